What follows belongs to an exercise in optimizing a design on an open flow for small area and a short achievable clock period; a production flow would make more cautious choices.
Where RTL was checked, it was by simulation tests only, not by an equivalence proof against the original.
Runs are listed by start time; runs that overlapped did not see each other's results, and the first one shown may already differ from the original design.
The series may have gaps, and a smaller design here may also do less where the tests do not look.
Function not checked in runs 2 to 4: the RTL went through the layout flow alone.
Power is estimated from default activity; no workload was simulated.

==> flow/run.sh <==
#!/bin/bash
# synth_recipe.tcl (not shown) runs the flow's synth.tcl, then flattens the netlist and writes it again
# the make line also repeats each setting of config.mk as NAME=value (left out here)
make -C /OpenROAD-flow-scripts/flow DESIGN_CONFIG=/design/flow/config.mk WORK_HOME=/design/flow/orfs CLKGATE_MAP_FILE= SYNTH_SCRIPT=/design/flow/synth_recipe.tcl finish
==> flow/config.mk <==
export PLATFORM = sky130hd
export DESIGN_NAME = sorting_network_top
export DESIGN_NICKNAME = sorting_network_top
export VERILOG_FILES = /design/flow/design.v
export SDC_FILE = /design/flow/constraint.sdc
export NUM_CORES = 4
export LEC_CHECK = 0
export CAP_MARGIN = 20
export CORE_MARGIN = 2
export CORE_UTILIZATION = 40
export SLEW_MARGIN = 20
==> flow/constraint.sdc <==
create_clock -name core_clock -period 5.0 [get_ports {clk_i}]
set_input_delay 1.0000 -clock core_clock [delete_from_list [all_inputs] [get_ports {clk_i}]]
set_output_delay 1.0000 -clock core_clock [all_outputs]
set_load 0.01 [all_outputs]
==> flow/design.v <==
module sorting_network_top (
  input          clk_i,
  input          rst_i,
  input  [99:0]  data_i,
  input          data_valid_i,
  output [99:0]  data_o,
  output         data_valid_o
);
  sorting_network #(
    .NUMBER_WIDTH   ( 10 ),
    .NUMBERS_AMOUNT ( 10 )
  ) u_sorting_network (
    .clk_i        ( clk_i        ),
    .rst_i        ( rst_i        ),
    .data_i       ( data_i       ),
    .data_valid_i ( data_valid_i ),
    .data_o       ( data_o       ),
    .data_valid_o ( data_valid_o )
  );
endmodule

module sorting_network #(
  parameter int NUMBER_WIDTH   = 10,
  parameter int NUMBERS_AMOUNT = 10
)(
  input                                                 clk_i,
  input                                                 rst_i,
  input  [NUMBERS_AMOUNT - 1 : 0][NUMBER_WIDTH - 1 : 0] data_i,
  input                                                 data_valid_i,
  output [NUMBERS_AMOUNT - 1 : 0][NUMBER_WIDTH - 1 : 0] data_o,
  output                                                data_valid_o
);
localparam int LAYERS_AMOUNT = NUMBERS_AMOUNT + 1;
function logic [2 * NUMBER_WIDTH - 1 : 0] comp_and_swap
(
  input logic [2 * NUMBER_WIDTH - 1 : 0] unsorted_data
);
  logic [2 * NUMBER_WIDTH - 1 : 0] sorted_data;
  if( unsorted_data[NUMBER_WIDTH - 1 : 0] > unsorted_data[2 * NUMBER_WIDTH - 1 : NUMBER_WIDTH] )
    begin
      sorted_data[NUMBER_WIDTH - 1 : 0]                = unsorted_data[2 * NUMBER_WIDTH - 1 : NUMBER_WIDTH];
      sorted_data[2 * NUMBER_WIDTH - 1 : NUMBER_WIDTH] = unsorted_data[NUMBER_WIDTH - 1 : 0];
    end
  else
    begin
      sorted_data[NUMBER_WIDTH - 1 : 0]                = unsorted_data[NUMBER_WIDTH - 1 : 0];
      sorted_data[2 * NUMBER_WIDTH - 1 : NUMBER_WIDTH] = unsorted_data[2 * NUMBER_WIDTH - 1 : NUMBER_WIDTH];
    end
  comp_and_swap = sorted_data;
endfunction
logic [LAYERS_AMOUNT - 1 : 0][NUMBERS_AMOUNT - 1 : 0][NUMBER_WIDTH - 1 : 0] network;
logic [LAYERS_AMOUNT - 1 : 0][NUMBERS_AMOUNT - 1 : 0][NUMBER_WIDTH - 1 : 0] network_comb;
logic [LAYERS_AMOUNT - 1 : 0]                                               data_valid_d;
always_comb
  begin
    network_comb[0] = data_i;
    network_comb[LAYERS_AMOUNT - 1 : 1] = network[LAYERS_AMOUNT - 1 : 1];
    for( int layer = 1; layer < LAYERS_AMOUNT; layer++ )
      if( layer % 2 )
        if( NUMBERS_AMOUNT % 2 )
          begin
            for( int pair = 0; pair < NUMBERS_AMOUNT - 1; pair += 2 )
              network_comb[layer][pair + 1 -: 2] = comp_and_swap( network[layer - 1][pair + 1 -: 2] );
            network_comb[layer][NUMBERS_AMOUNT - 1] = network[layer - 1][NUMBERS_AMOUNT - 1];
          end
        else
          for( int pair = 0; pair < NUMBERS_AMOUNT; pair += 2 )
            network_comb[layer][pair + 1 -: 2] = comp_and_swap( network[layer - 1][pair + 1 -: 2] );
      else
        if( NUMBERS_AMOUNT % 2 )
          begin
            network_comb[layer][0] = network[layer - 1][0];
            for( int pair = 1; pair < NUMBERS_AMOUNT; pair += 2 ) 
              network_comb[layer][pair + 1 -: 2] = comp_and_swap( network[layer - 1][pair + 1 -: 2] );
          end
        else
          begin
            network_comb[layer][0]                  = network[layer - 1][0];
            for( int pair = 1; pair < NUMBERS_AMOUNT - 1; pair += 2 ) 
              network_comb[layer][pair + 1 -: 2] = comp_and_swap( network[layer - 1][pair + 1 -: 2] );
            network_comb[layer][NUMBERS_AMOUNT - 1] = network[layer - 1][NUMBERS_AMOUNT - 1];
          end
  end
always_ff @( posedge clk_i, posedge rst_i )
  if( rst_i )
    network <= '0;
  else
    network <= network_comb;
always_ff @( posedge clk_i, posedge rst_i )
  if( rst_i )
    data_valid_d <= '0;
  else
    begin
      data_valid_d[0] <= data_valid_i;
      for( int i = 1; i < LAYERS_AMOUNT; i++ )
        data_valid_d[i] <= data_valid_d[i - 1];
    end
assign data_o       = network[LAYERS_AMOUNT - 1];
assign data_valid_o = data_valid_d[LAYERS_AMOUNT - 1];
endmodule
==> impl_metrics.tcl, run 1 <==
set metrics [dict create \
    ioPinCount 204 \
    timing.hold.ws_ps 330 \
    dpl.hpwl_um 118000 \
    period_needed_ps 2670 \
    gp_congestion 0.874 \
    fmax_mhz 374 \
    htreeDepth 3 \
    num_rows 155 \
    status "no timing/DRC/antenna violations" \
    worstSkewPairLatency_ps 760 \
    antenna_left 0 \
    cp_slowest_cell "clkdlybuf4s50_1" \
    hold_end "u_sorting_network.network[896]" \
    grt_max_degree 156 \
    multi_input_area_mm2 0.0374 \
    die_w_um 427 \
    ys_top_cells_by_count "dfrtp_1, nand4_1, o211ai_2" \
    register_area_mm2 0.0278 \
    cts-root-buf "clkbuf_16" \
    async_reset_ff_share_pct 100 \
    synth.most_common_cell "dfrtp_1" \
    netlist_area_mm2 0.0717 \
    portBuffers 203 \
    synth_edf_count 0 \
    cts_made_buffers 119 \
    antenna_found_initial 0 \
    maxCapViolCount 0 \
    path_cells "clkdlybuf4s50_1" \
    clkSinkCount 1111 \
    cp_max_fo 1 \
    postSynthAreaPerCell_um2 9.89 \
    synth_top_cell_area_share_pct 38.8 \
    cpLargestDelayFamily "buffers and inverters" \
    ys_warn_count 1 \
    placed_area_mm2 0.0730 \
    nFillCells 16800 \
    coreArea_mm2 0.178 \
    skew_ps 30.7 \
    cts_hold_buf 0 \
    die_area_mm2 0.183 \
    reg2reg_from "u_sorting_network.network[749]" \
    drc 0 \
    post_cts_resized 0 \
    wl_per_cell_um 18.5 \
    path_clk_slew_ps 60 \
    ys_seq_area_share_pct 38.8 \
    syn_to_final_growth_pct 7.77 \
    tns_ps 0 \
    path_buf_inv 1 \
    relSlewSlack_pct 38.3 \
    wirelength_um 172000 \
    r2r_cells 6 \
    fin_area_mm2 0.0772 \
    chipHeight_um 427 \
    start_util_pct 40.2 \
    clockBufferDepth 3 \
    hold_class "reg -> reg" \
    period_share_pct 53.4 \
    yosysTopAreaCell "dfrtp_1" \
    start_kind "flop" \
    synthCells 7242 \
    crit_path_max_incr_delay_ps 540 \
    fin_util_pct 43.3 \
    grt_overflow_total 0 \
    rrSetupSlack_ps 2420 \
    slew_viol_final 0 \
    yosys-top-cells-area "dfrtp_1, o211ai_2, nand4_1, ha_1, nand3_1" \
    via_per_inst 6.09 \
    vias 56700 \
    antenna_cells 0 \
    yosysUniqueCellTypes 23 \
    timing.rr.end "u_sorting_network.network[833]" \
    track_usage_pct 18.5 \
    postCtsSetupBuffers 0 \
    critPathRequiredTime_ps 4000 \
    rsz0062_at_grt "false" \
    setup_viol 0 \
    grt_pass1_vias 54400 \
    drt_iter0_markers 5383 \
    tightest_slew_ps 923 \
    tritoncts "done" \
    end_kind "output pin" \
    nets 7411 \
    hold_viol_final 0 \
    min_path_cells 0 \
    drive_gt1_share_pct 19.5 \
    startpoint "u_sorting_network.network[1017]" \
    grt_pass1_wl_um 286000 \
    cp.arrival_ps 1670 \
    synth_nets 7795 \
    critPathKind "reg -> out" \
    min_from "u_sorting_network.network[796]" \
    synth_seq_cells 1111 \
    first_pass_iters 6 \
    ys.flop_type "dfrtp_1" \
]
cells in the final DEF (no fill, tap or decap), drive strengths merged:
master,n
clkinvlp,7
o211a,90
and4,135
nand2,90
nand4,990
nand3,900
ha,450
nor2b,45
o211ai,990
a21oi,135
o21ai,900
clkinv,30
bufinv,10
inv,505
and3,45
clkbuf,170
a2bb2oi,45
dfrtp,1111
buf,112
clkdlybuf4s50,203
worst max-delay path by stage:
stage	end	slack, ps	depth (start not counted)
after floorplan	u_sorting_network.data_valid_d[0]	-11330	1
after global placement	u_sorting_network.network[51]	2360	4
after detailed placement	u_sorting_network.network[54]	2340	4
after CTS	data_o[17]	2230	1
after global routing	data_o[95]	2230	1
final	data_o[17]	2330	1
flip-flops by register name, summed over array words and instances (netlist names):
name,cells
u_sorting_network.network,1100
u_sorting_network.data_valid_d,11
stage by stage:
step	std cells	setup WS, ps
final	9318	2330
after global routing	9318	2230
after CTS	9318	2230
after detailed placement	9092	2340
after global placement	9090	2360
after floorplan	7242	-11330
area by class of cell:
class	instances	area share, %
Multi-Input combinational cell	4815	48.4
Clock inverter	56	0.833
Tap cell	2355	3.82
Clock buffer	170	4.61
Inverter	496	2.42
Timing Repair Buffer	315	3.90
Sequential cell	1111	36.0
cells by family (layout without fill, tap and decap cells):
kind of cell    after synthesis  in the layout  synth area share, %
simple gates               2205           2205                 18.3
compound gates             2160           2160                 26.0
buf+inv                    1316           1037                 9.02
flops                      1111           1111                 38.8
fa+ha+maj                   450            450                 7.86
metal layers:
metal | share of wire, % | vias up | track usage [%]
li1 | - | 26900 | -
met1 | 45 | 28000 | 26.1
met3 | 4.5 | 276 | 2.26
met5 | 0 | - | 0
met2 | 48 | 1595 | 30.0
met4 | 2.1 | 0 | 4.62
Power of run 1 is not shown: the default activity estimate is doubtful for this run.
==> run 2: changes to the inputs <==
==> flow/design.v (replaced) <==
module sorting_network_top (
  input          clk_i,
  input          rst_i,
  input  [99:0]  data_i,
  input          data_valid_i,
  output [99:0]  data_o,
  output         data_valid_o
);
  sorting_network #(
    .NUMBER_WIDTH   ( 10 ),
    .NUMBERS_AMOUNT ( 10 )
  ) u_sorting_network (
    .clk_i        ( clk_i        ),
    .rst_i        ( rst_i        ),
    .data_i       ( data_i       ),
    .data_valid_i ( data_valid_i ),
    .data_o       ( data_o       ),
    .data_valid_o ( data_valid_o )
  );
endmodule

module sorting_network #(
  parameter int NUMBER_WIDTH   = 10,
  parameter int NUMBERS_AMOUNT = 10
)(
  input                                                 clk_i,
  input                                                 rst_i,
  input  [NUMBERS_AMOUNT - 1 : 0][NUMBER_WIDTH - 1 : 0] data_i,
  input                                                 data_valid_i,
  output [NUMBERS_AMOUNT - 1 : 0][NUMBER_WIDTH - 1 : 0] data_o,
  output                                                data_valid_o
);
localparam int N  = NUMBERS_AMOUNT;
localparam int W  = NUMBER_WIDTH;
localparam int RW = $clog2( N + 1 );
logic [N - 1 : 0][N - 1 : 0]         gt_comb;
logic [N - 1 : 0][N - 1 : 0]         gt_q;
logic [N - 1 : 0][W - 1 : 0]         data_q;
logic [N - 1 : 0][RW - 1 : 0]        rank;
logic [N - 1 : 0][W - 1 : 0]         sorted_comb;
logic [N - 1 : 0][W - 1 : 0]         sorted_q;
logic [1 : 0]                        valid_d;
always_comb
  begin
    gt_comb = '0;
    for( int i = 0; i < N; i++ )
      for( int j = i + 1; j < N; j++ )
        gt_comb[i][j] = data_i[i] > data_i[j];
  end
always_ff @( posedge clk_i )
  begin
    data_q <= data_i;
    for( int i = 0; i < N; i++ )
      for( int j = i + 1; j < N; j++ )
        gt_q[i][j] <= gt_comb[i][j];
  end
always_comb
  begin
    for( int i = 0; i < N; i++ )
      begin
        rank[i] = '0;
        for( int j = 0; j < N; j++ )
          if( j < i )
            rank[i] = rank[i] + RW'( !gt_q[j][i] );
          else if( j > i )
            rank[i] = rank[i] + RW'( gt_q[i][j] );
      end
    for( int k = 0; k < N; k++ )
      begin
        sorted_comb[k] = '0;
        for( int i = 0; i < N; i++ )
          sorted_comb[k] = sorted_comb[k] | ( data_q[i] & {W{rank[i] == RW'( k )}} );
      end
  end
always_ff @( posedge clk_i )
  sorted_q <= sorted_comb;
always_ff @( posedge clk_i, posedge rst_i )
  if( rst_i )
    valid_d <= '0;
  else
    valid_d <= { valid_d[0], data_valid_i };
assign data_o       = sorted_q;
assign data_valid_o = valid_d[1];
endmodule
==> impl_metrics.tcl, run 2 <==
set metrics [dict create \
    synthCells 2879 \
    synthMuxAreaShare_pct 0 \
    post_cts_resized 0 \
    ioPinCount 204 \
    antenna_left 0 \
    die_area_mm2 0.0618 \
    placed_area_mm2 0.0274 \
    nFillCells 5646 \
    fin_area_mm2 0.0284 \
    critPathKind "reg -> reg" \
    cts_made_buffers 30 \
    grt_util_met2_pct 64.7 \
    synth_top_family_by_area "adder cells" \
    wl_per_cell_um 34.4 \
    clockBufferDepth 3 \
    clkSinkCount 247 \
    tritoncts "done" \
    period_needed_ps 4710 \
    rsz0062_at_grt "false" \
    syn_to_final_growth_pct 18.9 \
    synth.most_common_cell "ha_1" \
    synth_seq_cells 247 \
    grt_overflow_total 0 \
    gp_congestion 1.05 \
    maxCapViolCount 0 \
    skew_ps 18.3 \
    nets 3772 \
    cp.arrival_ps 5200 \
    synth_edf_count 0 \
    chipHeight_um 249 \
    cp_slowest_cell "a31o_1" \
    cts_hold_buf 0 \
    ys_warn_count 1 \
    synthAdderAreaFrac_pct 30.9 \
    hold_class "reg -> reg" \
    netlist_area_mm2 0.0239 \
    grt_pass1_wl_um 190000 \
    status "no timing/DRC/antenna violations" \
    mostFrequentLayoutCell "ha_1" \
    vias 27500 \
    grt_pass1_vias 27000 \
    tightest_slew_ps 1110 \
    yosysUniqueCellTypes 60 \
    start_util_pct 40.5 \
    start_kind "flop" \
    yosys-top-cells-area "ha_1, dfxtp_1, o22ai_1, nand2_1, fa_1" \
    postCtsSetupBuffers 0 \
    relSlewSlack_pct 26.0 \
    cp_max_fo 10 \
    ys_top_cells_by_count "ha_1, nand2_1, o22ai_1" \
    synth_top_cell_area_share_pct 26.7 \
    wirelength_um 135000 \
    grt.busiest_layer "met2" \
    synth_nets 3542 \
    portBuffers 203 \
    cpMostUsedCell "fa_1" \
    period_share_pct 94.2 \
    dpl.hpwl_um 97500 \
    postSynthAreaPerCell_um2 8.31 \
    largest_registers "u_sorting_network.data_q: 100 flops, u_sorting_network.sorted_q: 100 flops, u_sorting_network.gt_q: 45 flops" \
    cts-root-buf "clkbuf_16" \
    die_w_um 249 \
    async_reset_ff_share_pct 0.810 \
    ys.flop_type "dfxtp_1" \
    crit_path_max_incr_delay_ps 530 \
    coreArea_mm2 0.0590 \
    critPathRequiredTime_ps 5480 \
    layout_common_cells "ha_1, nand2_1, o22ai_1" \
    hold_viol_final 0 \
    synth-xor-area-share_pct 0 \
    path_cells "inv_1 -> ha_1 -> inv_1 -> fa_1 -> fa_1 -> fa_1 -> inv_1 -> ha_1 -> fa_1 -> nor2b_1 -> a31o_1 -> nand3_1 -> o21ai_0 -> or3_1 -> or3_1" \
    setup_viol 0 \
    grtUsageMet1_pct 49.9 \
    synth_simple_gate_area_share_pct 19.0 \
    synth_compound_area_share_pct 24.3 \
    htreeDepth 1 \
    track_usage_pct 41.7 \
    num_rows 89 \
    drt_iter0_markers 3958 \
    timing.hold.ws_ps 357 \
    worstSkewPairLatency_ps 620 \
    fmax_mhz 212 \
    first_pass_iters 12 \
    slew_viol_final 0 \
    yosysTopAreaCell "ha_1" \
    via_per_inst 7.04 \
    path_clk_slew_ps 70 \
    tns_ps 0 \
    grtUsageMet3_pct 11.4 \
    ys_seq_area_share_pct 20.7 \
    drive_gt1_share_pct 6.22 \
    grt_max_degree 26 \
    end_kind "flop" \
    antenna_found_initial 3 \
    drc 0 \
]
## run 2: changes by cell type after synthesis, sizes merged, moves of 282 or more
cell    change
o21ai     -837
clkbuf    -291
buf       -411
dfrtp    -1109
nand3     -780
o211ai    -967
inv       -282
nand4     -909
## run 2: layer usage
layer,routed length (um),up-vias
li1,-,11500
met1,49100,13000
met2,57300,2337
met3,16500,675
met4,11500,2
met5,18,-
## run 2: cells by family (layout without fill, tap and decap cells)
group                    after synthesis  in the layout
AO/OA/AOI/OAI                        839            839
adder cells (fa/ha/maj)              560            560
buffers and inverters                314            568
flip-flops                           247            247
other                                  0              4
AND/OR/NAND/NOR                      919            919
## run 2: stage by stage
stage | setup slack (ps) | utilization, % | cells
global placement | 304 | 46.4 | 3850
CTS | 245 | 48.2 | 3906
finish | 288 | 48.2 | 3910
detailed placement | 228 | 46.4 | 3850
floorplan | 793 | - | 2879
global route | 47.3 | 48.2 | 3906
## run 2: final cells by class
type                    count  area [um^2]  area share (%)
clock buffers              36          803            2.82
multi-input cells        2318        17800            62.6
flip-flops and latches    247         4950            17.4
diodes                      4         10.0          0.0352
inverters                 214          803            2.82
repair buffers            298         2830            9.96
clock inverters            20          273           0.959
well taps                 773          967            3.40
## run 2: worst paths after layout
check / start / slack [ps] / depth (start not counted) / to
setup reg to reg: u_sorting_network.gt_q[1] / 290 / 15 / u_sorting_network.sorted_q[2]
max in group asynchronous: rst_i / 4350 / 2 / u_sorting_network.valid_d[0]
setup / recovery: u_sorting_network.gt_q[1] / 290 / 15 / u_sorting_network.sorted_q[2]
hold / removal: u_sorting_network.valid_d[0] / 360 / 0 / u_sorting_network.valid_d[1]
hold reg to reg: u_sorting_network.valid_d[0] / 360 / 0 / u_sorting_network.valid_d[1]
min in group asynchronous: rst_i / 540 / 2 / u_sorting_network.valid_d[1]
## run 2: critical path, delay by kind of cell, from the launching register on
family                     cells  cell delay [ps]
AOI/OAI and AO/OA              2              620
adders and majority gates      6             2390
buffers and inverters          3              150
DFF                            1              330
and+or+nand+nor                4             1090
Power of run 2 is not shown: the default activity estimate is doubtful for this run.
==> run 3: changes to the inputs <==
==> flow/design.v (replaced) <==
module sorting_network_top (
  input          clk_i,
  input          rst_i,
  input  [99:0]  data_i,
  input          data_valid_i,
  output [99:0]  data_o,
  output         data_valid_o
);
  sorting_network #(
    .NUMBER_WIDTH   ( 10 ),
    .NUMBERS_AMOUNT ( 10 )
  ) u_sorting_network (
    .clk_i        ( clk_i        ),
    .rst_i        ( rst_i        ),
    .data_i       ( data_i       ),
    .data_valid_i ( data_valid_i ),
    .data_o       ( data_o       ),
    .data_valid_o ( data_valid_o )
  );
endmodule

module sorting_network #(
  parameter int NUMBER_WIDTH   = 10,
  parameter int NUMBERS_AMOUNT = 10
)(
  input                                                 clk_i,
  input                                                 rst_i,
  input  [NUMBERS_AMOUNT - 1 : 0][NUMBER_WIDTH - 1 : 0] data_i,
  input                                                 data_valid_i,
  output [NUMBERS_AMOUNT - 1 : 0][NUMBER_WIDTH - 1 : 0] data_o,
  output                                                data_valid_o
);
localparam int N = NUMBERS_AMOUNT;
localparam int W = NUMBER_WIDTH;
function automatic logic gt_f( input logic [W - 1 : 0] a, input logic [W - 1 : 0] b );
  logic c;
  c = 1'b0;
  for( int i = 0; i < W; i++ )
    c = ( a[i] & ~b[i] ) | ( a[i] & c ) | ( ~b[i] & c );
  gt_f = c;
endfunction
function automatic logic [3 : 0] csa9_f( input logic [8 : 0] b );
  logic [2 : 0] s, c;
  logic         w1, w2a, w2b, w4;
  for( int g = 0; g < 3; g++ )
    begin
      s[g] = b[3 * g] ^ b[3 * g + 1] ^ b[3 * g + 2];
      c[g] = ( b[3 * g] & b[3 * g + 1] ) | ( b[3 * g] & b[3 * g + 2] ) | ( b[3 * g + 1] & b[3 * g + 2] );
    end
  w1  = s[0] ^ s[1] ^ s[2];
  w2a = ( s[0] & s[1] ) | ( s[0] & s[2] ) | ( s[1] & s[2] );
  w2b = c[0] ^ c[1] ^ c[2];
  w4  = ( c[0] & c[1] ) | ( c[0] & c[2] ) | ( c[1] & c[2] );
  csa9_f = { w4, w2b, w2a, w1 };
endfunction
function automatic logic [9 : 0] dec_f( input logic [3 : 0] r );
  logic [4 : 0] m;
  m[0] = ~r[3] & ~r[2] & ~r[1];
  m[1] = ~r[3] & ( r[2] ^ r[1] );
  m[2] = ( ~r[3] & r[2] & r[1] ) | ( r[3] & ~r[2] & ~r[1] );
  m[3] = r[3] & ( r[2] ^ r[1] );
  m[4] = r[3] & r[2] & r[1];
  for( int k = 0; k < 10; k++ )
    dec_f[k] = m[k / 2] & ( r[0] == k[0] );
endfunction
logic [N - 1 : 0][N - 1 : 0]  gt;
logic [N - 1 : 0][8 : 0]      votes;
logic [N - 1 : 0][3 : 0]      rank;
logic [N - 1 : 0][9 : 0]      sel;
logic [N - 1 : 0][W - 1 : 0]  sorted;
logic [N - 1 : 0][W - 1 : 0]  data_q1;
logic [N - 1 : 0][W - 1 : 0]  sorted_q;
logic [N - 1 : 0][3 : 0]      rank_q;
logic [1 : 0]                 valid_d;
always_comb
  begin
    gt = '0;
    for( int i = 0; i < N; i++ )
      for( int j = i + 1; j < N; j++ )
        gt[i][j] = gt_f( data_i[i], data_i[j] );
  end
always_comb
  for( int i = 0; i < N; i++ )
    begin
      for( int j = 0; j < N - 1; j++ )
        votes[i][j] = ( j < i ) ? !gt[j][i] : gt[i][j + 1];
      rank[i] = csa9_f( votes[i] );
    end
always_comb
  for( int k = 0; k < N; k++ )
    begin
      sorted[k] = '0;
      for( int i = 0; i < N; i++ )
        begin
          sel[i]    = dec_f( rank_q[i] );
          sorted[k] = sorted[k] | ( data_q1[i] & {W{sel[i][k]}} );
        end
    end
always_ff @( posedge clk_i )
  begin
    data_q1  <= data_i;
    rank_q   <= rank;
    sorted_q <= sorted;
  end
always_ff @( posedge clk_i, posedge rst_i )
  if( rst_i )
    valid_d <= '0;
  else
    valid_d <= { valid_d[0], data_valid_i };
assign data_o       = sorted_q;
assign data_valid_o = valid_d[1];
endmodule
==> impl_metrics.tcl, run 3 <==
set metrics [dict create \
    status "no timing/DRC/antenna violations" \
    die_w_um 217 \
    ys_warn_count 1 \
    netlist_area_mm2 0.0182 \
    rrSetupSlack_ps 2550 \
    totalPowerFinal_w 0.0122 \
    die_area_mm2 0.0472 \
    maxCapViolCount 0 \
    hold_viol_final 0 \
    yosysTopAreaCell "dfxtp_1" \
    synth.most_common_cell "a22oi_1" \
    critPathRequiredTime_ps 5440 \
    drive_gt1_share_pct 13.4 \
    vias 23000 \
    timing.rr.end "u_sorting_network.sorted_q[55]" \
    cts_hold_buf 0 \
    end_kind "flop" \
    cp_max_fo 8 \
    power_density_mw_per_mm2 549 \
    async_reset_ff_share_pct 0.826 \
    gp_congestion 1.09 \
    slew_viol_final 0 \
    synthCells 2242 \
    yosysUniqueCellTypes 64 \
    setup_ws_ps 375 \
    ys_seq_area_share_pct 26.7 \
    antenna_left 0 \
    cp.arrival_ps 5060 \
    postSynthAreaPerCell_um2 8.11 \
    ys_top_cells_by_count "a22oi_1, dfxtp_1, nor2_1" \
    nets 2550 \
    cts-root-buf "clkbuf_16" \
    synth_edf_count 0 \
    tightest_slew_ps 1350 \
    cts_made_buffers 27 \
    first_pass_iters 7 \
    min_from "u_sorting_network.valid_d[0]" \
    tritoncts "done" \
    min_path_cells 0 \
    grt_pass1_vias 21700 \
    relSlewSlack_pct 9.65 \
    coreArea_mm2 0.0451 \
    clockBufferDepth 3 \
    crit_path_max_incr_delay_ps 750 \
    start_util_pct 40.3 \
    pre_cts_ws_ps -70.9 \
    ioPinCount 204 \
    dpl.hpwl_um 81200 \
    synth_seq_cells 242 \
    grt_overflow_total 0 \
    drc 0 \
    track_usage_pct 45.7 \
    skew_ps 20.6 \
    via_per_inst 7.62 \
    rsz0062_at_grt "false" \
    path_clk_slew_ps 60 \
    hold_end "u_sorting_network.valid_d[1]" \
    portBuffers 203 \
    period_share_pct 92.5 \
    worstSkewPairLatency_ps 570 \
    wirelength_um 111000 \
    critPathKind "in -> reg" \
    path_cells "clkdlybuf4s50_1 -> buf_4 -> a222oi_1 -> o221ai_1 -> o21ai_0 -> buf_4 -> o21ai_0 -> a222oi_1 -> a21oi_1 -> fa_1 -> inv_1 -> fa_1" \
    drt_iter0_markers 4266 \
    largest_registers "u_sorting_network.data_q1: 100 flops, u_sorting_network.sorted_q: 100 flops, u_sorting_network.rank_q: 40 flops" \
    num_rows 78 \
    antenna_cells 0 \
    yosys-top-cells-area "dfxtp_1, a22oi_1, a221oi_1, a22o_1, fa_1" \
    mostFrequentLayoutCell "a22oi_1" \
    grt_max_degree 19 \
    synth_nets 2394 \
    chipHeight_um 217 \
    grt_pass1_wl_um 158000 \
    syn_to_final_growth_pct 22.1 \
    ir_worst_vdd_mv 0.454 \
    nFillCells 4386 \
    cp_slowest_cell "clkdlybuf4s50_1" \
    htreeDepth 1 \
    period_needed_ps 4620 \
    reg2reg_from "u_sorting_network.rank_q[14]" \
    startpoint "data_i[24]" \
    leakage_nw 8.22 \
    postCtsSetupBuffers 0 \
    wl_per_cell_um 36.9 \
    post_cts_resized 0 \
    clkSinkCount 242 \
    synth_top_cell_area_share_pct 26.4 \
    start_kind "input port" \
    hold_class "reg -> reg" \
    tns_ps 0 \
    layout_common_cells "a22oi_1, dfxtp_1, clkdlybuf4s50_1" \
    fin_util_pct 49.2 \
    antenna_found_initial 1 \
    ys.flop_type "dfxtp_1" \
    fmax_mhz 216 \
    setup_viol 0 \
    r2r_cells 7 \
]
run 3: cell count changes after synthesis, moves of 60 or more:
cell,before,now
nor3_1,95,24
nand2_1,277,57
buf_1,11,76
a22o_1,29,100
inv_1,214,98
o22ai_1,254,82
nand3_1,120,5
nor2b_1,84,23
clkbuf_1,67,127
ha_1,510,6
a221oi_1,25,118
a22oi_1,60,370
run 3: worst max-delay path by stage:
| stage | endpoint | slack [ps] | cells past startpoint |
|---|---|---|---|
| global route | u_sorting_network.rank_q[28] | 290 | 12 |
| floorplan | u_sorting_network.rank_q[12] | 1310 | 11 |
| detailed placement | u_sorting_network.rank_q[28] | -70 | 12 |
| finish | u_sorting_network.rank_q[28] | 380 | 12 |
| global placement | u_sorting_network.rank_q[28] | -50 | 12 |
| CTS | u_sorting_network.rank_q[28] | 510 | 12 |
run 3: final cells by class:
cell class | count | area [um^2] | share of cell area [%]
clock inverters | 10 | 143 | 0.642
clock buffers | 34 | 722 | 3.25
flip-flops and latches | 242 | 4850 | 21.9
multi-input cells | 1608 | 11800 | 53.1
well taps | 600 | 751 | 3.38
repair buffers | 393 | 3470 | 15.6
inverters | 126 | 475 | 2.14
run 3: per-stage QoR:
stage               hold slack [ps]  cell area, um^2  instances
floorplan                       331            18200       2242
global placement                339            21300       2966
detailed placement              341            21300       2967
CTS                             365            22200       3011
global route                    379            22200       3013
finish                          367            22200       3013
run 3: power by group:
group	internal [W]	switching, W	leakage [nW]	total [W]
combinational	0.00268	0.00418	5.77	0.00687
clock	0.00117	0.000831	0.409	0.00200
sequential	0.00259	0.000737	2.04	0.00333
total	0.00644	0.00575	8.22	0.0122
run 3: cells by family after synthesis:
logic type,synth area share [%]
flip-flops,26.7
AND/OR/NAND/NOR,12.7
buffers and inverters,9.16
AO/OA/AOI/OAI,43.5
adder cells (fa/ha/maj),7.01
XOR/XNOR,0.867
run 3: per-layer routing:
metal | share of wire (%) | GRT usage (%)
met1 | 37 | 58.2
met2 | 43 | 69.1
met3 | 13 | 11.0
met4 | 8.2 | 29.2
met5 | 0 | 0
run 3: critical path: cells and delay by family:
| family | cells | cell delay [ps] |
|---|---|---|
| buffers and inverters | 4 | 1350 |
| AO/OA/AOI/OAI | 6 | 1700 |
| adder cells (fa/ha/maj) | 2 | 1000 |
==> run 4: changes to the inputs <==
--- a/flow/config.mk
+++ b/flow/config.mk
@@ -10,2 +10,3 @@
 export CORE_UTILIZATION = 40
+export SETUP_SLACK_MARGIN = 2.5
 export SLEW_MARGIN = 20
==> impl_metrics.tcl, run 4 <==
set metrics [dict create \
    dpl.hpwl_um 82000 \
    yosys-top-cells-area "dfxtp_1, a22oi_1, a221oi_1, a22o_1, fa_1" \
    drive_gt1_share_pct 32.9 \
    relSlewSlack_pct 14.9 \
    period_needed_ps 3610 \
    synth_seq_cells 242 \
    coreArea_mm2 0.0451 \
    rsz0062_at_grt "true" \
    grt_pass1_vias 22900 \
    num_rows 78 \
    cts-root-buf "clkbuf_16" \
    slew_viol_final 0 \
    placed_area_mm2 0.0215 \
    cp_max_fo 6 \
    first_pass_iters 13 \
    ys_seq_area_share_pct 26.7 \
    grt_overflow_total 0 \
    vias 24300 \
    power_density_mw_per_mm2 499 \
    reg2reg_from "u_sorting_network.rank_q[17]" \
    async_reset_ff_share_pct 0.826 \
    path_clk_slew_ps 70 \
    track_usage_pct 48.7 \
    critPathRequiredTime_ps 5510 \
    leakage_nw 9.60 \
    cts_made_buffers 26 \
    ioPinCount 204 \
    maxCapViolCount 0 \
    ys_warn_count 1 \
    status "no timing/DRC/antenna violations" \
    rrSetupSlack_ps 2540 \
    synthCells 2242 \
    cts_hold_buf 0 \
    nets 2731 \
    largest_registers "u_sorting_network.data_q1: 100 flops, u_sorting_network.sorted_q: 100 flops, u_sorting_network.rank_q: 40 flops" \
    start_kind "input port" \
    tightest_slew_ps 1270 \
    layout_common_cells "a22oi_1, buf_4, dfxtp_1" \
    antenna_left 0 \
    ys_top_cells_by_count "a22oi_1, dfxtp_1, nor2_1" \
    r2r_cells 7 \
    syn_to_final_growth_pct 39.6 \
    antenna_found_initial 4 \
    gp_congestion 1.09 \
    fin_area_mm2 0.0254 \
    grt_max_degree 19 \
    tns_ps 0 \
    synth.most_common_cell "a22oi_1" \
    totalPowerFinal_w 0.0127 \
    worstSkewPairLatency_ps 580 \
    yosysTopAreaCell "dfxtp_1" \
    yosysUniqueCellTypes 64 \
    clkSinkCount 242 \
    cp.arrival_ps 4120 \
    synth_nets 2394 \
    tritoncts "done" \
    setup_viol 0 \
    postSynthAreaPerCell_um2 8.11 \
    die_w_um 217 \
    start_util_pct 40.3 \
    fmax_mhz 277 \
    wirelength_um 119000 \
    die_area_mm2 0.0472 \
    portBuffers 203 \
    crit_path_end "u_sorting_network.rank_q[32]" \
    wl_per_cell_um 37.1 \
    chipHeight_um 217 \
    grt_pass1_wl_um 168000 \
    startpoint "data_i[86]" \
    ir_worst_vdd_mv 0.288 \
    drc 0 \
    synth_edf_count 0 \
    clockBufferDepth 3 \
    period_share_pct 72.2 \
    netlist_area_mm2 0.0182 \
    nFillCells 4136 \
    timing.rr.end "u_sorting_network.sorted_q[43]" \
    htreeDepth 1 \
    synth_top_cell_area_share_pct 26.4 \
    critPathKind "in -> reg" \
    mostFrequentLayoutCell "a22oi_1" \
    hold_viol_final 0 \
    via_per_inst 7.59 \
    end_kind "flop" \
    hold_class "reg -> reg" \
    drt_iter0_markers 4315 \
    ys.flop_type "dfxtp_1" \
    skew_ps 29.2 \
]
-- run 4: cell counts after synthesis --
No cell type changed its count.
-- run 4: how the worst min path moves through the flow --
stage,start,end,depth (start not counted)
2_1_floorplan,u_sorting_network.valid_d[0],u_sorting_network.valid_d[1],0
3_3_place_gp,u_sorting_network.valid_d[0],u_sorting_network.valid_d[1],0
3_5_place_dp,u_sorting_network.valid_d[0],u_sorting_network.valid_d[1],0
4_1_cts,u_sorting_network.valid_d[0],u_sorting_network.valid_d[1],0
5_1_grt,u_sorting_network.valid_d[0],u_sorting_network.valid_d[1],0
6_report,u_sorting_network.valid_d[0],u_sorting_network.valid_d[1],0
-- run 4: repair_timing --
| action | CTS | global route |
|---|---|---|
| resized for setup | 635 | 118 |
| buffers inserted | 128 | 43 |
| pin swaps | 141 | 85 |
| endpoints found under the setup margin | 40 | 44 |
| gates cloned | 12 | 1 |
-- run 4: metal layers --
layer,GRT usage [%],vias to the layer above,routed length [um]
met3,14.5,739,16700
met2,70.9,2553,48300
li1,-,9548,-
met4,34.1,2,11100
met1,61.5,11500,42600
met5,0,-,14
-- run 4: area by class of cell --
type	instances	area [um^2]	share of cell area, %
repair buffers	570	5160	20.3
clock buffers	33	708	2.79
clock inverters	13	136	0.537
diodes	4	10.0	0.0394
flip-flops and latches	242	4850	19.1
well taps	600	751	2.96
inverters	126	624	2.46
multi-input cells	1608	13100	51.6
repair inverters	5	36.3	0.143
-- run 4: stage by stage --
step / util [%] / hold WS (ps) / instances / setup WS, ps
3_3_place_gp: 47.6 / 336 / 2960 / 328
2_1_floorplan: - / 331 / 2242 / 1400
4_1_cts: 54.6 / 356 / 3150 / 1530
5_1_grt: 56.3 / 376 / 3197 / 1300
3_5_place_dp: 47.8 / 343 / 2964 / 174
6_report: 56.3 / 354 / 3201 / 1390
-- run 4: worst max-delay path, cell delays in order --
cell	delay, ps
buf_4	130
inv_4	80
a222oi_1	510
o221ai_1	250
o21ai_2	310
o21ai_1	120
a222oi_1	460
a21oi_1	130
fa_2	560
inv_2	40
fa_2	510
-- run 4: power by group --
part | switching, W | internal, W
logic | 0.00445 | 0.00295
clock network | 0.000852 | 0.00111
registers | 0.000708 | 0.00259
total | 0.00601 | 0.00665
-- run 4: cells by family (layout without fill, tap and decap cells) --
logic type	after synthesis	after routing	synth area share (%)
buffers and inverters	392	747	9.16
XOR/XNOR	18	18	0.867
AND/OR/NAND/NOR	453	453	12.7
other	0	4	0
flip-flops	242	242	26.7
AO/OA/AOI/OAI	1057	1057	43.5
adder cells (fa/ha/maj)	80	80	7.01
==> run 5: changes to the inputs <==
--- a/flow/design.v
+++ b/flow/design.v
@@ -71,5 +71,7 @@
 logic [N - 1 : 0][W - 1 : 0]  data_q1;
+logic [N - 1 : 0][W - 1 : 0]  data_q2;
 logic [N - 1 : 0][W - 1 : 0]  sorted_q;
+logic [N - 1 : 0][N - 1 : 0]  gt_q;
 logic [N - 1 : 0][3 : 0]      rank_q;
-logic [1 : 0]                 valid_d;
+logic [2 : 0]                 valid_d;
 always_comb
@@ -85,3 +87,3 @@
       for( int j = 0; j < N - 1; j++ )
-        votes[i][j] = ( j < i ) ? !gt[j][i] : gt[i][j + 1];
+        votes[i][j] = ( j < i ) ? !gt_q[j][i] : gt_q[i][j + 1];
       rank[i] = csa9_f( votes[i] );
@@ -95,3 +97,3 @@
           sel[i]    = dec_f( rank_q[i] );
-          sorted[k] = sorted[k] | ( data_q1[i] & {W{sel[i][k]}} );
+          sorted[k] = sorted[k] | ( data_q2[i] & {W{sel[i][k]}} );
         end
@@ -101,2 +103,6 @@
     data_q1  <= data_i;
+    for( int i = 0; i < N; i++ )
+      for( int j = i + 1; j < N; j++ )
+        gt_q[i][j] <= gt[i][j];
+    data_q2  <= data_q1;
     rank_q   <= rank;
@@ -108,5 +114,5 @@
   else
-    valid_d <= { valid_d[0], data_valid_i };
+    valid_d <= { valid_d[1 : 0], data_valid_i };
 assign data_o       = sorted_q;
-assign data_valid_o = valid_d[1];
+assign data_valid_o = valid_d[2];
 endmodule
--- a/flow/config.mk
+++ b/flow/config.mk
@@ -10,3 +10,3 @@
 export CORE_UTILIZATION = 40
-export SETUP_SLACK_MARGIN = 2.5
+export SETUP_SLACK_MARGIN = 2.7
 export SLEW_MARGIN = 20
==> impl_metrics.tcl, run 5 <==
set metrics [dict create \
    mostFrequentLayoutCell "dfxtp_1" \
    vias 24300 \
    drt_iter0_markers 4412 \
    setup_viol 0 \
    cp_max_fo 10 \
    p_clk_share_pct 21.4 \
    cp_slowest_cell "nor3_2" \
    start_util_pct 40.3 \
    tns_ps 0 \
    ys_top_cells_by_count "dfxtp_1, a22oi_1, nor2b_1" \
    ys_warn_count 1 \
    p_seq_share_pct 32.5 \
    ioPinCount 204 \
    yosys-top-cells-area "dfxtp_1, a22oi_1, nor2b_1, fa_1, nand2b_1" \
    cts_hold_buf 0 \
    grt_pass1_wl_um 174000 \
    die_w_um 239 \
    ir_worst_vdd_mv 0.288 \
    path_clk_slew_ps 70 \
    path_cells "nand2b_1 -> nor3_2 -> a221oi_1 -> nand4_1" \
    antenna_cells 0 \
    fin_util_pct 50.2 \
    combPwrFrac_pct 46.2 \
    period_needed_ps 2430 \
    yosysUniqueCellTypes 63 \
    start_kind "flop" \
    grt_pass1_vias 23500 \
    cp.arrival_ps 2900 \
    maxCapViolCount 0 \
    synthCells 2434 \
    cpLargestDelayFamily "simple AND/OR/NAND/NOR gates" \
    ys_seq_area_share_pct 35.2 \
    dpl.hpwl_um 87700 \
    tritoncts "done" \
    r2r_cells 4 \
    fin_area_mm2 0.0275 \
    cts-root-buf "clkbuf_16" \
    critPathKind "reg -> reg" \
    gp_congestion 0.997 \
    grt_overflow_total 0 \
    layout_common_cells "dfxtp_1, a22oi_1, nor2b_1" \
    chipHeight_um 239 \
    hold_viol_final 0 \
    clkSinkCount 388 \
    relSlewSlack_pct 12.1 \
    die_area_mm2 0.0572 \
    antenna_left 0 \
    yosysTopAreaCell "dfxtp_1" \
    antenna_found_initial 2 \
    fmax_mhz 411 \
    netlist_area_mm2 0.0221 \
    crit_path_max_incr_delay_ps 990 \
    drc 0 \
    p_sw_w 0.00647 \
    async_reset_ff_share_pct 0.773 \
    dp.cells 3150 \
    leakage_nw 10.1 \
    placed_area_mm2 0.0245 \
    worst-path-stages 4 \
    first_pass_iters 10 \
    htreeDepth 2 \
    rsz0062_at_grt "true" \
    worstSkewPairLatency_ps 590 \
    grtUsageMet3_pct 9.46 \
    wl_per_cell_um 37.6 \
    grt_max_degree 21 \
    grt.busiest_layer "met2" \
    skew_ps 35.2 \
    tightest_slew_ps 1310 \
    end_kind "flop" \
    path_buf_inv 0 \
    nFillCells 5125 \
    drive_gt1_share_pct 18.2 \
    synth_nets 2587 \
    synth_top_cell_area_share_pct 34.8 \
    ys.flop_type "dfxtp_1" \
    syn_to_final_growth_pct 24.3 \
    via_per_inst 7.37 \
    portBuffers 203 \
    status "no timing/DRC/antenna violations" \
    synth_edf_count 0 \
    grt_util_met2_pct 66.0 \
    hold_class "reg -> reg" \
    period_share_pct 48.6 \
    swShare_pct 44.2 \
    synth.most_common_cell "dfxtp_1" \
    min_path_cells 0 \
    postSynthAreaPerCell_um2 9.09 \
    nets 2716 \
    coreArea_mm2 0.0549 \
    power_density_mw_per_mm2 532 \
    largest_registers "u_sorting_network.data_q1: 100 flops, u_sorting_network.data_q2: 100 flops, u_sorting_network.sorted_q: 100 flops" \
    synth_seq_cells 388 \
    fin_cells 3299 \
    p_int_w 0.00816 \
    clockBufferDepth 3 \
    critPathRequiredTime_ps 5470 \
    cts_made_buffers 41 \
    track_usage_pct 42.2 \
    grtUsageMet1_pct 50.6 \
    num_rows 86 \
    wirelength_um 124000 \
    slew_viol_final 0 \
    totalPowerFinal_w 0.0146 \
]
## run 5: cell types whose count changed in the layout (fill, tap and decap cells not counted), moves of 29 or more
cell	previous run	this run
nor2b_1	20	223
a22oi_1	366	282
dlygate4sd2_1	7	113
fa_2	38	0
a211oi_1	1	30
fa_1	5	50
inv_2	39	2
nor2_1	115	34
buf_6	51	16
nand2b_1	66	160
clkdlybuf4s50_1	114	21
dfxtp_1	240	384
a211o_1	3	43
buf_4	311	91
## run 5: metal layers
layer  up-vias  routed length (um)  share of wire [%]
met5         -                   0                  0
met4         0               11700                9.4
met3       639               13100                 11
met2      2178               54200                 44
met1     11700               45000                 36
li1       9770                   -                  -
## run 5: logic make-up (layout without fill, tap and decap cells)
kind of cell	count (synthesis)	count (layout)	synth area share, %
AO/OA/AOI/OAI	938	938	33.8
XOR/XNOR	10	10	0.701
adder cells (fa/ha/maj)	51	51	4.57
buffers and inverters	342	503	6.19
flip-flops	388	388	35.2
AND/OR/NAND/NOR	705	705	19.6
## run 5: worst paths after layout
path                                               startpoint                        endpoint  slack (ps)
worst max-delay path             u_sorting_network.rank_q[16]  u_sorting_network.sorted_q[15]        2570
worst min-delay path            u_sorting_network.data_q1[81]   u_sorting_network.data_q2[81]         320
worst max register to register   u_sorting_network.rank_q[16]  u_sorting_network.sorted_q[15]        2570
worst min register to register  u_sorting_network.data_q1[81]   u_sorting_network.data_q2[81]         320
max in group asynchronous                               rst_i    u_sorting_network.valid_d[2]        4270
min in group asynchronous                               rst_i    u_sorting_network.valid_d[0]         610
## run 5: worst reg2reg max path, stage by stage, from the launching register on
cell and delay (ps):
dfxtp_1 620, nand2b_1 180, nor3_2 990, a221oi_1 270, nand4_1 250
## run 5: what timing repair did
action,CTS,global route
pin swaps,86,37
setup buffers,40,27
gates resized for setup,455,158
endpoints found under the setup margin,156,79
hold endpoints to repair,0,0
gates cloned,1,4
## run 5: power groups by stage
stage	combinational, W	sequential [W]	clock (W)
after floorplan	0.00383	0.00431	0
after global routing	0.00703	0.00479	0.00328
final	0.00675	0.00475	0.00313
after global placement	0.00643	0.00473	0
after CTS	0.00633	0.00468	0.00315
after detailed placement	0.00646	0.00476	0
## run 5: layout make-up
cell class | instances | area (um^2) | area share (%)
tap | 704 | 881 | 3.20
clock inverter | 23 | 260 | 0.946
clock buffer | 52 | 1150 | 4.17
sequential | 388 | 7780 | 28.3
timing repair buffer | 327 | 3000 | 10.9
timing repair inverter | 2 | 12.5 | 0.0455
multi-input combinational | 1704 | 14000 | 50.8
inverter | 99 | 465 | 1.69
## run 5: stage by stage
step,setup slack (ps),hold WS (ps)
2_1_floorplan,2720,310
3_3_place_gp,976,310
3_5_place_dp,1040,312
4_1_cts,2650,322
5_1_grt,2550,321
6_report,2570,318
==> run 6: changes to the inputs <==
==> flow/flow/run.sh (new file) <==
#!/bin/bash
# The standard layout (standard.sh: ORFS synthesis through finish), with two
# changes to how ORFS builds it:
#  - the port buffers that buffer_ports inserts are buf_4 cells instead of the delay-cell
#    footprint it picks by default, and
#  - timing repair may resize cells across footprints (MATCH_CELL_FOOTPRINT=0).
# Every tool's output goes to ORFS's own logs; make's output goes to flow_make.log here.
set -euo pipefail
bash standard.sh MATCH_CELL_FOOTPRINT=0 "BUFFER_PORTS_ARGS=-buffer_cell sky130_fd_sc_hd__buf_4" finish > flow_make.log 2>&1
==> flow/standard.sh (new file) <==
#!/bin/bash
# synth_recipe.tcl (not shown) runs the flow's synth.tcl, then flattens the netlist and writes it again
# the make line also repeats each setting of config.mk as NAME=value (left out here)
make -C /OpenROAD-flow-scripts/flow DESIGN_CONFIG=/design/flow/config.mk WORK_HOME=/design/flow/orfs CLKGATE_MAP_FILE= SYNTH_SCRIPT=/design/flow/synth_recipe.tcl "${@:-finish}"
--- a/flow/config.mk
+++ b/flow/config.mk
@@ -10,3 +10,3 @@
 export CORE_UTILIZATION = 40
-export SETUP_SLACK_MARGIN = 2.7
+export SETUP_SLACK_MARGIN = 2.9
 export SLEW_MARGIN = 20
removed: flow/run.sh
==> impl_metrics.tcl, run 6 <==
set metrics [dict create \
    combPwrFrac_pct 47.0 \
    reg2reg_from "u_sorting_network.rank_q[10]" \
    fin_cells 3263 \
    synth_top_cell_area_share_pct 34.8 \
    nets 2679 \
    cpLargestDelayFamily "compound AO/OA/AOI/OAI gates" \
    mostFrequentLayoutCell "dfxtp_1" \
    leakage_nw 9.63 \
    yosys-top-cells-area "dfxtp_1, a22oi_1, nor2b_1, fa_1, nand2b_1" \
    worst-path-stages 6 \
    synthCells 2434 \
    timing.rr.end "u_sorting_network.sorted_q[41]" \
    swShare_pct 43.9 \
    period_needed_ps 2410 \
    worstSkewPairLatency_ps 590 \
    rrSetupSlack_ps 2850 \
    coreArea_mm2 0.0549 \
    via_per_inst 7.38 \
    setup_viol 0 \
    antenna_left 0 \
    netlist_area_mm2 0.0221 \
    synth_nets 2587 \
    path_clk_slew_ps 60 \
    clockBufferDepth 3 \
    num_rows 86 \
    track_usage_pct 41.9 \
    cp.arrival_ps 2830 \
    die_w_um 239 \
    end_kind "flop" \
    relSlewSlack_pct 35.7 \
    syn_to_final_growth_pct 21.4 \
    startpoint "data_i[94]" \
    rsz0062_at_grt "true" \
    wl_per_cell_um 37.8 \
    yosysUniqueCellTypes 63 \
    htreeDepth 2 \
    layout_common_cells "dfxtp_1, a22oi_1, buf_4" \
    maxCapViolCount 0 \
    largest_registers "u_sorting_network.data_q1: 100 flops, u_sorting_network.data_q2: 100 flops, u_sorting_network.sorted_q: 100 flops" \
    skew_ps 41.5 \
    critPathRequiredTime_ps 5420 \
    dp.cells 3126 \
    cts_hold_buf 0 \
    grt_pass1_vias 22600 \
    grt_max_degree 21 \
    wirelength_um 123000 \
    hold_viol_final 0 \
    chipHeight_um 239 \
    power_density_mw_per_mm2 557 \
    ys_warn_count 1 \
    cp_max_fo 19 \
    synth_edf_count 0 \
    tightest_slew_ps 960 \
    drive_gt1_share_pct 22.3 \
    gp_congestion 1.04 \
    first_pass_iters 11 \
    ir_worst_vdd_mv 0.280 \
    tritoncts "done" \
    status "no timing/DRC/antenna violations" \
    crit_path_end "u_sorting_network.gt_q[59]" \
    drt_iter0_markers 4490 \
    dpl.hpwl_um 88100 \
    clkSinkCount 388 \
    ys_seq_area_share_pct 35.2 \
    portBuffers 203 \
    ioPinCount 204 \
    slew_viol_final 0 \
    start_util_pct 40.3 \
    postSynthAreaPerCell_um2 9.09 \
    die_area_mm2 0.0572 \
    async_reset_ff_share_pct 0.773 \
    p_seq_share_pct 32.0 \
    synth.most_common_cell "dfxtp_1" \
    critPathKind "in -> reg" \
    path_buf_inv 1 \
    fmax_mhz 414 \
    period_share_pct 48.3 \
    cp_slowest_cell "a211oi_1" \
    totalPowerFinal_w 0.0150 \
    antenna_found_initial 7 \
    cts-root-buf "clkbuf_16" \
    start_kind "input port" \
    p_sw_w 0.00657 \
    hold_class "in -> async" \
    ys.flop_type "dfxtp_1" \
    yosysTopAreaCell "dfxtp_1" \
    grt_overflow_total 0 \
    grt_pass1_wl_um 172000 \
    synth_seq_cells 388 \
    crit_path_max_incr_delay_ps 690 \
    tns_ps 0 \
    drc 0 \
    path_cells "buf_4 -> nor2b_1 -> a211oi_1 -> o21ai_0 -> o2111ai_1 -> o311ai_0" \
    ys_top_cells_by_count "dfxtp_1, a22oi_1, nor2b_1" \
    r2r_cells 5 \
    p_int_w 0.00838 \
    p_clk_share_pct 21.0 \
    vias 24100 \
    cts_made_buffers 41 \
]
## run 6: cell count changes in the layout (fill, tap and decap cells not counted), sizes merged, moves of 2 or more
cell	change
buf	+155
dlymetal6s2s	-17
clkinvlp	+2
inv	+3
clkdlybuf4s15	-18
clkinv	-8
dlygate4sd2	-113
clkdlybuf4s50	-21
clkbuf	-20
## run 6: routing by layer
| layer | track usage [%] | wire length (um) | vias up |
|---|---|---|---|
| met2 | 64.8 | 53100 | 2089 |
| li1 | - | - | 9687 |
| met5 | 0 | 0 | - |
| met4 | 32.1 | 12300 | 0 |
| met3 | 9.75 | 13000 | 628 |
| met1 | 50.5 | 45000 | 11700 |
## run 6: repair_timing
action	4_1_cts	5_1_grt
endpoints found under the hold margin	0	0
pin swaps	16	48
resized for setup	99	134
setup endpoints to repair	93	105
buffers inserted	25	36
## run 6: power groups by stage
stage | registers (W) | logic (W) | clock network (W)
2_1_floorplan | 0.00431 | 0.00384 | 0
3_3_place_gp | 0.00472 | 0.00627 | 0
3_5_place_dp | 0.00476 | 0.00631 | 0
4_1_cts | 0.00470 | 0.00645 | 0.00317
5_1_grt | 0.00482 | 0.00728 | 0.00328
6_report | 0.00479 | 0.00703 | 0.00314
## run 6: logic make-up after synthesis
family	after synthesis	synth area share (%)
compound gates	938	33.8
simple gates	705	19.6
flops	388	35.2
buf+inv	342	6.19
fa+ha+maj	51	4.57
xor+xnor	10	0.701
## run 6: per-stage QoR
step                area [um^2]  hold slack, ps  setup slack [ps]  utilization (%)
global placement          23800             310              1380             43.3
CTS                       25900             299              2790             47.2
detailed placement        23800             312              1650             43.5
finish                    26900             316              2590             48.9
floorplan                 22200             310              2880                -
global route              26900             309              2780             48.9
## run 6: how the worst min path moves through the flow
stage | startpoint | end | slack, ps | cells past startpoint
2_1_floorplan | u_sorting_network.data_q1[0] | u_sorting_network.data_q2[0] | 310 | 0
3_3_place_gp | u_sorting_network.data_q1[67] | u_sorting_network.data_q2[67] | 310 | 0
3_5_place_dp | u_sorting_network.data_q1[2] | u_sorting_network.data_q2[2] | 310 | 0
4_1_cts | rst_i | u_sorting_network.valid_d[0] | 300 | 2
5_1_grt | rst_i | u_sorting_network.valid_d[0] | 310 | 2
6_report | rst_i | u_sorting_network.valid_d[2] | 320 | 2
## run 6: area by class of cell
| cell class | count | area [um^2] |
|---|---|---|
| Clock buffer | 52 | 1130 |
| Clock inverter | 23 | 277 |
| Timing Repair Buffer | 292 | 2410 |
| Tap cell | 704 | 881 |
| Inverter | 99 | 427 |
| Sequential cell | 388 | 7790 |
| Multi-Input combinational cell | 1704 | 13900 |
| Antenna cell | 1 | 2.50 |
| Fill cell | 5095 | 28000 |
## run 6: worst reg2reg max path, cell delays in order, from the launching register on
cell and delay, ps:
dfxtp_1 720, nand3b_1 330, a21oi_4 490, a22oi_1 180, nand2_1 90, nand4b_1 210
==> run 7: changes to the inputs <==
--- a/flow/config.mk
+++ b/flow/config.mk
@@ -10,2 +10,4 @@
 export CORE_UTILIZATION = 40
+export CTS_CLUSTER_DIAMETER = 150
+export CTS_CLUSTER_SIZE = 30
 export SETUP_SLACK_MARGIN = 2.9
==> impl_metrics.tcl, run 7 <==
set metrics [dict create \
    status "no timing/DRC/antenna violations" \
    syn_to_final_growth_pct 17.0 \
    register_area_mm2 0.00779 \
    wl_per_cell_um 38.4 \
    die_w_um 239 \
    timing.hold.ws_ps 304 \
    gp_congestion 1.04 \
    cp_slowest_cell "nand4_1" \
    netlist_area_mm2 0.0221 \
    ys_top_cells_by_count "dfxtp_1, a22oi_1, nor2b_1" \
    ioPinCount 204 \
    grt_overflow_total 0 \
    vias 23900 \
    die_area_mm2 0.0572 \
    hold_class "in -> async" \
    chipHeight_um 239 \
    grt_pass1_wl_um 172000 \
    start_util_pct 40.3 \
    cts-root-buf "clkbuf_16" \
    synth_nets 2587 \
    end_kind "flop" \
    crit_path_max_incr_delay_ps 560 \
    ys_seq_area_share_pct 35.2 \
    nFillCells 5149 \
    start_kind "input port" \
    critPathRequiredTime_ps 5440 \
    mostFrequentLayoutCell "dfxtp_1" \
    fin_area_mm2 0.0259 \
    path_cells "buf_4 -> inv_1 -> a22oi_2 -> nand4_1 -> o2111ai_2 -> o311ai_1" \
    totalPowerFinal_w 0.0135 \
    coreArea_mm2 0.0549 \
    synth_seq_cells 388 \
    tritoncts "done" \
    multi_input_area_mm2 0.0139 \
    synthCells 2434 \
    period_share_pct 47.4 \
    antenna_found_initial 5 \
    postSynthAreaPerCell_um2 9.09 \
    setup_viol 0 \
    layout_common_cells "dfxtp_1, a22oi_1, buf_4" \
    cts_made_buffers 17 \
    rrSetupSlack_ps 2870 \
    yosysUniqueCellTypes 63 \
    path_clk_slew_ps 110 \
    dpl.hpwl_um 88100 \
    ys.flop_type "dfxtp_1" \
    leakage_nw 9.17 \
    maxCapViolCount 0 \
    ir_worst_vdd_mv 0.317 \
    slew_viol_final 0 \
    synth_edf_count 0 \
    worstSkewPairLatency_ps 570 \
    drive_gt1_share_pct 20.6 \
    clkSinkCount 388 \
    first_pass_iters 10 \
    hold_viol_final 0 \
    power_density_mw_per_mm2 522 \
    portBuffers 203 \
    drc 0 \
    skew_ps 35.0 \
    wirelength_um 123000 \
    via_per_inst 7.43 \
    antenna_left 0 \
    cts_hold_buf 0 \
    clockBufferDepth 3 \
    fmax_mhz 422 \
    grt_pass1_vias 22200 \
    tns_ps 0 \
    async_reset_ff_share_pct 0.773 \
    relSlewSlack_pct 33.5 \
    yosys-top-cells-area "dfxtp_1, a22oi_1, nor2b_1, fa_1, nand2b_1" \
    reg2reg_from "u_sorting_network.rank_q[10]" \
    rsz0062_at_grt "true" \
    htreeDepth 1 \
    placed_area_mm2 0.0238 \
    largest_registers "u_sorting_network.data_q1: 100 flops, u_sorting_network.data_q2: 100 flops, u_sorting_network.sorted_q: 100 flops" \
    r2r_cells 5 \
    startpoint "data_i[66]" \
    nets 2651 \
    yosysTopAreaCell "dfxtp_1" \
    critPathKind "in -> reg" \
    synth_top_cell_area_share_pct 34.8 \
    synth.most_common_cell "dfxtp_1" \
    fin_util_pct 47.2 \
    num_rows 86 \
    cp_max_fo 12 \
    period_needed_ps 2370 \
    cp.arrival_ps 2810 \
    timing.rr.end "u_sorting_network.sorted_q[40]" \
    drt_iter0_markers 4550 \
    tightest_slew_ps 996 \
    track_usage_pct 41.7 \
    grt_max_degree 32 \
    crit_path_end "u_sorting_network.gt_q[26]" \
    ys_warn_count 1 \
]
==> run 7: cell counts after synthesis <==
Identical to the previous run, type by type.
==> run 7: how the worst min path moves through the flow <==
stage / end / slack, ps
final: u_sorting_network.valid_d[0] / 300
after global routing: u_sorting_network.valid_d[2] / 300
after CTS: u_sorting_network.valid_d[0] / 300
after floorplan: u_sorting_network.data_q2[0] / 310
after global placement: u_sorting_network.data_q2[67] / 310
after detailed placement: u_sorting_network.data_q2[2] / 310
==> run 7: cell type report <==
type,count,area share (%)
multi-input cells,1704,53.7
flip-flops and latches,388,30.1
repair buffers,287,9.17
well taps,704,3.40
clock buffers,19,1.71
inverters,99,1.65
clock inverters,5,0.193
repair inverters,1,0.0290
diodes,2,0.0193
==> run 7: stage by stage <==
step                      worst slack, ps  cells
final                                2630   3209
after floorplan                      2880   2434
after detailed placement             1650   3126
after global routing                 2620   3207
after global placement               1380   3121
after CTS                            2770   3169
==> run 7: repair_timing <==
| action | 4_1_cts | 5_1_grt |
|---|---|---|
| pin swaps | 20 | 47 |
| buffers inserted | 18 | 38 |
| setup endpoints to repair | 92 | 102 |
| resized for setup | 110 | 122 |
| cloned | 1 | 0 |
==> run 7: critical path: cells and delay by family <==
kind            cells  cell delay (ps)
buf+inv             2              390
compound gates      3              850
simple gates        1              560
==> run 7: cell families (layout without fill, tap and decap cells) <==
group                    Yosys count  in the layout  share of synthesized area (%)
XOR/XNOR                          10             10                          0.701
flip-flops                       388            388                           35.2
other                              0              2                              0
AO/OA/AOI/OAI                    938            938                           33.8
AND/OR/NAND/NOR                  705            705                           19.6
adder cells (fa/ha/maj)           51             51                           4.57
buffers and inverters            342            411                           6.19
==> run 7: where the power goes <==
| group | internal, W | switching, W | total [W] |
|---|---|---|---|
| Sequential | 0.00385 | 0.000932 | 0.00478 |
| Clock | 0.000659 | 0.00103 | 0.00169 |
| Combinational | 0.00274 | 0.00430 | 0.00704 |
==> run 7: per-layer routing <==
layer / routed length, um / part of all wire (%) / up-vias / GRT usage (%)
met2: 53300 / 43 / 2050 / 65.3
met4: 11800 / 9.6 / 0 / 29.7
met5: 0 / 0 / - / 0
li1: - / - / 9598 / -
met1: 45300 / 37 / 11600 / 50.8
met3: 12800 / 10 / 627 / 9.31
==> run 8: changes to the inputs <==
==> flow/flow/run.sh (replaced) <==
#!/bin/bash
# The standard layout (standard.sh: ORFS synthesis through finish), with three
# changes to how ORFS builds it:
#  - the port buffers that buffer_ports inserts are buf_4 cells instead of the delay-cell
#    footprint it picks by default,
#  - timing repair may resize cells across footprints (MATCH_CELL_FOOTPRINT=0), and
#  - the pins are placed with inputs on the left edge and outputs on the right (flow/io.tcl).
# Every tool's output goes to ORFS's own logs; make's output goes to flow_make.log here.
set -euo pipefail
bash standard.sh MATCH_CELL_FOOTPRINT=0 "BUFFER_PORTS_ARGS=-buffer_cell sky130_fd_sc_hd__buf_4" \
  "IO_CONSTRAINTS=$PWD/flow/io.tcl" finish > flow_make.log 2>&1
==> flow/flow/io.tcl (new file) <==
# Pin placement: every input on the left edge, every output on the right edge, so the
# pipeline runs from left to right and the all-pairs comparators sit near their inputs.
set_io_pin_constraint -direction INPUT -region left:*
set_io_pin_constraint -direction OUTPUT -region right:*
==> impl_metrics.tcl, run 8 <==
set metrics [dict create \
    ys_top_cells_by_count "dfxtp_1, a22oi_1, nor2b_1" \
    dpl.hpwl_um 90700 \
    coreArea_mm2 0.0549 \
    ioPinCount 204 \
    grt_max_degree 31 \
    drc 0 \
    critPathRequiredTime_ps 4000 \
    cp_slowest_cell "dfrtp_2" \
    start_kind "flop" \
    worstSkewPairLatency_ps 580 \
    synth_top_cell_area_share_pct 34.8 \
    skew_ps 47.9 \
    power_density_mw_per_mm2 535 \
    num_rows 86 \
    via_per_inst 7.45 \
    critPathKind "reg -> out" \
    synth_seq_cells 388 \
    grt_overflow_total 0 \
    path_cells "buf_6" \
    grt_pass1_vias 22600 \
    vias 23900 \
    synthCells 2434 \
    die_area_mm2 0.0572 \
    synth.most_common_cell "dfxtp_1" \
    async_reset_ff_share_pct 0.773 \
    hold_class "reg -> reg" \
    maxCapViolCount 0 \
    totalPowerFinal_w 0.0139 \
    start_util_pct 40.3 \
    yosysUniqueCellTypes 63 \
    yosysTopAreaCell "dfxtp_1" \
    grt_pass1_wl_um 174000 \
    synth_nets 2587 \
    r2r_cells 5 \
    tns_ps 0 \
    reg2reg_from "u_sorting_network.rank_q[36]" \
    timing.hold.ws_ps 294 \
    tritoncts "done" \
    rsz0062_at_grt "true" \
    cp.arrival_ps 1220 \
    wl_per_cell_um 39.0 \
    first_pass_iters 10 \
    status "no timing/DRC/antenna violations" \
    mostFrequentLayoutCell "dfxtp_1" \
    min_from "u_sorting_network.data_q1[5]" \
    setup_viol 0 \
    end_kind "output pin" \
    ys_warn_count 1 \
    slew_viol_final 0 \
    portBuffers 203 \
    largest_registers "u_sorting_network.data_q1: 100 flops, u_sorting_network.data_q2: 100 flops, u_sorting_network.sorted_q: 100 flops" \
    cts-root-buf "clkbuf_16" \
    path_clk_slew_ps 120 \
    yosys-top-cells-area "dfxtp_1, a22oi_1, nor2b_1, fa_1, nand2b_1" \
    gp_congestion 1.08 \
    cp_max_fo 1 \
    period_needed_ps 2220 \
    nFillCells 5211 \
    timing.rr.end "u_sorting_network.sorted_q[34]" \
    layout_common_cells "dfxtp_1, a22oi_1, buf_4" \
    hold_end "u_sorting_network.data_q2[5]" \
    syn_to_final_growth_pct 17.2 \
    clockBufferDepth 3 \
    ys_seq_area_share_pct 35.2 \
    ir_worst_vdd_mv 0.405 \
    synth_edf_count 0 \
    fmax_mhz 451 \
    die_w_um 239 \
    hold_viol_final 0 \
    clkSinkCount 388 \
    cts_made_buffers 17 \
    crit_path_max_incr_delay_ps 510 \
    netlist_area_mm2 0.0221 \
    tightest_slew_ps 1030 \
    antenna_cells 0 \
    min_path_cells 0 \
    postSynthAreaPerCell_um2 9.09 \
    track_usage_pct 42.7 \
    leakage_nw 9.24 \
    antenna_left 0 \
    chipHeight_um 239 \
    antenna_found_initial 7 \
    ys.flop_type "dfxtp_1" \
    relSlewSlack_pct 30.8 \
    nets 2659 \
    cpLargestDelayFamily "flip-flops" \
    wirelength_um 125000 \
    path_buf_inv 1 \
    drt_iter0_markers 4033 \
    htreeDepth 1 \
    period_share_pct 44.3 \
    drive_gt1_share_pct 20.8 \
    rrSetupSlack_ps 2820 \
]
## run 8: cell counts after synthesis
Identical to the previous run, type by type.
## run 8: metal layers
metal	track usage [%]	wire, um	up-vias
li1	-	-	9604
met1	52.9	46800	11600
met2	65.0	53300	2146
met3	9.92	13700	547
met4	31.0	11500	4
met5	0.519	55	-
## run 8: through the flow
stage               cells  setup WS (ps)  util, %  instance area (um^2)
floorplan            2434           2880        -                 22200
global placement     3145           1280     43.7                 24000
detailed placement   3148           1770     43.8                 24000
CTS                  3185           2780     45.9                 25200
global route         3212           2750     47.3                 25900
finish               3212           2780     47.3                 25900
## run 8: how the worst max path moves through the flow
stage                                 endpoint  cells after the start                    startpoint
floorplan           u_sorting_network.gt_q[89]                      7                    data_i[92]
global placement    u_sorting_network.gt_q[58]                      6                    data_i[82]
detailed placement  u_sorting_network.gt_q[56]                      6                    data_i[62]
CTS                               data_valid_o                      1  u_sorting_network.valid_d[2]
global route                      data_valid_o                      1  u_sorting_network.valid_d[2]
finish                            data_valid_o                      1  u_sorting_network.valid_d[2]
## run 8: area by class of cell
| type | count | area (um^2) | share of cell area, % |
|---|---|---|---|
| Clock buffer | 18 | 429 | 1.65 |
| Timing Repair inverter | 1 | 7.51 | 0.0289 |
| Multi-Input combinational cell | 1704 | 13900 | 53.5 |
| Tap cell | 704 | 881 | 3.39 |
| Timing Repair Buffer | 295 | 2460 | 9.49 |
| Clock inverter | 3 | 45.0 | 0.174 |
| Sequential cell | 388 | 7810 | 30.1 |
| Inverter | 99 | 422 | 1.63 |
## run 8: kinds of logic after synthesis
family	count (synthesis)	share of synthesized area (%)
buf+inv	342	6.19
xor+xnor	10	0.701
compound gates	938	33.8
flops	388	35.2
fa+ha+maj	51	4.57
simple gates	705	19.6
## run 8: timing repair
action                                  4_1_cts  5_1_grt
resized for setup                           110      107
gates cloned                                  1        0
hold buffers                                  0        0
endpoints found under the setup margin       83       89
pin swaps                                    28       44
buffers inserted                             15       27
## run 8: where the power goes
group / switching [W] / total [W] / internal (W)
Sequential: 0.000963 / 0.00482 / 0.00386
Clock: 0.00102 / 0.00166 / 0.000643
Combinational: 0.00459 / 0.00740 / 0.00281
==> run 9: changes to the inputs <==
--- a/flow/design.v
+++ b/flow/design.v
@@ -55,3 +55,3 @@
 endfunction
-function automatic logic [9 : 0] dec_f( input logic [3 : 0] r );
+function automatic logic [5 : 0] half_f( input logic [3 : 0] r );
   logic [4 : 0] m;
@@ -62,4 +62,3 @@
   m[4] = r[3] & r[2] & r[1];
-  for( int k = 0; k < 10; k++ )
-    dec_f[k] = m[k / 2] & ( r[0] == k[0] );
+  half_f = { m, r[0] };
 endfunction
@@ -67,3 +66,3 @@
 logic [N - 1 : 0][8 : 0]      votes;
-logic [N - 1 : 0][3 : 0]      rank;
+logic [N - 1 : 0][5 : 0]      rank;
 logic [N - 1 : 0][9 : 0]      sel;
@@ -74,3 +73,3 @@
 logic [N - 1 : 0][N - 1 : 0]  gt_q;
-logic [N - 1 : 0][3 : 0]      rank_q;
+logic [N - 1 : 0][5 : 0]      rank_q;
 logic [2 : 0]                 valid_d;
@@ -88,3 +87,3 @@
         votes[i][j] = ( j < i ) ? !gt_q[j][i] : gt_q[i][j + 1];
-      rank[i] = csa9_f( votes[i] );
+      rank[i] = half_f( csa9_f( votes[i] ) );
     end
@@ -96,3 +95,4 @@
         begin
-          sel[i]    = dec_f( rank_q[i] );
+          for( int m = 0; m < N; m++ )
+            sel[i][m] = rank_q[i][1 + m / 2] & ( rank_q[i][0] == m[0] );
           sorted[k] = sorted[k] | ( data_q2[i] & {W{sel[i][k]}} );
--- a/flow/config.mk
+++ b/flow/config.mk
@@ -10,4 +10,4 @@
 export CORE_UTILIZATION = 40
-export CTS_CLUSTER_DIAMETER = 150
-export CTS_CLUSTER_SIZE = 30
+export CTS_CLUSTER_DIAMETER = 100
+export CTS_CLUSTER_SIZE = 20
 export SETUP_SLACK_MARGIN = 2.9
==> impl_metrics.tcl, run 9 <==
set metrics [dict create \
    grt_overflow_total 0 \
    totalPowerFinal_w 0.0139 \
    setup_ws_ps 2740 \
    synth_top_family_by_area "compound AO/OA/AOI/OAI gates" \
    antenna_found_initial 8 \
    gp_congestion 1.05 \
    period_share_pct 45.1 \
    synthAdderAreaFrac_pct 4.41 \
    grt_pass1_wl_um 183000 \
    yosys-top-cells-area "dfxtp_1, nor2b_1, a22oi_1, fa_1, nand2b_1" \
    grt_pass1_vias 23800 \
    cp_max_fo 1 \
    portBuffers 203 \
    wl_per_cell_um 39.9 \
    yosysTopAreaCell "dfxtp_1" \
    cp_slowest_cell "dfrtp_2" \
    start_kind "flop" \
    status "no timing/DRC/antenna violations" \
    relSlewSlack_pct 12.8 \
    timing.hold.ws_ps 272 \
    num_rows 87 \
    fin_util_pct 45.2 \
    start_util_pct 40.5 \
    vias 24700 \
    end_kind "output pin" \
    cpLargestDelayFamily "flip-flops" \
    nFillCells 5464 \
    fmax_mhz 443 \
    maxCapViolCount 0 \
    synth_compound_area_share_pct 33.1 \
    clockBufferDepth 3 \
    synth_simple_gate_area_share_pct 19.7 \
    cts_made_buffers 27 \
    slew_viol_final 0 \
    layout_common_cells "dfxtp_1, nor2b_1, a22oi_1" \
    drive_gt1_share_pct 13.8 \
    netlist_area_mm2 0.0229 \
    synth_edf_count 0 \
    synthCells 2540 \
    die_w_um 243 \
    synth_nets 2693 \
    ys_top_cells_by_count "dfxtp_1, nor2b_1, a22oi_1" \
    synthMuxAreaShare_pct 0 \
    die_area_mm2 0.0592 \
    ys.flop_type "dfxtp_1" \
    synth_seq_cells 408 \
    synth.most_common_cell "dfxtp_1" \
    register_area_mm2 0.00821 \
    track_usage_pct 42.6 \
    tns_ps 0 \
    skew_ps 51.2 \
    path_clk_slew_ps 90 \
    setup_viol 0 \
    chipHeight_um 243 \
    tritoncts "done" \
    hold_viol_final 0 \
    multi_input_area_mm2 0.0134 \
    ys_seq_area_share_pct 35.7 \
    path_cells "buf_6" \
    first_pass_iters 9 \
    ioPinCount 204 \
    synth_top_cell_area_share_pct 35.4 \
    tightest_slew_ps 1310 \
    ir_worst_vdd_mv 0.317 \
    pre_cts_ws_ps 2070 \
    syn_to_final_growth_pct 11.6 \
    power_density_mw_per_mm2 544 \
    synth-xor-area-share_pct 0.382 \
    critPathKind "reg -> out" \
    antenna_left 0 \
    cts-root-buf "clkbuf_16" \
    yosysUniqueCellTypes 45 \
    path_buf_inv 1 \
    mostFrequentLayoutCell "dfxtp_1" \
    wirelength_um 131000 \
    async_reset_ff_share_pct 0.735 \
    hold_class "in -> async" \
    htreeDepth 1 \
    drt_iter0_markers 4271 \
    rsz0062_at_grt "true" \
    nets 2679 \
    postSynthAreaPerCell_um2 9.02 \
    worstSkewPairLatency_ps 620 \
    leakage_nw 9.01 \
    critPathRequiredTime_ps 4000 \
    grt_max_degree 55 \
    coreArea_mm2 0.0565 \
    via_per_inst 7.49 \
    largest_registers "u_sorting_network.data_q1: 100 flops, u_sorting_network.data_q2: 100 flops, u_sorting_network.sorted_q: 100 flops" \
    drc 0 \
    dpl.hpwl_um 92300 \
    crit_path_max_incr_delay_ps 500 \
    cp.arrival_ps 1260 \
    clkSinkCount 408 \
    period_needed_ps 2260 \
    ys_warn_count 1 \
]
-- run 9: changes by cell type in the layout (fill, tap and decap cells not counted), moves of 26 or more --
| cell | previous run | this run |
|---|---|---|
| a32oi_1 | 0 | 94 |
| nor2b_1 | 222 | 304 |
| and2_1 | 1 | 48 |
| a22oi_1 | 294 | 249 |
| a32o_1 | 0 | 44 |
| buf_4 | 270 | 230 |
| a222oi_1 | 38 | 0 |
| nand4_1 | 106 | 141 |
| a22o_1 | 83 | 55 |
| nand2_1 | 49 | 23 |
-- run 9: repair_timing --
action | in CTS | in global routing
hold buffers | 0 | 0
resized for setup | 28 | 57
pin swaps | 0 | 2
buffers inserted | 5 | 1
endpoints found under the setup margin | 44 | 63
-- run 9: per-layer routing --
metal	routed length, um	track usage, %	vias to the layer above	part of all wire [%]
li1	-	-	9796	-
met1	49300	53.2	11800	38
met2	53200	62.6	2328	40
met3	16500	11.7	727	13
met4	12500	31.8	2	9.5
met5	13	0	-	0.0099
-- run 9: cell type report --
cell class	count	area share (%)
multi-input combinational	1748	52.3
sequential	408	32.1
timing repair buffer	236	7.03
tap	756	3.70
clock buffer	27	2.64
inverter	105	1.72
clock inverter	9	0.480
antenna	3	0.0294
-- run 9: power by group --
| part | switching, W | total (W) | internal, W |
|---|---|---|---|
| clock network | 0.00121 | 0.00226 | 0.00105 |
| logic | 0.00443 | 0.00677 | 0.00234 |
| registers | 0.000838 | 0.00488 | 0.00404 |
-- run 9: cell families (layout without fill, tap and decap cells) --
family / Yosys count / count (layout)
xor+xnor: 10 / 10
other cells: 0 / 3
fa+ha+maj: 51 / 51
simple gates: 736 / 736
flops: 408 / 408
buf+inv: 384 / 377
compound gates: 951 / 951
-- run 9: final timing paths --
| kind | start | slack (ps) | endpoint | depth (start not counted) |
|---|---|---|---|---|
| max | u_sorting_network.valid_d[2] | 2740 | data_valid_o | 1 |
| min | rst_i | 270 | u_sorting_network.valid_d[1] | 2 |
| max reg2reg | u_sorting_network.rank_q[30] | 2850 | u_sorting_network.sorted_q[3] | 4 |
| min reg2reg | u_sorting_network.data_q1[65] | 320 | u_sorting_network.data_q2[65] | 0 |
| max in group asynchronous | rst_i | 4580 | u_sorting_network.valid_d[2] | 2 |
| min in group core_clock | u_sorting_network.data_q1[65] | 320 | u_sorting_network.data_q2[65] | 0 |
-- run 9: per-stage QoR --
stage	cells	area [um^2]
2_1_floorplan	2540	22900
3_3_place_gp	3247	24500
3_5_place_dp	3247	24500
4_1_cts	3288	25400
5_1_grt	3289	25600
6_report	3292	25600
==> run 10: changes to the inputs <==
==> flow/flow/run.sh (replaced) <==
#!/bin/bash
# The standard layout (standard.sh: ORFS synthesis through finish), with these
# changes to how ORFS builds it:
#  - port buffers: buf_4 on every input, buf_2 on every output (flow/pre_gpl.tcl), instead
#    of the delay-cell footprint that buffer_ports picks by default,
#  - timing repair may resize cells across footprints (MATCH_CELL_FOOTPRINT=0), and
#  - the pins are placed with inputs on the left edge and outputs on the right (flow/io.tcl).
# Every tool's output goes to ORFS's own logs; make's output goes to flow_make.log here.
set -euo pipefail
bash standard.sh MATCH_CELL_FOOTPRINT=0 \
  "PRE_GLOBAL_PLACE_TCL=$PWD/flow/pre_gpl.tcl" \
  "BUFFER_PORTS_ARGS=-inputs -buffer_cell sky130_fd_sc_hd__buf_4" \
  "IO_CONSTRAINTS=$PWD/flow/io.tcl" finish > flow_make.log 2>&1
==> flow/flow/pre_gpl.tcl (new file) <==
# Output ports get buf_2 buffers (the standard buffer_ports call that follows then buffers
# the inputs only, with the cell BUFFER_PORTS_ARGS names).
buffer_ports -outputs -buffer_cell sky130_fd_sc_hd__buf_2
--- a/flow/config.mk
+++ b/flow/config.mk
@@ -10,4 +10,2 @@
 export CORE_UTILIZATION = 40
-export CTS_CLUSTER_DIAMETER = 100
-export CTS_CLUSTER_SIZE = 20
 export SETUP_SLACK_MARGIN = 2.9
==> impl_metrics.tcl, run 10 <==
set metrics [dict create \
    ys_seq_area_share_pct 35.7 \
    cts-root-buf "clkbuf_16" \
    layout_common_cells "dfxtp_1, nor2b_1, a22oi_1" \
    nFillCells 5419 \
    r2r_cells 3 \
    setup_viol 0 \
    relSlewSlack_pct 18.5 \
    largest_registers "u_sorting_network.data_q1: 100 flops, u_sorting_network.data_q2: 100 flops, u_sorting_network.sorted_q: 100 flops" \
    mostFrequentLayoutCell "dfxtp_1" \
    synth_edf_count 0 \
    combPwrFrac_pct 42.6 \
    synth_nets 2693 \
    slew_viol_final 0 \
    tns_ps 0 \
    leakage_nw 8.92 \
    drt_iter0_markers 4672 \
    dpl.hpwl_um 90800 \
    grt_pass1_vias 23800 \
    ioPinCount 204 \
    power_density_mw_per_mm2 566 \
    rsz0062_at_grt "true" \
    vias 25000 \
    gp_congestion 1.06 \
    ys_warn_count 1 \
    track_usage_pct 42.8 \
    synth_top_cell_area_share_pct 35.4 \
    die_area_mm2 0.0592 \
    ys_top_cells_by_count "dfxtp_1, nor2b_1, a22oi_1" \
    cts_made_buffers 43 \
    p_sw_w 0.00669 \
    cp_slowest_cell "nand4_1" \
    tritoncts "done" \
    period_needed_ps 2220 \
    antenna_found_initial 10 \
    critPathRequiredTime_ps 5450 \
    portBuffers 203 \
    async_reset_ff_share_pct 0.735 \
    clkSinkCount 408 \
    path_clk_slew_ps 60 \
    postSynthAreaPerCell_um2 9.02 \
    cp_max_fo 13 \
    totalPowerFinal_w 0.0145 \
    p_seq_share_pct 35.0 \
    synth_seq_cells 408 \
    grt_pass1_wl_um 183000 \
    fmax_mhz 450 \
    pre_cts_ws_ps 1690 \
    end_kind "flop" \
    num_rows 87 \
    rrSetupSlack_ps 2860 \
    ys.flop_type "dfxtp_1" \
    netlist_area_mm2 0.0229 \
    wl_per_cell_um 40.5 \
    via_per_inst 7.70 \
    antenna_left 0 \
    hold_viol_final 0 \
    clockBufferDepth 3 \
    coreArea_mm2 0.0565 \
    timing.rr.end "u_sorting_network.sorted_q[2]" \
    hold_class "in -> async" \
    cpLargestDelayFamily "compound AO/OA/AOI/OAI gates" \
    nets 2607 \
    cts_hold_buf 0 \
    grt_overflow_total 0 \
    start_util_pct 40.5 \
    crit_path_max_incr_delay_ps 420 \
    synth.most_common_cell "dfxtp_1" \
    drive_gt1_share_pct 12.2 \
    setup_ws_ps 2780 \
    cp.arrival_ps 2670 \
    yosys-top-cells-area "dfxtp_1, nor2b_1, a22oi_1, fa_1, nand2b_1" \
    ir_worst_vdd_mv 0.338 \
    worstSkewPairLatency_ps 610 \
    path_buf_inv 3 \
    skew_ps 37.3 \
    synthCells 2540 \
    critPathKind "in -> reg" \
    drc 0 \
    syn_to_final_growth_pct 12.1 \
    htreeDepth 2 \
    reg2reg_from "u_sorting_network.rank_q[43]" \
    wirelength_um 131000 \
    die_w_um 243 \
    first_pass_iters 9 \
    yosysTopAreaCell "dfxtp_1" \
    period_share_pct 44.4 \
    start_kind "input port" \
    p_clk_share_pct 22.5 \
    chipHeight_um 243 \
    yosysUniqueCellTypes 45 \
    tightest_slew_ps 1220 \
    grt_max_degree 40 \
    swShare_pct 46.1 \
    maxCapViolCount 0 \
    path_cells "buf_8 -> clkinvlp_4 -> buf_12 -> a2111oi_4 -> nand4_1 -> o2111ai_2 -> o311ai_2" \
    p_int_w 0.00784 \
    status "no timing/DRC/antenna violations" \
]
==> run 10: cell counts after synthesis <==
Identical to the previous run, type by type.
==> run 10: kinds of logic after synthesis <==
| logic type | count (synthesis) | share of synthesized area [%] |
|---|---|---|
| xor+xnor | 10 | 0.382 |
| fa+ha+maj | 51 | 4.41 |
| simple gates | 736 | 19.7 |
| buf+inv | 384 | 6.71 |
| compound gates | 951 | 33.1 |
| flops | 408 | 35.7 |
==> run 10: metrics by stage <==
step                      hold WS (ps)  std cells  area [um^2]  util (%)
after detailed placement           312       3151        23700      42.0
after global routing               293       3245        25700      45.4
after global placement             311       3151        23700      42.0
after CTS                          262       3239        25300      44.8
final                              290       3249        25700      45.4
after floorplan                    310       2540        22900         -
==> run 10: area by class of cell <==
type	instances	area [um^2]	share of cell area, %
clock buffers	61	1230	4.81
clock inverters	19	224	0.872
flip-flops and latches	408	8200	31.9
multi-input cells	1748	13500	52.4
diodes	4	10.0	0.0390
inverters	105	437	1.70
repair buffers	147	1160	4.53
repair inverters	1	7.51	0.0292
well taps	756	946	3.68
==> run 10: how the worst max path moves through the flow <==
stage	startpoint	to	slack [ps]	cells after the start
global placement	data_i[62]	u_sorting_network.gt_q[6]	1690	6
floorplan	data_i[12]	u_sorting_network.gt_q[1]	2880	6
detailed placement	data_i[62]	u_sorting_network.gt_q[6]	1690	6
CTS	data_i[62]	u_sorting_network.gt_q[6]	2800	6
global route	data_i[17]	u_sorting_network.gt_q[1]	2810	6
finish	data_i[82]	u_sorting_network.gt_q[48]	2780	7
==> run 10: what timing repair did <==
item                                    in CTS  in global routing
gates cloned                                 1                  0
endpoints found under the setup margin      49                 74
pin swaps                                    0                 15
buffers inserted                             7                  6
gates resized for setup                     23                 75
==> run 10: metal layers <==
metal	share of wire (%)	track usage, %	vias up
met5	0.0084	0.408	-
met4	8.9	29.8	2
met3	14	15.4	761
met2	40	60.9	2571
met1	37	53.6	12000
li1	-	-	9701
==> run 10: worst register-to-register path, stage by stage (launching register included) <==
cell and delay (ps):
dfxtp_1 740, nor2b_1 830, a22oi_1 180, nand4_1 270
==> run 10: power groups by stage <==
stage | Clock, W | Combinational, W | Sequential, W
2_1_floorplan | 0 | 0.00351 | 0.00458
3_3_place_gp | 0 | 0.00567 | 0.00507
3_5_place_dp | 0 | 0.00567 | 0.00509
4_1_cts | 0.00331 | 0.00570 | 0.00503
5_1_grt | 0.00343 | 0.00630 | 0.00510
6_report | 0.00326 | 0.00618 | 0.00508
==> run 11: changes to the inputs <==
--- a/flow/config.mk
+++ b/flow/config.mk
@@ -10,2 +10,4 @@
 export CORE_UTILIZATION = 40
+export CTS_CLUSTER_DIAMETER = 100
+export CTS_CLUSTER_SIZE = 20
 export SETUP_SLACK_MARGIN = 2.9
==> impl_metrics.tcl, run 11 <==
set metrics [dict create \
    grt_overflow_total 0 \
    synth_nets 2693 \
    cp_max_fo 11 \
    setup_viol 0 \
    rsz0062_at_grt "true" \
    nFillCells 5452 \
    tns_ps 0 \
    largest_registers "u_sorting_network.data_q1: 100 flops, u_sorting_network.data_q2: 100 flops, u_sorting_network.sorted_q: 100 flops" \
    cts-root-buf "clkbuf_16" \
    yosysUniqueCellTypes 45 \
    die_w_um 243 \
    first_pass_iters 9 \
    cp_slowest_cell "a21oi_2" \
    crit_path_max_incr_delay_ps 490 \
    hold_viol_final 0 \
    leakage_nw 8.55 \
    wl_per_cell_um 41.0 \
    highest_layer "met4" \
    cts_made_buffers 27 \
    wl_met1_um 49700 \
    critPathRequiredTime_ps 5520 \
    yosys-top-cells-area "dfxtp_1, nor2b_1, a22oi_1, fa_1, nand2b_1" \
    totalPowerFinal_w 0.0135 \
    synth_top_cell_area_share_pct 35.4 \
    met3_length_um 17700 \
    antenna_left 0 \
    ioPinCount 204 \
    yosysTopAreaCell "dfxtp_1" \
    start_util_pct 40.5 \
    syn_to_final_growth_pct 8.76 \
    start_kind "input port" \
    nets 2585 \
    tightest_slew_ps 1250 \
    netlist_area_mm2 0.0229 \
    via_per_inst 7.76 \
    dpl.hpwl_um 90800 \
    synth_seq_cells 408 \
    status "no timing/DRC/antenna violations" \
    maxCapViolCount 0 \
    portBuffers 203 \
    grt_pass1_wl_um 183000 \
    clkSinkCount 408 \
    synthCells 2540 \
    ys_top_cells_by_count "dfxtp_1, nor2b_1, a22oi_1" \
    clockBufferDepth 3 \
    wl_met2_um 52800 \
    placed_area_mm2 0.0237 \
    htreeDepth 1 \
    slew_viol_final 0 \
    grt_pass1_vias 23600 \
    relSlewSlack_pct 16.4 \
    fmax_mhz 445 \
    worstSkewPairLatency_ps 620 \
    num_rows 87 \
    wirelength_um 131000 \
    mostFrequentLayoutCell "dfxtp_1" \
    drc 0 \
    antenna_found_initial 10 \
    gp_congestion 1.06 \
    period_needed_ps 2250 \
    hold_class "in -> async" \
    drt_iter0_markers 4608 \
    path_clk_slew_ps 80 \
    ir_worst_vdd_mv 0.302 \
    fin_area_mm2 0.0249 \
    synth.most_common_cell "dfxtp_1" \
    coreArea_mm2 0.0565 \
    path_cells "buf_4 -> clkinv_1 -> a21oi_2 -> o2111ai_1 -> o311ai_1" \
    cp.arrival_ps 2770 \
    postSynthAreaPerCell_um2 9.02 \
    layout_common_cells "dfxtp_1, nor2b_1, a22oi_1" \
    end_kind "flop" \
    drive_gt1_share_pct 10.5 \
    chipHeight_um 243 \
    track_usage_pct 42.7 \
    skew_ps 24.8 \
    register_area_mm2 0.00820 \
    ys.flop_type "dfxtp_1" \
    ys_seq_area_share_pct 35.7 \
    synth_edf_count 0 \
    grt_max_degree 40 \
    ys_warn_count 1 \
    multi_input_area_mm2 0.0134 \
    period_share_pct 44.9 \
    tritoncts "done" \
    power_density_mw_per_mm2 541 \
    vias 24800 \
    critPathKind "in -> reg" \
    die_area_mm2 0.0592 \
    async_reset_ff_share_pct 0.735 \
]
run 11: cell counts after synthesis:
No cell type changed its count.
run 11: what timing repair did:
| action | CTS | global route |
|---|---|---|
| hold buffers | 0 | 0 |
| setup endpoints to repair | 47 | 71 |
| endpoints found under the hold margin | 0 | 0 |
| resized for setup | 23 | 65 |
| cloned | 1 | 0 |
| buffers inserted | 7 | 0 |
| pin swaps | 0 | 9 |
run 11: logic make-up (layout without fill, tap and decap cells):
family	after synthesis	count (layout)	share of synthesized area [%]
compound gates	951	951	33.1
xor+xnor	10	10	0.382
fa+ha+maj	51	51	4.41
buf+inv	384	282	6.71
flops	408	408	35.7
other cells	0	3	0
simple gates	736	736	19.7
run 11: layout make-up:
cell class	instances	area share, %
antenna	3	0.0301
clock buffer	28	2.81
clock inverter	7	0.427
inverter	105	1.75
multi-input combinational	1748	53.8
sequential	408	32.9
tap	756	3.80
timing repair buffer	141	4.41
timing repair inverter	1	0.0301
run 11: path summary, 6_finish.rpt:
path | startpoint | endpoint | slack, ps | cells after the start
worst max-delay path | data_i[27] | u_sorting_network.gt_q[25] | 2750 | 5
worst min-delay path | rst_i | u_sorting_network.valid_d[0] | 250 | 2
worst max register to register | u_sorting_network.rank_q[34] | u_sorting_network.sorted_q[66] | 2800 | 4
worst min register to register | u_sorting_network.data_q1[74] | u_sorting_network.data_q2[74] | 320 | 0
max in group asynchronous | rst_i | u_sorting_network.valid_d[2] | 4610 | 2
min in group core_clock | u_sorting_network.data_q1[74] | u_sorting_network.data_q2[74] | 320 | 0
run 11: worst max-delay path: cells and delay by family:
family | cells | cell delay [ps]
buf+inv | 2 | 750
compound gates | 3 | 1010
run 11: power by group:
part / total [W] / internal [W] / switching [W]
clock network: 0.00223 / 0.00104 / 0.00119
logic: 0.00617 / 0.00191 / 0.00427
registers: 0.00507 / 0.00405 / 0.00102
total: 0.0135 / 0.00700 / 0.00647
run 11: metal layers:
layer	global-route usage (%)	up-vias
met4	28.7	0
met5	0.408	-
met3	13.3	678
met2	61.5	2620
met1	54.5	11900
li1	-	9621
run 11: metrics by stage:
| step | hold slack, ps | util, % | setup WS, ps | std cells |
|---|---|---|---|---|
| final | 252 | 44.1 | 2750 | 3197 |
| after global routing | 257 | 44.1 | 2820 | 3195 |
| after CTS | 238 | 43.7 | 2820 | 3194 |
| after detailed placement | 312 | 42.0 | 1690 | 3151 |
| after global placement | 311 | 42.0 | 1690 | 3151 |
| after floorplan | 310 | - | 2880 | 2540 |
==> run 12: changes to the inputs <==
--- a/flow/config.mk
+++ b/flow/config.mk
@@ -9,3 +9,3 @@
 export CORE_MARGIN = 2
-export CORE_UTILIZATION = 40
+export CORE_UTILIZATION = 50
 export CTS_CLUSTER_DIAMETER = 100
==> impl_metrics.tcl, run 12 <==
set metrics [dict create \
    setup_viol 0 \
    mostFrequentLayoutCell "dfxtp_1" \
    die_w_um 218 \
    drive_gt1_share_pct 11.8 \
    clkSinkCount 408 \
    die_area_mm2 0.0475 \
    skew_ps 35.2 \
    fmax_mhz 417 \
    power_density_mw_per_mm2 533 \
    grt_max_degree 50 \
    ir_worst_vdd_mv 0.479 \
    track_usage_pct 50.4 \
    rsz0062_at_grt "true" \
    dp.cells 2991 \
    cpLargestDelayFamily "compound AO/OA/AOI/OAI gates" \
    drc 0 \
    ioPinCount 204 \
    synth_edf_count 0 \
    worstSkewPairLatency_ps 610 \
    period_needed_ps 2400 \
    slew_viol_final 0 \
    maxCapViolCount 0 \
    synthCells 2540 \
    syn_to_final_growth_pct 8.84 \
    period_share_pct 48.0 \
    synth_nets 2693 \
    nFillCells 4100 \
    status "no timing/DRC/antenna violations" \
    coreArea_mm2 0.0453 \
    grt_pass1_vias 23700 \
    path_buf_inv 2 \
    critPathKind "in -> reg" \
    ys_seq_area_share_pct 35.7 \
    start_kind "input port" \
    clockBufferDepth 3 \
    htreeDepth 1 \
    chipHeight_um 218 \
    layout_common_cells "dfxtp_1, nor2b_1, a22oi_1" \
    antenna_found_initial 7 \
    yosys-top-cells-area "dfxtp_1, nor2b_1, a22oi_1, fa_1, nand2b_1" \
    nets 2592 \
    first_pass_iters 9 \
    tightest_slew_ps 1370 \
    ys_top_cells_by_count "dfxtp_1, nor2b_1, a22oi_1" \
    netlist_area_mm2 0.0229 \
    portBuffers 203 \
    end_kind "flop" \
    path_clk_slew_ps 80 \
    multi_input_area_mm2 0.0136 \
    wirelength_um 123000 \
    vias 25200 \
    yosysTopAreaCell "dfxtp_1" \
    cts_made_buffers 26 \
    ys.flop_type "dfxtp_1" \
    synth.most_common_cell "dfxtp_1" \
    async_reset_ff_share_pct 0.735 \
    hold_viol_final 0 \
    critPathRequiredTime_ps 5470 \
    via_per_inst 8.26 \
    postSynthAreaPerCell_um2 9.02 \
    cts_hold_buf 0 \
    drt_iter0_markers 4949 \
    grt_overflow_total 0 \
    start_util_pct 50.6 \
    cp.arrival_ps 2870 \
    fin_cells 3051 \
    largest_registers "u_sorting_network.data_q1: 100 flops, u_sorting_network.data_q2: 100 flops, u_sorting_network.sorted_q: 100 flops" \
    cts-root-buf "clkbuf_16" \
    ys_warn_count 1 \
    yosysUniqueCellTypes 45 \
    num_rows 78 \
    register_area_mm2 0.00820 \
    dpl.hpwl_um 84500 \
    timing.hold.ws_ps 255 \
    synth_seq_cells 408 \
    cp_max_fo 12 \
    gp_congestion 1.13 \
    crit_path_max_incr_delay_ps 610 \
    grt_pass1_wl_um 174000 \
    cp_slowest_cell "nand4_1" \
    relSlewSlack_pct 8.42 \
    path_cells "buf_4 -> clkinvlp_4 -> a22oi_1 -> nand4_1 -> o2111ai_2 -> o311ai_1" \
    wl_per_cell_um 40.4 \
    synth_top_cell_area_share_pct 35.4 \
    leakage_nw 8.60 \
    tns_ps 0 \
    tritoncts "done" \
    antenna_left 0 \
    hold_class "in -> async" \
]
## run 12: area by class of cell
type	instances	share of cell area, %
Timing Repair Buffer	148	4.76
Clock inverter	7	0.326
Multi-Input combinational cell	1748	54.5
Clock buffer	27	2.62
Timing Repair inverter	2	0.0502
Tap cell	600	3.01
Sequential cell	408	32.9
Inverter	105	1.75
Antenna cell	6	0.0602
## run 12: final timing paths
kind	startpoint	to	slack, ps	cells after the start
worst max-delay path	data_i[67]	u_sorting_network.gt_q[16]	2600	6
min in group core_clock	u_sorting_network.data_q1[39]	u_sorting_network.data_q2[39]	320	0
worst max register to register	u_sorting_network.rank_q[12]	u_sorting_network.sorted_q[15]	2800	5
worst min-delay path	rst_i	u_sorting_network.valid_d[1]	260	2
worst min register to register	u_sorting_network.data_q1[39]	u_sorting_network.data_q2[39]	320	0
max in group asynchronous	rst_i	u_sorting_network.valid_d[2]	4600	2
## run 12: logic make-up (layout without fill, tap and decap cells)
| logic type | after synthesis | after routing | share of synthesized area (%) |
|---|---|---|---|
| simple gates | 736 | 736 | 19.7 |
| buf+inv | 384 | 289 | 6.71 |
| other cells | 0 | 6 | 0 |
| fa+ha+maj | 51 | 51 | 4.41 |
| compound gates | 951 | 951 | 33.1 |
| flops | 408 | 408 | 35.7 |
| xor+xnor | 10 | 10 | 0.382 |
## run 12: worst register-to-register path: cells and delay by family, from the launching register on
family | cells | cell delay, ps
AO/OA/AOI/OAI | 2 | 550
buffers and inverters | 1 | 270
flip-flops | 1 | 310
AND/OR/NAND/NOR | 2 | 820
## run 12: metrics by stage
stage,instance area [um^2],worst slack [ps],power [W],utilization [%]
finish,24900,2600,0.0133,55.1
global route,24900,2690,0.0135,55.0
CTS,24500,2880,0.0126,54.0
detailed placement,23500,1990,0.0106,51.9
global placement,23500,2000,0.0105,51.9
floorplan,22900,2880,0.00809,-
## run 12: repair_timing
| action | CTS | global route |
|---|---|---|
| setup endpoints to repair | 51 | 88 |
| setup buffers | 9 | 9 |
| gates resized for setup | 40 | 92 |
| cloned | 0 | 2 |
| pin swaps | 7 | 32 |
## run 12: where the power goes
| part | total (W) | switching (W) | leakage [nW] | internal, W |
|---|---|---|---|---|
| Combinational | 0.00593 | 0.00402 | 4.80 | 0.00191 |
| Sequential | 0.00525 | 0.00120 | 3.44 | 0.00405 |
| Clock | 0.00211 | 0.00115 | 0.354 | 0.000958 |
## run 12: per-layer routing
| metal | GRT usage [%] | wire length, um | share of wire [%] |
|---|---|---|---|
| met1 | 61.8 | 43300 | 35 |
| met3 | 19.6 | 19000 | 15 |
| met2 | 71.4 | 48400 | 39 |
| met5 | 0.208 | 30 | 0.024 |
| met4 | 37.3 | 12700 | 10 |
==> run 13: changes to the inputs <==
--- a/flow/config.mk
+++ b/flow/config.mk
@@ -9,6 +9,6 @@
 export CORE_MARGIN = 2
-export CORE_UTILIZATION = 50
+export CORE_UTILIZATION = 40
 export CTS_CLUSTER_DIAMETER = 100
 export CTS_CLUSTER_SIZE = 20
-export SETUP_SLACK_MARGIN = 2.9
+export SETUP_SLACK_MARGIN = 3.3
 export SLEW_MARGIN = 20
==> impl_metrics.tcl, run 13 <==
set metrics [dict create \
    status "no timing/DRC/antenna violations" \
    die_area_mm2 0.0592 \
    synth_nets 2693 \
    slew_viol_final 0 \
    period_share_pct 42.7 \
    critPathKind "reg -> out" \
    grt_max_degree 33 \
    syn_to_final_growth_pct 26.8 \
    htreeDepth 1 \
    postSynthAreaPerCell_um2 9.02 \
    fmax_mhz 469 \
    period_needed_ps 2130 \
    drive_gt1_share_pct 33.7 \
    ir_worst_vdd_mv 0.370 \
    hold_viol_final 0 \
    antenna_left 0 \
    relSlewSlack_pct 43.8 \
    cts-root-buf "clkbuf_16" \
    cp_max_fo 1 \
    antenna_found_initial 13 \
    mostFrequentLayoutCell "dfxtp_1" \
    coreArea_mm2 0.0565 \
    yosysTopAreaCell "dfxtp_1" \
    start_kind "flop" \
    tightest_slew_ps 839 \
    synth_seq_cells 408 \
    vias 25700 \
    hold_class "in -> async" \
    start_util_pct 40.5 \
    largest_registers "u_sorting_network.data_q1: 100 flops, u_sorting_network.data_q2: 100 flops, u_sorting_network.sorted_q: 100 flops" \
    ys_warn_count 1 \
    critPathRequiredTime_ps 4000 \
    async_reset_ff_share_pct 0.735 \
    cts_hold_buf 0 \
    leakage_nw 9.96 \
    skew_ps 21.0 \
    wirelength_um 139000 \
    chipHeight_um 243 \
    timing.hold.ws_ps 248 \
    dp.cells 3144 \
    maxCapViolCount 0 \
    clkSinkCount 408 \
    die_w_um 243 \
    nets 2692 \
    nFillCells 5083 \
    tns_ps 0 \
    rrSetupSlack_ps 3110 \
    grt_overflow_total 0 \
    layout_common_cells "dfxtp_1, nor2b_1, a22oi_1" \
    ys.flop_type "dfxtp_1" \
    ys_top_cells_by_count "dfxtp_1, nor2b_1, a22oi_1" \
    netlist_area_mm2 0.0229 \
    rsz0062_at_grt "true" \
    cts_made_buffers 30 \
    gp_congestion 1.07 \
    grt_pass1_wl_um 189000 \
    fin_cells 3311 \
    drc 0 \
    synthCells 2540 \
    tritoncts "done" \
    first_pass_iters 8 \
    clockBufferDepth 3 \
    path_clk_slew_ps 80 \
    drt_iter0_markers 4472 \
    dpl.hpwl_um 93100 \
    ys_seq_area_share_pct 35.7 \
    end_kind "output pin" \
    power_density_mw_per_mm2 515 \
    yosysUniqueCellTypes 45 \
    cp.arrival_ps 1130 \
    yosys-top-cells-area "dfxtp_1, nor2b_1, a22oi_1, fa_1, nand2b_1" \
    synth.most_common_cell "dfxtp_1" \
    wl_per_cell_um 41.9 \
    synth_top_cell_area_share_pct 35.4 \
    synth_edf_count 0 \
    via_per_inst 7.76 \
    grt_pass1_vias 24100 \
    setup_viol 0 \
    portBuffers 203 \
    fin_area_mm2 0.0290 \
    track_usage_pct 44.3 \
    placed_area_mm2 0.0244 \
    totalPowerFinal_w 0.0150 \
    num_rows 87 \
    ioPinCount 204 \
    worstSkewPairLatency_ps 620 \
]
[run 13: cell types whose count changed in the layout (fill, tap and decap cells not counted), moves of 28 or more]
cell       previous run  this run
inv_1                78        44
dfxtp_4               1        31
nor2b_2              10        38
nor2b_4               2        42
a2111oi_4             5        33
dfxtp_2               6       130
buf_12                1        32
nor2b_1             304       236
dfxtp_1             398       244
inv_2                 3        32
fa_2                  9        47
fa_1                 41         3
[run 13: worst paths after layout]
path,cells past startpoint,from,endpoint
setup reg to reg,5,u_sorting_network.gt_q[56],u_sorting_network.rank_q[38]
max in group asynchronous,2,rst_i,u_sorting_network.valid_d[1]
setup / recovery,0,u_sorting_network.valid_d[2],data_valid_o
min in group core_clock,0,u_sorting_network.data_q1[47],u_sorting_network.data_q2[47]
hold / removal,2,rst_i,u_sorting_network.valid_d[2]
hold reg to reg,0,u_sorting_network.data_q1[47],u_sorting_network.data_q2[47]
[run 13: layer usage]
metal | vias up | track usage (%) | routed length [um]
li1 | 9880 | - | -
met1 | 12400 | 55.4 | 51100
met2 | 2616 | 64.9 | 57000
met3 | 809 | 13.5 | 17700
met4 | 6 | 31.1 | 12800
met5 | - | 0 | 35
[run 13: area by class of cell]
type / instances / area [um^2] / share of cell area (%)
multi-input cells: 1748 / 15400 / 52.9
flip-flops and latches: 408 / 8460 / 29.1
repair buffers: 243 / 2800 / 9.65
well taps: 756 / 946 / 3.26
clock buffers: 30 / 751 / 2.59
inverters: 105 / 510 / 1.76
clock inverters: 13 / 175 / 0.603
repair inverters: 3 / 22.5 / 0.0776
diodes: 5 / 12.5 / 0.0431
[run 13: logic make-up after synthesis]
family | after synthesis | synth area share, %
simple gates | 736 | 19.7
buf+inv | 384 | 6.71
flops | 408 | 35.7
xor+xnor | 10 | 0.382
fa+ha+maj | 51 | 4.41
compound gates | 951 | 33.1
[run 13: through the flow]
step	util (%)	setup WS (ps)
global route	51.4	2840
detailed placement	43.2	2030
finish	51.4	2870
floorplan	-	3020
CTS	48.1	2850
global placement	43.2	2050
[run 13: repair_timing]
| item | 4_1_cts | 5_1_grt |
|---|---|---|
| gates resized for setup | 471 | 277 |
| setup buffers | 56 | 54 |
| setup endpoints to repair | 296 | 261 |
| gates cloned | 5 | 4 |
| pin swaps | 91 | 122 |
[run 13: report_power, final]
group	switching (W)	internal [W]	leakage, nW
clock	0.00129	0.00114	0.451
combinational	0.00465	0.00259	6.05
sequential	0.00110	0.00418	3.46
total	0.00705	0.00792	9.96
==> run 14: changes to the inputs <==
--- a/flow/config.mk
+++ b/flow/config.mk
@@ -12,3 +12,3 @@
 export CTS_CLUSTER_SIZE = 20
-export SETUP_SLACK_MARGIN = 3.3
+export SETUP_SLACK_MARGIN = 2.7
 export SLEW_MARGIN = 20
==> impl_metrics.tcl, run 14 <==
set metrics [dict create \
    ys.flop_type "dfxtp_1" \
    layout_common_cells "dfxtp_1, nor2b_1, a22oi_1" \
    fin_cells 3189 \
    grt_overflow_total 0 \
    path_clk_slew_ps 80 \
    grt_util_met2_pct 61.8 \
    grtUsageMet1_pct 53.4 \
    synth_seq_cells 408 \
    p_seq_share_pct 38.7 \
    status "no timing/DRC/antenna violations" \
    critPathRequiredTime_ps 5500 \
    grt_pass1_wl_um 182000 \
    cts_made_buffers 26 \
    grt_pass1_vias 23800 \
    maxCapViolCount 0 \
    power_density_mw_per_mm2 541 \
    fmax_mhz 415 \
    cp.arrival_ps 2910 \
    synthCells 2540 \
    hold_viol_final 0 \
    ir_worst_vdd_mv 0.347 \
    ioPinCount 204 \
    die_w_um 243 \
    dpl.hpwl_um 90000 \
    p_sw_w 0.00641 \
    drive_gt1_share_pct 8.11 \
    nFillCells 5494 \
    cpLargestDelayFamily "simple AND/OR/NAND/NOR gates" \
    portBuffers 203 \
    hold_class "in -> async" \
    period_needed_ps 2410 \
    tightest_slew_ps 1260 \
    leakage_nw 8.46 \
    ys_warn_count 1 \
    antenna_left 0 \
    postSynthAreaPerCell_um2 9.02 \
    yosysUniqueCellTypes 45 \
    chipHeight_um 243 \
    clkSinkCount 408 \
    yosysTopAreaCell "dfxtp_1" \
    grt_max_degree 41 \
    dp.cells 3147 \
    synth_top_cell_area_share_pct 35.4 \
    yosys-top-cells-area "dfxtp_1, nor2b_1, a22oi_1, fa_1, nand2b_1" \
    drc 0 \
    critPathKind "reg -> reg" \
    num_rows 87 \
    largest_registers "u_sorting_network.data_q1: 100 flops, u_sorting_network.data_q2: 100 flops, u_sorting_network.sorted_q: 100 flops" \
    grtUsageMet3_pct 14.0 \
    synth_nets 2693 \
    rsz0062_at_grt "true" \
    cp_slowest_cell "nor2b_1" \
    cp_max_fo 12 \
    first_pass_iters 10 \
    tritoncts "done" \
    period_share_pct 48.2 \
    grt.busiest_layer "met2" \
    vias 25000 \
    combPwrFrac_pct 45.2 \
    skew_ps 18.8 \
    path_buf_inv 0 \
    path_cells "nor2b_1 -> a22oi_1 -> nand4_1" \
    start_kind "flop" \
    wirelength_um 131000 \
    slew_viol_final 0 \
    syn_to_final_growth_pct 7.05 \
    tns_ps 0 \
    ys_seq_area_share_pct 35.7 \
    via_per_inst 7.85 \
    p_clk_share_pct 16.1 \
    coreArea_mm2 0.0565 \
    worstSkewPairLatency_ps 590 \
    crit_path_max_incr_delay_ps 1030 \
    wl_per_cell_um 41.2 \
    antenna_found_initial 8 \
    synth_edf_count 0 \
    mostFrequentLayoutCell "dfxtp_1" \
    async_reset_ff_share_pct 0.735 \
    totalPowerFinal_w 0.0133 \
    gp_congestion 1.08 \
    start_util_pct 40.5 \
    die_area_mm2 0.0592 \
    synth.most_common_cell "dfxtp_1" \
    drt_iter0_markers 4802 \
    clockBufferDepth 3 \
    relSlewSlack_pct 15.7 \
    ys_top_cells_by_count "dfxtp_1, nor2b_1, a22oi_1" \
    end_kind "flop" \
    swShare_pct 48.3 \
    htreeDepth 1 \
    netlist_area_mm2 0.0229 \
    track_usage_pct 42.4 \
    cts-root-buf "clkbuf_16" \
    p_int_w 0.00686 \
    nets 2575 \
    setup_viol 0 \
]
==> run 14: layout make-up <==
type	count	area, um^2	area share, %
inverter	105	402	1.64
sequential	408	8190	33.4
clock buffer	28	668	2.72
antenna	5	12.5	0.0510
tap	756	946	3.86
multi-input combinational	1748	13200	53.9
timing repair buffer	133	998	4.07
clock inverter	6	77.6	0.316
==> run 14: power by group through the flow <==
stage	Combinational, W	Clock, W	Sequential (W)
3_5_place_dp	0.00554	0	0.00515
4_1_cts	0.00555	0.00216	0.00507
2_1_floorplan	0.00351	0	0.00458
3_3_place_gp	0.00552	0	0.00513
5_1_grt	0.00611	0.00227	0.00515
6_report	0.00600	0.00213	0.00514
==> run 14: cell families after synthesis <==
| kind of cell | Yosys count | share of synthesized area, % |
|---|---|---|
| fa+ha+maj | 51 | 4.41 |
| buf+inv | 384 | 6.71 |
| xor+xnor | 10 | 0.382 |
| simple gates | 736 | 19.7 |
| flops | 408 | 35.7 |
| compound gates | 951 | 33.1 |
==> run 14: timing repair <==
item,4_1_cts,5_1_grt
gates resized for setup,2,7
buffers inserted,0,3
endpoints found under the setup margin,3,8
gates cloned,0,0
hold buffers,0,0
endpoints found under the hold margin,0,0
pin swaps,0,1
==> run 14: final timing paths <==
check | startpoint | to | slack [ps] | cells after the start
min in group core_clock | u_sorting_network.data_q1[81] | u_sorting_network.data_q2[81] | 320 | 0
worst min-delay path | rst_i | u_sorting_network.valid_d[0] | 260 | 2
worst max-delay path | u_sorting_network.rank_q[45] | u_sorting_network.sorted_q[42] | 2590 | 3
max in group asynchronous | rst_i | u_sorting_network.valid_d[2] | 4610 | 2
worst min register to register | u_sorting_network.data_q1[81] | u_sorting_network.data_q2[81] | 320 | 0
worst max register to register | u_sorting_network.rank_q[45] | u_sorting_network.sorted_q[42] | 2590 | 3
==> run 14: stage by stage <==
step	utilization [%]	worst slack [ps]	cell area [um^2]	hold WS (ps)
finish	43.4	2590	24500	263
CTS	43.3	2710	24400	251
detailed placement	42.0	1940	23700	312
floorplan	-	2850	22900	310
global placement	41.9	1910	23700	310
global route	43.4	2570	24500	263
==> run 14: per-layer routing <==
layer	vias up	part of all wire [%]
met5	-	0.030
met3	788	14
met1	11900	37
met4	6	8.6
met2	2692	40
li1	9613	-
==> run 15: changes to the inputs <==
--- a/flow/config.mk
+++ b/flow/config.mk
@@ -10,5 +10,6 @@
 export CORE_UTILIZATION = 40
-export CTS_CLUSTER_DIAMETER = 100
-export CTS_CLUSTER_SIZE = 20
-export SETUP_SLACK_MARGIN = 2.7
+export CTS_BUF_LIST = sky130_fd_sc_hd__clkbuf_8
+export CTS_CLUSTER_DIAMETER = 80
+export CTS_CLUSTER_SIZE = 16
+export SETUP_SLACK_MARGIN = 2.9
 export SLEW_MARGIN = 20
==> impl_metrics.tcl, run 15 <==
set metrics [dict create \
    vias 25000 \
    fmax_mhz 442 \
    cts-root-buf "clkbuf_8" \
    p_seq_share_pct 38.6 \
    chipHeight_um 243 \
    hold_class "in -> async" \
    cp_max_fo 11 \
    synthCells 2540 \
    tightest_slew_ps 1260 \
    relSlewSlack_pct 15.9 \
    setup_viol 0 \
    portBuffers 203 \
    cts_made_buffers 35 \
    worstSkewPairLatency_ps 660 \
    path_clk_slew_ps 110 \
    slew_viol_final 0 \
    period_share_pct 45.3 \
    crit_path_max_incr_delay_ps 600 \
    syn_to_final_growth_pct 7.84 \
    grt_pass1_wl_um 183000 \
    grt_overflow_total 0 \
    cp.arrival_ps 2800 \
    drc 0 \
    gp_congestion 1.06 \
    nets 2597 \
    layout_common_cells "dfxtp_1, nor2b_1, a22oi_1" \
    grt_pass1_vias 23700 \
    antenna_found_initial 16 \
    async_reset_ff_share_pct 0.735 \
    status "no timing/DRC/antenna violations" \
    synth_edf_count 0 \
    cp_slowest_cell "a21oi_1" \
    wl_per_cell_um 40.9 \
    p_clk_share_pct 14.2 \
    timing.hold.ws_ps 235 \
    largest_registers "u_sorting_network.data_q1: 100 flops, u_sorting_network.data_q2: 100 flops, u_sorting_network.sorted_q: 100 flops" \
    clockBufferDepth 3 \
    ys_seq_area_share_pct 35.7 \
    path_cells "buf_4 -> clkinv_1 -> a21oi_1 -> o2111ai_2 -> o311ai_1" \
    yosys-top-cells-area "dfxtp_1, nor2b_1, a22oi_1, fa_1, nand2b_1" \
    die_area_mm2 0.0592 \
    clkSinkCount 408 \
    mostFrequentLayoutCell "dfxtp_1" \
    start_kind "input port" \
    period_needed_ps 2260 \
    synth_top_cell_area_share_pct 35.4 \
    drt_iter0_markers 4586 \
    critPathKind "in -> reg" \
    synth_seq_cells 408 \
    dpl.hpwl_um 90800 \
    fin_util_pct 43.7 \
    yosysTopAreaCell "dfxtp_1" \
    grt_max_degree 40 \
    path_buf_inv 2 \
    via_per_inst 7.79 \
    ys_top_cells_by_count "dfxtp_1, nor2b_1, a22oi_1" \
    htreeDepth 2 \
    num_rows 87 \
    netlist_area_mm2 0.0229 \
    p_sw_w 0.00647 \
    synth.most_common_cell "dfxtp_1" \
    tritoncts "done" \
    ys.flop_type "dfxtp_1" \
    totalPowerFinal_w 0.0131 \
    tns_ps 0 \
    yosysUniqueCellTypes 45 \
    swShare_pct 49.2 \
    drive_gt1_share_pct 10.7 \
    ir_worst_vdd_mv 0.307 \
    cpLargestDelayFamily "compound AO/OA/AOI/OAI gates" \
    first_pass_iters 7 \
    p_int_w 0.00667 \
    wirelength_um 132000 \
    die_w_um 243 \
    synth_nets 2693 \
    rsz0062_at_grt "true" \
    critPathRequiredTime_ps 5540 \
    postSynthAreaPerCell_um2 9.02 \
    antenna_left 0 \
    combPwrFrac_pct 47.1 \
    track_usage_pct 42.8 \
    end_kind "flop" \
    hold_viol_final 0 \
    skew_ps 57.8 \
    start_util_pct 40.5 \
    power_density_mw_per_mm2 532 \
    ys_warn_count 1 \
    maxCapViolCount 0 \
    ioPinCount 204 \
    coreArea_mm2 0.0565 \
    leakage_nw 8.50 \
]
[run 15: per-stage QoR]
step                cells  setup WS [ps]  instance area, um^2
floorplan            2540           2880                22900
CTS                  3201           2820                24400
global placement     3151           1690                23700
detailed placement   3151           1690                23700
global route         3211           2790                24700
finish               3217           2740                24700
[run 15: cells by family (layout without fill, tap and decap cells)]
group	after synthesis	after routing	synth area share [%]
other	0	7	0
XOR/XNOR	10	10	0.382
adder cells (fa/ha/maj)	51	51	4.41
buffers and inverters	384	298	6.71
AO/OA/AOI/OAI	951	951	33.1
flip-flops	408	408	35.7
AND/OR/NAND/NOR	736	736	19.7
[run 15: final timing paths]
check	depth (start not counted)	slack, ps	start	endpoint
hold reg to reg	0	320	u_sorting_network.data_q1[43]	u_sorting_network.data_q2[43]
setup / recovery	5	2740	data_i[37]	u_sorting_network.gt_q[36]
setup reg to reg	3	2880	u_sorting_network.rank_q[27]	u_sorting_network.sorted_q[43]
hold / removal	2	240	rst_i	u_sorting_network.valid_d[0]
min in group core_clock	0	320	u_sorting_network.data_q1[43]	u_sorting_network.data_q2[43]
max in group asynchronous	2	4630	rst_i	u_sorting_network.valid_d[2]
[run 15: cell type report]
class / instances / area, um^2
tap: 756 / 946
fill: 5475 / 31800
inverter: 105 / 429
multi-input combinational: 1748 / 13400
clock inverter: 10 / 108
sequential: 408 / 8200
clock buffer: 37 / 509
antenna: 7 / 17.5
timing repair buffer: 145 / 1120
timing repair inverter: 1 / 7.51
[run 15: power by group through the flow]
stage / Sequential (W) / Combinational (W) / Clock [W]
floorplan: 0.00458 / 0.00351 / 0
CTS: 0.00502 / 0.00569 / 0.00192
global route: 0.00510 / 0.00627 / 0.00203
detailed placement: 0.00509 / 0.00567 / 0
finish: 0.00508 / 0.00619 / 0.00187
global placement: 0.00507 / 0.00567 / 0
[run 15: repair_timing]
item | 4_1_cts | 5_1_grt
buffers inserted | 3 | 8
cloned | 0 | 1
pin swaps | 0 | 8
resized for setup | 23 | 55
hold buffers | 0 | 0
setup endpoints to repair | 51 | 68
[run 15: routing by layer]
metal / track usage [%] / vias to the layer above / share of wire, % / wire length, um
met1: 53.5 / 11900 / 37 / 48800
met2: 60.4 / 2712 / 39 / 51500
li1: - / 9655 / - / -
met5: 0.408 / - / 0.045 / 59
met3: 15.8 / 799 / 14 / 18800
met4: 30.5 / 8 / 9.4 / 12400
==> run 16: changes to the inputs <==
==> flow/flow/run.sh (replaced) <==
#!/bin/bash
# The standard layout (standard.sh: ORFS synthesis through finish), with these
# changes to how ORFS builds it:
#  - port buffers: buf_2 on every port, instead of the delay-cell footprint that
#    buffer_ports picks by default,
#  - timing repair may resize cells across footprints (MATCH_CELL_FOOTPRINT=0), and
#  - the pins are placed with inputs on the left edge and outputs on the right (flow/io.tcl).
# Every tool's output goes to ORFS's own logs; make's output goes to flow_make.log here.
set -euo pipefail
bash standard.sh MATCH_CELL_FOOTPRINT=0 \
  "BUFFER_PORTS_ARGS=-buffer_cell sky130_fd_sc_hd__buf_2" \
  "IO_CONSTRAINTS=$PWD/flow/io.tcl" finish > flow_make.log 2>&1
--- a/flow/config.mk
+++ b/flow/config.mk
@@ -10,5 +10,4 @@
 export CORE_UTILIZATION = 40
-export CTS_BUF_LIST = sky130_fd_sc_hd__clkbuf_8
-export CTS_CLUSTER_DIAMETER = 80
-export CTS_CLUSTER_SIZE = 16
+export CTS_CLUSTER_DIAMETER = 100
+export CTS_CLUSTER_SIZE = 20
 export SETUP_SLACK_MARGIN = 2.9
removed: flow/flow/pre_gpl.tcl
==> impl_metrics.tcl, run 16 <==
set metrics [dict create \
    ir_worst_vdd_mv 0.317 \
    leakage_nw 9.05 \
    track_usage_pct 42.5 \
    yosysUniqueCellTypes 45 \
    coreArea_mm2 0.0565 \
    nets 2711 \
    grt_pass1_vias 24000 \
    dp.cells 3253 \
    r2r_cells 3 \
    ys_seq_area_share_pct 35.7 \
    vias 25100 \
    p_clk_share_pct 15.9 \
    path_buf_inv 1 \
    yosysTopAreaCell "dfxtp_1" \
    rrSetupSlack_ps 2860 \
    largest_registers "u_sorting_network.data_q1: 100 flops, u_sorting_network.data_q2: 100 flops, u_sorting_network.sorted_q: 100 flops" \
    hold_class "in -> async" \
    async_reset_ff_share_pct 0.735 \
    critPathRequiredTime_ps 4000 \
    end_kind "output pin" \
    relSlewSlack_pct 16.7 \
    htreeDepth 1 \
    synth_edf_count 0 \
    grt_max_degree 33 \
    die_w_um 243 \
    rsz0062_at_grt "true" \
    fmax_mhz 445 \
    syn_to_final_growth_pct 11.6 \
    p_sw_w 0.00643 \
    status "no timing/DRC/antenna violations" \
    fin_cells 3324 \
    synth.most_common_cell "dfxtp_1" \
    placed_area_mm2 0.0240 \
    synth_nets 2693 \
    ys.flop_type "dfxtp_1" \
    wl_per_cell_um 39.2 \
    grt_pass1_wl_um 182000 \
    timing.rr.end "u_sorting_network.sorted_q[6]" \
    critPathKind "reg -> out" \
    portBuffers 203 \
    cpLargestDelayFamily "flip-flops" \
    ys_top_cells_by_count "dfxtp_1, nor2b_1, a22oi_1" \
    yosys-top-cells-area "dfxtp_1, nor2b_1, a22oi_1, fa_1, nand2b_1" \
    gp_congestion 1.06 \
    ys_warn_count 1 \
    nFillCells 5487 \
    synthCells 2540 \
    tns_ps 0 \
    path_cells "buf_6" \
    slew_viol_final 0 \
    grt_overflow_total 0 \
    drt_iter0_markers 4485 \
    crit_path_max_incr_delay_ps 510 \
    totalPowerFinal_w 0.0137 \
    worstSkewPairLatency_ps 590 \
    power_density_mw_per_mm2 534 \
    drc 0 \
    synth_seq_cells 408 \
    cp_max_fo 1 \
    period_needed_ps 2250 \
    via_per_inst 7.54 \
    clkSinkCount 408 \
    mostFrequentLayoutCell "dfxtp_1" \
    ioPinCount 204 \
    start_util_pct 40.5 \
    postSynthAreaPerCell_um2 9.02 \
    hold_viol_final 0 \
    p_int_w 0.00722 \
    dpl.hpwl_um 91000 \
    first_pass_iters 10 \
    setup_viol 0 \
    reg2reg_from "u_sorting_network.rank_q[6]" \
    drive_gt1_share_pct 15.9 \
    cp_slowest_cell "dfrtp_2" \
    tritoncts "done" \
    skew_ps 15.3 \
    layout_common_cells "dfxtp_1, nor2b_1, a22oi_1" \
    fin_area_mm2 0.0256 \
    tightest_slew_ps 1250 \
    clockBufferDepth 3 \
    synth_top_cell_area_share_pct 35.4 \
    cts-root-buf "clkbuf_16" \
    maxCapViolCount 0 \
    p_seq_share_pct 35.4 \
    antenna_left 0 \
    die_area_mm2 0.0592 \
    antenna_found_initial 8 \
    num_rows 87 \
    chipHeight_um 243 \
    path_clk_slew_ps 70 \
    cts_made_buffers 27 \
    combPwrFrac_pct 48.7 \
    period_share_pct 45.0 \
    cp.arrival_ps 1250 \
    start_kind "flop" \
    wirelength_um 130000 \
    swShare_pct 47.1 \
    netlist_area_mm2 0.0229 \
]
[run 16: cell counts after synthesis]
No cell type changed its count.
[run 16: worst max path at each step]
stage	cells past startpoint	start	endpoint	slack, ps
6_report	1	u_sorting_network.valid_d[2]	data_valid_o	2750
5_1_grt	1	u_sorting_network.valid_d[2]	data_valid_o	2720
4_1_cts	1	u_sorting_network.valid_d[2]	data_valid_o	2740
3_5_place_dp	6	data_i[82]	u_sorting_network.gt_q[58]	1720
3_3_place_gp	6	data_i[82]	u_sorting_network.gt_q[58]	1700
2_1_floorplan	6	data_i[12]	u_sorting_network.gt_q[1]	2880
[run 16: power by group through the flow]
stage               Combinational, W  Sequential (W)  Clock, W
floorplan                    0.00351         0.00458         0
global placement             0.00614         0.00480         0
detailed placement           0.00615         0.00483         0
CTS                          0.00620         0.00476   0.00221
finish                       0.00666         0.00483   0.00217
global route                 0.00687         0.00486   0.00233
[run 16: what timing repair did]
action | CTS | global route
pin swaps | 4 | 17
hold buffers | 0 | 0
cloned | 0 | 0
buffers inserted | 20 | 12
setup endpoints to repair | 74 | 89
gates resized for setup | 81 | 97
[run 16: layer usage]
metal  part of all wire, %  global-route usage, %  up-vias
met5                 0.031                  0.408        -
met1                    38                   53.8    11900
met4                   9.0                   29.5        6
li1                      -                      -     9894
met3                    13                   12.6      757
met2                    40                   61.7     2545
[run 16: area by class of cell]
cell class	instances	area, um^2	share of cell area (%)
timing repair buffer	268	1630	6.38
clock buffer	28	679	2.66
multi-input combinational	1748	13500	53.0
inverter	105	454	1.78
clock inverter	6	88.8	0.348
antenna	5	12.5	0.0489
sequential	408	8210	32.1
tap	756	946	3.70
[run 16: cells by family (layout without fill, tap and decap cells)]
kind of cell    Yosys count  in the layout  synth area share, %
compound gates          951            951                 33.1
simple gates            736            736                 19.7
flops                   408            408                 35.7
buf+inv                 384            407                 6.71
fa+ha+maj                51             51                 4.41
xor+xnor                 10             10                0.382
other cells               0              5                    0
[run 16: stage by stage]
stage          utilization, %  hold slack [ps]  setup slack, ps
2_1_floorplan               -              310             2880
3_3_place_gp             42.5              310             1700
3_5_place_dp             42.5              312             1720
4_1_cts                  44.5              245             2740
5_1_grt                  45.2              265             2720
6_report                 45.2              268             2750
==> run 17: changes to the inputs <==
--- a/flow/flow/run.sh
+++ b/flow/flow/run.sh
@@ -3,4 +3,4 @@
 # changes to how ORFS builds it:
-#  - port buffers: buf_2 on every port, instead of the delay-cell footprint that
-#    buffer_ports picks by default,
+#  - port buffers: buf_4 on every input, buf_2 on every output (flow/pre_gpl.tcl), instead
+#    of the delay-cell footprint that buffer_ports picks by default,
 #  - timing repair may resize cells across footprints (MATCH_CELL_FOOTPRINT=0), and
@@ -10,3 +10,4 @@
 bash standard.sh MATCH_CELL_FOOTPRINT=0 \
-  "BUFFER_PORTS_ARGS=-buffer_cell sky130_fd_sc_hd__buf_2" \
+  "PRE_GLOBAL_PLACE_TCL=$PWD/flow/pre_gpl.tcl" \
+  "BUFFER_PORTS_ARGS=-inputs -buffer_cell sky130_fd_sc_hd__buf_4" \
   "IO_CONSTRAINTS=$PWD/flow/io.tcl" finish > flow_make.log 2>&1
==> flow/flow/pre_gpl.tcl (new file) <==
# Output ports get buf_2 buffers (the standard buffer_ports call that follows then buffers
# the inputs only, with the cell BUFFER_PORTS_ARGS names).
buffer_ports -outputs -buffer_cell sky130_fd_sc_hd__buf_2
--- a/flow/config.mk
+++ b/flow/config.mk
@@ -8,2 +8,3 @@
 export CAP_MARGIN = 20
+export CORE_ASPECT_RATIO = 0.5
 export CORE_MARGIN = 2
==> impl_metrics.tcl, run 17 <==
set metrics [dict create \
    synth_edf_count 0 \
    nets 2582 \
    via_per_inst 7.77 \
    layout_common_cells "dfxtp_1, nor2b_1, a22oi_1" \
    nFillCells 5545 \
    grt_overflow_total 0 \
    coreArea_mm2 0.0561 \
    wirelength_um 128000 \
    dp.cells 3151 \
    tns_ps 0 \
    synth_nets 2693 \
    ys_warn_count 1 \
    htreeDepth 1 \
    fin_cells 3202 \
    die_w_um 342 \
    tritoncts "done" \
    start_util_pct 40.8 \
    yosys-top-cells-area "dfxtp_1, nor2b_1, a22oi_1, fa_1, nand2b_1" \
    leakage_nw 8.49 \
    drt_iter0_markers 5329 \
    drc 0 \
    clockBufferDepth 3 \
    hold_class "in -> async" \
    r2r_cells 3 \
    yosysTopAreaCell "dfxtp_1" \
    power_density_mw_per_mm2 551 \
    setup_viol 0 \
    period_share_pct 45.5 \
    reg2reg_from "u_sorting_network.rank_q[23]" \
    critPathKind "reg -> reg" \
    path_clk_slew_ps 90 \
    vias 24900 \
    cp.arrival_ps 2730 \
    tightest_slew_ps 1280 \
    clkSinkCount 408 \
    cts-root-buf "clkbuf_16" \
    cp_max_fo 13 \
    cts_hold_buf 0 \
    dpl.hpwl_um 89600 \
    track_usage_pct 41.1 \
    ys_top_cells_by_count "dfxtp_1, nor2b_1, a22oi_1" \
    hold_viol_final 0 \
    ioPinCount 204 \
    cts_made_buffers 24 \
    worstSkewPairLatency_ps 610 \
    maxCapViolCount 0 \
    async_reset_ff_share_pct 0.735 \
    gp_congestion 1.11 \
    antenna_left 0 \
    grt_util_met2_pct 50.8 \
    setup_ws_ps 2720 \
    slew_viol_final 0 \
    first_pass_iters 9 \
    fmax_mhz 439 \
    largest_registers "u_sorting_network.data_q1: 100 flops, u_sorting_network.data_q2: 100 flops, u_sorting_network.sorted_q: 100 flops" \
    grt_max_degree 50 \
    chipHeight_um 173 \
    start_kind "flop" \
    ys_seq_area_share_pct 35.7 \
    mostFrequentLayoutCell "dfxtp_1" \
    timing.rr.end "u_sorting_network.sorted_q[96]" \
    relSlewSlack_pct 14.5 \
    grtUsageMet1_pct 58.4 \
    ys.flop_type "dfxtp_1" \
    critPathRequiredTime_ps 5460 \
    yosysUniqueCellTypes 45 \
    num_rows 61 \
    rrSetupSlack_ps 2720 \
    synthCells 2540 \
    grtUsageMet3_pct 21.7 \
    ir_worst_vdd_mv 0.265 \
    pre_cts_ws_ps 2070 \
    skew_ps 35.9 \
    postSynthAreaPerCell_um2 9.02 \
    netlist_area_mm2 0.0229 \
    synth.most_common_cell "dfxtp_1" \
    drive_gt1_share_pct 9.54 \
    synth_seq_cells 408 \
    grt.busiest_layer "met1" \
    status "no timing/DRC/antenna violations" \
    synth_top_cell_area_share_pct 35.4 \
    wl_per_cell_um 40.1 \
    syn_to_final_growth_pct 7.88 \
    grt_pass1_wl_um 176000 \
    period_needed_ps 2280 \
    antenna_found_initial 11 \
    grt_pass1_vias 22800 \
    end_kind "flop" \
    portBuffers 203 \
    totalPowerFinal_w 0.0136 \
    rsz0062_at_grt "true" \
    die_area_mm2 0.0593 \
]
[run 17: cell type report]
cell class                      instances  area, um^2  area share, %
Tap cell                              756         946           3.83
Antenna cell                           15        37.5          0.152
Multi-Input combinational cell       1748       13300           54.0
Sequential cell                       408        8210           33.2
Clock buffer                           25         604           2.45
Timing Repair Buffer                  142        1120           4.54
Clock inverter                          3        46.3          0.187
Inverter                              105         412           1.67
[run 17: critical path, stage by stage (launching register included)]
cell,delay (ps)
dfxtp_1,1070
and2_1,590
a221oi_1,190
nand4_1,310
[run 17: worst max-delay path by stage]
stage	start	to	slack, ps	cells past startpoint
2_1_floorplan	data_i[12]	u_sorting_network.gt_q[1]	2880	6
3_3_place_gp	data_i[42]	u_sorting_network.gt_q[14]	2110	6
3_5_place_dp	data_i[42]	u_sorting_network.gt_q[14]	2070	6
4_1_cts	u_sorting_network.valid_d[2]	data_valid_o	2810	0
5_1_grt	u_sorting_network.valid_d[2]	data_valid_o	2800	0
6_report	u_sorting_network.rank_q[23]	u_sorting_network.sorted_q[96]	2720	3
[run 17: what timing repair did]
| item | 4_1_cts | 5_1_grt |
|---|---|---|
| gates resized for setup | 23 | 42 |
| buffers inserted | 5 | 3 |
| cloned | 0 | 0 |
| endpoints found under the setup margin | 75 | 57 |
| pin swaps | 0 | 8 |
[run 17: through the flow]
step           hold WS, ps  area (um^2)  util, %
6_report               251        24700     44.0
5_1_grt                240        24700     44.0
2_1_floorplan          310        22900        -
4_1_cts                237        24500     43.6
3_5_place_dp           312        23700     42.3
3_3_place_gp           311        23700     42.3
[run 17: cell families after synthesis]
| kind of cell | share of synthesized area, % |
|---|---|
| compound gates | 33.1 |
| simple gates | 19.7 |
| flops | 35.7 |
| buf+inv | 6.71 |
| fa+ha+maj | 4.41 |
| xor+xnor | 0.382 |
[run 17: power breakdown]
part,internal [W],switching [W]
registers,0.00406,0.00124
logic,0.00195,0.00436
clock network,0.000875,0.00114
total,0.00688,0.00674
[run 17: routing by layer]
layer | part of all wire (%) | up-vias
met3 | 19 | 615
met1 | 41 | 11900
met5 | 0.040 | -
li1 | - | 9618
met4 | 5.5 | 8
met2 | 35 | 2763
==> run 18: changes to the inputs <==
--- a/flow/flow/run.sh
+++ b/flow/flow/run.sh
@@ -3,3 +3,3 @@
 # changes to how ORFS builds it:
-#  - port buffers: buf_4 on every input, buf_2 on every output (flow/pre_gpl.tcl), instead
+#  - port buffers: buf_6 on every input, buf_2 on every output (flow/pre_gpl.tcl), instead
 #    of the delay-cell footprint that buffer_ports picks by default,
@@ -11,3 +11,3 @@
   "PRE_GLOBAL_PLACE_TCL=$PWD/flow/pre_gpl.tcl" \
-  "BUFFER_PORTS_ARGS=-inputs -buffer_cell sky130_fd_sc_hd__buf_4" \
+  "BUFFER_PORTS_ARGS=-inputs -buffer_cell sky130_fd_sc_hd__buf_6" \
   "IO_CONSTRAINTS=$PWD/flow/io.tcl" finish > flow_make.log 2>&1
--- a/flow/config.mk
+++ b/flow/config.mk
@@ -8,3 +8,2 @@
 export CAP_MARGIN = 20
-export CORE_ASPECT_RATIO = 0.5
 export CORE_MARGIN = 2
==> impl_metrics.tcl, run 18 <==
set metrics [dict create \
    leakage_nw 8.66 \
    cp.arrival_ps 2880 \
    layout_common_cells "dfxtp_1, nor2b_1, a22oi_1" \
    reg2reg_from "u_sorting_network.rank_q[37]" \
    ys_warn_count 1 \
    worstSkewPairLatency_ps 610 \
    async_reset_ff_share_pct 0.735 \
    portBuffers 203 \
    synth_top_cell_area_share_pct 35.4 \
    path_buf_inv 1 \
    p_seq_share_pct 38.5 \
    path_cells "buf_6 -> nor2b_1 -> a2111oi_2 -> nand4_1 -> o2111ai_1 -> o311ai_1" \
    syn_to_final_growth_pct 10.2 \
    timing.rr.end "u_sorting_network.sorted_q[9]" \
    slew_viol_final 0 \
    p_int_w 0.00697 \
    combPwrFrac_pct 45.3 \
    period_share_pct 48.5 \
    antenna_found_initial 7 \
    end_kind "flop" \
    fin_util_pct 44.7 \
    setup_viol 0 \
    tns_ps 0 \
    fmax_mhz 412 \
    synth_seq_cells 408 \
    relSlewSlack_pct 18.3 \
    tritoncts "done" \
    netlist_area_mm2 0.0229 \
    via_per_inst 7.76 \
    ys_seq_area_share_pct 35.7 \
    ir_worst_vdd_mv 0.293 \
    grt_max_degree 41 \
    mostFrequentLayoutCell "dfxtp_1" \
    clkSinkCount 408 \
    gp_congestion 1.12 \
    htreeDepth 1 \
    synth_edf_count 0 \
    die_area_mm2 0.0592 \
    cts_made_buffers 27 \
    postSynthAreaPerCell_um2 9.02 \
    grt_overflow_total 0 \
    p_clk_share_pct 16.2 \
    first_pass_iters 10 \
    grt_pass1_wl_um 185000 \
    grt_pass1_vias 23600 \
    hold_viol_final 0 \
    ys_top_cells_by_count "dfxtp_1, nor2b_1, a22oi_1" \
    dpl.hpwl_um 92500 \
    cp_max_fo 19 \
    power_density_mw_per_mm2 532 \
    start_util_pct 40.5 \
    skew_ps 33.3 \
    synth_nets 2693 \
    yosys-top-cells-area "dfxtp_1, nor2b_1, a22oi_1, fa_1, nand2b_1" \
    p_sw_w 0.00646 \
    wl_per_cell_um 42.0 \
    ys.flop_type "dfxtp_1" \
    drc 0 \
    wirelength_um 134000 \
    status "no timing/DRC/antenna violations" \
    period_needed_ps 2430 \
    tightest_slew_ps 1220 \
    clockBufferDepth 3 \
    synth.most_common_cell "dfxtp_1" \
    track_usage_pct 43.5 \
    cpLargestDelayFamily "compound AO/OA/AOI/OAI gates" \
    die_w_um 243 \
    r2r_cells 3 \
    path_clk_slew_ps 80 \
    critPathKind "in -> reg" \
    cp_slowest_cell "a2111oi_2" \
    critPathRequiredTime_ps 5450 \
    drt_iter0_markers 4739 \
    num_rows 87 \
    largest_registers "u_sorting_network.data_q1: 100 flops, u_sorting_network.data_q2: 100 flops, u_sorting_network.sorted_q: 100 flops" \
    chipHeight_um 243 \
    yosysUniqueCellTypes 45 \
    crit_path_max_incr_delay_ps 550 \
    synthCells 2540 \
    yosysTopAreaCell "dfxtp_1" \
    start_kind "input port" \
    cts-root-buf "clkbuf_16" \
    ioPinCount 204 \
    drive_gt1_share_pct 10.3 \
    swShare_pct 48.1 \
    coreArea_mm2 0.0565 \
    timing.hold.ws_ps 248 \
    antenna_left 0 \
    vias 24800 \
    hold_class "in -> async" \
    rsz0062_at_grt "true" \
    rrSetupSlack_ps 2890 \
    nets 2581 \
    maxCapViolCount 0 \
]
-- run 18: power groups by stage --
stage	Clock (W)	Sequential, W	Combinational, W
finish	0.00218	0.00517	0.00608
global placement	0	0.00515	0.00560
global route	0.00232	0.00519	0.00622
detailed placement	0	0.00518	0.00561
CTS	0.00220	0.00510	0.00563
floorplan	0	0.00458	0.00351
-- run 18: final cells by class --
type	count	area, um^2
Timing Repair Buffer	138	1480
Multi-Input combinational cell	1748	13400
Fill cell	5420	31300
Inverter	105	427
Antenna cell	6	15.0
Clock buffer	28	679
Sequential cell	408	8210
Clock inverter	8	98.8
Tap cell	756	946
-- run 18: cell families (layout without fill, tap and decap cells) --
| logic type | count (synthesis) | count (layout) | synth area share, % |
|---|---|---|---|
| DFF | 408 | 408 | 35.7 |
| adders and majority gates | 51 | 51 | 4.41 |
| buffers and inverters | 384 | 279 | 6.71 |
| and+or+nand+nor | 736 | 736 | 19.7 |
| AOI/OAI and AO/OA | 951 | 951 | 33.1 |
| other | 0 | 6 | 0 |
| xor gates and xnor gates | 10 | 10 | 0.382 |
-- run 18: worst reg2reg max path: stages (launching register included) --
cell and delay (ps):
dfxtp_1 690, nor2b_1 830, a22oi_1 220, nand4_1 260
-- run 18: how the worst max path moves through the flow --
| stage | start | slack [ps] | cells past startpoint | endpoint |
|---|---|---|---|---|
| global placement | data_i[24] | 1970 | 6 | u_sorting_network.gt_q[29] |
| detailed placement | data_i[44] | 1900 | 6 | u_sorting_network.gt_q[49] |
| finish | data_i[44] | 2570 | 6 | u_sorting_network.gt_q[49] |
| global route | data_i[44] | 2660 | 6 | u_sorting_network.gt_q[49] |
| floorplan | data_i[12] | 2880 | 6 | u_sorting_network.gt_q[1] |
| CTS | data_i[44] | 2730 | 6 | u_sorting_network.gt_q[49] |
-- run 18: repair_timing --
action	4_1_cts	5_1_grt
pin swaps	0	11
buffers inserted	5	1
setup endpoints to repair	40	69
resized for setup	23	53
hold buffers	0	0
-- run 18: stage by stage --
step	total power, W	cells	cell area (um^2)	setup slack [ps]
2_1_floorplan	0.00809	2540	22900	2880
3_3_place_gp	0.0108	3149	24100	1970
3_5_place_dp	0.0108	3149	24100	1900
4_1_cts	0.0129	3190	25000	2730
5_1_grt	0.0137	3192	25200	2660
6_report	0.0134	3197	25200	2570
-- run 18: layer usage --
metal | wire (um) | GRT usage [%] | up-vias
met5 | 19 | 0 | -
met4 | 11700 | 30.4 | 4
met1 | 50300 | 55.2 | 11900
met3 | 18400 | 13.8 | 734
met2 | 53700 | 62.5 | 2571
li1 | - | - | 9621
==> run 19: changes to the inputs <==
--- a/flow/flow/run.sh
+++ b/flow/flow/run.sh
@@ -3,3 +3,3 @@
 # changes to how ORFS builds it:
-#  - port buffers: buf_6 on every input, buf_2 on every output (flow/pre_gpl.tcl), instead
+#  - port buffers: buf_4 on every input, buf_2 on every output (flow/pre_gpl.tcl), instead
 #    of the delay-cell footprint that buffer_ports picks by default,
@@ -11,3 +11,3 @@
   "PRE_GLOBAL_PLACE_TCL=$PWD/flow/pre_gpl.tcl" \
-  "BUFFER_PORTS_ARGS=-inputs -buffer_cell sky130_fd_sc_hd__buf_6" \
+  "BUFFER_PORTS_ARGS=-inputs -buffer_cell sky130_fd_sc_hd__buf_4" \
   "IO_CONSTRAINTS=$PWD/flow/io.tcl" finish > flow_make.log 2>&1
--- a/flow/config.mk
+++ b/flow/config.mk
@@ -12,3 +12,3 @@
 export CTS_CLUSTER_SIZE = 20
-export SETUP_SLACK_MARGIN = 2.9
+export SETUP_SLACK_MARGIN = 3.05
 export SLEW_MARGIN = 20
==> impl_metrics.tcl, run 19 <==
set metrics [dict create \
    ys.flop_type "dfxtp_1" \
    netlist_area_mm2 0.0229 \
    cp_max_fo 16 \
    cts_hold_buf 0 \
    pre_cts_ws_ps 2040 \
    synth_edf_count 0 \
    relSlewSlack_pct 16.8 \
    cts-root-buf "clkbuf_16" \
    hold_class "in -> async" \
    vias 24800 \
    rsz0062_at_grt "true" \
    path_clk_slew_ps 80 \
    synthCells 2540 \
    fin_cells 3241 \
    nets 2627 \
    layout_common_cells "dfxtp_1, nor2b_1, a22oi_1" \
    synth.most_common_cell "dfxtp_1" \
    start_kind "input port" \
    drive_gt1_share_pct 21.8 \
    die_area_mm2 0.0592 \
    critPathRequiredTime_ps 5490 \
    yosysTopAreaCell "dfxtp_1" \
    ys_warn_count 1 \
    via_per_inst 7.65 \
    fin_util_pct 47.1 \
    power_density_mw_per_mm2 523 \
    critPathKind "in -> reg" \
    track_usage_pct 43.5 \
    clkSinkCount 408 \
    mostFrequentLayoutCell "dfxtp_1" \
    setup_ws_ps 2830 \
    synth_nets 2693 \
    drc 0 \
    antenna_left 0 \
    status "no timing/DRC/antenna violations" \
    first_pass_iters 11 \
    wirelength_um 135000 \
    wl_per_cell_um 41.6 \
    grt_pass1_wl_um 185000 \
    drt_iter0_markers 4164 \
    placed_area_mm2 0.0243 \
    fin_area_mm2 0.0266 \
    start_util_pct 40.5 \
    setup_viol 0 \
    async_reset_ff_share_pct 0.735 \
    largest_registers "u_sorting_network.data_q1: 100 flops, u_sorting_network.data_q2: 100 flops, u_sorting_network.sorted_q: 100 flops" \
    tightest_slew_ps 1250 \
    cts_made_buffers 27 \
    synth_top_cell_area_share_pct 35.4 \
    gp_congestion 1.06 \
    tns_ps 0 \
    slew_viol_final 0 \
    worstSkewPairLatency_ps 620 \
    yosysUniqueCellTypes 45 \
    syn_to_final_growth_pct 16.2 \
    period_needed_ps 2170 \
    ir_worst_vdd_mv 0.362 \
    die_w_um 243 \
    end_kind "flop" \
    postSynthAreaPerCell_um2 9.02 \
    timing.rr.end "u_sorting_network.sorted_q[43]" \
    synth_seq_cells 408 \
    ys_top_cells_by_count "dfxtp_1, nor2b_1, a22oi_1" \
    fmax_mhz 460 \
    antenna_found_initial 11 \
    yosys-top-cells-area "dfxtp_1, nor2b_1, a22oi_1, fa_1, nand2b_1" \
    skew_ps 44.5 \
    grt_overflow_total 0 \
    grt_max_degree 33 \
    num_rows 87 \
    dpl.hpwl_um 94400 \
    maxCapViolCount 0 \
    grt_pass1_vias 23000 \
    r2r_cells 3 \
    cp.arrival_ps 2660 \
    tritoncts "done" \
    ys_seq_area_share_pct 35.7 \
    hold_viol_final 0 \
    ioPinCount 204 \
    chipHeight_um 243 \
    leakage_nw 9.11 \
    htreeDepth 1 \
    dp.cells 3147 \
    clockBufferDepth 3 \
    portBuffers 203 \
    period_share_pct 43.5 \
    reg2reg_from "u_sorting_network.rank_q[33]" \
    coreArea_mm2 0.0565 \
    rrSetupSlack_ps 3030 \
]
## run 19: cell counts after synthesis
No cell type changed its count.
## run 19: cells by family after synthesis
family	after synthesis	synth area share [%]
fa+ha+maj	51	4.41
simple gates	736	19.7
flops	408	35.7
buf+inv	384	6.71
xor+xnor	10	0.382
compound gates	951	33.1
## run 19: metrics by stage
step	hold slack [ps]	power (W)
6_report	273	0.0139
5_1_grt	283	0.0142
4_1_cts	249	0.0133
3_5_place_dp	312	0.0108
3_3_place_gp	311	0.0108
2_1_floorplan	310	0.00818
## run 19: how the worst max path moves through the flow
stage,endpoint,start,cells after the start,slack [ps]
2_1_floorplan,u_sorting_network.gt_q[48],data_i[43],6,3020
3_3_place_gp,u_sorting_network.gt_q[46],data_i[62],6,1980
3_5_place_dp,u_sorting_network.gt_q[46],data_i[62],6,2040
4_1_cts,data_valid_o,u_sorting_network.valid_d[2],0,2870
5_1_grt,u_sorting_network.gt_q[4],data_i[44],6,2780
6_report,u_sorting_network.gt_q[4],data_i[42],6,2830
## run 19: area by class of cell
type | instances | area (um^2)
timing repair inverter | 1 | 5.00
tap | 756 | 946
multi-input combinational | 1748 | 14300
clock buffer | 27 | 676
clock inverter | 8 | 135
inverter | 105 | 492
sequential | 408 | 8350
antenna | 5 | 12.5
timing repair buffer | 183 | 1720
fill | 5349 | 29900
## run 19: per-layer routing
metal	part of all wire, %	track usage (%)	wire length, um	vias up
li1	-	-	-	9728
met1	38	55.4	50700	12000
met2	41	65.2	55800	2396
met3	12	10.7	15900	657
met4	9.0	29.2	12200	8
met5	0.036	0	49	-
## run 19: power breakdown
| group | internal (W) | switching [W] | total (W) |
|---|---|---|---|
| Sequential | 0.00416 | 0.00112 | 0.00528 |
| Combinational | 0.00210 | 0.00428 | 0.00638 |
| Clock | 0.00105 | 0.00120 | 0.00225 |
| Total | 0.00731 | 0.00660 | 0.0139 |
## run 19: worst max-delay path, cell delays in order
cell,delay (ps)
buf_6,210
inv_4,160
a2111oi_2,820
nand4_1,170
o2111ai_1,150
o311ai_1,120
## run 19: timing repair
item / 4_1_cts / 5_1_grt
buffers inserted: 9 / 43
resized for setup: 179 / 156
pin swaps: 19 / 45
setup endpoints to repair: 235 / 212
cloned: 1 / 1
==> run 20: changes to the inputs <==
--- a/flow/config.mk
+++ b/flow/config.mk
@@ -12,3 +12,4 @@
 export CTS_CLUSTER_SIZE = 20
-export SETUP_SLACK_MARGIN = 3.05
+export PLACE_DENSITY = 0.7
+export SETUP_SLACK_MARGIN = 2.9
 export SLEW_MARGIN = 20
==> impl_metrics.tcl, run 20 <==
set metrics [dict create \
    status "no timing/DRC/antenna violations" \
    drt_iter0_markers 4546 \
    synth_top_cell_area_share_pct 35.4 \
    cp_max_fo 9 \
    mostFrequentLayoutCell "dfxtp_1" \
    maxCapViolCount 0 \
    end_kind "flop" \
    postSynthAreaPerCell_um2 9.02 \
    ys_seq_area_share_pct 35.7 \
    hold_class "in -> async" \
    ys.flop_type "dfxtp_1" \
    highest_layer "met5" \
    yosys-top-cells-area "dfxtp_1, nor2b_1, a22oi_1, fa_1, nand2b_1" \
    path_clk_slew_ps 90 \
    path_cells "nor2b_1 -> a221oi_1 -> nand4_1" \
    first_pass_iters 10 \
    synth_nets 2693 \
    start_kind "flop" \
    wl_per_cell_um 41.4 \
    portBuffers 203 \
    fin_util_pct 44.1 \
    track_usage_pct 43.1 \
    gp_congestion 1.09 \
    ioPinCount 204 \
    cp.arrival_ps 2780 \
    vias 25100 \
    ys_warn_count 1 \
    fin_area_mm2 0.0249 \
    nets 2585 \
    wl_met1_um 48000 \
    synthCells 2540 \
    largest_registers "u_sorting_network.data_q1: 100 flops, u_sorting_network.data_q2: 100 flops, u_sorting_network.sorted_q: 100 flops" \
    grt_max_degree 33 \
    ir_worst_vdd_mv 0.409 \
    synth_edf_count 0 \
    cp_slowest_cell "nor2b_1" \
    placed_area_mm2 0.0238 \
    crit_path_max_incr_delay_ps 1060 \
    syn_to_final_growth_pct 8.65 \
    slew_viol_final 0 \
    clkSinkCount 408 \
    dpl.hpwl_um 89600 \
    drive_gt1_share_pct 10.3 \
    setup_viol 0 \
    met3_length_um 19200 \
    die_w_um 243 \
    fmax_mhz 441 \
    nFillCells 5392 \
    tns_ps 0 \
    cts-root-buf "clkbuf_16" \
    clockBufferDepth 3 \
    coreArea_mm2 0.0565 \
    grt_overflow_total 0 \
    ys_top_cells_by_count "dfxtp_1, nor2b_1, a22oi_1" \
    synth.most_common_cell "dfxtp_1" \
    hold_viol_final 0 \
    leakage_nw 8.58 \
    grt_pass1_wl_um 185000 \
    cpLargestDelayFamily "simple AND/OR/NAND/NOR gates" \
    rsz0062_at_grt "true" \
    tritoncts "done" \
    power_density_mw_per_mm2 546 \
    critPathRequiredTime_ps 5510 \
    skew_ps 17.8 \
    antenna_found_initial 11 \
    chipHeight_um 243 \
    tightest_slew_ps 1290 \
    synth_seq_cells 408 \
    period_needed_ps 2270 \
    antenna_left 0 \
    grt_pass1_vias 23900 \
    layout_common_cells "dfxtp_1, nor2b_1, a22oi_1" \
    relSlewSlack_pct 14.1 \
    path_buf_inv 0 \
    cts_made_buffers 26 \
    netlist_area_mm2 0.0229 \
    via_per_inst 7.85 \
    yosysTopAreaCell "dfxtp_1" \
    wirelength_um 132000 \
    critPathKind "reg -> reg" \
    r2r_cells 3 \
    start_util_pct 40.5 \
    drc 0 \
    yosysUniqueCellTypes 45 \
    timing.hold.ws_ps 261 \
    num_rows 87 \
    wl_met2_um 53800 \
    async_reset_ff_share_pct 0.735 \
    die_area_mm2 0.0592 \
    worst-path-stages 3 \
    worstSkewPairLatency_ps 600 \
    period_share_pct 45.4 \
    htreeDepth 1 \
]
[run 20: path summary, 6_finish.rpt]
check	from	end	slack, ps
worst max register to register	u_sorting_network.rank_q[29]	u_sorting_network.sorted_q[86]	2730
max in group asynchronous	rst_i	u_sorting_network.valid_d[2]	4600
min in group core_clock	u_sorting_network.data_q1[79]	u_sorting_network.data_q2[79]	330
worst min-delay path	rst_i	u_sorting_network.valid_d[0]	260
worst min register to register	u_sorting_network.data_q1[79]	u_sorting_network.data_q2[79]	330
worst max-delay path	u_sorting_network.rank_q[29]	u_sorting_network.sorted_q[86]	2730
[run 20: through the flow]
step / instances / worst slack [ps] / total power, W
5_1_grt: 3195 / 2840 / 0.0138
3_5_place_dp: 3153 / 1900 / 0.0108
2_1_floorplan: 2540 / 2880 / 0.00809
3_3_place_gp: 3153 / 1870 / 0.0107
4_1_cts: 3191 / 2860 / 0.0129
6_report: 3198 / 2730 / 0.0136
[run 20: power breakdown]
part | total (W) | leakage, nW | internal (W) | switching [W]
Clock | 0.00219 | 0.380 | 0.00103 | 0.00115
Sequential | 0.00518 | 3.44 | 0.00406 | 0.00112
Combinational | 0.00622 | 4.75 | 0.00193 | 0.00429
[run 20: timing repair]
action,4_1_cts,5_1_grt
pin swaps,1,1
gates resized for setup,31,50
gates cloned,0,0
endpoints found under the hold margin,0,0
buffers inserted,4,3
setup endpoints to repair,82,75
hold buffers,0,0
[run 20: area by class of cell]
cell class	instances	area, um^2	share of cell area, %
multi-input cells	1748	13400	53.8
clock inverters	7	100	0.402
flip-flops and latches	408	8210	33.0
inverters	105	427	1.71
well taps	756	946	3.80
diodes	4	10.0	0.0402
repair buffers	143	1130	4.56
clock buffers	27	676	2.71
[run 20: worst reg2reg max path, delay by kind of cell, from the launching register on]
family | cells | cell delay, ps
compound gates | 1 | 260
simple gates | 2 | 1290
flops | 1 | 630
[run 20: routing by layer]
metal | global-route usage [%] | vias up
li1 | - | 9637
met1 | 53.1 | 12100
met2 | 63.3 | 2627
met3 | 16.0 | 783
met4 | 26.8 | 10
met5 | 0.327 | -
[run 20: logic make-up (layout without fill, tap and decap cells)]
group,count (synthesis),count (layout),share of synthesized area (%)
DFF,408,408,35.7
adders and majority gates,51,51,4.41
other,0,4,0
xor gates and xnor gates,10,10,0.382
buffers and inverters,384,282,6.71
and+or+nand+nor,736,736,19.7
AOI/OAI and AO/OA,951,951,33.1
==> run 21: changes to the inputs <==
--- a/flow/design.v
+++ b/flow/design.v
@@ -55,3 +55,3 @@
 endfunction
-function automatic logic [5 : 0] half_f( input logic [3 : 0] r );
+function automatic logic [9 : 0] dec_f( input logic [3 : 0] r );
   logic [4 : 0] m;
@@ -62,3 +62,4 @@
   m[4] = r[3] & r[2] & r[1];
-  half_f = { m, r[0] };
+  for( int k = 0; k < 10; k++ )
+    dec_f[k] = m[k / 2] & ( r[0] == k[0] );
 endfunction
@@ -66,3 +67,3 @@
 logic [N - 1 : 0][8 : 0]      votes;
-logic [N - 1 : 0][5 : 0]      rank;
+logic [N - 1 : 0][3 : 0]      rank;
 logic [N - 1 : 0][9 : 0]      sel;
@@ -73,3 +74,3 @@
 logic [N - 1 : 0][N - 1 : 0]  gt_q;
-logic [N - 1 : 0][5 : 0]      rank_q;
+logic [N - 1 : 0][3 : 0]      rank_q;
 logic [2 : 0]                 valid_d;
@@ -87,3 +88,3 @@
         votes[i][j] = ( j < i ) ? !gt_q[j][i] : gt_q[i][j + 1];
-      rank[i] = half_f( csa9_f( votes[i] ) );
+      rank[i] = csa9_f( votes[i] );
     end
@@ -95,4 +96,3 @@
         begin
-          for( int m = 0; m < N; m++ )
-            sel[i][m] = rank_q[i][1 + m / 2] & ( rank_q[i][0] == m[0] );
+          sel[i]    = dec_f( rank_q[i] );
           sorted[k] = sorted[k] | ( data_q2[i] & {W{sel[i][k]}} );
--- a/flow/config.mk
+++ b/flow/config.mk
@@ -12,3 +12,2 @@
 export CTS_CLUSTER_SIZE = 20
-export PLACE_DENSITY = 0.7
 export SETUP_SLACK_MARGIN = 2.9
==> impl_metrics.tcl, run 21 <==
set metrics [dict create \
    antenna_found_initial 12 \
    ys_warn_count 1 \
    synth_nets 2587 \
    slew_viol_final 0 \
    power_density_mw_per_mm2 550 \
    ioPinCount 204 \
    syn_to_final_growth_pct 12.7 \
    start_util_pct 40.3 \
    largest_registers "u_sorting_network.data_q1: 100 flops, u_sorting_network.data_q2: 100 flops, u_sorting_network.sorted_q: 100 flops" \
    grt_pass1_vias 22800 \
    tritoncts "done" \
    synth_top_cell_area_share_pct 34.8 \
    synthCells 2434 \
    worstSkewPairLatency_ps 590 \
    fin_area_mm2 0.0249 \
    async_reset_ff_share_pct 0.773 \
    synth.most_common_cell "dfxtp_1" \
    yosys-top-cells-area "dfxtp_1, a22oi_1, nor2b_1, fa_1, nand2b_1" \
    setup_viol 0 \
    ir_worst_vdd_mv 0.281 \
    cp.arrival_ps 2590 \
    cp_max_fo 10 \
    portBuffers 203 \
    chipHeight_um 239 \
    grt_max_degree 21 \
    die_w_um 239 \
    end_kind "flop" \
    layout_common_cells "dfxtp_1, a22oi_1, nor2b_1" \
    leakage_nw 8.71 \
    coreArea_mm2 0.0549 \
    grt_pass1_wl_um 175000 \
    netlist_area_mm2 0.0221 \
    relSlewSlack_pct 34.5 \
    num_rows 86 \
    drive_gt1_share_pct 15.6 \
    postSynthAreaPerCell_um2 9.09 \
    track_usage_pct 42.9 \
    synth_seq_cells 388 \
    hold_class "in -> async" \
    cts_hold_buf 0 \
    critPathRequiredTime_ps 5390 \
    synth_edf_count 0 \
    placed_area_mm2 0.0232 \
    vias 24200 \
    path_clk_slew_ps 80 \
    gp_congestion 1.10 \
    yosysUniqueCellTypes 63 \
    yosysTopAreaCell "dfxtp_1" \
    drt_iter0_markers 4292 \
    start_kind "flop" \
    ys.flop_type "dfxtp_1" \
    skew_ps 22.9 \
    nets 2559 \
    period_needed_ps 2200 \
    cts-root-buf "clkbuf_16" \
    drc 0 \
    maxCapViolCount 0 \
    via_per_inst 7.74 \
    tns_ps 0 \
    first_pass_iters 9 \
    fin_util_pct 45.4 \
    htreeDepth 1 \
    ys_top_cells_by_count "dfxtp_1, a22oi_1, nor2b_1" \
    mostFrequentLayoutCell "dfxtp_1" \
    wirelength_um 127000 \
    clockBufferDepth 3 \
    die_area_mm2 0.0572 \
    cts_made_buffers 27 \
    tightest_slew_ps 977 \
    dpl.hpwl_um 90300 \
    status "no timing/DRC/antenna violations" \
    hold_viol_final 0 \
    wl_per_cell_um 40.5 \
    grt_overflow_total 0 \
    antenna_left 0 \
    period_share_pct 43.9 \
    critPathKind "reg -> reg" \
    fmax_mhz 455 \
    ys_seq_area_share_pct 35.2 \
    rsz0062_at_grt "true" \
    clkSinkCount 388 \
]
-- run 21: changes by cell type in the layout (fill, tap and decap cells not counted), sizes merged, moves of 35 or more --
cell    change
a32oi      -94
nor2b      -92
a22oi      +58
and2       -49
a32o       -44
buf        +41
a222oi     +38
nor2       +37
nand4      -35
-- run 21: critical path, stage by stage (launching register included) --
cell and delay (ps):
dfxtp_1 660, nor3b_1 140, o21a_1 410, a22o_1 270, a221oi_1 250, nand3_1 260
-- run 21: path summary, 6_finish.rpt --
kind / slack, ps / cells after the start / end / from
max: 2800 / 5 / u_sorting_network.sorted_q[59] / u_sorting_network.rank_q[34]
min: 270 / 2 / u_sorting_network.valid_d[0] / rst_i
max reg2reg: 2800 / 5 / u_sorting_network.sorted_q[59] / u_sorting_network.rank_q[34]
min reg2reg: 320 / 0 / u_sorting_network.data_q2[75] / u_sorting_network.data_q1[75]
max in group asynchronous: 4590 / 2 / u_sorting_network.valid_d[2] / rst_i
min in group core_clock: 320 / 0 / u_sorting_network.data_q2[75] / u_sorting_network.data_q1[75]
-- run 21: logic make-up after synthesis --
kind of cell	share of synthesized area, %
compound gates	33.8
simple gates	19.6
flops	35.2
buf+inv	6.19
fa+ha+maj	4.57
xor+xnor	0.701
-- run 21: timing repair --
| action | in CTS | in global routing |
|---|---|---|
| resized for setup | 62 | 79 |
| setup buffers | 11 | 27 |
| gates cloned | 0 | 2 |
| pin swaps | 5 | 14 |
| setup endpoints to repair | 75 | 77 |
-- run 21: per-layer routing --
metal | wire length (um) | track usage (%) | share of wire (%)
met2 | 53000 | 64.9 | 42
met3 | 14900 | 10.3 | 12
met1 | 46900 | 53.3 | 37
met4 | 11800 | 31.3 | 9.3
met5 | 41 | 0 | 0.032
-- run 21: area by class of cell --
cell class | instances | area [um^2]
tap | 704 | 881
timing repair inverter | 2 | 15.0
inverter | 99 | 430
clock buffer | 28 | 679
sequential | 388 | 7790
antenna | 5 | 12.5
timing repair buffer | 184 | 1550
multi-input combinational | 1704 | 13500
fill | 5288 | 29900
clock inverter | 8 | 114
-- run 21: power breakdown --
group	leakage, nW	switching (W)	internal [W]
Sequential	3.28	0.00121	0.00386
Clock	0.381	0.00115	0.00101
Combinational	5.05	0.00419	0.00230
-- run 21: through the flow --
stage	total power, W	instances	worst slack [ps]	hold slack [ps]
floorplan	0.00815	2434	2880	310
global placement	0.0108	3038	1740	310
detailed placement	0.0109	3041	1980	312
CTS	0.0131	3088	2740	254
global route	0.0141	3117	2780	277
finish	0.0137	3122	2800	271
==> run 22: changes to the inputs <==
--- a/flow/design.v
+++ b/flow/design.v
@@ -55,3 +55,3 @@
 endfunction
-function automatic logic [9 : 0] dec_f( input logic [3 : 0] r );
+function automatic logic [5 : 0] half_f( input logic [3 : 0] r );
   logic [4 : 0] m;
@@ -62,4 +62,3 @@
   m[4] = r[3] & r[2] & r[1];
-  for( int k = 0; k < 10; k++ )
-    dec_f[k] = m[k / 2] & ( r[0] == k[0] );
+  half_f = { m, r[0] };
 endfunction
@@ -67,3 +66,3 @@
 logic [N - 1 : 0][8 : 0]      votes;
-logic [N - 1 : 0][3 : 0]      rank;
+logic [N - 1 : 0][5 : 0]      rank;
 logic [N - 1 : 0][9 : 0]      sel;
@@ -74,3 +73,3 @@
 logic [N - 1 : 0][N - 1 : 0]  gt_q;
-logic [N - 1 : 0][3 : 0]      rank_q;
+logic [N - 1 : 0][5 : 0]      rank_q;
 logic [2 : 0]                 valid_d;
@@ -88,3 +87,3 @@
         votes[i][j] = ( j < i ) ? !gt_q[j][i] : gt_q[i][j + 1];
-      rank[i] = csa9_f( votes[i] );
+      rank[i] = half_f( csa9_f( votes[i] ) );
     end
@@ -96,3 +95,4 @@
         begin
-          sel[i]    = dec_f( rank_q[i] );
+          for( int m = 0; m < N; m++ )
+            sel[i][m] = rank_q[i][1 + m / 2] & ( rank_q[i][0] == m[0] );
           sorted[k] = sorted[k] | ( data_q2[i] & {W{sel[i][k]}} );
--- a/flow/config.mk
+++ b/flow/config.mk
@@ -10,4 +10,4 @@
 export CORE_UTILIZATION = 40
-export CTS_CLUSTER_DIAMETER = 100
-export CTS_CLUSTER_SIZE = 20
+export CTS_CLUSTER_DIAMETER = 110
+export CTS_CLUSTER_SIZE = 24
 export SETUP_SLACK_MARGIN = 2.9
==> impl_metrics.tcl, run 22 <==
set metrics [dict create \
    status "no timing/DRC/antenna violations" \
    wirelength_um 131000 \
    ioPinCount 204 \
    period_needed_ps 2270 \
    timing.rr.end "u_sorting_network.sorted_q[66]" \
    synth.most_common_cell "dfxtp_1" \
    start_kind "input port" \
    wl_per_cell_um 41.1 \
    layout_common_cells "dfxtp_1, nor2b_1, a22oi_1" \
    critPathKind "in -> reg" \
    ir_worst_vdd_mv 0.299 \
    reg2reg_from "u_sorting_network.rank_q[34]" \
    coreArea_mm2 0.0565 \
    grt_pass1_vias 23500 \
    rsz0062_at_grt "true" \
    r2r_cells 4 \
    ys_seq_area_share_pct 35.7 \
    async_reset_ff_share_pct 0.735 \
    synth_edf_count 0 \
    worstSkewPairLatency_ps 590 \
    grtUsageMet1_pct 53.8 \
    relSlewSlack_pct 15.1 \
    ys.flop_type "dfxtp_1" \
    grt_overflow_total 0 \
    grt_util_met2_pct 60.9 \
    via_per_inst 7.81 \
    tightest_slew_ps 1270 \
    chipHeight_um 243 \
    fmax_mhz 440 \
    postSynthAreaPerCell_um2 9.02 \
    leakage_nw 8.52 \
    htreeDepth 1 \
    clockBufferDepth 3 \
    yosysUniqueCellTypes 45 \
    swShare_pct 48.4 \
    hold_class "in -> async" \
    cp_max_fo 19 \
    synthAdderAreaFrac_pct 4.41 \
    grtUsageMet3_pct 14.8 \
    p_seq_share_pct 38.1 \
    power_density_mw_per_mm2 535 \
    path_cells "buf_4 -> nor2b_1 -> a2111oi_4 -> nand4_1 -> o2111ai_1 -> o311ai_1" \
    pre_cts_ws_ps 1690 \
    critPathRequiredTime_ps 5470 \
    vias 24900 \
    ys_top_cells_by_count "dfxtp_1, nor2b_1, a22oi_1" \
    path_buf_inv 1 \
    nFillCells 5462 \
    drt_iter0_markers 4756 \
    maxCapViolCount 0 \
    synth_nets 2693 \
    period_share_pct 45.4 \
    skew_ps 43.5 \
    synth_top_family_by_area "compound AO/OA/AOI/OAI gates" \
    path_clk_slew_ps 100 \
    synth_compound_area_share_pct 33.1 \
    crit_path_max_incr_delay_ps 480 \
    mostFrequentLayoutCell "dfxtp_1" \
    largest_registers "u_sorting_network.data_q1: 100 flops, u_sorting_network.data_q2: 100 flops, u_sorting_network.sorted_q: 100 flops" \
    hold_viol_final 0 \
    syn_to_final_growth_pct 8.55 \
    nets 2584 \
    drc 0 \
    p_int_w 0.00687 \
    grt_pass1_wl_um 183000 \
    synthMuxAreaShare_pct 0 \
    cts_made_buffers 23 \
    synth_top_cell_area_share_pct 35.4 \
    fin_cells 3194 \
    cts-root-buf "clkbuf_16" \
    drive_gt1_share_pct 10.8 \
    start_util_pct 40.5 \
    gp_congestion 1.06 \
    cts_hold_buf 0 \
    synth-xor-area-share_pct 0.382 \
    cpLargestDelayFamily "compound AO/OA/AOI/OAI gates" \
    yosys-top-cells-area "dfxtp_1, nor2b_1, a22oi_1, fa_1, nand2b_1" \
    num_rows 87 \
    dpl.hpwl_um 90800 \
    die_w_um 243 \
    cp_slowest_cell "a2111oi_4" \
    rrSetupSlack_ps 2790 \
    cp.arrival_ps 2740 \
    grt.busiest_layer "met2" \
    synth_simple_gate_area_share_pct 19.7 \
    netlist_area_mm2 0.0229 \
    antenna_found_initial 12 \
    die_area_mm2 0.0592 \
    p_sw_w 0.00644 \
    tns_ps 0 \
    portBuffers 203 \
    grt_max_degree 40 \
    antenna_left 0 \
    setup_ws_ps 2730 \
    yosysTopAreaCell "dfxtp_1" \
    end_kind "flop" \
    dp.cells 3151 \
    slew_viol_final 0 \
    setup_viol 0 \
    combPwrFrac_pct 46.6 \
    tritoncts "done" \
    first_pass_iters 7 \
    track_usage_pct 42.7 \
    synth_seq_cells 408 \
    clkSinkCount 408 \
    synthCells 2540 \
    ys_warn_count 1 \
    p_clk_share_pct 15.3 \
]
run 22: changes by cell type after synthesis, moves of 26 or more:
cell | previous run | this run
and2_1 | 1 | 50
a22o_1 | 83 | 55
a32oi_1 | 0 | 94
clkbuf_1 | 128 | 171
nor2b_1 | 224 | 314
a222oi_1 | 38 | 0
a22oi_1 | 304 | 249
nor2_1 | 55 | 18
nand4_1 | 106 | 141
nand2_1 | 49 | 23
o311ai_1 | 14 | 45
o311ai_0 | 31 | 0
a32o_1 | 0 | 44
run 22: how the worst max path moves through the flow:
| stage | startpoint | endpoint | slack (ps) | depth (start not counted) |
|---|---|---|---|---|
| 5_1_grt | data_i[86] | u_sorting_network.gt_q[8] | 2770 | 6 |
| 6_report | data_i[64] | u_sorting_network.gt_q[6] | 2730 | 6 |
| 3_3_place_gp | data_i[62] | u_sorting_network.gt_q[6] | 1690 | 6 |
| 2_1_floorplan | data_i[12] | u_sorting_network.gt_q[1] | 2880 | 6 |
| 3_5_place_dp | data_i[62] | u_sorting_network.gt_q[6] | 1690 | 6 |
| 4_1_cts | data_i[62] | u_sorting_network.gt_q[6] | 2800 | 6 |
run 22: cells by family after synthesis:
kind of cell / count (synthesis)
xor+xnor: 10
buf+inv: 384
flops: 408
compound gates: 951
simple gates: 736
fa+ha+maj: 51
run 22: routing by layer:
layer  vias to the layer above  part of all wire (%)  wire, um
met4                         6                   9.2     12100
li1                       9618                     -         -
met3                       781                    14     18200
met5                         -                 0.036        47
met2                      2600                    40     51900
met1                     11900                    37     49000
run 22: power groups by stage:
stage	sequential [W]	clock [W]	combinational, W
floorplan	0.00458	0	0.00351
global placement	0.00507	0	0.00567
detailed placement	0.00509	0	0.00567
CTS	0.00502	0.00208	0.00570
global route	0.00510	0.00219	0.00630
finish	0.00507	0.00204	0.00620
run 22: metrics by stage:
step | total power, W | utilization (%) | hold slack (ps) | instance area, um^2
after floorplan | 0.00809 | - | 310 | 22900
after global placement | 0.0107 | 42.0 | 311 | 23700
after detailed placement | 0.0108 | 42.0 | 312 | 23700
after CTS | 0.0128 | 43.5 | 267 | 24600
after global routing | 0.0136 | 44.0 | 275 | 24900
final | 0.0133 | 44.0 | 277 | 24900
run 22: timing repair:
action | in CTS | in global routing
gates resized for setup | 24 | 79
setup endpoints to repair | 53 | 76
pin swaps | 0 | 12
setup buffers | 7 | 4
run 22: layout make-up:
cell class	instances	area, um^2	area share, %
Antenna cell	2	5.00	0.0201
Clock buffer	24	601	2.42
Clock inverter	6	86.3	0.347
Inverter	105	439	1.77
Multi-Input combinational cell	1748	13400	54.1
Sequential cell	408	8200	33.0
Tap cell	756	946	3.80
Timing Repair Buffer	145	1140	4.60

## separate check: timing with driven ports
The results above use ideal ports. As a check the final layouts listed here were re-extracted and re-timed, cells and wires unchanged.
Step 1 assumes that a clkbuf_16 drives the clock port and a buf_2 every other input.
Step 2 times the ports against the registers' clock, not the clock port: input delays grow and output delays shrink by t, the midpoint of the rising clock arrivals with the driver on.
Slacks: ideal ports / drivers / drivers and shift; pairs: ideal ports / drivers.
| run | t, ns | setup WS [ns] | worst setup path after step 2 | latest minus earliest clock arrival (ns) | worst data-port slew with drivers (ns) |
|---|---|---|---|---|---|
| run 1 | 0.820 | 2.329 / 2.251 / 2.395 | input, reset recovery | 0.035 / 0.035 | 0.04 |
| run 2 | 0.671 | 0.288 / 0.288 / 0.288 | register to register | 0.019 / 0.019 | 0.04 |
| run 3 | 0.626 | 0.375 / 0.397 / -0.229 | input to register | 0.021 / 0.020 | 0.12 |
| run 4 | 0.624 | 1.389 / 1.362 / 0.738 | input to register | 0.032 / 0.032 | 0.13 |
| run 5 | 0.639 | 2.569 / 2.569 / 1.979 | input to register | 0.037 / 0.037 | 0.07 |
| run 6 | 0.633 | 2.585 / 2.624 / 1.991 | input to register | 0.042 / 0.042 | 0.10 |
| run 7 | 0.625 | 2.632 / 2.661 / 2.036 | input to register | 0.043 / 0.042 | 0.09 |
| run 8 | 0.617 | 2.785 / 2.725 / 2.219 | input to register | 0.052 / 0.051 | 0.08 |
| run 9 | 0.663 | 2.745 / 2.678 / 2.211 | input to register | 0.052 / 0.052 | 0.07 |
| run 10 | 0.649 | 2.780 / 2.777 / 2.127 | input to register | 0.039 / 0.039 | 0.07 |
| run 11 | 0.669 | 2.754 / 2.794 / 2.125 | input to register | 0.026 / 0.025 | 0.08 |
| run 12 | 0.655 | 2.602 / 2.637 / 1.983 | input to register | 0.035 / 0.035 | 0.07 |
| run 13 | 0.671 | 2.866 / 2.803 / 2.412 | input to register | 0.026 / 0.026 | 0.18 |
| run 14 | 0.653 | 2.589 / 2.589 / 1.966 | input to register | 0.027 / 0.027 | 0.09 |
| run 15 | 0.687 | 2.736 / 2.763 / 2.076 | input to register | 0.058 / 0.058 | 0.07 |
| run 16 | 0.644 | 2.751 / 2.690 / 2.142 | input to register | 0.023 / 0.022 | 0.09 |
| run 17 | 0.655 | 2.724 / 2.724 / 2.185 | input to register | 0.045 / 0.045 | 0.06 |
| run 18 | 0.658 | 2.575 / 2.600 / 1.942 | input to register | 0.040 / 0.040 | 0.09 |
| run 19 | 0.667 | 2.825 / 2.830 / 2.163 | input to register | 0.046 / 0.045 | 0.09 |
| run 20 | 0.656 | 2.732 / 2.732 / 2.231 | input to register | 0.023 / 0.024 | 0.05 |
| run 21 | 0.639 | 2.805 / 2.804 / 2.165 | input to register | 0.032 / 0.032 | 0.08 |
| run 22 | 0.636 | 2.730 / 2.773 / 2.137 | input to register | 0.044 / 0.044 | 0.07 |
With both steps, setup timing fails in run 3, where it was met with ideal ports. For run 19, which loses most, drivers alone change the setup slack by +0.005 ns; drivers and shift together by -0.662 ns. The worst setup slack also covers recovery checks on asynchronous resets.
